This design comes from an exercise in tuning for small area on the open sky130 flow, not from production work.
RTL that was checked went through simulation tests only; none was proved equivalent to the original.
The runs stand in the order in which they began. Some may have run side by side, so a run need not build on the results above it, and the first need not be the original design.
The series may have gaps, and a smaller design here may also do less where the tests do not look.
Function not checked in runs 6, 15 and 16: the RTL went through the layout flow alone.
Power figures rest on the tool's default switching activity, not on a simulated workload.

## flow/config.mk

```make
export PLATFORM = sky130hd
export DESIGN_NAME = fir_filter
export DESIGN_NICKNAME = fir_filter
export VERILOG_FILES = /design/flow/design.v
export SDC_FILE = /design/flow/constraint.sdc
export NUM_CORES = 4
export LEC_CHECK = 0
export CAP_MARGIN = 20
export CORE_MARGIN = 2
export CORE_UTILIZATION = 40
export SLEW_MARGIN = 20
```

## flow/constraint.sdc

```tcl
create_clock -name core_clock -period 8.0 [get_ports {clk}]
set_input_delay 1.6000 -clock core_clock [delete_from_list [all_inputs] [get_ports {clk}]]
set_output_delay 1.6000 -clock core_clock [all_outputs]
set_load 0.01 [all_outputs]
```

## flow/design.v

```verilog
`timescale 1ns/1ns
module fir_filter (
    input clk,     
    input rst,     
    input signed  [16-1 : 0] input_sig,
    input ready,
    output signed [16-1 : 0] filtred_sig
);
(* ram_style = "block" *) wire signed [16-1 : 0] fir_coefs [0 : 127];
(* ram_style = "block" *) reg signed [16-1: 0] delay [0 : 127];
integer i;
reg  signed [2*16-1: 0] coll_sum;
reg signed [2*16-1 : 0] result;
reg signed [2*16-1 : 0] mult;
reg [6 : 0] r_index;
reg [6 : 0] w_index;
reg [6 : 0] del_index;
reg signed [16-1 : 0] m0;
reg signed [16-1 : 0] m1;
reg signed [16-1 : 0] m0_d;
reg signed [16-1 : 0] m1_d;
always @(posedge clk) begin
    if (rst) begin
        coll_sum <= 0;
        result <= 0;
        mult <= 0;
        r_index <= 8'h7F;
        w_index <= 0;
        del_index <= 0;
    end
    else begin
    if ( r_index == 8'h7F && ready) begin
        result <=  coll_sum  ; 
        w_index <= w_index + 1;
        delay[w_index] <= input_sig;
    end
    if (ready) begin
        r_index <= r_index + 1;
        del_index <= w_index - r_index - 1;
        if (r_index) begin
            m0 <=  fir_coefs[r_index];
            m1 <= delay[del_index];
            m0_d <= m0;
            m1_d <= m1;
            mult <= m0_d * m1_d ;
            coll_sum <= coll_sum + mult;
        end
        else begin
            coll_sum <= 0;
        end
    end
    end
end
assign filtred_sig = result>>> 12;
assign fir_coefs[0] = 16'sd1;
assign fir_coefs[1] = 16'sd1;
assign fir_coefs[2] = 16'sd1;
assign fir_coefs[3] = 16'sd1;
assign fir_coefs[4] = -16'sd1;
assign fir_coefs[5] = -16'sd2;
assign fir_coefs[6] = -16'sd4;
assign fir_coefs[7] = -16'sd4;
assign fir_coefs[8] = -16'sd2;
assign fir_coefs[9] = 16'sd2;
assign fir_coefs[10] = 16'sd6;
assign fir_coefs[11] = 16'sd9;
assign fir_coefs[12] = 16'sd8;
assign fir_coefs[13] = 16'sd4;
assign fir_coefs[14] = -16'sd4;
assign fir_coefs[15] = -16'sd13;
assign fir_coefs[16] = -16'sd18;
assign fir_coefs[17] = -16'sd16;
assign fir_coefs[18] = -16'sd7;
assign fir_coefs[19] = 16'sd8;
assign fir_coefs[20] = 16'sd23;
assign fir_coefs[21] = 16'sd32;
assign fir_coefs[22] = 16'sd29;
assign fir_coefs[23] = 16'sd12;
assign fir_coefs[24] = -16'sd14;
assign fir_coefs[25] = -16'sd39;
assign fir_coefs[26] = -16'sd54;
assign fir_coefs[27] = -16'sd48;
assign fir_coefs[28] = -16'sd20;
assign fir_coefs[29] = 16'sd22;
assign fir_coefs[30] = 16'sd63;
assign fir_coefs[31] = 16'sd85;
assign fir_coefs[32] = 16'sd75;
assign fir_coefs[33] = 16'sd31;
assign fir_coefs[34] = -16'sd34;
assign fir_coefs[35] = -16'sd97;
assign fir_coefs[36] = -16'sd131;
assign fir_coefs[37] = -16'sd115;
assign fir_coefs[38] = -16'sd48;
assign fir_coefs[39] = 16'sd52;
assign fir_coefs[40] = 16'sd147;
assign fir_coefs[41] = 16'sd197;
assign fir_coefs[42] = 16'sd173;
assign fir_coefs[43] = 16'sd72;
assign fir_coefs[44] = -16'sd78;
assign fir_coefs[45] = -16'sd221;
assign fir_coefs[46] = -16'sd298;
assign fir_coefs[47] = -16'sd262;
assign fir_coefs[48] = -16'sd109;
assign fir_coefs[49] = 16'sd120;
assign fir_coefs[50] = 16'sd344;
assign fir_coefs[51] = 16'sd469;
assign fir_coefs[52] = 16'sd421;
assign fir_coefs[53] = 16'sd179;
assign fir_coefs[54] = -16'sd201;
assign fir_coefs[55] = -16'sd596;
assign fir_coefs[56] = -16'sd846;
assign fir_coefs[57] = -16'sd798;
assign fir_coefs[58] = -16'sd364;
assign fir_coefs[59] = 16'sd448;
assign fir_coefs[60] = 16'sd1517;
assign fir_coefs[61] = 16'sd2638;
assign fir_coefs[62] = 16'sd3568;
assign fir_coefs[63] = 16'sd4095;
assign fir_coefs[64] = 16'sd4095;
assign fir_coefs[65] = 16'sd3568;
assign fir_coefs[66] = 16'sd2638;
assign fir_coefs[67] = 16'sd1517;
assign fir_coefs[68] = 16'sd448;
assign fir_coefs[69] = -16'sd364;
assign fir_coefs[70] = -16'sd798;
assign fir_coefs[71] = -16'sd846;
assign fir_coefs[72] = -16'sd596;
assign fir_coefs[73] = -16'sd201;
assign fir_coefs[74] = 16'sd179;
assign fir_coefs[75] = 16'sd421;
assign fir_coefs[76] = 16'sd469;
assign fir_coefs[77] = 16'sd344;
assign fir_coefs[78] = 16'sd120;
assign fir_coefs[79] = -16'sd109;
assign fir_coefs[80] = -16'sd262;
assign fir_coefs[81] = -16'sd298;
assign fir_coefs[82] = -16'sd221;
assign fir_coefs[83] = -16'sd78;
assign fir_coefs[84] = 16'sd72;
assign fir_coefs[85] = 16'sd173;
assign fir_coefs[86] = 16'sd197;
assign fir_coefs[87] = 16'sd147;
assign fir_coefs[88] = 16'sd52;
assign fir_coefs[89] = -16'sd48;
assign fir_coefs[90] = -16'sd115;
assign fir_coefs[91] = -16'sd131;
assign fir_coefs[92] = -16'sd97;
assign fir_coefs[93] = -16'sd34;
assign fir_coefs[94] = 16'sd31;
assign fir_coefs[95] = 16'sd75;
assign fir_coefs[96] = 16'sd85;
assign fir_coefs[97] = 16'sd63;
assign fir_coefs[98] = 16'sd22;
assign fir_coefs[99] = -16'sd20;
assign fir_coefs[100] = -16'sd48;
assign fir_coefs[101] = -16'sd54;
assign fir_coefs[102] = -16'sd39;
assign fir_coefs[103] = -16'sd14;
assign fir_coefs[104] = 16'sd12;
assign fir_coefs[105] = 16'sd29;
assign fir_coefs[106] = 16'sd32;
assign fir_coefs[107] = 16'sd23;
assign fir_coefs[108] = 16'sd8;
assign fir_coefs[109] = -16'sd7;
assign fir_coefs[110] = -16'sd16;
assign fir_coefs[111] = -16'sd18;
assign fir_coefs[112] = -16'sd13;
assign fir_coefs[113] = -16'sd4;
assign fir_coefs[114] = 16'sd4;
assign fir_coefs[115] = 16'sd8;
assign fir_coefs[116] = 16'sd9;
assign fir_coefs[117] = 16'sd6;
assign fir_coefs[118] = 16'sd2;
assign fir_coefs[119] = -16'sd2;
assign fir_coefs[120] = -16'sd4;
assign fir_coefs[121] = -16'sd4;
assign fir_coefs[122] = -16'sd2;
assign fir_coefs[123] = -16'sd1;
assign fir_coefs[124] = 16'sd1;
assign fir_coefs[125] = 16'sd1;
assign fir_coefs[126] = 16'sd1;
assign fir_coefs[127] = 16'sd1;
endmodule
```

## flow/run.sh

```bash
#!/bin/bash
# synth_recipe.tcl (not shown) runs the flow's synth.tcl, then flattens the netlist and writes it again
# the make line also repeats each setting of config.mk as NAME=value (left out here)
make -C /OpenROAD-flow-scripts/flow DESIGN_CONFIG=/design/flow/config.mk WORK_HOME=/design/flow/orfs CLKGATE_MAP_FILE= SYNTH_SCRIPT=/design/flow/synth_recipe.tcl finish
```

==> results of run 1 <==
-- worst register-to-register path: stages (launching register included) --
cell	delay, ns
edfxtp_1	0.76
nand2_1	0.17
fa_1	0.52
fa_1	0.58
fa_1	0.45
fa_1	0.55
inv_1	0.05
fa_1	0.48
inv_1	0.07
fa_1	0.48
inv_1	0.04
ha_1	0.36
and3_1	0.25
and3_1	0.18
a21oi_1	0.31
a21oi_1	0.22
a211oi_1	0.41
nor4b_1	0.14
o31a_1	0.30
o31a_1	0.27
-- cells in the mapped netlist (all sizes together), types with 78 or more instances --
master and instances:
ha 112, nand2 261, a21oi 86, buf 93, mux4 672, dfxtp 93, nor2 211, and2 107
clkbuf 161, edfxtp 2106, o21ai 78, fa 216, inv 278
-- stage by stage --
step	power (mW)	worst slack (ns)
2_1_floorplan	19.7	2.03
3_3_place_gp	22.0	1.47
3_5_place_dp	22.1	1.37
4_1_cts	32.2	1.31
5_1_grt	33.6	0.910
6_report	31.9	1.28
-- power by group --
part	switching [mW]	total, mW	internal (mW)
clock	4.37	10.1	5.70
sequential	0.173	12.9	12.8
combinational	5.09	8.87	3.78
-- sequential cells by signal, indices dropped and copies added (netlist names) --
register / count
m1_d: 16
coll_sum: 28
w_index: 7
m1: 16
m0_d: 13
r_index: 7
mult: 28
m0: 13
delay: 2048
del_index: 7
result: 16
-- final timing paths --
path	slack, ns	endpoint	from	depth (start not counted)
min reg2reg	0.42	m1_d[15]$_DFFE_PP_	m1[15]$_DFFE_PP_	0
max	1.28	mult[27]$_SDFFE_PP0P_	m0_d[9]$_DFFE_PP_	19
min	0.42	m1_d[15]$_DFFE_PP_	m1[15]$_DFFE_PP_	0
max reg2reg	1.28	mult[27]$_SDFFE_PP0P_	m0_d[9]$_DFFE_PP_	19
-- cell families (layout without fill, tap and decap cells) --
group                    after synthesis  after routing  synth area share
multiplexers                         700            700             0.163
AO/OA/AOI/OAI                        332            332            0.0227
XOR/XNOR                              60             60           0.00554
adder cells (fa/ha/maj)              328            328            0.0604
buffers and inverters                532            908            0.0219
flip-flops                          2199           2199             0.686
AND/OR/NAND/NOR                      796            796            0.0403
other                                  0              4                 0
-- per-layer routing --
metal,GRT usage,part of all wire,vias up
li1,-,-,19999
met1,0.281,0.44,25707
met2,0.299,0.47,1618
met3,0.0309,0.065,289
met4,0.0430,0.020,6
met5,0,0.00015,-
-- layout make-up --
class,count,area (um2),area share
diodes,4,10.0,0.0000937
repair buffers,230,1960,0.0184
clock inverters,128,1260,0.0118
flip-flops and latches,2199,65100,0.610
inverters,278,1040,0.00977
clock buffers,272,5770,0.0541
multi-input cells,2216,27700,0.259
well taps,3150,3940,0.0369
==> flow_metrics.py, run 1 <==
metrics = {
    "synthesis": {
        "async_reset_ff_frac": 0,
        "synthesis.area_um2": 94800,
        "synth_top_cell_by_area": "edfxtp_1",
        "yosysUniqueCellTypes": 74,
        "synth_ff_type": "edfxtp_1",
        "synth-edff-count": 2106,
        "avgSynthCellArea_um2": 19.2,
        "synth_top_area_frac": 0.667,
        "synthTopCellsByArea": "edfxtp_1 (67%), mux4_2 (16%), fa_1 (4.6%)",
        "yosysWarningCount": 1,
        "postSynthCellCount": 4947,
        "synth_seq_cells": 2199,
        "yosysSeqAreaShare": 0.686,
    },
    "clock_tree": {
        "htreeDepth": 4,
        "clock-sinks": 2199,
        "clock_latency_ns": 0.88,
        "cts_root_buffer": "clkbuf_16",
        "cts_tree": "yes",
        "path_clk_slew_ns": 0.06,
        "cts_buffers": 220,
        "ctsHoldBuffers": 0,
        "post_cts_buffers": 0,
        "cts.repair.resized": 0,
        "cts_buffer_depth": 3,
    },
    "cells_and_area": {
        "utilization": 0.454,
        "drive_gt1_frac": 0.232,
        "fillers": 19871,
        "layout_common_cells": "edfxtp_1 (2106), mux4_2 (672), inv_1 (274), nand2_1 (261), clkbuf_16 (222)",
        "post-route-cell-area_um2": 107000,
        "fin_nets": 5492,
        "fin_cells": 8477,
        "final_common_cell": "edfxtp_1",
        "syn_to_final_growth_pct": 12.6,
    },
    "timing": {
        "period_minus_slack_ns": 6.72,
        "slew_headroom": 0.229,
        "slew_violations": 0,
        "hold_viol_final": 0,
        "fmax_mhz": 149,
        "setup_tns_ns": 0,
        "post-route-period-util": 0.840,
        "tightest_slew_ns": 1.16,
        "setup_viol": 0,
        "holdWs_ns": 0.415,
        "grt_setup_unrepaired": "false",
        "clock_skew_ns": 0.0515,
    },
    "floorplanning": {
        "chipWidth_um": 491,
        "fp.dieH_um": 491,
        "start_util": 0.403,
        "placementRows": 178,
        "ioPinCount": 35,
        "core_area_um2": 235000,
        "die-area_um2": 241000,
    },
    "power_and_ir_drop": {
        "ir_worst_vdd_mv": 0.801,
        "cellLeakagePower_nw": 34.4,
        "p_per_area_nw_per_um2": 299,
    },
    "routing": {
        "viasPerCell": 5.62,
        "drc": 0,
        "wire_per_inst_um": 27.2,
        "ant_nets": 0,
        "dr.pass1.iters": 6,
        "dr.first_iter.drc_count": 5152,
        "wirelength_um": 231000,
        "vias": 47619,
    },
    "placement": {
        "io_buffers": 34,
        "place_area_um2": 99700,
        "dp_hpwl_um": 140000,
        "place.gp.congestion": 0.866,
        "dp_cells": 8070,
    },
    "grt": {
        "grt_usage": 0.191,
        "grt_pass1_wl_um": 337000,
        "overflow": 0,
        "antenna_found_initial": 7,
        "grt_pass1_vias": 47922,
        "grt_max_degree": 120,
    },
    "critical_path": {
        "start_kind": "flip-flop",
        "critPathKind": "reg -> reg",
        "cp_num_buf_inv": 3,
        "cp_common_cell": "fa_1",
        "path_cells": "nand2_1 > fa_1 > fa_1 > fa_1 > fa_1 > inv_1 > fa_1 > inv_1 > fa_1 > inv_1 > ha_1 > and3_1 > and3_1 > a21oi_1 > a21oi_1 > a211oi_1 > nor4b_1 > o31a_1 > o31a_1",
        "cp.arrival_ns": 7.44,
        "critical-path-top-delay-family": "adder cells",
        "max_stage_delay_ns": 0.76,
        "path_max_fanout": 16,
        "worstPathRequired_ns": 8.73,
        "end_kind": "flip-flop",
        "cp_slowest_cell": "edfxtp_1",
    },
    "worst_hold_path": {
        "hold_class": "reg -> reg",
    },
    "run": {
        "max_cap_viol_count": 0,
    },
    "outcome": {
        "status": "timing/DRC/antenna clean",
    },
}
==> run 2, diff against run 1 <==
==> flow/design.v (replaced) <==
`timescale 1ns/1ns
module fir_filter (
    input clk,     
    input rst,     
    input signed  [16-1 : 0] input_sig,
    input ready,
    output signed [16-1 : 0] filtred_sig
);
reg [128*16-1 : 0] ring;
reg [6:0] cnt;         
reg [6:0] agehead;     
reg [7:0] ph;          
reg pending;
reg signed [16-1 : 0] stage;
reg [27:0] acc;
reg [16-1 : 0] result;
wire accept = !rst && ready && (cnt == 7'd127);
wire use_stage = pending && (agehead == 7'd0);
wire signed [16-1 : 0] head = use_stage ? stage : ring[16-1 : 0];
wire active = (ph != 8'd0) && (ph <= 8'd128);
reg signed [12:0] coef;
always @(*) begin
    case (agehead)
    7'd0: coef = 13'sd1;
    7'd1: coef = 13'sd1;
    7'd2: coef = 13'sd1;
    7'd3: coef = -13'sd1;
    7'd4: coef = -13'sd2;
    7'd5: coef = -13'sd4;
    7'd6: coef = -13'sd4;
    7'd7: coef = -13'sd2;
    7'd8: coef = 13'sd2;
    7'd9: coef = 13'sd6;
    7'd10: coef = 13'sd9;
    7'd11: coef = 13'sd8;
    7'd12: coef = 13'sd4;
    7'd13: coef = -13'sd4;
    7'd14: coef = -13'sd13;
    7'd15: coef = -13'sd18;
    7'd16: coef = -13'sd16;
    7'd17: coef = -13'sd7;
    7'd18: coef = 13'sd8;
    7'd19: coef = 13'sd23;
    7'd20: coef = 13'sd32;
    7'd21: coef = 13'sd29;
    7'd22: coef = 13'sd12;
    7'd23: coef = -13'sd14;
    7'd24: coef = -13'sd39;
    7'd25: coef = -13'sd54;
    7'd26: coef = -13'sd48;
    7'd27: coef = -13'sd20;
    7'd28: coef = 13'sd22;
    7'd29: coef = 13'sd63;
    7'd30: coef = 13'sd85;
    7'd31: coef = 13'sd75;
    7'd32: coef = 13'sd31;
    7'd33: coef = -13'sd34;
    7'd34: coef = -13'sd97;
    7'd35: coef = -13'sd131;
    7'd36: coef = -13'sd115;
    7'd37: coef = -13'sd48;
    7'd38: coef = 13'sd52;
    7'd39: coef = 13'sd147;
    7'd40: coef = 13'sd197;
    7'd41: coef = 13'sd173;
    7'd42: coef = 13'sd72;
    7'd43: coef = -13'sd78;
    7'd44: coef = -13'sd221;
    7'd45: coef = -13'sd298;
    7'd46: coef = -13'sd262;
    7'd47: coef = -13'sd109;
    7'd48: coef = 13'sd120;
    7'd49: coef = 13'sd344;
    7'd50: coef = 13'sd469;
    7'd51: coef = 13'sd421;
    7'd52: coef = 13'sd179;
    7'd53: coef = -13'sd201;
    7'd54: coef = -13'sd596;
    7'd55: coef = -13'sd846;
    7'd56: coef = -13'sd798;
    7'd57: coef = -13'sd364;
    7'd58: coef = 13'sd448;
    7'd59: coef = 13'sd1517;
    7'd60: coef = 13'sd2638;
    7'd61: coef = 13'sd3568;
    7'd62: coef = 13'sd4095;
    7'd63: coef = 13'sd4095;
    7'd64: coef = 13'sd3568;
    7'd65: coef = 13'sd2638;
    7'd66: coef = 13'sd1517;
    7'd67: coef = 13'sd448;
    7'd68: coef = -13'sd364;
    7'd69: coef = -13'sd798;
    7'd70: coef = -13'sd846;
    7'd71: coef = -13'sd596;
    7'd72: coef = -13'sd201;
    7'd73: coef = 13'sd179;
    7'd74: coef = 13'sd421;
    7'd75: coef = 13'sd469;
    7'd76: coef = 13'sd344;
    7'd77: coef = 13'sd120;
    7'd78: coef = -13'sd109;
    7'd79: coef = -13'sd262;
    7'd80: coef = -13'sd298;
    7'd81: coef = -13'sd221;
    7'd82: coef = -13'sd78;
    7'd83: coef = 13'sd72;
    7'd84: coef = 13'sd173;
    7'd85: coef = 13'sd197;
    7'd86: coef = 13'sd147;
    7'd87: coef = 13'sd52;
    7'd88: coef = -13'sd48;
    7'd89: coef = -13'sd115;
    7'd90: coef = -13'sd131;
    7'd91: coef = -13'sd97;
    7'd92: coef = -13'sd34;
    7'd93: coef = 13'sd31;
    7'd94: coef = 13'sd75;
    7'd95: coef = 13'sd85;
    7'd96: coef = 13'sd63;
    7'd97: coef = 13'sd22;
    7'd98: coef = -13'sd20;
    7'd99: coef = -13'sd48;
    7'd100: coef = -13'sd54;
    7'd101: coef = -13'sd39;
    7'd102: coef = -13'sd14;
    7'd103: coef = 13'sd12;
    7'd104: coef = 13'sd29;
    7'd105: coef = 13'sd32;
    7'd106: coef = 13'sd23;
    7'd107: coef = 13'sd8;
    7'd108: coef = -13'sd7;
    7'd109: coef = -13'sd16;
    7'd110: coef = -13'sd18;
    7'd111: coef = -13'sd13;
    7'd112: coef = -13'sd4;
    7'd113: coef = 13'sd4;
    7'd114: coef = 13'sd8;
    7'd115: coef = 13'sd9;
    7'd116: coef = 13'sd6;
    7'd117: coef = 13'sd2;
    7'd118: coef = -13'sd2;
    7'd119: coef = -13'sd4;
    7'd120: coef = -13'sd4;
    7'd121: coef = -13'sd2;
    7'd122: coef = -13'sd1;
    7'd123: coef = 13'sd0;
    7'd124: coef = 13'sd0;
    default: coef = 13'sd1;
    endcase
end
wire signed [27:0] prod = head * coef;
wire [27:0] sum = (ph == 8'd1 ? 28'd0 : acc) + (active ? prod : 28'd0);
always @(posedge clk) begin
    ring <= {head, ring[128*16-1 : 16]};
    acc <= sum;
    if (rst) begin
        cnt <= 7'd127;
        agehead <= 7'd0;
        ph <= 8'd129;
        pending <= 1'b0;
    end
    else begin
        if (ready)
            cnt <= cnt + 7'd1;
        agehead <= agehead + 7'd1 + {6'd0, accept};
        if (accept)
            ph <= 8'd1;
        else if (ph != 8'd129)
            ph <= ph + 8'd1;
        if (accept) begin
            pending <= 1'b1;
            stage <= input_sig;
        end
        else if (use_stage)
            pending <= 1'b0;
    end
    if (accept)
        result <= sum[27:12];
end
assign filtred_sig = result;
endmodule
==> run 2 against run 1 <==
Effect of this change:
- global-route usage fell by 7.4 points
- still clean
- first-iteration DRC count decreased by 74%
- sequential power decreased by 13%
- synthesized cell count down 27%
- core utilization grew 2.3 points
- combinational power is 82% lower
- clock-buffer cell count down 10
- die area is 42% lower
==> flow_metrics.py, run 2 <==
metrics = {
    "timing": {
        "slew_violations": 0,
        "tightest_slew_ns": 0.965,
        "fin_ws_ns": 0.135,
        "setup_viol": 0,
        "setup_tns_ns": 0,
        "hold_viol_final": 0,
        "post-route-period-util": 0.983,
        "grt_setup_unrepaired": "true",
        "fmax_mhz": 127,
        "slew_headroom": 0.354,
        "period_minus_slack_ns": 7.86,
        "holdWs_ns": 0.302,
        "clock_skew_ns": 0.0387,
    },
    "synthesis": {
        "synth_seq_cells": 2144,
        "synthesis.area_um2": 55000,
        "synth-edff-count": 32,
        "postSynthCellCount": 3630,
        "async_reset_ff_frac": 0,
        "ys_top_cells_by_count": "dfxtp_1 (2112), inv_1 (198), fa_1 (192)",
        "synth_top_cell_by_area": "dfxtp_1",
        "synthTopCellsByArea": "dfxtp_1 (77%), fa_1 (7.0%), ha_1 (2.6%)",
        "synth_ff_type": "dfxtp_1",
        "synth_top_area_frac": 0.769,
        "yosysSeqAreaShare": 0.787,
        "synth.most_common_cell": "dfxtp_1",
        "yosysWarningCount": 1,
        "avgSynthCellArea_um2": 15.1,
        "yosysUniqueCellTypes": 81,
    },
    "critical_path": {
        "timing.rr.start": "agehead[4]$_SDFF_PP0_",
        "cp.arrival_ns": 8.39,
        "path_max_fanout": 5,
        "end_kind": "flip-flop",
        "max_stage_delay_ns": 0.55,
        "crit_start": "agehead[4]$_SDFF_PP0_",
        "cp_slowest_cell": "fa_1",
        "cp_common_cell": "fa_1",
        "critPathKind": "reg -> reg",
        "start_kind": "flip-flop",
        "worstPathRequired_ns": 8.52,
    },
    "grt": {
        "overflow": 0,
        "antenna_found_initial": 1,
        "grt_max_degree": 52,
        "grt_pass1_wl_um": 132000,
        "grt_pass1_vias": 25300,
        "grt_usage": 0.117,
    },
    "clock_tree": {
        "cts_root_buffer": "clkbuf_16",
        "path_clk_slew_ns": 0.06,
        "cts_tree": "yes",
        "clock-sinks": 2144,
        "cts_buffers": 187,
        "ctsHoldBuffers": 0,
        "cts_buffer_depth": 3,
        "htreeDepth": 4,
        "clock_latency_ns": 0.79,
    },
    "cells_and_area": {
        "syn_to_final_growth_pct": 18.8,
        "utilization": 0.476,
        "post-route-cell-area_um2": 65300,
        "largest-register": "ring",
        "final_common_cell": "dfxtp_1",
        "fin_nets": 4250,
        "fillers": 11840,
        "fin_cells": 5876,
        "drive_gt1_frac": 0.140,
        "biggestRegsByFlops": "ring x2048, acc x28",
        "layout_common_cells": "dfxtp_1 (2110), inv_1 (193), fa_1 (191), clkbuf_16 (191), nand2_1 (172)",
        "largest_reg_flops": 2048,
        "diodes": 0,
    },
    "routing": {
        "ant_nets": 0,
        "wire_per_inst_um": 13.6,
        "dr.pass1.iters": 5,
        "drc": 0,
        "wirelength_um": 80000,
        "viasPerCell": 4.24,
        "dr.first_iter.drc_count": 1351,
        "vias": 24885,
    },
    "run": {
        "max_cap_viol_count": 0,
    },
    "power_and_ir_drop": {
        "seq_power_share": 0.512,
        "clkPwrFrac": 0.415,
        "power.switching_mw": 4.81,
        "swShare": 0.220,
        "ir_worst_vdd_mv": 0.235,
        "cellLeakagePower_nw": 27.3,
        "power_mw": 21.9,
        "p_int_mw": 17.1,
        "p_per_area_nw_per_um2": 335,
        "power_frac_comb": 0.074,
    },
    "placement": {
        "dp_cells": 5514,
        "place.gp.congestion": 0.812,
        "pre_cts_slack_ns": -0.246,
        "place_area_um2": 58200,
        "io_buffers": 34,
        "dp_hpwl_um": 48800,
    },
    "worst_hold_path": {
        "hold_class": "reg -> reg",
        "hp-start": "ring[1940]$_DFF_P_",
    },
    "floorplanning": {
        "chipWidth_um": 375,
        "die-area_um2": 140000,
        "placementRows": 136,
        "fp.dieH_um": 375,
        "start_util": 0.401,
        "core_area_um2": 137000,
        "ioPinCount": 35,
    },
    "outcome": {
        "status": "timing/DRC/antenna clean",
    },
}
-- run 2: changes by cell type in the layout (fill, tap and decap cells not counted), sizes merged, moves of 13 or more --
| cell | before | now |
|---|---|---|
| buf | 213 | 152 |
| dfxtp | 93 | 2112 |
| o21ai | 78 | 65 |
| clkdlybuf4s50 | 17 | 34 |
| nor2 | 211 | 97 |
| edfxtp | 2106 | 32 |
| nand2 | 261 | 176 |
| nand3b | 17 | 1 |
| clkinv | 100 | 53 |
| mux4 | 672 | 0 |
| inv | 284 | 208 |
| nor3 | 34 | 19 |
| fa | 216 | 192 |
-- run 2: worst paths after layout --
check | cells past startpoint | slack [ns] | to
setup / recovery | 29 | 0.14 | result[14]$_DFFE_PP_
hold / removal | 0 | 0.30 | ring[1924]$_DFF_P_
setup reg to reg | 29 | 0.14 | result[14]$_DFFE_PP_
hold reg to reg | 0 | 0.30 | ring[1924]$_DFF_P_
-- run 2: area by class of cell --
type | count | area [um2] | area share
sequential | 2144 | 43200 | 0.663
multi-input combinational | 1206 | 11000 | 0.169
clock buffer | 262 | 5420 | 0.0830
tap | 1794 | 2240 | 0.0344
timing repair buffer | 186 | 1530 | 0.0234
clock inverter | 85 | 1050 | 0.0161
inverter | 199 | 747 | 0.0114
-- run 2: timing repair --
item,in CTS,in global routing
endpoints found under the setup margin,8,18
gates resized for setup,14,85
gates cloned,1,0
buffers inserted,0,14
pin swaps,8,63
-- run 2: cell families (layout without fill, tap and decap cells) --
| logic type | after synthesis | after routing | share of synthesized area |
|---|---|---|---|
| flip-flops | 2144 | 2144 | 0.787 |
| AND/OR/NAND/NOR | 508 | 509 | 0.0452 |
| adder cells (fa/ha/maj) | 307 | 307 | 0.0961 |
| AO/OA/AOI/OAI | 301 | 301 | 0.0363 |
| buffers and inverters | 281 | 732 | 0.0198 |
| XOR/XNOR | 69 | 69 | 0.0115 |
| multiplexers | 20 | 20 | 0.00408 |
-- run 2: critical path: cells and delay by family, from the launching register on --
| family | cells | cell delay, ns |
|---|---|---|
| mux | 1 | 0.33 |
| compound gates | 6 | 1.23 |
| buf+inv | 5 | 0.59 |
| simple gates | 7 | 1.20 |
| fa+ha+maj | 8 | 3.64 |
| xor+xnor | 2 | 0.28 |
| flops | 1 | 0.34 |
-- run 2: metal layers --
metal,vias up,routed length (um),GRT usage
met1,12032,39500,0.164
met4,0,2450,0.0533
met3,182,3820,0.0259
li1,12162,-,-
met5,-,0,0
met2,509,34200,0.172
-- run 2: power groups by stage --
stage               Sequential [mW]  Combinational [mW]  Clock, mW
floorplan                      11.4               0.991          0
CTS                            11.2                1.54       9.40
finish                         11.2                1.61       9.08
global route                   11.2                1.80       9.82
detailed placement             11.4                1.51          0
global placement               11.4                1.52          0
==> run 3, diff against run 2 <==
==> flow/design.v (replaced) <==
`timescale 1ns/1ns
module fir_filter (
    input clk,     
    input rst,     
    input signed  [16-1 : 0] input_sig,
    input ready,
    output signed [16-1 : 0] filtred_sig
);
reg [128*16-1 : 0] ring;
reg [6:0] cnt;         
reg [6:0] kidx;        
reg [7:0] ph;          
reg pending;
reg signed [16-1 : 0] stage;
reg [27:0] acc;
reg [16-1 : 0] result;
wire accept = !rst && ready && (cnt == 7'd127);
wire use_stage = pending && (kidx == 7'd1);
wire [16-1 : 0] head = use_stage ? stage : ring[16-1 : 0];
wire active = (ph != 8'd0) && (ph <= 8'd128);
wire [27:0] acc_sel = (ph == 8'd1) ? 28'd0 : acc;
wire [5:0] fidx = kidx[6] ? ~kidx[5:0] : kidx[5:0];
reg signed [12:0] fc;
always @(*) begin
    case (fidx)
    6'd0: fc = 13'sd1;
    6'd1: fc = 13'sd1;
    6'd2: fc = 13'sd1;
    6'd3: fc = 13'sd1;
    6'd4: fc = -13'sd1;
    6'd5: fc = -13'sd2;
    6'd6: fc = -13'sd4;
    6'd7: fc = -13'sd4;
    6'd8: fc = -13'sd2;
    6'd9: fc = 13'sd2;
    6'd10: fc = 13'sd6;
    6'd11: fc = 13'sd9;
    6'd12: fc = 13'sd8;
    6'd13: fc = 13'sd4;
    6'd14: fc = -13'sd4;
    6'd15: fc = -13'sd13;
    6'd16: fc = -13'sd18;
    6'd17: fc = -13'sd16;
    6'd18: fc = -13'sd7;
    6'd19: fc = 13'sd8;
    6'd20: fc = 13'sd23;
    6'd21: fc = 13'sd32;
    6'd22: fc = 13'sd29;
    6'd23: fc = 13'sd12;
    6'd24: fc = -13'sd14;
    6'd25: fc = -13'sd39;
    6'd26: fc = -13'sd54;
    6'd27: fc = -13'sd48;
    6'd28: fc = -13'sd20;
    6'd29: fc = 13'sd22;
    6'd30: fc = 13'sd63;
    6'd31: fc = 13'sd85;
    6'd32: fc = 13'sd75;
    6'd33: fc = 13'sd31;
    6'd34: fc = -13'sd34;
    6'd35: fc = -13'sd97;
    6'd36: fc = -13'sd131;
    6'd37: fc = -13'sd115;
    6'd38: fc = -13'sd48;
    6'd39: fc = 13'sd52;
    6'd40: fc = 13'sd147;
    6'd41: fc = 13'sd197;
    6'd42: fc = 13'sd173;
    6'd43: fc = 13'sd72;
    6'd44: fc = -13'sd78;
    6'd45: fc = -13'sd221;
    6'd46: fc = -13'sd298;
    6'd47: fc = -13'sd262;
    6'd48: fc = -13'sd109;
    6'd49: fc = 13'sd120;
    6'd50: fc = 13'sd344;
    6'd51: fc = 13'sd469;
    6'd52: fc = 13'sd421;
    6'd53: fc = 13'sd179;
    6'd54: fc = -13'sd201;
    6'd55: fc = -13'sd596;
    6'd56: fc = -13'sd846;
    6'd57: fc = -13'sd798;
    6'd58: fc = -13'sd364;
    6'd59: fc = 13'sd448;
    6'd60: fc = 13'sd1517;
    6'd61: fc = 13'sd2638;
    6'd62: fc = 13'sd3568;
    6'd63: fc = 13'sd4095;
    default: fc = 13'sd0;
    endcase
end
wire [12:0] coef = (active && kidx != 7'd124 && kidx != 7'd125) ? fc : 13'd0;
wire [14:0] pp0 = head[14:0] & {15{coef[0]}};
wire ppn0 = ~(head[15] & coef[0]);
wire [14:0] pp1 = head[14:0] & {15{coef[1]}};
wire ppn1 = ~(head[15] & coef[1]);
wire [14:0] pp2 = head[14:0] & {15{coef[2]}};
wire ppn2 = ~(head[15] & coef[2]);
wire [14:0] pp3 = head[14:0] & {15{coef[3]}};
wire ppn3 = ~(head[15] & coef[3]);
wire [14:0] pp4 = head[14:0] & {15{coef[4]}};
wire ppn4 = ~(head[15] & coef[4]);
wire [14:0] pp5 = head[14:0] & {15{coef[5]}};
wire ppn5 = ~(head[15] & coef[5]);
wire [14:0] pp6 = head[14:0] & {15{coef[6]}};
wire ppn6 = ~(head[15] & coef[6]);
wire [14:0] pp7 = head[14:0] & {15{coef[7]}};
wire ppn7 = ~(head[15] & coef[7]);
wire [14:0] pp8 = head[14:0] & {15{coef[8]}};
wire ppn8 = ~(head[15] & coef[8]);
wire [14:0] pp9 = head[14:0] & {15{coef[9]}};
wire ppn9 = ~(head[15] & coef[9]);
wire [14:0] pp10 = head[14:0] & {15{coef[10]}};
wire ppn10 = ~(head[15] & coef[10]);
wire [14:0] pp11 = head[14:0] & {15{coef[11]}};
wire ppn11 = ~(head[15] & coef[11]);
wire [14:0] pq = ~(head[14:0] & {15{coef[12]}});
wire pt = head[15] & coef[12];
wire k12 = ~acc_sel[12];
wire k15 = ~acc_sel[15];
wire hs0 = k12 ^ pp0[12];
wire hc0 = k12 & pp0[12];
wire fs0 = acc_sel[12] ^ acc_sel[13] ^ pp0[13];
wire fc0 = (acc_sel[12] & acc_sel[13]) | (pp0[13] & (acc_sel[12] ^ acc_sel[13]));
wire hs1 = pp1[12] ^ pp2[11];
wire hc1 = pp1[12] & pp2[11];
wire fs1 = acc_sel[14] ^ pp0[14] ^ pp1[13];
wire fc1 = (acc_sel[14] & pp0[14]) | (pp1[13] & (acc_sel[14] ^ pp0[14]));
wire hs2 = pp2[12] ^ pp3[11];
wire hc2 = pp2[12] & pp3[11];
wire fs2 = k15 ^ ppn0 ^ pp1[14];
wire fc2 = (k15 & ppn0) | (pp1[14] & (k15 ^ ppn0));
wire hs3 = pp2[13] ^ pp3[12];
wire hc3 = pp2[13] & pp3[12];
wire fs3 = acc_sel[15] ^ acc_sel[16] ^ ppn1;
wire fc3 = (acc_sel[15] & acc_sel[16]) | (ppn1 & (acc_sel[15] ^ acc_sel[16]));
wire hs4 = pp2[14] ^ pp3[13];
wire hc4 = pp2[14] & pp3[13];
wire hs5 = acc_sel[17] ^ ppn2;
wire hc5 = acc_sel[17] & ppn2;
wire hs6 = acc_sel[8] ^ pp0[8];
wire hc6 = acc_sel[8] & pp0[8];
wire fs4 = acc_sel[9] ^ pp0[9] ^ pp1[8];
wire fc4 = (acc_sel[9] & pp0[9]) | (pp1[8] & (acc_sel[9] ^ pp0[9]));
wire hs7 = pp2[7] ^ pp3[6];
wire hc7 = pp2[7] & pp3[6];
wire fs5 = acc_sel[10] ^ pp0[10] ^ pp1[9];
wire fc5 = (acc_sel[10] & pp0[10]) | (pp1[9] & (acc_sel[10] ^ pp0[10]));
wire fs6 = pp2[8] ^ pp3[7] ^ pp4[6];
wire fc6 = (pp2[8] & pp3[7]) | (pp4[6] & (pp2[8] ^ pp3[7]));
wire hs8 = pp5[5] ^ pp6[4];
wire hc8 = pp5[5] & pp6[4];
wire fs7 = acc_sel[11] ^ pp0[11] ^ pp1[10];
wire fc7 = (acc_sel[11] & pp0[11]) | (pp1[10] & (acc_sel[11] ^ pp0[11]));
wire fs8 = pp2[9] ^ pp3[8] ^ pp4[7];
wire fc8 = (pp2[9] & pp3[8]) | (pp4[7] & (pp2[9] ^ pp3[8]));
wire fs9 = pp5[6] ^ pp6[5] ^ pp7[4];
wire fc9 = (pp5[6] & pp6[5]) | (pp7[4] & (pp5[6] ^ pp6[5]));
wire hs9 = pp8[3] ^ pp9[2];
wire hc9 = pp8[3] & pp9[2];
wire fs10 = pp1[11] ^ pp2[10] ^ pp3[9];
wire fc10 = (pp1[11] & pp2[10]) | (pp3[9] & (pp1[11] ^ pp2[10]));
wire fs11 = pp4[8] ^ pp5[7] ^ pp6[6];
wire fc11 = (pp4[8] & pp5[7]) | (pp6[6] & (pp4[8] ^ pp5[7]));
wire fs12 = pp7[5] ^ pp8[4] ^ pp9[3];
wire fc12 = (pp7[5] & pp8[4]) | (pp9[3] & (pp7[5] ^ pp8[4]));
wire fs13 = pp10[2] ^ pp11[1] ^ pq[0];
wire fc13 = (pp10[2] & pp11[1]) | (pq[0] & (pp10[2] ^ pp11[1]));
wire fs14 = pp3[10] ^ pp4[9] ^ pp5[8];
wire fc14 = (pp3[10] & pp4[9]) | (pp5[8] & (pp3[10] ^ pp4[9]));
wire fs15 = pp6[7] ^ pp7[6] ^ pp8[5];
wire fc15 = (pp6[7] & pp7[6]) | (pp8[5] & (pp6[7] ^ pp7[6]));
wire fs16 = pp9[4] ^ pp10[3] ^ pp11[2];
wire fc16 = (pp9[4] & pp10[3]) | (pp11[2] & (pp9[4] ^ pp10[3]));
wire fs17 = pq[1] ^ hc0 ^ fs0;
wire fc17 = (pq[1] & hc0) | (fs0 & (pq[1] ^ hc0));
wire fs18 = pp4[10] ^ pp5[9] ^ pp6[8];
wire fc18 = (pp4[10] & pp5[9]) | (pp6[8] & (pp4[10] ^ pp5[9]));
wire fs19 = pp7[7] ^ pp8[6] ^ pp9[5];
wire fc19 = (pp7[7] & pp8[6]) | (pp9[5] & (pp7[7] ^ pp8[6]));
wire fs20 = pp10[4] ^ pp11[3] ^ pq[2];
wire fc20 = (pp10[4] & pp11[3]) | (pq[2] & (pp10[4] ^ pp11[3]));
wire fs21 = fc0 ^ hc1 ^ fs1;
wire fc21 = (fc0 & hc1) | (fs1 & (fc0 ^ hc1));
wire fs22 = pp4[11] ^ pp5[10] ^ pp6[9];
wire fc22 = (pp4[11] & pp5[10]) | (pp6[9] & (pp4[11] ^ pp5[10]));
wire fs23 = pp7[8] ^ pp8[7] ^ pp9[6];
wire fc23 = (pp7[8] & pp8[7]) | (pp9[6] & (pp7[8] ^ pp8[7]));
wire fs24 = pp10[5] ^ pp11[4] ^ pq[3];
wire fc24 = (pp10[5] & pp11[4]) | (pq[3] & (pp10[5] ^ pp11[4]));
wire fs25 = fc1 ^ hc2 ^ fs2;
wire fc25 = (fc1 & hc2) | (fs2 & (fc1 ^ hc2));
wire fs26 = pp4[12] ^ pp5[11] ^ pp6[10];
wire fc26 = (pp4[12] & pp5[11]) | (pp6[10] & (pp4[12] ^ pp5[11]));
wire fs27 = pp7[9] ^ pp8[8] ^ pp9[7];
wire fc27 = (pp7[9] & pp8[8]) | (pp9[7] & (pp7[9] ^ pp8[8]));
wire fs28 = pp10[6] ^ pp11[5] ^ pq[4];
wire fc28 = (pp10[6] & pp11[5]) | (pq[4] & (pp10[6] ^ pp11[5]));
wire fs29 = fc2 ^ hc3 ^ fs3;
wire fc29 = (fc2 & hc3) | (fs3 & (fc2 ^ hc3));
wire fs30 = pp3[14] ^ pp4[13] ^ pp5[12];
wire fc30 = (pp3[14] & pp4[13]) | (pp5[12] & (pp3[14] ^ pp4[13]));
wire fs31 = pp6[11] ^ pp7[10] ^ pp8[9];
wire fc31 = (pp6[11] & pp7[10]) | (pp8[9] & (pp6[11] ^ pp7[10]));
wire fs32 = pp9[8] ^ pp10[7] ^ pp11[6];
wire fc32 = (pp9[8] & pp10[7]) | (pp11[6] & (pp9[8] ^ pp10[7]));
wire fs33 = pq[5] ^ fc3 ^ hc4;
wire fc33 = (pq[5] & fc3) | (hc4 & (pq[5] ^ fc3));
wire fs34 = acc_sel[18] ^ ppn3 ^ pp4[14];
wire fc34 = (acc_sel[18] & ppn3) | (pp4[14] & (acc_sel[18] ^ ppn3));
wire fs35 = pp5[13] ^ pp6[12] ^ pp7[11];
wire fc35 = (pp5[13] & pp6[12]) | (pp7[11] & (pp5[13] ^ pp6[12]));
wire fs36 = pp8[10] ^ pp9[9] ^ pp10[8];
wire fc36 = (pp8[10] & pp9[9]) | (pp10[8] & (pp8[10] ^ pp9[9]));
wire hs10 = pp11[7] ^ pq[6];
wire hc10 = pp11[7] & pq[6];
wire fs37 = acc_sel[19] ^ ppn4 ^ pp5[14];
wire fc37 = (acc_sel[19] & ppn4) | (pp5[14] & (acc_sel[19] ^ ppn4));
wire fs38 = pp6[13] ^ pp7[12] ^ pp8[11];
wire fc38 = (pp6[13] & pp7[12]) | (pp8[11] & (pp6[13] ^ pp7[12]));
wire hs11 = pp9[10] ^ pp10[9];
wire hc11 = pp9[10] & pp10[9];
wire fs39 = acc_sel[20] ^ ppn5 ^ pp6[14];
wire fc39 = (acc_sel[20] & ppn5) | (pp6[14] & (acc_sel[20] ^ ppn5));
wire hs12 = pp7[13] ^ pp8[12];
wire hc12 = pp7[13] & pp8[12];
wire hs13 = acc_sel[21] ^ ppn6;
wire hc13 = acc_sel[21] & ppn6;
wire hs14 = acc_sel[5] ^ pp0[5];
wire hc14 = acc_sel[5] & pp0[5];
wire fs40 = acc_sel[6] ^ pp0[6] ^ pp1[5];
wire fc40 = (acc_sel[6] & pp0[6]) | (pp1[5] & (acc_sel[6] ^ pp0[6]));
wire hs15 = pp2[4] ^ pp3[3];
wire hc15 = pp2[4] & pp3[3];
wire fs41 = acc_sel[7] ^ pp0[7] ^ pp1[6];
wire fc41 = (acc_sel[7] & pp0[7]) | (pp1[6] & (acc_sel[7] ^ pp0[7]));
wire fs42 = pp2[5] ^ pp3[4] ^ pp4[3];
wire fc42 = (pp2[5] & pp3[4]) | (pp4[3] & (pp2[5] ^ pp3[4]));
wire hs16 = pp5[2] ^ pp6[1];
wire hc16 = pp5[2] & pp6[1];
wire fs43 = pp1[7] ^ pp2[6] ^ pp3[5];
wire fc43 = (pp1[7] & pp2[6]) | (pp3[5] & (pp1[7] ^ pp2[6]));
wire fs44 = pp4[4] ^ pp5[3] ^ pp6[2];
wire fc44 = (pp4[4] & pp5[3]) | (pp6[2] & (pp4[4] ^ pp5[3]));
wire fs45 = pp7[1] ^ pp8[0] ^ hs6;
wire fc45 = (pp7[1] & pp8[0]) | (hs6 & (pp7[1] ^ pp8[0]));
wire fs46 = pp4[5] ^ pp5[4] ^ pp6[3];
wire fc46 = (pp4[5] & pp5[4]) | (pp6[3] & (pp4[5] ^ pp5[4]));
wire fs47 = pp7[2] ^ pp8[1] ^ pp9[0];
wire fc47 = (pp7[2] & pp8[1]) | (pp9[0] & (pp7[2] ^ pp8[1]));
wire fs48 = hc6 ^ fs4 ^ hs7;
wire fc48 = (hc6 & fs4) | (hs7 & (hc6 ^ fs4));
wire fs49 = pp7[3] ^ pp8[2] ^ pp9[1];
wire fc49 = (pp7[3] & pp8[2]) | (pp9[1] & (pp7[3] ^ pp8[2]));
wire fs50 = pp10[0] ^ fc4 ^ hc7;
wire fc50 = (pp10[0] & fc4) | (hc7 & (pp10[0] ^ fc4));
wire fs51 = fs5 ^ fs6 ^ hs8;
wire fc51 = (fs5 & fs6) | (hs8 & (fs5 ^ fs6));
wire fs52 = pp10[1] ^ pp11[0] ^ fc5;
wire fc52 = (pp10[1] & pp11[0]) | (fc5 & (pp10[1] ^ pp11[0]));
wire fs53 = fc6 ^ hc8 ^ fs7;
wire fc53 = (fc6 & hc8) | (fs7 & (fc6 ^ hc8));
wire fs54 = fs8 ^ fs9 ^ hs9;
wire fc54 = (fs8 & fs9) | (hs9 & (fs8 ^ fs9));
wire fs55 = fc7 ^ fc8 ^ fc9;
wire fc55 = (fc7 & fc8) | (fc9 & (fc7 ^ fc8));
wire fs56 = hc9 ^ fs10 ^ fs11;
wire fc56 = (hc9 & fs10) | (fs11 & (hc9 ^ fs10));
wire fs57 = fs12 ^ fs13 ^ hs0;
wire fc57 = (fs12 & fs13) | (hs0 & (fs12 ^ fs13));
wire fs58 = fc10 ^ fc11 ^ fc12;
wire fc58 = (fc10 & fc11) | (fc12 & (fc10 ^ fc11));
wire fs59 = fc13 ^ fs14 ^ fs15;
wire fc59 = (fc13 & fs14) | (fs15 & (fc13 ^ fs14));
wire fs60 = fs16 ^ hs1 ^ fs17;
wire fc60 = (fs16 & hs1) | (fs17 & (fs16 ^ hs1));
wire fs61 = fc14 ^ fc15 ^ fc16;
wire fc61 = (fc14 & fc15) | (fc16 & (fc14 ^ fc15));
wire fs62 = fs18 ^ fs19 ^ fs20;
wire fc62 = (fs18 & fs19) | (fs20 & (fs18 ^ fs19));
wire fs63 = hs2 ^ fc17 ^ fs21;
wire fc63 = (hs2 & fc17) | (fs21 & (hs2 ^ fc17));
wire fs64 = fc18 ^ fc19 ^ fc20;
wire fc64 = (fc18 & fc19) | (fc20 & (fc18 ^ fc19));
wire fs65 = fs22 ^ fs23 ^ fs24;
wire fc65 = (fs22 & fs23) | (fs24 & (fs22 ^ fs23));
wire fs66 = hs3 ^ fc21 ^ fs25;
wire fc66 = (hs3 & fc21) | (fs25 & (hs3 ^ fc21));
wire fs67 = fc22 ^ fc23 ^ fc24;
wire fc67 = (fc22 & fc23) | (fc24 & (fc22 ^ fc23));
wire fs68 = fs26 ^ fs27 ^ fs28;
wire fc68 = (fs26 & fs27) | (fs28 & (fs26 ^ fs27));
wire fs69 = hs4 ^ fc25 ^ fs29;
wire fc69 = (hs4 & fc25) | (fs29 & (hs4 ^ fc25));
wire fs70 = fc26 ^ fc27 ^ fc28;
wire fc70 = (fc26 & fc27) | (fc28 & (fc26 ^ fc27));
wire fs71 = fs30 ^ fs31 ^ fs32;
wire fc71 = (fs30 & fs31) | (fs32 & (fs30 ^ fs31));
wire fs72 = hs5 ^ fc29 ^ fs33;
wire fc72 = (hs5 & fc29) | (fs33 & (hs5 ^ fc29));
wire fs73 = fc30 ^ fc31 ^ fc32;
wire fc73 = (fc30 & fc31) | (fc32 & (fc30 ^ fc31));
wire fs74 = fs34 ^ fs35 ^ fs36;
wire fc74 = (fs34 & fs35) | (fs36 & (fs34 ^ fs35));
wire fs75 = hs10 ^ hc5 ^ fc33;
wire fc75 = (hs10 & hc5) | (fc33 & (hs10 ^ hc5));
wire fs76 = pp11[8] ^ pq[7] ^ fc34;
wire fc76 = (pp11[8] & pq[7]) | (fc34 & (pp11[8] ^ pq[7]));
wire fs77 = fc35 ^ fc36 ^ hc10;
wire fc77 = (fc35 & fc36) | (hc10 & (fc35 ^ fc36));
wire fs78 = fs37 ^ fs38 ^ hs11;
wire fc78 = (fs37 & fs38) | (hs11 & (fs37 ^ fs38));
wire fs79 = pp9[11] ^ pp10[10] ^ pp11[9];
wire fc79 = (pp9[11] & pp10[10]) | (pp11[9] & (pp9[11] ^ pp10[10]));
wire fs80 = pq[8] ^ fc37 ^ fc38;
wire fc80 = (pq[8] & fc37) | (fc38 & (pq[8] ^ fc37));
wire fs81 = hc11 ^ fs39 ^ hs12;
wire fc81 = (hc11 & fs39) | (hs12 & (hc11 ^ fs39));
wire fs82 = pp7[14] ^ pp8[13] ^ pp9[12];
wire fc82 = (pp7[14] & pp8[13]) | (pp9[12] & (pp7[14] ^ pp8[13]));
wire fs83 = pp10[11] ^ pp11[10] ^ pq[9];
wire fc83 = (pp10[11] & pp11[10]) | (pq[9] & (pp10[11] ^ pp11[10]));
wire fs84 = fc39 ^ hc12 ^ hs13;
wire fc84 = (fc39 & hc12) | (hs13 & (fc39 ^ hc12));
wire fs85 = acc_sel[22] ^ ppn7 ^ pp8[14];
wire fc85 = (acc_sel[22] & ppn7) | (pp8[14] & (acc_sel[22] ^ ppn7));
wire fs86 = pp9[13] ^ pp10[12] ^ pp11[11];
wire fc86 = (pp9[13] & pp10[12]) | (pp11[11] & (pp9[13] ^ pp10[12]));
wire hs17 = pq[10] ^ hc13;
wire hc17 = pq[10] & hc13;
wire fs87 = acc_sel[23] ^ ppn8 ^ pp9[14];
wire fc87 = (acc_sel[23] & ppn8) | (pp9[14] & (acc_sel[23] ^ ppn8));
wire hs18 = pp10[13] ^ pp11[12];
wire hc18 = pp10[13] & pp11[12];
wire hs19 = acc_sel[24] ^ ppn9;
wire hc19 = acc_sel[24] & ppn9;
wire hs20 = acc_sel[3] ^ pp0[3];
wire hc20 = acc_sel[3] & pp0[3];
wire fs88 = acc_sel[4] ^ pp0[4] ^ pp1[3];
wire fc88 = (acc_sel[4] & pp0[4]) | (pp1[3] & (acc_sel[4] ^ pp0[4]));
wire hs21 = pp2[2] ^ pp3[1];
wire hc21 = pp2[2] & pp3[1];
wire fs89 = pp1[4] ^ pp2[3] ^ pp3[2];
wire fc89 = (pp1[4] & pp2[3]) | (pp3[2] & (pp1[4] ^ pp2[3]));
wire fs90 = pp4[1] ^ pp5[0] ^ hs14;
wire fc90 = (pp4[1] & pp5[0]) | (hs14 & (pp4[1] ^ pp5[0]));
wire fs91 = pp4[2] ^ pp5[1] ^ pp6[0];
wire fc91 = (pp4[2] & pp5[1]) | (pp6[0] & (pp4[2] ^ pp5[1]));
wire fs92 = hc14 ^ fs40 ^ hs15;
wire fc92 = (hc14 & fs40) | (hs15 & (hc14 ^ fs40));
wire fs93 = pp7[0] ^ fc40 ^ hc15;
wire fc93 = (pp7[0] & fc40) | (hc15 & (pp7[0] ^ fc40));
wire fs94 = fs41 ^ fs42 ^ hs16;
wire fc94 = (fs41 & fs42) | (hs16 & (fs41 ^ fs42));
wire fs95 = fc41 ^ fc42 ^ hc16;
wire fc95 = (fc41 & fc42) | (hc16 & (fc41 ^ fc42));
wire fs96 = fs43 ^ fs44 ^ fs45;
wire fc96 = (fs43 & fs44) | (fs45 & (fs43 ^ fs44));
wire fs97 = fc43 ^ fc44 ^ fs46;
wire fc97 = (fc43 & fc44) | (fs46 & (fc43 ^ fc44));
wire fs98 = fs47 ^ fc45 ^ fs48;
wire fc98 = (fs47 & fc45) | (fs48 & (fs47 ^ fc45));
wire fs99 = fc46 ^ fc47 ^ fs49;
wire fc99 = (fc46 & fc47) | (fs49 & (fc46 ^ fc47));
wire fs100 = fc48 ^ fs50 ^ fs51;
wire fc100 = (fc48 & fs50) | (fs51 & (fc48 ^ fs50));
wire fs101 = fc49 ^ fc50 ^ fc51;
wire fc101 = (fc49 & fc50) | (fc51 & (fc49 ^ fc50));
wire fs102 = fs52 ^ fs53 ^ fs54;
wire fc102 = (fs52 & fs53) | (fs54 & (fs52 ^ fs53));
wire fs103 = fc52 ^ fc53 ^ fc54;
wire fc103 = (fc52 & fc53) | (fc54 & (fc52 ^ fc53));
wire fs104 = fs55 ^ fs56 ^ fs57;
wire fc104 = (fs55 & fs56) | (fs57 & (fs55 ^ fs56));
wire fs105 = fc55 ^ fc56 ^ fc57;
wire fc105 = (fc55 & fc56) | (fc57 & (fc55 ^ fc56));
wire fs106 = fs58 ^ fs59 ^ fs60;
wire fc106 = (fs58 & fs59) | (fs60 & (fs58 ^ fs59));
wire fs107 = fc58 ^ fc59 ^ fs61;
wire fc107 = (fc58 & fc59) | (fs61 & (fc58 ^ fc59));
wire fs108 = fs62 ^ fc60 ^ fs63;
wire fc108 = (fs62 & fc60) | (fs63 & (fs62 ^ fc60));
wire fs109 = fc61 ^ fc62 ^ fs64;
wire fc109 = (fc61 & fc62) | (fs64 & (fc61 ^ fc62));
wire fs110 = fs65 ^ fc63 ^ fs66;
wire fc110 = (fs65 & fc63) | (fs66 & (fs65 ^ fc63));
wire fs111 = fc64 ^ fc65 ^ fs67;
wire fc111 = (fc64 & fc65) | (fs67 & (fc64 ^ fc65));
wire fs112 = fs68 ^ fc66 ^ fs69;
wire fc112 = (fs68 & fc66) | (fs69 & (fs68 ^ fc66));
wire fs113 = fc67 ^ fc68 ^ fs70;
wire fc113 = (fc67 & fc68) | (fs70 & (fc67 ^ fc68));
wire fs114 = fs71 ^ fc69 ^ fs72;
wire fc114 = (fs71 & fc69) | (fs72 & (fs71 ^ fc69));
wire fs115 = fc70 ^ fc71 ^ fs73;
wire fc115 = (fc70 & fc71) | (fs73 & (fc70 ^ fc71));
wire fs116 = fs74 ^ fc72 ^ fs75;
wire fc116 = (fs74 & fc72) | (fs75 & (fs74 ^ fc72));
wire fs117 = fc73 ^ fc74 ^ fs76;
wire fc117 = (fc73 & fc74) | (fs76 & (fc73 ^ fc74));
wire fs118 = fs77 ^ fs78 ^ fc75;
wire fc118 = (fs77 & fs78) | (fc75 & (fs77 ^ fs78));
wire fs119 = fs79 ^ fc76 ^ fc77;
wire fc119 = (fs79 & fc76) | (fc77 & (fs79 ^ fc76));
wire fs120 = fc78 ^ fs80 ^ fs81;
wire fc120 = (fc78 & fs80) | (fs81 & (fc78 ^ fs80));
wire fs121 = fc79 ^ fs82 ^ fs83;
wire fc121 = (fc79 & fs82) | (fs83 & (fc79 ^ fs82));
wire fs122 = fc80 ^ fc81 ^ fs84;
wire fc122 = (fc80 & fc81) | (fs84 & (fc80 ^ fc81));
wire fs123 = fc82 ^ fc83 ^ fs85;
wire fc123 = (fc82 & fc83) | (fs85 & (fc82 ^ fc83));
wire fs124 = fs86 ^ fc84 ^ hs17;
wire fc124 = (fs86 & fc84) | (hs17 & (fs86 ^ fc84));
wire fs125 = pq[11] ^ fc85 ^ fc86;
wire fc125 = (pq[11] & fc85) | (fc86 & (pq[11] ^ fc85));
wire fs126 = fs87 ^ hs18 ^ hc17;
wire fc126 = (fs87 & hs18) | (hc17 & (fs87 ^ hs18));
wire fs127 = pp10[14] ^ pp11[13] ^ pq[12];
wire fc127 = (pp10[14] & pp11[13]) | (pq[12] & (pp10[14] ^ pp11[13]));
wire fs128 = fc87 ^ hc18 ^ hs19;
wire fc128 = (fc87 & hc18) | (hs19 & (fc87 ^ hc18));
wire fs129 = acc_sel[25] ^ ppn10 ^ pp11[14];
wire fc129 = (acc_sel[25] & ppn10) | (pp11[14] & (acc_sel[25] ^ ppn10));
wire hs22 = pq[13] ^ hc19;
wire hc22 = pq[13] & hc19;
wire hs23 = acc_sel[26] ^ ppn11;
wire hc23 = acc_sel[26] & ppn11;
wire hs24 = acc_sel[2] ^ pp0[2];
wire hc24 = acc_sel[2] & pp0[2];
wire fs130 = pp1[2] ^ pp2[1] ^ pp3[0];
wire fc130 = (pp1[2] & pp2[1]) | (pp3[0] & (pp1[2] ^ pp2[1]));
wire fs131 = pp4[0] ^ hc20 ^ fs88;
wire fc131 = (pp4[0] & hc20) | (fs88 & (pp4[0] ^ hc20));
wire fs132 = fc88 ^ hc21 ^ fs89;
wire fc132 = (fc88 & hc21) | (fs89 & (fc88 ^ hc21));
wire fs133 = fc89 ^ fs91 ^ fc90;
wire fc133 = (fc89 & fs91) | (fc90 & (fc89 ^ fs91));
wire fs134 = fc91 ^ fc92 ^ fs93;
wire fc134 = (fc91 & fc92) | (fs93 & (fc91 ^ fc92));
wire fs135 = fc93 ^ fc94 ^ fs95;
wire fc135 = (fc93 & fc94) | (fs95 & (fc93 ^ fc94));
wire fs136 = fc95 ^ fs97 ^ fc96;
wire fc136 = (fc95 & fs97) | (fc96 & (fc95 ^ fs97));
wire fs137 = fc97 ^ fs99 ^ fc98;
wire fc137 = (fc97 & fs99) | (fc98 & (fc97 ^ fs99));
wire fs138 = fc99 ^ fc100 ^ fs101;
wire fc138 = (fc99 & fc100) | (fs101 & (fc99 ^ fc100));
wire fs139 = fc101 ^ fc102 ^ fs103;
wire fc139 = (fc101 & fc102) | (fs103 & (fc101 ^ fc102));
wire fs140 = fc103 ^ fc104 ^ fs105;
wire fc140 = (fc103 & fc104) | (fs105 & (fc103 ^ fc104));
wire fs141 = fc105 ^ fs107 ^ fc106;
wire fc141 = (fc105 & fs107) | (fc106 & (fc105 ^ fs107));
wire fs142 = fc107 ^ fs109 ^ fc108;
wire fc142 = (fc107 & fs109) | (fc108 & (fc107 ^ fs109));
wire fs143 = fc109 ^ fs111 ^ fc110;
wire fc143 = (fc109 & fs111) | (fc110 & (fc109 ^ fs111));
wire fs144 = fc111 ^ fs113 ^ fc112;
wire fc144 = (fc111 & fs113) | (fc112 & (fc111 ^ fs113));
wire fs145 = fc113 ^ fs115 ^ fc114;
wire fc145 = (fc113 & fs115) | (fc114 & (fc113 ^ fs115));
wire fs146 = fc115 ^ fs117 ^ fc116;
wire fc146 = (fc115 & fs117) | (fc116 & (fc115 ^ fs117));
wire fs147 = fc117 ^ fs119 ^ fs120;
wire fc147 = (fc117 & fs119) | (fs120 & (fc117 ^ fs119));
wire fs148 = fs121 ^ fc119 ^ fc120;
wire fc148 = (fs121 & fc119) | (fc120 & (fs121 ^ fc119));
wire fs149 = fc121 ^ fs123 ^ fc122;
wire fc149 = (fc121 & fs123) | (fc122 & (fc121 ^ fs123));
wire fs150 = fc123 ^ fs125 ^ fc124;
wire fc150 = (fc123 & fs125) | (fc124 & (fc123 ^ fs125));
wire fs151 = fs127 ^ fc125 ^ fs128;
wire fc151 = (fs127 & fc125) | (fs128 & (fs127 ^ fc125));
wire fs152 = fc127 ^ fs129 ^ fc128;
wire fc152 = (fc127 & fs129) | (fc128 & (fc127 ^ fs129));
wire fs153 = pq[14] ^ fc129 ^ hs23;
wire fc153 = (pq[14] & fc129) | (hs23 & (pq[14] ^ fc129));
wire hs25 = acc_sel[27] ^ pt;
wire hc25 = acc_sel[27] & pt;
wire hs26 = acc_sel[1] ^ pp0[1];
wire hc26 = acc_sel[1] & pp0[1];
wire fs154 = pp1[1] ^ pp2[0] ^ hs24;
wire fc154 = (pp1[1] & pp2[0]) | (hs24 & (pp1[1] ^ pp2[0]));
wire fs155 = hc24 ^ fs130 ^ hs20;
wire fc155 = (hc24 & fs130) | (hs20 & (hc24 ^ fs130));
wire fs156 = fc130 ^ hs21 ^ fs131;
wire fc156 = (fc130 & hs21) | (fs131 & (fc130 ^ hs21));
wire fs157 = fc131 ^ fs132 ^ fs90;
wire fc157 = (fc131 & fs132) | (fs90 & (fc131 ^ fs132));
wire fs158 = fc132 ^ fs92 ^ fs133;
wire fc158 = (fc132 & fs92) | (fs133 & (fc132 ^ fs92));
wire fs159 = fs94 ^ fc133 ^ fs134;
wire fc159 = (fs94 & fc133) | (fs134 & (fs94 ^ fc133));
wire fs160 = fc134 ^ fs135 ^ fs96;
wire fc160 = (fc134 & fs135) | (fs96 & (fc134 ^ fs135));
wire fs161 = fc135 ^ fs98 ^ fs136;
wire fc161 = (fc135 & fs98) | (fs136 & (fc135 ^ fs98));
wire fs162 = fs100 ^ fc136 ^ fs137;
wire fc162 = (fs100 & fc136) | (fs137 & (fs100 ^ fc136));
wire fs163 = fs102 ^ fc137 ^ fs138;
wire fc163 = (fs102 & fc137) | (fs138 & (fs102 ^ fc137));
wire fs164 = fs104 ^ fc138 ^ fs139;
wire fc164 = (fs104 & fc138) | (fs139 & (fs104 ^ fc138));
wire fs165 = fc139 ^ fs140 ^ fs106;
wire fc165 = (fc139 & fs140) | (fs106 & (fc139 ^ fs140));
wire fs166 = fc140 ^ fs108 ^ fs141;
wire fc166 = (fc140 & fs108) | (fs141 & (fc140 ^ fs108));
wire fs167 = fs110 ^ fc141 ^ fs142;
wire fc167 = (fs110 & fc141) | (fs142 & (fs110 ^ fc141));
wire fs168 = fs112 ^ fc142 ^ fs143;
wire fc168 = (fs112 & fc142) | (fs143 & (fs112 ^ fc142));
wire fs169 = fs114 ^ fc143 ^ fs144;
wire fc169 = (fs114 & fc143) | (fs144 & (fs114 ^ fc143));
wire fs170 = fs116 ^ fc144 ^ fs145;
wire fc170 = (fs116 & fc144) | (fs145 & (fs116 ^ fc144));
wire fs171 = fs118 ^ fc145 ^ fs146;
wire fc171 = (fs118 & fc145) | (fs146 & (fs118 ^ fc145));
wire fs172 = fs147 ^ fc118 ^ fc146;
wire fc172 = (fs147 & fc118) | (fc146 & (fs147 ^ fc118));
wire fs173 = fs122 ^ fc147 ^ fs148;
wire fc173 = (fs122 & fc147) | (fs148 & (fs122 ^ fc147));
wire fs174 = fs124 ^ fc148 ^ fs149;
wire fc174 = (fs124 & fc148) | (fs149 & (fs124 ^ fc148));
wire fs175 = fs126 ^ fc149 ^ fs150;
wire fc175 = (fs126 & fc149) | (fs150 & (fs126 ^ fc149));
wire fs176 = fs151 ^ fc126 ^ fc150;
wire fc176 = (fs151 & fc126) | (fc150 & (fs151 ^ fc126));
wire fs177 = hs22 ^ fc151 ^ fs152;
wire fc177 = (hs22 & fc151) | (fs152 & (hs22 ^ fc151));
wire fs178 = fs153 ^ hc22 ^ fc152;
wire fc178 = (fs153 & hc22) | (fc152 & (fs153 ^ hc22));
wire fs179 = hs25 ^ hc23 ^ fc153;
wire fc179 = (hs25 & hc23) | (fc153 & (hs25 ^ hc23));
wire [27:0] tree_a = {fc178, fc177, fc176, fc175, fc174, fc173, fc172, fc171, fc170, fc169, fc168, fc167, fc166, fc165, fc164, fc163, fc162, fc161, fc160, fc159, fc158, fc157, fc156, fc155, fc154, hc26, hs26, acc_sel[0]};
wire [27:0] tree_b = {fs179, fs178, fs177, fs176, fs175, fs174, fs173, fs172, fs171, fs170, fs169, fs168, fs167, fs166, fs165, fs164, fs163, fs162, fs161, fs160, fs159, fs158, fs157, fs156, fs155, fs154, pp1[0], pp0[0]};
wire [27:0] sum = tree_a + tree_b;
always @(posedge clk) begin
    ring <= {head, ring[128*16-1 : 16]};
    acc <= sum;
    if (rst) begin
        cnt <= 7'd127;
        kidx <= 7'd1;
        ph <= 8'd129;
        pending <= 1'b0;
    end
    else begin
        if (ready)
            cnt <= cnt + 7'd1;
        kidx <= kidx + 7'd1 + {6'd0, accept};
        if (accept)
            ph <= 8'd1;
        else if (ph != 8'd129)
            ph <= ph + 8'd1;
        if (accept) begin
            pending <= 1'b1;
            stage <= input_sig;
        end
        else if (use_stage)
            pending <= 1'b0;
    end
    if (accept)
        result <= sum[27:12];
end
assign filtred_sig = result;
endmodule
--- a/flow/config.mk
+++ b/flow/config.mk
@@ -8,4 +8,6 @@
 export CAP_MARGIN = 20
 export CORE_MARGIN = 2
 export CORE_UTILIZATION = 40
+export CTS_BUF_LIST = sky130_fd_sc_hd__clkbuf_4 sky130_fd_sc_hd__clkbuf_8
+export GPL_TIMING_DRIVEN = 0
 export SLEW_MARGIN = 20
==> run 3 against run 2 <==
Effect of this change:
- global-route usage rose by 0.10 points
- final cell count is 3.1% lower
- setup slack improved by 0.072 ns
- via count fell by 6.7%
- sequential power about the same
- first-iteration DRC count shrank 8.7%
- critical path type unchanged
==> flow_metrics.py, run 3 <==
metrics = {
    "critical_path": {
        "crit_end": "result[15]$_DFFE_PP_",
        "cp_num_buf_inv": 7,
        "critical-path-top-delay-family": "adder cells",
        "end_kind": "flip-flop",
        "critPathKind": "reg -> reg",
        "timing.rr.start": "kidx[6]$_SDFF_PP0_",
        "cp_slowest_cell": "fa_2",
        "rrSetupSlack_ns": 0.21,
        "path_max_fanout": 10,
        "max_stage_delay_ns": 0.62,
        "reg2reg_depth": 25,
        "crit_start": "kidx[6]$_SDFF_PP0_",
        "start_kind": "flip-flop",
        "r2r_end": "result[15]$_DFFE_PP_",
        "cp_common_cell": "fa_1",
        "cp.depth": 25,
        "cp.arrival_ns": 8.42,
        "worstPathRequired_ns": 8.63,
    },
    "timing": {
        "hold_viol_final": 0,
        "period_minus_slack_ns": 7.79,
        "fin_ws_ns": 0.208,
        "setup_viol": 0,
        "slew_headroom": 0.329,
        "post-route-period-util": 0.974,
        "clock_skew_ns": 0.0715,
        "tightest_slew_ns": 0.987,
        "slew_violations": 0,
        "grt_setup_unrepaired": "true",
        "fmax_mhz": 128,
    },
    "synthesis": {
        "synth_seq_cells": 2131,
        "ys_top_cells_by_count": "dfxtp_1 (2099), inv_1 (228), fa_1 (180)",
        "synth.most_common_cell": "dfxtp_1",
        "synthTopCellsByArea": "dfxtp_1 (81%), fa_1 (6.9%), edfxtp_1 (1.8%)",
        "postSynthCellCount": 3317,
        "async_reset_ff_frac": 0,
        "avgSynthCellArea_um2": 15.7,
        "yosysSeqAreaShare": 0.824,
        "synth-edff-count": 32,
        "yosysWarningCount": 1,
        "synth_ff_type": "dfxtp_1",
        "yosysUniqueCellTypes": 65,
        "synth_top_area_frac": 0.805,
        "synthesis.area_um2": 52200,
        "synth_top_cell_by_area": "dfxtp_1",
    },
    "floorplanning": {
        "die-area_um2": 133000,
        "ioPinCount": 35,
        "core_area_um2": 129000,
        "chipWidth_um": 365,
        "start_util": 0.403,
        "fp.dieH_um": 365,
        "placementRows": 132,
    },
    "outcome": {
        "status": "timing/DRC/antenna clean",
    },
    "clock_tree": {
        "clock_latency_ns": 0.92,
        "cts_root_buffer": "clkbuf_8",
        "cts_buffer_depth": 4,
        "cts_tree": "yes",
        "clock-sinks": 2131,
        "path_clk_slew_ns": 0.06,
        "ctsHoldBuffers": 0,
        "cts_buffers": 310,
        "htreeDepth": 5,
    },
    "routing": {
        "vias": 23217,
        "dr.first_iter.drc_count": 1233,
        "ant_nets": 0,
        "dr.pass1.iters": 5,
        "viasPerCell": 4.08,
        "drc": 0,
        "wirelength_um": 76200,
        "wire_per_inst_um": 13.4,
    },
    "grt": {
        "grt_usage": 0.118,
        "grt_max_degree": 17,
        "overflow": 0,
        "antenna_found_initial": 4,
        "grt_pass1_wl_um": 124000,
        "grt_pass1_vias": 23780,
    },
    "cells_and_area": {
        "post-route-cell-area_um2": 62800,
        "fin_nets": 4012,
        "drive_gt1_frac": 0.191,
        "syn_to_final_growth_pct": 20.4,
        "final_common_cell": "dfxtp_1",
        "largest_reg_flops": 2048,
        "largest-register": "ring",
        "biggestRegsByFlops": "ring x2048, acc x28",
        "layout_common_cells": "dfxtp_1 (2097), clkbuf_8 (380), inv_1 (225), fa_1 (175), nand2_1 (144)",
        "fin_cells": 5695,
        "utilization": 0.485,
    },
    "placement": {
        "dp_cells": 5098,
        "dp_hpwl_um": 45500,
        "io_buffers": 34,
        "place_area_um2": 54800,
        "place.gp.congestion": 0.861,
        "pre_cts_slack_ns": -1.53,
    },
    "power_and_ir_drop": {
        "p_int_mw": 18.0,
        "power_mw": 24.2,
        "cellLeakagePower_nw": 25.7,
        "power_frac_comb": 0.176,
        "p_per_area_nw_per_um2": 385,
        "seq_power_share": 0.467,
        "ir_worst_vdd_mv": 0.344,
        "power.switching_mw": 6.22,
        "swShare": 0.257,
        "clkPwrFrac": 0.357,
    },
    "worst_hold_path": {
        "hp-start": "ring[691]$_DFF_P_",
        "hold_class": "reg -> reg",
    },
    "run": {
        "max_cap_viol_count": 0,
    },
}
## run 3: cell types whose count changed after synthesis, moves of 28 or more
| cell | delta |
|---|---|
| clkbuf_1 | -42 |
| ha_1 | -48 |
| inv_1 | +30 |
| nor2_1 | +60 |
| o21ai_0 | -28 |
| a21oi_1 | -42 |
| and2_1 | -77 |
## run 3: worst reg2reg max path, delay by kind of cell, from the launching register on
kind / cells / cell delay, ns
flops: 1 / 0.33
fa+ha+maj: 7 / 3.11
xor+xnor: 1 / 0.53
simple gates: 1 / 0.05
buf+inv: 7 / 1.23
compound gates: 9 / 2.27
## run 3: final cells by class
type,instances,area [um2]
fillers,11094,66700
multi-input cells,907,8860
plain buffers,36,272
well taps,1742,2180
repair buffers,125,1180
flip-flops and latches,2131,43000
diodes,3,7.51
clock buffers,467,5880
inverters,235,916
clock inverters,49,539
## run 3: worst min-delay path by stage
stage,end,cells past startpoint
floorplan,ring[0]$_DFF_P_,0
global placement,ring[797]$_DFF_P_,0
detailed placement,ring[1299]$_DFF_P_,0
CTS,ring[952]$_DFF_P_,0
global route,ring[675]$_DFF_P_,0
finish,ring[675]$_DFF_P_,0
## run 3: power groups by stage
stage          logic, mW  registers [mW]  clock network [mW]
2_1_floorplan       2.67            11.4                   0
4_1_cts             3.99            11.3                8.96
6_report            4.27            11.3                8.63
5_1_grt             4.73            11.3                9.44
3_3_place_gp        3.70            11.5                   0
3_5_place_dp        3.73            11.5                   0
## run 3: repair_timing
| action | 4_1_cts | 5_1_grt |
|---|---|---|
| cloned | 1 | 1 |
| pin swaps | 12 | 33 |
| gates resized for setup | 71 | 119 |
| endpoints found under the setup margin | 30 | 22 |
| setup buffers | 16 | 68 |
## run 3: logic make-up (layout without fill, tap and decap cells)
kind of cell,Yosys count,in the layout,synth area share
other cells,0,3,0
mux,19,19,0.00388
fa+ha+maj,247,247,0.0851
simple gates,416,416,0.0348
xor+xnor,51,51,0.00885
compound gates,174,174,0.0226
buf+inv,279,912,0.0210
flops,2131,2131,0.824
## run 3: routing by layer
metal	track usage	wire (um)
met4	0.0631	2320
met3	0.0310	4000
met1	0.170	39100
met2	0.160	30800
met5	0	0
## run 3: stage by stage
step / hold slack, ns / setup TNS [ns]
floorplan: 0.310 / 0
global placement: 0.310 / -36.66
detailed placement: 0.312 / -27.05
CTS: 0.245 / 0
global route: 0.258 / -0.0719
finish: 0.255 / 0
==> run 4, diff against run 3 <==
==> flow/flow/run.sh (new file) <==
#!/bin/bash
set -e
cd "$(dirname "$0")/.."
cp standard.sh standard_sh_copy.txt
export CTS_ARGS="$(cat flow/cts_args.txt)"
echo "CTS_ARGS=$CTS_ARGS" > flow_settings.log
bash standard.sh > standard.log 2>&1
==> flow/flow/cts_args.txt (new file) <==
-sink_clustering_enable -repair_clock_nets -sink_buffer_max_cap_derate 1.0 -dont_use_dummy_load -buf_list sky130_fd_sc_hd__clkbuf_4 -sink_clustering_size 12 -sink_clustering_max_diameter 40
==> flow/standard.sh (new file) <==
#!/bin/bash
# synth_recipe.tcl (not shown) runs the flow's synth.tcl, then flattens the netlist and writes it again
# the make line also repeats each setting of config.mk as NAME=value (left out here)
make -C /OpenROAD-flow-scripts/flow DESIGN_CONFIG=/design/flow/config.mk WORK_HOME=/design/flow/orfs CLKGATE_MAP_FILE= SYNTH_SCRIPT=/design/flow/synth_recipe.tcl "${@:-finish}"
--- a/flow/config.mk
+++ b/flow/config.mk
@@ -8,6 +8,5 @@
 export CAP_MARGIN = 20
 export CORE_MARGIN = 2
 export CORE_UTILIZATION = 40
-export CTS_BUF_LIST = sky130_fd_sc_hd__clkbuf_4 sky130_fd_sc_hd__clkbuf_8
 export GPL_TIMING_DRIVEN = 0
 export SLEW_MARGIN = 20
removed: flow/run.sh
==> run 4 against run 3 <==
Effect of this change:
- via count decreased by 4.7%
- clock power down 54%
- largest power group unchanged
- area after synthesis did not move
- sequential power hardly changed
- largest cell class unchanged
==> flow_metrics.py, run 4 <==
metrics = {
    "outcome": {
        "status": "timing/DRC/antenna clean",
    },
    "clock_tree": {
        "clock_latency_ns": 1.10,
        "htreeDepth": 4,
        "cts_tree": "yes",
        "cts_buffer_depth": 3,
        "ctsHoldBuffers": 0,
        "clock-sinks": 2131,
        "path_clk_slew_ns": 0.12,
        "cts_root_buffer": "clkbuf_4",
        "cts_buffers": 202,
    },
    "synthesis": {
        "synth_seq_cells": 2131,
        "yosysUniqueCellTypes": 65,
        "synth_top_cell_by_area": "dfxtp_1",
        "yosysWarningCount": 1,
        "avgSynthCellArea_um2": 15.7,
        "synthesis.area_um2": 52200,
        "postSynthCellCount": 3317,
        "yosysSeqAreaShare": 0.824,
        "synth_top_area_frac": 0.805,
        "ys_top_cells_by_count": "dfxtp_1 (2099), inv_1 (228), fa_1 (180)",
        "synth_ff_type": "dfxtp_1",
        "async_reset_ff_frac": 0,
        "synthTopCellsByArea": "dfxtp_1 (81%), fa_1 (6.9%), edfxtp_1 (1.8%)",
        "synth.most_common_cell": "dfxtp_1",
        "synth-edff-count": 32,
    },
    "cells_and_area": {
        "layout_common_cells": "dfxtp_1 (2098), inv_1 (226), clkbuf_4 (203), fa_1 (178), nand2_1 (147)",
        "syn_to_final_growth_pct": 10.0,
        "final_common_cell": "dfxtp_1",
        "post-route-cell-area_um2": 57400,
        "fin_cells": 5347,
        "fin_nets": 3868,
        "largest-register": "ring",
        "drive_gt1_frac": 0.107,
        "largest_reg_flops": 2048,
        "biggestRegsByFlops": "ring x2048, acc x28",
        "fillers": 11632,
    },
    "power_and_ir_drop": {
        "cellLeakagePower_nw": 23.0,
        "seq_power_share": 0.582,
        "power_frac_comb": 0.214,
        "clkPwrFrac": 0.204,
        "power.switching_mw": 5.34,
        "p_per_area_nw_per_um2": 337,
        "swShare": 0.276,
        "ir_worst_vdd_mv": 0.340,
        "p_int_mw": 14.0,
    },
    "critical_path": {
        "timing.rr.start": "kidx[6]$_SDFF_PP0_",
        "rrSetupSlack_ns": 0.18,
        "cp.arrival_ns": 8.60,
        "start_kind": "flip-flop",
        "r2r_end": "result[15]$_DFFE_PP_",
        "worstPathRequired_ns": 8.79,
        "path_max_fanout": 10,
        "end_kind": "flip-flop",
        "critPathKind": "reg -> reg",
        "reg2reg_depth": 24,
    },
    "floorplanning": {
        "fp.dieH_um": 365,
        "placementRows": 132,
        "core_area_um2": 129000,
        "chipWidth_um": 365,
        "ioPinCount": 35,
        "die-area_um2": 133000,
        "start_util": 0.403,
    },
    "routing": {
        "vias": 22132,
        "drc": 0,
        "ant_nets": 0,
        "dr.pass1.iters": 5,
        "dr.first_iter.drc_count": 1174,
        "wirelength_um": 72200,
        "viasPerCell": 4.14,
        "wire_per_inst_um": 13.5,
    },
    "timing": {
        "hold_viol_final": 0,
        "period_minus_slack_ns": 7.82,
        "slew_headroom": 0.317,
        "grt_setup_unrepaired": "true",
        "holdWs_ns": 0.228,
        "clock_skew_ns": 0.137,
        "slew_violations": 0,
        "setup_viol": 0,
        "post-route-period-util": 0.977,
        "tightest_slew_ns": 1.00,
        "fmax_mhz": 128,
        "setup_tns_ns": 0,
    },
    "worst_hold_path": {
        "whs_endpoint": "ring[111]$_DFF_P_",
        "hold_depth": 0,
        "hold_class": "reg -> reg",
        "hp-start": "ring[127]$_DFF_P_",
    },
    "placement": {
        "dp_cells": 5098,
        "place.gp.congestion": 0.861,
        "io_buffers": 34,
        "dp_hpwl_um": 45500,
        "place_area_um2": 54800,
    },
    "grt": {
        "grt_usage": 0.113,
        "grt_pass1_vias": 22293,
        "grt_pass1_wl_um": 118000,
        "grt_max_degree": 17,
        "antenna_found_initial": 7,
        "overflow": 0,
    },
    "run": {
        "max_cap_viol_count": 0,
    },
}
run 4: cell type report:
| cell class | instances | area (um2) | area share |
|---|---|---|---|
| Antenna cell | 5 | 12.5 | 0.000218 |
| Buffer | 36 | 235 | 0.00410 |
| Sequential cell | 2131 | 43000 | 0.749 |
| Multi-Input combinational cell | 907 | 8700 | 0.152 |
| Inverter | 235 | 911 | 0.0159 |
| Timing Repair Buffer | 89 | 867 | 0.0151 |
| Clock buffer | 202 | 1520 | 0.0264 |
| Tap cell | 1742 | 2180 | 0.0380 |
run 4: worst max-delay path, stage by stage (launching register included):
cell,delay (ns)
dfxtp_1,0.32
buf_6,0.16
buf_12,0.15
buf_2,0.25
xor2_2,0.52
clkbuf_1,0.68
a211o_4,0.32
nor2_1,0.07
fa_1,0.44
fa_1,0.52
inv_1,0.06
fa_1,0.47
fa_1,0.38
inv_1,0.07
fa_1,0.42
fa_2,0.58
ha_4,0.22
a21o_1,0.19
a31o_2,0.23
a211o_4,0.36
a221oi_4,0.33
a21oi_2,0.13
o41a_1,0.50
o21ai_2,0.16
a211oi_2,0.05
run 4: how the worst max path moves through the flow:
stage / cells past startpoint / start / endpoint
global placement: 31 / kidx[6]$_SDFF_PP0_ / result[14]$_DFFE_PP_
finish: 24 / kidx[6]$_SDFF_PP0_ / result[15]$_DFFE_PP_
floorplan: 27 / kidx[6]$_SDFF_PP0_ / result[15]$_DFFE_PP_
detailed placement: 28 / kidx[6]$_SDFF_PP0_ / result[15]$_DFFE_PP_
CTS: 29 / kidx[6]$_SDFF_PP0_ / result[15]$_DFFE_PP_
global route: 29 / ph[0]$_SDFFE_PP1P_ / result[15]$_DFFE_PP_
run 4: through the flow:
step	utilization	total power [mW]	worst slack, ns
after floorplan	-	14.1	0.347
after global placement	0.422	15.2	-2.00
after detailed placement	0.423	15.2	-1.53
after CTS	0.439	19.5	0.00210
after global routing	0.443	20.5	-0.0469
final	0.443	19.4	0.184
run 4: kinds of logic after synthesis:
| logic type | count (synthesis) | share of synthesized area |
|---|---|---|
| adder cells (fa/ha/maj) | 247 | 0.0851 |
| XOR/XNOR | 51 | 0.00885 |
| multiplexers | 19 | 0.00388 |
| flip-flops | 2131 | 0.824 |
| buffers and inverters | 279 | 0.0210 |
| AND/OR/NAND/NOR | 416 | 0.0348 |
| AO/OA/AOI/OAI | 174 | 0.0226 |
run 4: metal layers:
metal | wire length [um] | up-vias | track usage
met5 | 0 | - | 0
met4 | 2140 | 0 | 0.0536
met3 | 3590 | 162 | 0.0279
met2 | 28600 | 420 | 0.154
met1 | 37900 | 10713 | 0.166
li1 | - | 10837 | -
run 4: power groups by stage:
| stage | sequential (mW) | combinational [mW] | clock (mW) |
|---|---|---|---|
| final | 11.3 | 4.15 | 3.95 |
| after CTS | 11.3 | 3.98 | 4.23 |
| after global routing | 11.3 | 4.61 | 4.64 |
| after global placement | 11.5 | 3.70 | 0 |
| after detailed placement | 11.5 | 3.73 | 0 |
| after floorplan | 11.4 | 2.67 | 0 |
run 4: timing repair:
action,CTS,global route
gates cloned,1,0
setup buffers,18,31
pin swaps,10,13
hold endpoints to repair,0,0
endpoints found under the setup margin,30,21
resized for setup,65,72
==> run 5, diff against run 4 <==
==> flow/flow/cts_args.txt (replaced) <==
-sink_clustering_enable -repair_clock_nets -sink_buffer_max_cap_derate 1.0 -dont_use_dummy_load -buf_list sky130_fd_sc_hd__clkbuf_8 -sink_clustering_size 20 -sink_clustering_max_diameter 50
==> run 5 against run 4 <==
Effect of this change:
- still clean
- critical path depth is 6 higher
- final cell count is 1.1% lower
- register-to-register slack hardly changed
- critical endpoint unchanged
- largest cell class unchanged
- largest power group unchanged
==> flow_metrics.py, run 5 <==
metrics = {
    "outcome": {
        "status": "timing/DRC/antenna clean",
    },
    "timing": {
        "period_minus_slack_ns": 7.82,
        "fmax_mhz": 128,
        "clock_skew_ns": 0.0659,
        "setup_viol": 0,
        "holdWs_ns": 0.274,
        "slew_violations": 0,
        "hold_viol_final": 0,
        "slew_headroom": 0.309,
        "post-route-period-util": 0.978,
        "tightest_slew_ns": 1.02,
        "grt_setup_unrepaired": "true",
    },
    "floorplanning": {
        "start_util": 0.403,
        "die-area_um2": 133000,
        "placementRows": 132,
        "core_area_um2": 129000,
        "ioPinCount": 35,
        "chipWidth_um": 365,
        "fp.dieH_um": 365,
    },
    "power_and_ir_drop": {
        "p_int_mw": 14.5,
        "power.switching_mw": 5.40,
        "swShare": 0.272,
        "power_frac_comb": 0.217,
        "p_per_area_nw_per_um2": 342,
        "ir_worst_vdd_mv": 0.414,
        "seq_power_share": 0.567,
        "clkPwrFrac": 0.216,
        "cellLeakagePower_nw": 23.1,
    },
    "worst_hold_path": {
        "whs_endpoint": "ring[942]$_DFF_P_",
        "hold_depth": 0,
        "hp-start": "ring[958]$_DFF_P_",
        "hold_class": "reg -> reg",
    },
    "grt": {
        "overflow": 0,
        "grt_pass1_wl_um": 116000,
        "grt_max_degree": 21,
        "grt_pass1_vias": 21582,
        "grt_usage": 0.111,
        "antenna_found_initial": 6,
    },
    "critical_path": {
        "cp.arrival_ns": 8.37,
        "cp_common_cell": "fa_1",
        "critPathKind": "reg -> reg",
        "end_kind": "flip-flop",
        "max_stage_delay_ns": 0.62,
        "path_max_fanout": 10,
        "start_kind": "flip-flop",
        "cp_slowest_cell": "fa_2",
        "worstPathRequired_ns": 8.55,
        "timing.rr.start": "kidx[6]$_SDFF_PP0_",
        "rrSetupSlack_ns": 0.18,
        "r2r_end": "result[15]$_DFFE_PP_",
        "reg2reg_depth": 30,
    },
    "routing": {
        "drc": 0,
        "wirelength_um": 71900,
        "vias": 21828,
        "dr.first_iter.drc_count": 1116,
        "viasPerCell": 4.13,
        "ant_nets": 0,
        "dr.pass1.iters": 6,
        "wire_per_inst_um": 13.6,
    },
    "synthesis": {
        "synthTopCellsByArea": "dfxtp_1 (81%), fa_1 (6.9%), edfxtp_1 (1.8%)",
        "synthesis.area_um2": 52200,
        "synth.most_common_cell": "dfxtp_1",
        "synth_ff_type": "dfxtp_1",
        "async_reset_ff_frac": 0,
        "synth_top_area_frac": 0.805,
        "synth_seq_cells": 2131,
        "yosysWarningCount": 1,
        "synth_top_cell_by_area": "dfxtp_1",
        "synth-edff-count": 32,
        "yosysUniqueCellTypes": 65,
        "yosysSeqAreaShare": 0.824,
        "avgSynthCellArea_um2": 15.7,
        "postSynthCellCount": 3317,
        "ys_top_cells_by_count": "dfxtp_1 (2099), inv_1 (228), fa_1 (180)",
    },
    "placement": {
        "io_buffers": 34,
        "dp_hpwl_um": 45500,
        "place.gp.congestion": 0.861,
        "dp_cells": 5098,
        "place_area_um2": 54800,
    },
    "clock_tree": {
        "cts_root_buffer": "clkbuf_8",
        "cts_tree": "yes",
        "htreeDepth": 4,
        "cts_buffer_depth": 3,
        "clock-sinks": 2131,
        "ctsHoldBuffers": 0,
        "cts_buffers": 133,
        "clock_latency_ns": 0.82,
        "path_clk_slew_ns": 0.11,
    },
    "cells_and_area": {
        "syn_to_final_growth_pct": 11.2,
        "post-route-cell-area_um2": 58000,
        "biggestRegsByFlops": "ring x2048, acc x28",
        "largest_reg_flops": 2048,
        "layout_common_cells": "dfxtp_1 (2097), inv_1 (225), fa_1 (173), nand2_1 (145), nor2_1 (143)",
        "largest-register": "ring",
        "fin_nets": 3813,
        "fin_cells": 5290,
        "final_common_cell": "dfxtp_1",
        "drive_gt1_frac": 0.0984,
    },
    "run": {
        "max_cap_viol_count": 0,
    },
}
## run 5: cell counts after synthesis
No cell type changed its count.
## run 5: cells by family after synthesis
kind of cell,after synthesis,share of synthesized area
AOI/OAI and AO/OA,174,0.0226
xor gates and xnor gates,51,0.00885
adders and majority gates,247,0.0851
buffers and inverters,279,0.0210
DFF,2131,0.824
muxes,19,0.00388
and+or+nand+nor,416,0.0348
## run 5: power by group through the flow
stage          logic (mW)  registers (mW)  clock network [mW]
2_1_floorplan        2.67            11.4                   0
3_3_place_gp         3.70            11.5                   0
3_5_place_dp         3.73            11.5                   0
4_1_cts              3.97            11.3                4.54
5_1_grt              4.76            11.3                4.92
6_report             4.30            11.3                4.29
## run 5: worst max-delay path, delay by kind of cell, from the launching register on
kind | cells | cell delay [ns]
flops | 1 | 0.32
compound gates | 11 | 2.77
mux | 1 | 0.13
xor+xnor | 1 | 0.14
buf+inv | 6 | 0.69
simple gates | 3 | 0.24
fa+ha+maj | 8 | 3.26
## run 5: timing repair
item,CTS,global route
cloned,0,1
resized for setup,63,113
pin swaps,12,29
buffers inserted,18,45
endpoints found under the setup margin,30,23
## run 5: metal layers
metal | track usage | share of wire | vias to the layer above
met5 | 0 | 0 | -
met4 | 0.0475 | 0.030 | 0
met3 | 0.0268 | 0.054 | 152
met2 | 0.152 | 0.39 | 389
met1 | 0.165 | 0.52 | 10628
li1 | - | - | 10659
## run 5: final cells by class
class                   instances  area (um2)
clock buffers                 133        1830
multi-input cells             907        8820
plain buffers                  36         256
repair buffers                103        1000
inverters                     235         911
diodes                          3        7.51
well taps                    1742        2180
fillers                     11538       71500
flip-flops and latches       2131       43000
## run 5: worst max-delay path by stage
stage                             from              endpoint  slack, ns
detailed placement  kidx[6]$_SDFF_PP0_  result[15]$_DFFE_PP_      -1.53
global route        kidx[6]$_SDFF_PP0_  result[15]$_DFFE_PP_      -0.05
global placement    kidx[6]$_SDFF_PP0_  result[14]$_DFFE_PP_      -2.00
finish              kidx[6]$_SDFF_PP0_  result[15]$_DFFE_PP_       0.18
CTS                 kidx[6]$_SDFF_PP0_  result[14]$_DFFE_PP_       0.01
floorplan           kidx[6]$_SDFF_PP0_  result[15]$_DFFE_PP_       0.35
## run 5: through the flow
step | power (mW) | worst slack, ns | util | TNS, ns
floorplan | 14.1 | 0.347 | - | 0
global placement | 15.2 | -2.00 | 0.422 | -36.66
detailed placement | 15.2 | -1.53 | 0.423 | -27.05
CTS | 19.8 | 0.0118 | 0.441 | 0
global route | 21.0 | -0.0533 | 0.448 | -0.0533
finish | 19.8 | 0.180 | 0.448 | 0
==> run 6, diff against run 5 <==
--- a/flow/design.v
+++ b/flow/design.v
@@ -12,17 +12,27 @@
 reg [7:0] ph;          
 reg pending;
 reg signed [16-1 : 0] stage;
+reg [12:0] ncoef;      
 reg [27:0] acc;
-reg [16-1 : 0] result;
+reg c7, c14, c21;
+reg [16-1 : 0] res;
+reg res_l, res_c14, res_c21;
 wire accept = !rst && ready && (cnt == 7'd127);
 wire use_stage = pending && (kidx == 7'd1);
 wire [16-1 : 0] head = use_stage ? stage : ring[16-1 : 0];
-wire active = (ph != 8'd0) && (ph <= 8'd128);
-wire [27:0] acc_sel = (ph == 8'd1) ? 28'd0 : acc;
-wire [5:0] fidx = kidx[6] ? ~kidx[5:0] : kidx[5:0];
+wire clr = (ph == 8'd1);
+wire [27:0] acc_sel = clr ? 28'd0 : acc;
+wire csel7 = !clr && c7;
+wire csel14 = !clr && c14;
+wire csel21 = !clr && c21;
+wire [6:0] kidx_n = rst ? 7'd1 : kidx + 7'd1 + {6'd0, accept};
+wire [7:0] ph_n = rst ? 8'd129 : accept ? 8'd1 : (ph == 8'd129) ? ph : ph + 8'd1;
+wire active_n = (ph_n != 8'd0) && (ph_n <= 8'd128);
+wire [12:0] coef = ~ncoef;
+wire [5:0] fidx_n = kidx_n[6] ? ~kidx_n[5:0] : kidx_n[5:0];
 reg signed [12:0] fc;
 always @(*) begin
-    case (fidx)
+    case (fidx_n)
     6'd0: fc = 13'sd1;
     6'd1: fc = 13'sd1;
     6'd2: fc = 13'sd1;
@@ -90,7 +100,6 @@
     default: fc = 13'sd0;
     endcase
 end
-wire [12:0] coef = (active && kidx != 7'd124 && kidx != 7'd125) ? fc : 13'd0;
 wire [14:0] pp0 = head[14:0] & {15{coef[0]}};
 wire ppn0 = ~(head[15] & coef[0]);
 wire [14:0] pp1 = head[14:0] & {15{coef[1]}};
@@ -533,26 +542,82 @@
 wire fc178 = (fs153 & hc22) | (fc152 & (fs153 ^ hc22));
 wire fs179 = hs25 ^ hc23 ^ fc153;
 wire fc179 = (hs25 & hc23) | (fc153 & (hs25 ^ hc23));
-wire [27:0] tree_a = {fc178, fc177, fc176, fc175, fc174, fc173, fc172, fc171, fc170, fc169, fc168, fc167, fc166, fc165, fc164, fc163, fc162, fc161, fc160, fc159, fc158, fc157, fc156, fc155, fc154, hc26, hs26, acc_sel[0]};
-wire [27:0] tree_b = {fs179, fs178, fs177, fs176, fs175, fs174, fs173, fs172, fs171, fs170, fs169, fs168, fs167, fs166, fs165, fs164, fs163, fs162, fs161, fs160, fs159, fs158, fs157, fs156, fs155, fs154, pp1[0], pp0[0]};
-wire [27:0] sum = tree_a + tree_b;
+wire hs27 = acc_sel[0] ^ pp0[0];
+wire hc27 = acc_sel[0] & pp0[0];
+wire fs180 = hs26 ^ pp1[0] ^ hc27;
+wire fc180 = (hs26 & pp1[0]) | (hc27 & (hs26 ^ pp1[0]));
+wire fs181 = hc26 ^ fs154 ^ fc180;
+wire fc181 = (hc26 & fs154) | (fc180 & (hc26 ^ fs154));
+wire fs182 = fc154 ^ fs155 ^ fc181;
+wire fc182 = (fc154 & fs155) | (fc181 & (fc154 ^ fs155));
+wire fs183 = fc155 ^ fs156 ^ fc182;
+wire fc183 = (fc155 & fs156) | (fc182 & (fc155 ^ fs156));
+wire fs184 = fc156 ^ fs157 ^ fc183;
+wire fc184 = (fc156 & fs157) | (fc183 & (fc156 ^ fs157));
+wire fs185 = fc157 ^ fs158 ^ fc184;
+wire fc185 = (fc157 & fs158) | (fc184 & (fc157 ^ fs158));
+wire cout7 = fc185;
+wire fs186 = fc158 ^ fs159 ^ csel7;
+wire fc186 = (fc158 & fs159) | (csel7 & (fc158 ^ fs159));
+wire fs187 = fc159 ^ fs160 ^ fc186;
+wire fc187 = (fc159 & fs160) | (fc186 & (fc159 ^ fs160));
+wire fs188 = fc160 ^ fs161 ^ fc187;
+wire fc188 = (fc160 & fs161) | (fc187 & (fc160 ^ fs161));
+wire fs189 = fc161 ^ fs162 ^ fc188;
+wire fc189 = (fc161 & fs162) | (fc188 & (fc161 ^ fs162));
+wire fs190 = fc162 ^ fs163 ^ fc189;
+wire fc190 = (fc162 & fs163) | (fc189 & (fc162 ^ fs163));
+wire fs191 = fc163 ^ fs164 ^ fc190;
+wire fc191 = (fc163 & fs164) | (fc190 & (fc163 ^ fs164));
+wire fs192 = fc164 ^ fs165 ^ fc191;
+wire fc192 = (fc164 & fs165) | (fc191 & (fc164 ^ fs165));
+wire cout14 = fc192;
+wire fs193 = fc165 ^ fs166 ^ csel14;
+wire fc193 = (fc165 & fs166) | (csel14 & (fc165 ^ fs166));
+wire fs194 = fc166 ^ fs167 ^ fc193;
+wire fc194 = (fc166 & fs167) | (fc193 & (fc166 ^ fs167));
+wire fs195 = fc167 ^ fs168 ^ fc194;
+wire fc195 = (fc167 & fs168) | (fc194 & (fc167 ^ fs168));
+wire fs196 = fc168 ^ fs169 ^ fc195;
+wire fc196 = (fc168 & fs169) | (fc195 & (fc168 ^ fs169));
+wire fs197 = fc169 ^ fs170 ^ fc196;
+wire fc197 = (fc169 & fs170) | (fc196 & (fc169 ^ fs170));
+wire fs198 = fc170 ^ fs171 ^ fc197;
+wire fc198 = (fc170 & fs171) | (fc197 & (fc170 ^ fs171));
+wire fs199 = fc171 ^ fs172 ^ fc198;
+wire fc199 = (fc171 & fs172) | (fc198 & (fc171 ^ fs172));
+wire cout21 = fc199;
+wire fs200 = fc172 ^ fs173 ^ csel21;
+wire fc200 = (fc172 & fs173) | (csel21 & (fc172 ^ fs173));
+wire fs201 = fc173 ^ fs174 ^ fc200;
+wire fc201 = (fc173 & fs174) | (fc200 & (fc173 ^ fs174));
+wire fs202 = fc174 ^ fs175 ^ fc201;
+wire fc202 = (fc174 & fs175) | (fc201 & (fc174 ^ fs175));
+wire fs203 = fc175 ^ fs176 ^ fc202;
+wire fc203 = (fc175 & fs176) | (fc202 & (fc175 ^ fs176));
+wire fs204 = fc176 ^ fs177 ^ fc203;
+wire fc204 = (fc176 & fs177) | (fc203 & (fc176 ^ fs177));
+wire fs205 = fc177 ^ fs178 ^ fc204;
+wire fc205 = (fc177 & fs178) | (fc204 & (fc177 ^ fs178));
+wire fs206 = fc178 ^ fs179 ^ fc205;
+wire fc206 = (fc178 & fs179) | (fc205 & (fc178 ^ fs179));
+wire [27:0] sum = {fs206, fs205, fs204, fs203, fs202, fs201, fs200, fs199, fs198, fs197, fs196, fs195, fs194, fs193, fs192, fs191, fs190, fs189, fs188, fs187, fs186, fs185, fs184, fs183, fs182, fs181, fs180, hs27};
 always @(posedge clk) begin
     ring <= {head, ring[128*16-1 : 16]};
     acc <= sum;
+    c7 <= cout7;
+    c14 <= cout14;
+    c21 <= cout21;
+    ncoef <= (active_n && kidx_n != 7'd124 && kidx_n != 7'd125) ? ~fc : 13'h1fff;
+    kidx <= kidx_n;
+    ph <= ph_n;
     if (rst) begin
         cnt <= 7'd127;
-        kidx <= 7'd1;
-        ph <= 8'd129;
         pending <= 1'b0;
     end
     else begin
         if (ready)
             cnt <= cnt + 7'd1;
-        kidx <= kidx + 7'd1 + {6'd0, accept};
-        if (accept)
-            ph <= 8'd1;
-        else if (ph != 8'd129)
-            ph <= ph + 8'd1;
         if (accept) begin
             pending <= 1'b1;
             stage <= input_sig;
@@ -560,8 +625,44 @@
         else if (use_stage)
             pending <= 1'b0;
     end
-    if (accept)
-        result <= sum[27:12];
+    if (accept) begin
+        res <= sum[27:12];
+        res_c14 <= cout14;
+        res_c21 <= cout21;
+        res_l <= cout7 && (sum[11:7] == 5'h1f);
+    end
 end
-assign filtred_sig = result;
+wire os0 = res[0] ^ res_l;
+wire oc0 = res[0] & res_l;
+wire os1 = res[1] ^ oc0;
+wire oc1 = res[1] & oc0;
+wire os2 = res[2] ^ res_c14 ^ oc1;
+wire oc2 = (res[2] & res_c14) | (oc1 & (res[2] ^ res_c14));
+wire os3 = res[3] ^ oc2;
+wire oc3 = res[3] & oc2;
+wire os4 = res[4] ^ oc3;
+wire oc4 = res[4] & oc3;
+wire os5 = res[5] ^ oc4;
+wire oc5 = res[5] & oc4;
+wire os6 = res[6] ^ oc5;
+wire oc6 = res[6] & oc5;
+wire os7 = res[7] ^ oc6;
+wire oc7 = res[7] & oc6;
+wire os8 = res[8] ^ oc7;
+wire oc8 = res[8] & oc7;
+wire os9 = res[9] ^ res_c21 ^ oc8;
+wire oc9 = (res[9] & res_c21) | (oc8 & (res[9] ^ res_c21));
+wire os10 = res[10] ^ oc9;
+wire oc10 = res[10] & oc9;
+wire os11 = res[11] ^ oc10;
+wire oc11 = res[11] & oc10;
+wire os12 = res[12] ^ oc11;
+wire oc12 = res[12] & oc11;
+wire os13 = res[13] ^ oc12;
+wire oc13 = res[13] & oc12;
+wire os14 = res[14] ^ oc13;
+wire oc14 = res[14] & oc13;
+wire os15 = res[15] ^ oc14;
+wire oc15 = res[15] & oc14;
+assign filtred_sig = {os15, os14, os13, os12, os11, os10, os9, os8, os7, os6, os5, os4, os3, os2, os1, os0};
 endmodule
==> flow/flow/cts_args.txt (replaced) <==
-sink_clustering_enable -repair_clock_nets -sink_buffer_max_cap_derate 1.0 -dont_use_dummy_load -buf_list sky130_fd_sc_hd__clkbuf_4 -sink_clustering_size 12 -sink_clustering_max_diameter 40
--- a/flow/config.mk
+++ b/flow/config.mk
@@ -5,6 +5,7 @@
 export SDC_FILE = /design/flow/constraint.sdc
 export NUM_CORES = 4
 export LEC_CHECK = 0
+export ABC_AREA = 1
 export CAP_MARGIN = 20
 export CORE_MARGIN = 2
 export CORE_UTILIZATION = 40
==> run 6 against run 5 <==
Effect of this change:
- still clean
- routed wire length shrank 4.9%
- combinational power shrank 37%
- total power shrank 8.7%
- via count shrank 2.0%
- first-iteration DRC count grew 1.4%
- critical path depth shrank 6
- clock skew grew 0.015 ns
- final cell count grew 1.8%
- fmax grew 2.1%
- clock-buffer cell count grew 72
- largest cell class unchanged
==> flow_metrics.py, run 6 <==
metrics = {
    "outcome": {
        "status": "timing/DRC/antenna clean",
    },
    "cells_and_area": {
        "final_common_cell": "dfxtp_1",
        "fin_nets": 3907,
        "largest_reg_flops": 2048,
        "biggestRegsByFlops": "ring x2048, acc x28",
        "drive_gt1_frac": 0.0932,
        "fillers": 11867,
        "syn_to_final_growth_pct": 8.10,
        "largest-register": "ring",
        "fin_cells": 5386,
        "layout_common_cells": "dfxtp_1 (2115), inv_1 (294), nand2_1 (279), fa_1 (207), clkbuf_4 (206)",
    },
    "placement": {
        "dp_hpwl_um": 42800,
        "dp_cells": 5166,
        "io_buffers": 33,
        "place.gp.congestion": 0.893,
    },
    "critical_path": {
        "path_cells": "inv_1 > nor4_4 > nand2_2 > buf_4 > o21ai_2 > clkinv_1 > nand2_1 > fa_1 > fa_1 > inv_1 > fa_1 > fa_1 > fa_1 > inv_1 > fa_1 > fa_1 > fa_1 > inv_1 > fa_1 > inv_1 > fa_1 > inv_1 > fa_1 > fa_1",
        "cp_slowest_cell": "clkinv_1",
        "start_kind": "flip-flop",
        "rrSetupSlack_ns": 0.34,
        "cp_common_cell": "fa_1",
        "worstPathRequired_ns": 8.79,
        "r2r_end": "res[8]$_DFFE_PP_",
        "path_max_fanout": 10,
        "timing.rr.start": "pending$_SDFFE_PP0P_",
        "max_stage_delay_ns": 0.61,
        "cp.arrival_ns": 8.45,
        "end_kind": "flip-flop",
        "reg2reg_depth": 24,
        "critPathKind": "reg -> reg",
    },
    "grt": {
        "overflow": 0,
        "grt_usage": 0.107,
        "grt_pass1_wl_um": 115000,
        "grt_pass1_vias": 22208,
        "grt_max_degree": 20,
        "antenna_found_initial": 4,
    },
    "power_and_ir_drop": {
        "power_frac_comb": 0.149,
        "power_mw": 18.1,
        "swShare": 0.248,
        "p_per_area_nw_per_um2": 319,
        "clkPwrFrac": 0.221,
        "seq_power_share": 0.630,
        "power.switching_mw": 4.48,
        "cellLeakagePower_nw": 23.1,
        "p_int_mw": 13.6,
        "ir_worst_vdd_mv": 0.232,
    },
    "synthesis": {
        "postSynthCellCount": 3378,
        "avgSynthCellArea_um2": 15.6,
        "synth_xor_area_frac": 0.00181,
        "synth_top_family_by_area": "adder cells",
        "yosysUniqueCellTypes": 44,
        "synthTopCellsByArea": "dfxtp_1 (81%), fa_1 (7.9%), inv_1 (2.1%)",
        "synth_top_cell_by_area": "dfxtp_1",
        "synth_compound_area_frac": 0.00614,
        "synth_ff_type": "dfxtp_1",
        "synthAdderAreaFrac": 0.0912,
        "synth-simple-area-share": 0.0464,
        "synth_seq_cells": 2150,
        "yosysSeqAreaShare": 0.825,
        "ys_top_cells_by_count": "dfxtp_1 (2115), inv_1 (295), nand2_1 (278)",
        "synth_top_area_frac": 0.805,
        "yosysWarningCount": 1,
        "synth-edff-count": 35,
        "synthesis.area_um2": 52600,
        "synth.most_common_cell": "dfxtp_1",
        "synthMuxAreaShare": 0,
        "async_reset_ff_frac": 0,
    },
    "clock_tree": {
        "path_clk_slew_ns": 0.11,
        "clock-sinks": 2150,
        "ctsHoldBuffers": 0,
        "htreeDepth": 4,
        "cts_buffer_depth": 3,
        "cts_root_buffer": "clkbuf_4",
        "cts_buffers": 205,
        "clock_latency_ns": 1.07,
        "cts_tree": "yes",
    },
    "timing": {
        "hold_viol_final": 0,
        "setup_tns_ns": 0,
        "post-route-period-util": 0.958,
        "slew_violations": 0,
        "fmax_mhz": 130,
        "setup_viol": 0,
        "tightest_slew_ns": 0.910,
        "slew_headroom": 0.393,
        "period_minus_slack_ns": 7.66,
        "clock_skew_ns": 0.0813,
    },
    "floorplanning": {
        "placementRows": 133,
        "core_area_um2": 131000,
        "fp.dieH_um": 367,
        "die-area_um2": 134000,
        "chipWidth_um": 367,
        "start_util": 0.401,
        "ioPinCount": 35,
    },
    "run": {
        "max_cap_viol_count": 0,
    },
    "routing": {
        "viasPerCell": 3.97,
        "dr.first_iter.drc_count": 1132,
        "vias": 21396,
        "wirelength_um": 68400,
        "wire_per_inst_um": 12.7,
        "drc": 0,
        "dr.pass1.iters": 5,
        "ant_nets": 0,
    },
    "worst_hold_path": {
        "hold_depth": 0,
        "whs_endpoint": "ring[13]$_DFF_P_",
        "hold_class": "reg -> reg",
        "hp-start": "ring[29]$_DFF_P_",
    },
}
==> run 6: cell types whose count changed after synthesis, moves of 27 or more <==
cell,before,now
nand2_1,148,278
nand3_1,18,73
fa_1,180,207
a21oi_1,42,7
inv_1,228,295
xnor2_1,30,3
==> run 6: cell families (layout without fill, tap and decap cells) <==
family                     after synthesis  count (layout)
AOI/OAI and AO/OA                       40              40
adders and majority gates              259             259
DFF                                   2150            2150
and+or+nand+nor                        555             556
xor gates and xnor gates                10              10
other                                    0               4
buffers and inverters                  364             612
==> run 6: worst max-delay path by stage <==
stage                          from                end  slack, ns  depth (start not counted)
3_3_place_gp          ph[0]$_DFF_P_  res[15]$_DFFE_PP_      -0.31                         26
2_1_floorplan       kidx[6]$_DFF_P_   res[8]$_DFFE_PP_       0.70                         26
3_5_place_dp          ph[0]$_DFF_P_  res[15]$_DFFE_PP_      -0.32                         26
5_1_grt        pending$_SDFFE_PP0P_   res[8]$_DFFE_PP_     -0.006                         27
4_1_cts             kidx[4]$_DFF_P_  res[15]$_DFFE_PP_       0.03                         25
6_report       pending$_SDFFE_PP0P_   res[8]$_DFFE_PP_       0.34                         24
==> run 6: metal layers <==
layer,up-vias,routed length (um),GRT usage
li1,10636,-,-
met1,10243,34500,0.151
met2,374,28300,0.153
met3,141,4010,0.0309
met4,2,1650,0.0447
met5,-,13,0
==> run 6: area by class of cell <==
type                       count  area (um2)  area share
multi-input combinational    865        7720       0.136
inverter                     319        1210      0.0213
sequential                  2150       43400       0.764
clock buffer                 205        1540      0.0271
antenna                        4        10.0    0.000176
timing repair buffer          44         438     0.00771
tap                         1755        2200      0.0386
buffer                        44         325     0.00572
==> run 6: power by group through the flow <==
stage	logic, mW	clock network (mW)	registers [mW]
2_1_floorplan	1.99	0	11.6
3_3_place_gp	2.79	0	11.7
3_5_place_dp	2.80	0	11.7
4_1_cts	2.81	4.28	11.4
5_1_grt	3.26	4.70	11.5
6_report	2.71	4.00	11.4
==> run 6: stage by stage <==
step	utilization	hold WS, ns	setup WS (ns)	cell area, um2
2_1_floorplan	-	0.310	0.703	52600
3_3_place_gp	0.421	0.310	-0.306	55100
3_5_place_dp	0.421	0.312	-0.316	55100
4_1_cts	0.433	0.251	0.0336	56700
5_1_grt	0.434	0.226	-0.00554	56800
6_report	0.434	0.250	0.337	56800
==> run 6: worst max-delay path: cells and delay by family (launching register included) <==
kind | cells | cell delay [ns]
adders and majority gates | 12 | 4.73
buffers and inverters | 8 | 1.18
and+or+nand+nor | 3 | 0.74
AOI/OAI and AO/OA | 1 | 0.46
DFF | 1 | 0.31
==> run 6: what timing repair did <==
| action | 4_1_cts | 5_1_grt |
|---|---|---|
| gates cloned | 0 | 1 |
| endpoints found under the setup margin | 4 | 5 |
| pin swaps | 1 | 4 |
| resized for setup | 3 | 16 |
| setup buffers | 2 | 9 |
==> run 7, diff against run 6 <==
==> flow/design.v (replaced) <==
`timescale 1ns/1ns
module fir_filter (
    input clk,     
    input rst,     
    input signed  [16-1 : 0] input_sig,
    input ready,
    output signed [16-1 : 0] filtred_sig
);
reg [128*16-1 : 0] ring;
reg [6:0] cnt;         
reg [6:0] kidx;        
reg [7:0] ph;          
reg pending;
reg signed [16-1 : 0] stage;
reg [12:0] ncoef;      
reg [27:0] acc;
reg c7, c14, c21;
reg [16-1 : 0] res;
reg res_l, res_c14, res_c21;
wire accept = !rst && ready && (cnt == 7'd127);
wire use_stage = pending && (kidx == 7'd1);
wire [16-1 : 0] head = use_stage ? stage : ring[16-1 : 0];
wire clr = (ph == 8'd1);
wire [27:0] acc_sel = clr ? 28'd0 : acc;
wire csel7 = !clr && c7;
wire csel14 = !clr && c14;
wire csel21 = !clr && c21;
wire [6:0] kidx_n = rst ? 7'd1 : kidx + 7'd1 + {6'd0, accept};
wire [7:0] ph_n = rst ? 8'd129 : accept ? 8'd1 : (ph == 8'd129) ? ph : ph + 8'd1;
wire active_n = (ph_n != 8'd0) && (ph_n <= 8'd128);
wire [12:0] coef = ~ncoef;
wire [5:0] fidx_n = kidx_n[6] ? ~kidx_n[5:0] : kidx_n[5:0];
reg signed [12:0] fc;
always @(*) begin
    case (fidx_n)
    6'd0: fc = 13'sd1;
    6'd1: fc = 13'sd1;
    6'd2: fc = 13'sd1;
    6'd3: fc = 13'sd1;
    6'd4: fc = -13'sd1;
    6'd5: fc = -13'sd2;
    6'd6: fc = -13'sd4;
    6'd7: fc = -13'sd4;
    6'd8: fc = -13'sd2;
    6'd9: fc = 13'sd2;
    6'd10: fc = 13'sd6;
    6'd11: fc = 13'sd9;
    6'd12: fc = 13'sd8;
    6'd13: fc = 13'sd4;
    6'd14: fc = -13'sd4;
    6'd15: fc = -13'sd13;
    6'd16: fc = -13'sd18;
    6'd17: fc = -13'sd16;
    6'd18: fc = -13'sd7;
    6'd19: fc = 13'sd8;
    6'd20: fc = 13'sd23;
    6'd21: fc = 13'sd32;
    6'd22: fc = 13'sd29;
    6'd23: fc = 13'sd12;
    6'd24: fc = -13'sd14;
    6'd25: fc = -13'sd39;
    6'd26: fc = -13'sd54;
    6'd27: fc = -13'sd48;
    6'd28: fc = -13'sd20;
    6'd29: fc = 13'sd22;
    6'd30: fc = 13'sd63;
    6'd31: fc = 13'sd85;
    6'd32: fc = 13'sd75;
    6'd33: fc = 13'sd31;
    6'd34: fc = -13'sd34;
    6'd35: fc = -13'sd97;
    6'd36: fc = -13'sd131;
    6'd37: fc = -13'sd115;
    6'd38: fc = -13'sd48;
    6'd39: fc = 13'sd52;
    6'd40: fc = 13'sd147;
    6'd41: fc = 13'sd197;
    6'd42: fc = 13'sd173;
    6'd43: fc = 13'sd72;
    6'd44: fc = -13'sd78;
    6'd45: fc = -13'sd221;
    6'd46: fc = -13'sd298;
    6'd47: fc = -13'sd262;
    6'd48: fc = -13'sd109;
    6'd49: fc = 13'sd120;
    6'd50: fc = 13'sd344;
    6'd51: fc = 13'sd469;
    6'd52: fc = 13'sd421;
    6'd53: fc = 13'sd179;
    6'd54: fc = -13'sd201;
    6'd55: fc = -13'sd596;
    6'd56: fc = -13'sd846;
    6'd57: fc = -13'sd798;
    6'd58: fc = -13'sd364;
    6'd59: fc = 13'sd448;
    6'd60: fc = 13'sd1517;
    6'd61: fc = 13'sd2638;
    6'd62: fc = 13'sd3568;
    6'd63: fc = 13'sd4095;
    default: fc = 13'sd0;
    endcase
end
wire [14:0] pp0 = head[14:0] & {15{coef[0]}};
wire ppn0 = ~(head[15] & coef[0]);
wire [14:0] pp1 = head[14:0] & {15{coef[1]}};
wire ppn1 = ~(head[15] & coef[1]);
wire [14:0] pp2 = head[14:0] & {15{coef[2]}};
wire ppn2 = ~(head[15] & coef[2]);
wire [14:0] pp3 = head[14:0] & {15{coef[3]}};
wire ppn3 = ~(head[15] & coef[3]);
wire [14:0] pp4 = head[14:0] & {15{coef[4]}};
wire ppn4 = ~(head[15] & coef[4]);
wire [14:0] pp5 = head[14:0] & {15{coef[5]}};
wire ppn5 = ~(head[15] & coef[5]);
wire [14:0] pp6 = head[14:0] & {15{coef[6]}};
wire ppn6 = ~(head[15] & coef[6]);
wire [14:0] pp7 = head[14:0] & {15{coef[7]}};
wire ppn7 = ~(head[15] & coef[7]);
wire [14:0] pp8 = head[14:0] & {15{coef[8]}};
wire ppn8 = ~(head[15] & coef[8]);
wire [14:0] pp9 = head[14:0] & {15{coef[9]}};
wire ppn9 = ~(head[15] & coef[9]);
wire [14:0] pp10 = head[14:0] & {15{coef[10]}};
wire ppn10 = ~(head[15] & coef[10]);
wire [14:0] pp11 = head[14:0] & {15{coef[11]}};
wire ppn11 = ~(head[15] & coef[11]);
wire [14:0] pq = ~(head[14:0] & {15{coef[12]}});
wire pt = head[15] & coef[12];
wire k12 = ~acc_sel[12];
wire k15 = ~acc_sel[15];
wire hs0, hc0;
fir_ha u_hs0 (.a(k12), .b(pp0[12]), .s(hs0), .co(hc0));
wire fs0, fc0;
fir_fa u_fs0 (.a(acc_sel[12]), .b(acc_sel[13]), .c(pp0[13]), .s(fs0), .co(fc0));
wire hs1, hc1;
fir_ha u_hs1 (.a(pp1[12]), .b(pp2[11]), .s(hs1), .co(hc1));
wire fs1, fc1;
fir_fa u_fs1 (.a(acc_sel[14]), .b(pp0[14]), .c(pp1[13]), .s(fs1), .co(fc1));
wire hs2, hc2;
fir_ha u_hs2 (.a(pp2[12]), .b(pp3[11]), .s(hs2), .co(hc2));
wire fs2, fc2;
fir_fa u_fs2 (.a(k15), .b(ppn0), .c(pp1[14]), .s(fs2), .co(fc2));
wire hs3, hc3;
fir_ha u_hs3 (.a(pp2[13]), .b(pp3[12]), .s(hs3), .co(hc3));
wire fs3, fc3;
fir_fa u_fs3 (.a(acc_sel[15]), .b(acc_sel[16]), .c(ppn1), .s(fs3), .co(fc3));
wire hs4, hc4;
fir_ha u_hs4 (.a(pp2[14]), .b(pp3[13]), .s(hs4), .co(hc4));
wire hs5, hc5;
fir_ha u_hs5 (.a(acc_sel[17]), .b(ppn2), .s(hs5), .co(hc5));
wire hs6, hc6;
fir_ha u_hs6 (.a(acc_sel[8]), .b(pp0[8]), .s(hs6), .co(hc6));
wire fs4, fc4;
fir_fa u_fs4 (.a(acc_sel[9]), .b(pp0[9]), .c(pp1[8]), .s(fs4), .co(fc4));
wire hs7, hc7;
fir_ha u_hs7 (.a(pp2[7]), .b(pp3[6]), .s(hs7), .co(hc7));
wire fs5, fc5;
fir_fa u_fs5 (.a(acc_sel[10]), .b(pp0[10]), .c(pp1[9]), .s(fs5), .co(fc5));
wire fs6, fc6;
fir_fa u_fs6 (.a(pp2[8]), .b(pp3[7]), .c(pp4[6]), .s(fs6), .co(fc6));
wire hs8, hc8;
fir_ha u_hs8 (.a(pp5[5]), .b(pp6[4]), .s(hs8), .co(hc8));
wire fs7, fc7;
fir_fa u_fs7 (.a(acc_sel[11]), .b(pp0[11]), .c(pp1[10]), .s(fs7), .co(fc7));
wire fs8, fc8;
fir_fa u_fs8 (.a(pp2[9]), .b(pp3[8]), .c(pp4[7]), .s(fs8), .co(fc8));
wire fs9, fc9;
fir_fa u_fs9 (.a(pp5[6]), .b(pp6[5]), .c(pp7[4]), .s(fs9), .co(fc9));
wire hs9, hc9;
fir_ha u_hs9 (.a(pp8[3]), .b(pp9[2]), .s(hs9), .co(hc9));
wire fs10, fc10;
fir_fa u_fs10 (.a(pp1[11]), .b(pp2[10]), .c(pp3[9]), .s(fs10), .co(fc10));
wire fs11, fc11;
fir_fa u_fs11 (.a(pp4[8]), .b(pp5[7]), .c(pp6[6]), .s(fs11), .co(fc11));
wire fs12, fc12;
fir_fa u_fs12 (.a(pp7[5]), .b(pp8[4]), .c(pp9[3]), .s(fs12), .co(fc12));
wire fs13, fc13;
fir_fa u_fs13 (.a(pp10[2]), .b(pp11[1]), .c(pq[0]), .s(fs13), .co(fc13));
wire fs14, fc14;
fir_fa u_fs14 (.a(pp3[10]), .b(pp4[9]), .c(pp5[8]), .s(fs14), .co(fc14));
wire fs15, fc15;
fir_fa u_fs15 (.a(pp6[7]), .b(pp7[6]), .c(pp8[5]), .s(fs15), .co(fc15));
wire fs16, fc16;
fir_fa u_fs16 (.a(pp9[4]), .b(pp10[3]), .c(pp11[2]), .s(fs16), .co(fc16));
wire fs17, fc17;
fir_fa u_fs17 (.a(pq[1]), .b(hc0), .c(fs0), .s(fs17), .co(fc17));
wire fs18, fc18;
fir_fa u_fs18 (.a(pp4[10]), .b(pp5[9]), .c(pp6[8]), .s(fs18), .co(fc18));
wire fs19, fc19;
fir_fa u_fs19 (.a(pp7[7]), .b(pp8[6]), .c(pp9[5]), .s(fs19), .co(fc19));
wire fs20, fc20;
fir_fa u_fs20 (.a(pp10[4]), .b(pp11[3]), .c(pq[2]), .s(fs20), .co(fc20));
wire fs21, fc21;
fir_fa u_fs21 (.a(fc0), .b(hc1), .c(fs1), .s(fs21), .co(fc21));
wire fs22, fc22;
fir_fa u_fs22 (.a(pp4[11]), .b(pp5[10]), .c(pp6[9]), .s(fs22), .co(fc22));
wire fs23, fc23;
fir_fa u_fs23 (.a(pp7[8]), .b(pp8[7]), .c(pp9[6]), .s(fs23), .co(fc23));
wire fs24, fc24;
fir_fa u_fs24 (.a(pp10[5]), .b(pp11[4]), .c(pq[3]), .s(fs24), .co(fc24));
wire fs25, fc25;
fir_fa u_fs25 (.a(fc1), .b(hc2), .c(fs2), .s(fs25), .co(fc25));
wire fs26, fc26;
fir_fa u_fs26 (.a(pp4[12]), .b(pp5[11]), .c(pp6[10]), .s(fs26), .co(fc26));
wire fs27, fc27;
fir_fa u_fs27 (.a(pp7[9]), .b(pp8[8]), .c(pp9[7]), .s(fs27), .co(fc27));
wire fs28, fc28;
fir_fa u_fs28 (.a(pp10[6]), .b(pp11[5]), .c(pq[4]), .s(fs28), .co(fc28));
wire fs29, fc29;
fir_fa u_fs29 (.a(fc2), .b(hc3), .c(fs3), .s(fs29), .co(fc29));
wire fs30, fc30;
fir_fa u_fs30 (.a(pp3[14]), .b(pp4[13]), .c(pp5[12]), .s(fs30), .co(fc30));
wire fs31, fc31;
fir_fa u_fs31 (.a(pp6[11]), .b(pp7[10]), .c(pp8[9]), .s(fs31), .co(fc31));
wire fs32, fc32;
fir_fa u_fs32 (.a(pp9[8]), .b(pp10[7]), .c(pp11[6]), .s(fs32), .co(fc32));
wire fs33, fc33;
fir_fa u_fs33 (.a(pq[5]), .b(fc3), .c(hc4), .s(fs33), .co(fc33));
wire fs34, fc34;
fir_fa u_fs34 (.a(acc_sel[18]), .b(ppn3), .c(pp4[14]), .s(fs34), .co(fc34));
wire fs35, fc35;
fir_fa u_fs35 (.a(pp5[13]), .b(pp6[12]), .c(pp7[11]), .s(fs35), .co(fc35));
wire fs36, fc36;
fir_fa u_fs36 (.a(pp8[10]), .b(pp9[9]), .c(pp10[8]), .s(fs36), .co(fc36));
wire hs10, hc10;
fir_ha u_hs10 (.a(pp11[7]), .b(pq[6]), .s(hs10), .co(hc10));
wire fs37, fc37;
fir_fa u_fs37 (.a(acc_sel[19]), .b(ppn4), .c(pp5[14]), .s(fs37), .co(fc37));
wire fs38, fc38;
fir_fa u_fs38 (.a(pp6[13]), .b(pp7[12]), .c(pp8[11]), .s(fs38), .co(fc38));
wire hs11, hc11;
fir_ha u_hs11 (.a(pp9[10]), .b(pp10[9]), .s(hs11), .co(hc11));
wire fs39, fc39;
fir_fa u_fs39 (.a(acc_sel[20]), .b(ppn5), .c(pp6[14]), .s(fs39), .co(fc39));
wire hs12, hc12;
fir_ha u_hs12 (.a(pp7[13]), .b(pp8[12]), .s(hs12), .co(hc12));
wire hs13, hc13;
fir_ha u_hs13 (.a(acc_sel[21]), .b(ppn6), .s(hs13), .co(hc13));
wire hs14, hc14;
fir_ha u_hs14 (.a(acc_sel[5]), .b(pp0[5]), .s(hs14), .co(hc14));
wire fs40, fc40;
fir_fa u_fs40 (.a(acc_sel[6]), .b(pp0[6]), .c(pp1[5]), .s(fs40), .co(fc40));
wire hs15, hc15;
fir_ha u_hs15 (.a(pp2[4]), .b(pp3[3]), .s(hs15), .co(hc15));
wire fs41, fc41;
fir_fa u_fs41 (.a(acc_sel[7]), .b(pp0[7]), .c(pp1[6]), .s(fs41), .co(fc41));
wire fs42, fc42;
fir_fa u_fs42 (.a(pp2[5]), .b(pp3[4]), .c(pp4[3]), .s(fs42), .co(fc42));
wire hs16, hc16;
fir_ha u_hs16 (.a(pp5[2]), .b(pp6[1]), .s(hs16), .co(hc16));
wire fs43, fc43;
fir_fa u_fs43 (.a(pp1[7]), .b(pp2[6]), .c(pp3[5]), .s(fs43), .co(fc43));
wire fs44, fc44;
fir_fa u_fs44 (.a(pp4[4]), .b(pp5[3]), .c(pp6[2]), .s(fs44), .co(fc44));
wire fs45, fc45;
fir_fa u_fs45 (.a(pp7[1]), .b(pp8[0]), .c(hs6), .s(fs45), .co(fc45));
wire fs46, fc46;
fir_fa u_fs46 (.a(pp4[5]), .b(pp5[4]), .c(pp6[3]), .s(fs46), .co(fc46));
wire fs47, fc47;
fir_fa u_fs47 (.a(pp7[2]), .b(pp8[1]), .c(pp9[0]), .s(fs47), .co(fc47));
wire fs48, fc48;
fir_fa u_fs48 (.a(hc6), .b(fs4), .c(hs7), .s(fs48), .co(fc48));
wire fs49, fc49;
fir_fa u_fs49 (.a(pp7[3]), .b(pp8[2]), .c(pp9[1]), .s(fs49), .co(fc49));
wire fs50, fc50;
fir_fa u_fs50 (.a(pp10[0]), .b(fc4), .c(hc7), .s(fs50), .co(fc50));
wire fs51, fc51;
fir_fa u_fs51 (.a(fs5), .b(fs6), .c(hs8), .s(fs51), .co(fc51));
wire fs52, fc52;
fir_fa u_fs52 (.a(pp10[1]), .b(pp11[0]), .c(fc5), .s(fs52), .co(fc52));
wire fs53, fc53;
fir_fa u_fs53 (.a(fc6), .b(hc8), .c(fs7), .s(fs53), .co(fc53));
wire fs54, fc54;
fir_fa u_fs54 (.a(fs8), .b(fs9), .c(hs9), .s(fs54), .co(fc54));
wire fs55, fc55;
fir_fa u_fs55 (.a(fc7), .b(fc8), .c(fc9), .s(fs55), .co(fc55));
wire fs56, fc56;
fir_fa u_fs56 (.a(hc9), .b(fs10), .c(fs11), .s(fs56), .co(fc56));
wire fs57, fc57;
fir_fa u_fs57 (.a(fs12), .b(fs13), .c(hs0), .s(fs57), .co(fc57));
wire fs58, fc58;
fir_fa u_fs58 (.a(fc10), .b(fc11), .c(fc12), .s(fs58), .co(fc58));
wire fs59, fc59;
fir_fa u_fs59 (.a(fc13), .b(fs14), .c(fs15), .s(fs59), .co(fc59));
wire fs60, fc60;
fir_fa u_fs60 (.a(fs16), .b(hs1), .c(fs17), .s(fs60), .co(fc60));
wire fs61, fc61;
fir_fa u_fs61 (.a(fc14), .b(fc15), .c(fc16), .s(fs61), .co(fc61));
wire fs62, fc62;
fir_fa u_fs62 (.a(fs18), .b(fs19), .c(fs20), .s(fs62), .co(fc62));
wire fs63, fc63;
fir_fa u_fs63 (.a(hs2), .b(fc17), .c(fs21), .s(fs63), .co(fc63));
wire fs64, fc64;
fir_fa u_fs64 (.a(fc18), .b(fc19), .c(fc20), .s(fs64), .co(fc64));
wire fs65, fc65;
fir_fa u_fs65 (.a(fs22), .b(fs23), .c(fs24), .s(fs65), .co(fc65));
wire fs66, fc66;
fir_fa u_fs66 (.a(hs3), .b(fc21), .c(fs25), .s(fs66), .co(fc66));
wire fs67, fc67;
fir_fa u_fs67 (.a(fc22), .b(fc23), .c(fc24), .s(fs67), .co(fc67));
wire fs68, fc68;
fir_fa u_fs68 (.a(fs26), .b(fs27), .c(fs28), .s(fs68), .co(fc68));
wire fs69, fc69;
fir_fa u_fs69 (.a(hs4), .b(fc25), .c(fs29), .s(fs69), .co(fc69));
wire fs70, fc70;
fir_fa u_fs70 (.a(fc26), .b(fc27), .c(fc28), .s(fs70), .co(fc70));
wire fs71, fc71;
fir_fa u_fs71 (.a(fs30), .b(fs31), .c(fs32), .s(fs71), .co(fc71));
wire fs72, fc72;
fir_fa u_fs72 (.a(hs5), .b(fc29), .c(fs33), .s(fs72), .co(fc72));
wire fs73, fc73;
fir_fa u_fs73 (.a(fc30), .b(fc31), .c(fc32), .s(fs73), .co(fc73));
wire fs74, fc74;
fir_fa u_fs74 (.a(fs34), .b(fs35), .c(fs36), .s(fs74), .co(fc74));
wire fs75, fc75;
fir_fa u_fs75 (.a(hs10), .b(hc5), .c(fc33), .s(fs75), .co(fc75));
wire fs76, fc76;
fir_fa u_fs76 (.a(pp11[8]), .b(pq[7]), .c(fc34), .s(fs76), .co(fc76));
wire fs77, fc77;
fir_fa u_fs77 (.a(fc35), .b(fc36), .c(hc10), .s(fs77), .co(fc77));
wire fs78, fc78;
fir_fa u_fs78 (.a(fs37), .b(fs38), .c(hs11), .s(fs78), .co(fc78));
wire fs79, fc79;
fir_fa u_fs79 (.a(pp9[11]), .b(pp10[10]), .c(pp11[9]), .s(fs79), .co(fc79));
wire fs80, fc80;
fir_fa u_fs80 (.a(pq[8]), .b(fc37), .c(fc38), .s(fs80), .co(fc80));
wire fs81, fc81;
fir_fa u_fs81 (.a(hc11), .b(fs39), .c(hs12), .s(fs81), .co(fc81));
wire fs82, fc82;
fir_fa u_fs82 (.a(pp7[14]), .b(pp8[13]), .c(pp9[12]), .s(fs82), .co(fc82));
wire fs83, fc83;
fir_fa u_fs83 (.a(pp10[11]), .b(pp11[10]), .c(pq[9]), .s(fs83), .co(fc83));
wire fs84, fc84;
fir_fa u_fs84 (.a(fc39), .b(hc12), .c(hs13), .s(fs84), .co(fc84));
wire fs85, fc85;
fir_fa u_fs85 (.a(acc_sel[22]), .b(ppn7), .c(pp8[14]), .s(fs85), .co(fc85));
wire fs86, fc86;
fir_fa u_fs86 (.a(pp9[13]), .b(pp10[12]), .c(pp11[11]), .s(fs86), .co(fc86));
wire hs17, hc17;
fir_ha u_hs17 (.a(pq[10]), .b(hc13), .s(hs17), .co(hc17));
wire fs87, fc87;
fir_fa u_fs87 (.a(acc_sel[23]), .b(ppn8), .c(pp9[14]), .s(fs87), .co(fc87));
wire hs18, hc18;
fir_ha u_hs18 (.a(pp10[13]), .b(pp11[12]), .s(hs18), .co(hc18));
wire hs19, hc19;
fir_ha u_hs19 (.a(acc_sel[24]), .b(ppn9), .s(hs19), .co(hc19));
wire hs20, hc20;
fir_ha u_hs20 (.a(acc_sel[3]), .b(pp0[3]), .s(hs20), .co(hc20));
wire fs88, fc88;
fir_fa u_fs88 (.a(acc_sel[4]), .b(pp0[4]), .c(pp1[3]), .s(fs88), .co(fc88));
wire hs21, hc21;
fir_ha u_hs21 (.a(pp2[2]), .b(pp3[1]), .s(hs21), .co(hc21));
wire fs89, fc89;
fir_fa u_fs89 (.a(pp1[4]), .b(pp2[3]), .c(pp3[2]), .s(fs89), .co(fc89));
wire fs90, fc90;
fir_fa u_fs90 (.a(pp4[1]), .b(pp5[0]), .c(hs14), .s(fs90), .co(fc90));
wire fs91, fc91;
fir_fa u_fs91 (.a(pp4[2]), .b(pp5[1]), .c(pp6[0]), .s(fs91), .co(fc91));
wire fs92, fc92;
fir_fa u_fs92 (.a(hc14), .b(fs40), .c(hs15), .s(fs92), .co(fc92));
wire fs93, fc93;
fir_fa u_fs93 (.a(pp7[0]), .b(fc40), .c(hc15), .s(fs93), .co(fc93));
wire fs94, fc94;
fir_fa u_fs94 (.a(fs41), .b(fs42), .c(hs16), .s(fs94), .co(fc94));
wire fs95, fc95;
fir_fa u_fs95 (.a(fc41), .b(fc42), .c(hc16), .s(fs95), .co(fc95));
wire fs96, fc96;
fir_fa u_fs96 (.a(fs43), .b(fs44), .c(fs45), .s(fs96), .co(fc96));
wire fs97, fc97;
fir_fa u_fs97 (.a(fc43), .b(fc44), .c(fs46), .s(fs97), .co(fc97));
wire fs98, fc98;
fir_fa u_fs98 (.a(fs47), .b(fc45), .c(fs48), .s(fs98), .co(fc98));
wire fs99, fc99;
fir_fa u_fs99 (.a(fc46), .b(fc47), .c(fs49), .s(fs99), .co(fc99));
wire fs100, fc100;
fir_fa u_fs100 (.a(fc48), .b(fs50), .c(fs51), .s(fs100), .co(fc100));
wire fs101, fc101;
fir_fa u_fs101 (.a(fc49), .b(fc50), .c(fc51), .s(fs101), .co(fc101));
wire fs102, fc102;
fir_fa u_fs102 (.a(fs52), .b(fs53), .c(fs54), .s(fs102), .co(fc102));
wire fs103, fc103;
fir_fa u_fs103 (.a(fc52), .b(fc53), .c(fc54), .s(fs103), .co(fc103));
wire fs104, fc104;
fir_fa u_fs104 (.a(fs55), .b(fs56), .c(fs57), .s(fs104), .co(fc104));
wire fs105, fc105;
fir_fa u_fs105 (.a(fc55), .b(fc56), .c(fc57), .s(fs105), .co(fc105));
wire fs106, fc106;
fir_fa u_fs106 (.a(fs58), .b(fs59), .c(fs60), .s(fs106), .co(fc106));
wire fs107, fc107;
fir_fa u_fs107 (.a(fc58), .b(fc59), .c(fs61), .s(fs107), .co(fc107));
wire fs108, fc108;
fir_fa u_fs108 (.a(fs62), .b(fc60), .c(fs63), .s(fs108), .co(fc108));
wire fs109, fc109;
fir_fa u_fs109 (.a(fc61), .b(fc62), .c(fs64), .s(fs109), .co(fc109));
wire fs110, fc110;
fir_fa u_fs110 (.a(fs65), .b(fc63), .c(fs66), .s(fs110), .co(fc110));
wire fs111, fc111;
fir_fa u_fs111 (.a(fc64), .b(fc65), .c(fs67), .s(fs111), .co(fc111));
wire fs112, fc112;
fir_fa u_fs112 (.a(fs68), .b(fc66), .c(fs69), .s(fs112), .co(fc112));
wire fs113, fc113;
fir_fa u_fs113 (.a(fc67), .b(fc68), .c(fs70), .s(fs113), .co(fc113));
wire fs114, fc114;
fir_fa u_fs114 (.a(fs71), .b(fc69), .c(fs72), .s(fs114), .co(fc114));
wire fs115, fc115;
fir_fa u_fs115 (.a(fc70), .b(fc71), .c(fs73), .s(fs115), .co(fc115));
wire fs116, fc116;
fir_fa u_fs116 (.a(fs74), .b(fc72), .c(fs75), .s(fs116), .co(fc116));
wire fs117, fc117;
fir_fa u_fs117 (.a(fc73), .b(fc74), .c(fs76), .s(fs117), .co(fc117));
wire fs118, fc118;
fir_fa u_fs118 (.a(fs77), .b(fs78), .c(fc75), .s(fs118), .co(fc118));
wire fs119, fc119;
fir_fa u_fs119 (.a(fs79), .b(fc76), .c(fc77), .s(fs119), .co(fc119));
wire fs120, fc120;
fir_fa u_fs120 (.a(fc78), .b(fs80), .c(fs81), .s(fs120), .co(fc120));
wire fs121, fc121;
fir_fa u_fs121 (.a(fc79), .b(fs82), .c(fs83), .s(fs121), .co(fc121));
wire fs122, fc122;
fir_fa u_fs122 (.a(fc80), .b(fc81), .c(fs84), .s(fs122), .co(fc122));
wire fs123, fc123;
fir_fa u_fs123 (.a(fc82), .b(fc83), .c(fs85), .s(fs123), .co(fc123));
wire fs124, fc124;
fir_fa u_fs124 (.a(fs86), .b(fc84), .c(hs17), .s(fs124), .co(fc124));
wire fs125, fc125;
fir_fa u_fs125 (.a(pq[11]), .b(fc85), .c(fc86), .s(fs125), .co(fc125));
wire fs126, fc126;
fir_fa u_fs126 (.a(fs87), .b(hs18), .c(hc17), .s(fs126), .co(fc126));
wire fs127, fc127;
fir_fa u_fs127 (.a(pp10[14]), .b(pp11[13]), .c(pq[12]), .s(fs127), .co(fc127));
wire fs128, fc128;
fir_fa u_fs128 (.a(fc87), .b(hc18), .c(hs19), .s(fs128), .co(fc128));
wire fs129, fc129;
fir_fa u_fs129 (.a(acc_sel[25]), .b(ppn10), .c(pp11[14]), .s(fs129), .co(fc129));
wire hs22, hc22;
fir_ha u_hs22 (.a(pq[13]), .b(hc19), .s(hs22), .co(hc22));
wire hs23, hc23;
fir_ha u_hs23 (.a(acc_sel[26]), .b(ppn11), .s(hs23), .co(hc23));
wire hs24, hc24;
fir_ha u_hs24 (.a(acc_sel[2]), .b(pp0[2]), .s(hs24), .co(hc24));
wire fs130, fc130;
fir_fa u_fs130 (.a(pp1[2]), .b(pp2[1]), .c(pp3[0]), .s(fs130), .co(fc130));
wire fs131, fc131;
fir_fa u_fs131 (.a(pp4[0]), .b(hc20), .c(fs88), .s(fs131), .co(fc131));
wire fs132, fc132;
fir_fa u_fs132 (.a(fc88), .b(hc21), .c(fs89), .s(fs132), .co(fc132));
wire fs133, fc133;
fir_fa u_fs133 (.a(fc89), .b(fs91), .c(fc90), .s(fs133), .co(fc133));
wire fs134, fc134;
fir_fa u_fs134 (.a(fc91), .b(fc92), .c(fs93), .s(fs134), .co(fc134));
wire fs135, fc135;
fir_fa u_fs135 (.a(fc93), .b(fc94), .c(fs95), .s(fs135), .co(fc135));
wire fs136, fc136;
fir_fa u_fs136 (.a(fc95), .b(fs97), .c(fc96), .s(fs136), .co(fc136));
wire fs137, fc137;
fir_fa u_fs137 (.a(fc97), .b(fs99), .c(fc98), .s(fs137), .co(fc137));
wire fs138, fc138;
fir_fa u_fs138 (.a(fc99), .b(fc100), .c(fs101), .s(fs138), .co(fc138));
wire fs139, fc139;
fir_fa u_fs139 (.a(fc101), .b(fc102), .c(fs103), .s(fs139), .co(fc139));
wire fs140, fc140;
fir_fa u_fs140 (.a(fc103), .b(fc104), .c(fs105), .s(fs140), .co(fc140));
wire fs141, fc141;
fir_fa u_fs141 (.a(fc105), .b(fs107), .c(fc106), .s(fs141), .co(fc141));
wire fs142, fc142;
fir_fa u_fs142 (.a(fc107), .b(fs109), .c(fc108), .s(fs142), .co(fc142));
wire fs143, fc143;
fir_fa u_fs143 (.a(fc109), .b(fs111), .c(fc110), .s(fs143), .co(fc143));
wire fs144, fc144;
fir_fa u_fs144 (.a(fc111), .b(fs113), .c(fc112), .s(fs144), .co(fc144));
wire fs145, fc145;
fir_fa u_fs145 (.a(fc113), .b(fs115), .c(fc114), .s(fs145), .co(fc145));
wire fs146, fc146;
fir_fa u_fs146 (.a(fc115), .b(fs117), .c(fc116), .s(fs146), .co(fc146));
wire fs147, fc147;
fir_fa u_fs147 (.a(fc117), .b(fs119), .c(fs120), .s(fs147), .co(fc147));
wire fs148, fc148;
fir_fa u_fs148 (.a(fs121), .b(fc119), .c(fc120), .s(fs148), .co(fc148));
wire fs149, fc149;
fir_fa u_fs149 (.a(fc121), .b(fs123), .c(fc122), .s(fs149), .co(fc149));
wire fs150, fc150;
fir_fa u_fs150 (.a(fc123), .b(fs125), .c(fc124), .s(fs150), .co(fc150));
wire fs151, fc151;
fir_fa u_fs151 (.a(fs127), .b(fc125), .c(fs128), .s(fs151), .co(fc151));
wire fs152, fc152;
fir_fa u_fs152 (.a(fc127), .b(fs129), .c(fc128), .s(fs152), .co(fc152));
wire fs153, fc153;
fir_fa u_fs153 (.a(pq[14]), .b(fc129), .c(hs23), .s(fs153), .co(fc153));
wire hs25, hc25;
fir_ha u_hs25 (.a(acc_sel[27]), .b(pt), .s(hs25), .co(hc25));
wire hs26, hc26;
fir_ha u_hs26 (.a(acc_sel[1]), .b(pp0[1]), .s(hs26), .co(hc26));
wire fs154, fc154;
fir_fa u_fs154 (.a(pp1[1]), .b(pp2[0]), .c(hs24), .s(fs154), .co(fc154));
wire fs155, fc155;
fir_fa u_fs155 (.a(hc24), .b(fs130), .c(hs20), .s(fs155), .co(fc155));
wire fs156, fc156;
fir_fa u_fs156 (.a(fc130), .b(hs21), .c(fs131), .s(fs156), .co(fc156));
wire fs157, fc157;
fir_fa u_fs157 (.a(fc131), .b(fs132), .c(fs90), .s(fs157), .co(fc157));
wire fs158, fc158;
fir_fa u_fs158 (.a(fc132), .b(fs92), .c(fs133), .s(fs158), .co(fc158));
wire fs159, fc159;
fir_fa u_fs159 (.a(fs94), .b(fc133), .c(fs134), .s(fs159), .co(fc159));
wire fs160, fc160;
fir_fa u_fs160 (.a(fc134), .b(fs135), .c(fs96), .s(fs160), .co(fc160));
wire fs161, fc161;
fir_fa u_fs161 (.a(fc135), .b(fs98), .c(fs136), .s(fs161), .co(fc161));
wire fs162, fc162;
fir_fa u_fs162 (.a(fs100), .b(fc136), .c(fs137), .s(fs162), .co(fc162));
wire fs163, fc163;
fir_fa u_fs163 (.a(fs102), .b(fc137), .c(fs138), .s(fs163), .co(fc163));
wire fs164, fc164;
fir_fa u_fs164 (.a(fs104), .b(fc138), .c(fs139), .s(fs164), .co(fc164));
wire fs165, fc165;
fir_fa u_fs165 (.a(fc139), .b(fs140), .c(fs106), .s(fs165), .co(fc165));
wire fs166, fc166;
fir_fa u_fs166 (.a(fc140), .b(fs108), .c(fs141), .s(fs166), .co(fc166));
wire fs167, fc167;
fir_fa u_fs167 (.a(fs110), .b(fc141), .c(fs142), .s(fs167), .co(fc167));
wire fs168, fc168;
fir_fa u_fs168 (.a(fs112), .b(fc142), .c(fs143), .s(fs168), .co(fc168));
wire fs169, fc169;
fir_fa u_fs169 (.a(fs114), .b(fc143), .c(fs144), .s(fs169), .co(fc169));
wire fs170, fc170;
fir_fa u_fs170 (.a(fs116), .b(fc144), .c(fs145), .s(fs170), .co(fc170));
wire fs171, fc171;
fir_fa u_fs171 (.a(fs118), .b(fc145), .c(fs146), .s(fs171), .co(fc171));
wire fs172, fc172;
fir_fa u_fs172 (.a(fs147), .b(fc118), .c(fc146), .s(fs172), .co(fc172));
wire fs173, fc173;
fir_fa u_fs173 (.a(fs122), .b(fc147), .c(fs148), .s(fs173), .co(fc173));
wire fs174, fc174;
fir_fa u_fs174 (.a(fs124), .b(fc148), .c(fs149), .s(fs174), .co(fc174));
wire fs175, fc175;
fir_fa u_fs175 (.a(fs126), .b(fc149), .c(fs150), .s(fs175), .co(fc175));
wire fs176, fc176;
fir_fa u_fs176 (.a(fs151), .b(fc126), .c(fc150), .s(fs176), .co(fc176));
wire fs177, fc177;
fir_fa u_fs177 (.a(hs22), .b(fc151), .c(fs152), .s(fs177), .co(fc177));
wire fs178, fc178;
fir_fa u_fs178 (.a(fs153), .b(hc22), .c(fc152), .s(fs178), .co(fc178));
wire fs179, fc179;
fir_fa u_fs179 (.a(hs25), .b(hc23), .c(fc153), .s(fs179), .co(fc179));
wire hs27, hc27;
fir_ha u_hs27 (.a(acc_sel[0]), .b(pp0[0]), .s(hs27), .co(hc27));
wire fs180, fc180;
fir_fa u_fs180 (.a(hs26), .b(pp1[0]), .c(hc27), .s(fs180), .co(fc180));
wire fs181, fc181;
fir_fa u_fs181 (.a(hc26), .b(fs154), .c(fc180), .s(fs181), .co(fc181));
wire fs182, fc182;
fir_fa u_fs182 (.a(fc154), .b(fs155), .c(fc181), .s(fs182), .co(fc182));
wire fs183, fc183;
fir_fa u_fs183 (.a(fc155), .b(fs156), .c(fc182), .s(fs183), .co(fc183));
wire fs184, fc184;
fir_fa u_fs184 (.a(fc156), .b(fs157), .c(fc183), .s(fs184), .co(fc184));
wire fs185, fc185;
fir_fa u_fs185 (.a(fc157), .b(fs158), .c(fc184), .s(fs185), .co(fc185));
wire cout7 = fc185;
wire fs186, fc186;
fir_fa u_fs186 (.a(fc158), .b(fs159), .c(csel7), .s(fs186), .co(fc186));
wire fs187, fc187;
fir_fa u_fs187 (.a(fc159), .b(fs160), .c(fc186), .s(fs187), .co(fc187));
wire fs188, fc188;
fir_fa u_fs188 (.a(fc160), .b(fs161), .c(fc187), .s(fs188), .co(fc188));
wire fs189, fc189;
fir_fa u_fs189 (.a(fc161), .b(fs162), .c(fc188), .s(fs189), .co(fc189));
wire fs190, fc190;
fir_fa u_fs190 (.a(fc162), .b(fs163), .c(fc189), .s(fs190), .co(fc190));
wire fs191, fc191;
fir_fa u_fs191 (.a(fc163), .b(fs164), .c(fc190), .s(fs191), .co(fc191));
wire fs192, fc192;
fir_fa u_fs192 (.a(fc164), .b(fs165), .c(fc191), .s(fs192), .co(fc192));
wire cout14 = fc192;
wire fs193, fc193;
fir_fa u_fs193 (.a(fc165), .b(fs166), .c(csel14), .s(fs193), .co(fc193));
wire fs194, fc194;
fir_fa u_fs194 (.a(fc166), .b(fs167), .c(fc193), .s(fs194), .co(fc194));
wire fs195, fc195;
fir_fa u_fs195 (.a(fc167), .b(fs168), .c(fc194), .s(fs195), .co(fc195));
wire fs196, fc196;
fir_fa u_fs196 (.a(fc168), .b(fs169), .c(fc195), .s(fs196), .co(fc196));
wire fs197, fc197;
fir_fa u_fs197 (.a(fc169), .b(fs170), .c(fc196), .s(fs197), .co(fc197));
wire fs198, fc198;
fir_fa u_fs198 (.a(fc170), .b(fs171), .c(fc197), .s(fs198), .co(fc198));
wire fs199, fc199;
fir_fa u_fs199 (.a(fc171), .b(fs172), .c(fc198), .s(fs199), .co(fc199));
wire cout21 = fc199;
wire fs200, fc200;
fir_fa u_fs200 (.a(fc172), .b(fs173), .c(csel21), .s(fs200), .co(fc200));
wire fs201, fc201;
fir_fa u_fs201 (.a(fc173), .b(fs174), .c(fc200), .s(fs201), .co(fc201));
wire fs202, fc202;
fir_fa u_fs202 (.a(fc174), .b(fs175), .c(fc201), .s(fs202), .co(fc202));
wire fs203, fc203;
fir_fa u_fs203 (.a(fc175), .b(fs176), .c(fc202), .s(fs203), .co(fc203));
wire fs204, fc204;
fir_fa u_fs204 (.a(fc176), .b(fs177), .c(fc203), .s(fs204), .co(fc204));
wire fs205, fc205;
fir_fa u_fs205 (.a(fc177), .b(fs178), .c(fc204), .s(fs205), .co(fc205));
wire fs206, fc206;
fir_fa u_fs206 (.a(fc178), .b(fs179), .c(fc205), .s(fs206), .co(fc206));
wire [27:0] sum = {fs206, fs205, fs204, fs203, fs202, fs201, fs200, fs199, fs198, fs197, fs196, fs195, fs194, fs193, fs192, fs191, fs190, fs189, fs188, fs187, fs186, fs185, fs184, fs183, fs182, fs181, fs180, hs27};
always @(posedge clk) begin
    ring <= {head, ring[128*16-1 : 16]};
    acc <= sum;
    c7 <= cout7;
    c14 <= cout14;
    c21 <= cout21;
    ncoef <= (active_n && kidx_n != 7'd124 && kidx_n != 7'd125) ? ~fc : 13'h1fff;
    kidx <= kidx_n;
    ph <= ph_n;
    if (rst) begin
        cnt <= 7'd127;
        pending <= 1'b0;
    end
    else begin
        if (ready)
            cnt <= cnt + 7'd1;
        if (accept) begin
            pending <= 1'b1;
            stage <= input_sig;
        end
        else if (use_stage)
            pending <= 1'b0;
    end
    if (accept) begin
        res <= sum[27:12];
        res_c14 <= cout14;
        res_c21 <= cout21;
        res_l <= cout7 && (sum[11:7] == 5'h1f);
    end
end
wire os0 = res[0] ^ res_l;
wire oc0 = res[0] & res_l;
wire os1 = res[1] ^ oc0;
wire oc1 = res[1] & oc0;
wire os2 = res[2] ^ res_c14 ^ oc1;
wire oc2 = (res[2] & res_c14) | (oc1 & (res[2] ^ res_c14));
wire os3 = res[3] ^ oc2;
wire oc3 = res[3] & oc2;
wire os4 = res[4] ^ oc3;
wire oc4 = res[4] & oc3;
wire os5 = res[5] ^ oc4;
wire oc5 = res[5] & oc4;
wire os6 = res[6] ^ oc5;
wire oc6 = res[6] & oc5;
wire os7 = res[7] ^ oc6;
wire oc7 = res[7] & oc6;
wire os8 = res[8] ^ oc7;
wire oc8 = res[8] & oc7;
wire os9 = res[9] ^ res_c21 ^ oc8;
wire oc9 = (res[9] & res_c21) | (oc8 & (res[9] ^ res_c21));
wire os10 = res[10] ^ oc9;
wire oc10 = res[10] & oc9;
wire os11 = res[11] ^ oc10;
wire oc11 = res[11] & oc10;
wire os12 = res[12] ^ oc11;
wire oc12 = res[12] & oc11;
wire os13 = res[13] ^ oc12;
wire oc13 = res[13] & oc12;
wire os14 = res[14] ^ oc13;
wire oc14 = res[14] & oc13;
wire os15 = res[15] ^ oc14;
wire oc15 = res[15] & oc14;
assign filtred_sig = {os15, os14, os13, os12, os11, os10, os9, os8, os7, os6, os5, os4, os3, os2, os1, os0};
endmodule
module fir_fa (input a, input b, input c, output s, output co);
assign s = a ^ b ^ c;
assign co = (a & b) | (c & (a ^ b));
endmodule
module fir_ha (input a, input b, output s, output co);
assign s = a ^ b;
assign co = a & b;
endmodule
--- a/flow/config.mk
+++ b/flow/config.mk
@@ -11,3 +11,5 @@
 export CORE_UTILIZATION = 40
 export GPL_TIMING_DRIVEN = 0
 export SLEW_MARGIN = 20
+export SYNTH_HIERARCHICAL = 1
+export SYNTH_MINIMUM_KEEP_SIZE = 0
==> run 7 against run 6 <==
Effect of this change:
- sequential power is essentially flat
- clock skew grew 0.042 ns
- still clean on timing, DRC and antenna
- first-iteration DRC count shrank 21%
- fmax shrank 0.93%
- routed wire length shrank 2.4%
- critical endpoint unchanged
- combinational power is essentially flat
- critical path type unchanged
- final cell count shrank 5.5%
- worst hold slack lost 0.0062 ns
- core utilization grew 0.32 points
- area after synthesis shrank 1.7%
- global-route usage is essentially flat
==> flow_metrics.py, run 7 <==
metrics = {
    "routing": {
        "dr.first_iter.drc_count": 892,
        "dr.pass1.iters": 4,
        "ant_nets": 0,
        "m1WireLength_um": 33700,
        "wire_per_inst_um": 13.1,
        "met3_length_um": 4000,
        "drc": 0,
        "highest_layer": "met5",
        "wirelength_um": 66700,
        "viasPerCell": 4.07,
        "wl_met2_um": 27000,
        "vias": 20716,
    },
    "floorplanning": {
        "ioPinCount": 35,
        "core_area_um2": 128000,
        "start_util": 0.404,
        "chipWidth_um": 363,
        "placementRows": 131,
        "fp.dieH_um": 363,
        "die-area_um2": 132000,
    },
    "cells_and_area": {
        "seq_area_um2": 43400,
        "fin_nets": 3702,
        "post-route-cell-area_um2": 55900,
        "final_common_cell": "dfxtp_1",
        "layout_common_cells": "dfxtp_1 (2115), nor2_1 (244), clkbuf_4 (211), fa_1 (209), nand2_1 (164)",
        "largest-register": "ring",
        "fillers": 11481,
        "multi_input_area_um2": 7670,
        "syn_to_final_growth_pct": 8.17,
        "largest_reg_flops": 2048,
        "drive_gt1_frac": 0.0974,
        "biggestRegsByFlops": "ring x2048, acc x28",
    },
    "timing": {
        "clock_skew_ns": 0.123,
        "slew_headroom": 0.424,
        "setup_tns_ns": 0,
        "hold_viol_final": 0,
        "post-route-period-util": 0.967,
        "setup_viol": 0,
        "fmax_mhz": 129,
        "tightest_slew_ns": 0.864,
        "holdWs_ns": 0.244,
        "period_minus_slack_ns": 7.73,
        "slew_violations": 0,
    },
    "power_and_ir_drop": {
        "p_per_area_nw_per_um2": 327,
        "cellLeakagePower_nw": 22.9,
        "ir_worst_vdd_mv": 0.194,
        "power_mw": 18.3,
    },
    "critical_path": {
        "critical-path-top-delay-family": "adder cells",
        "max_stage_delay_ns": 0.57,
        "worstPathRequired_ns": 8.84,
        "cp.arrival_ns": 8.58,
        "cp_slowest_cell": "o21ai_2",
        "cp_common_cell": "fa_1",
        "cp_num_buf_inv": 2,
        "critPathKind": "reg -> reg",
        "path_max_fanout": 10,
        "end_kind": "flip-flop",
        "path_cells": "nor4_1 > nand2_2 > buf_4 > o21ai_2 > clkbuf_1 > nor2_1 > fa_1 > fa_1 > fa_1 > fa_1 > fa_1 > fa_1 > fa_1 > fa_1 > fa_1 > fa_1 > fa_1 > fa_1",
        "start_kind": "flip-flop",
    },
    "clock_tree": {
        "cts_tree": "yes",
        "cts_buffers": 208,
        "cts_buffer_depth": 3,
        "cts_root_buffer": "clkbuf_4",
        "htreeDepth": 4,
        "clock-sinks": 2150,
        "path_clk_slew_ns": 0.11,
        "clock_latency_ns": 1.15,
        "ctsHoldBuffers": 0,
    },
    "run": {
        "max_cap_viol_count": 0,
    },
    "synthesis": {
        "postSynthCellCount": 3170,
        "synthTopCellsByArea": "dfxtp_1 (82%), fa_1 (8.1%), edfxtp_1 (2.0%)",
        "yosysSeqAreaShare": 0.840,
        "yosysUniqueCellTypes": 35,
        "synth_top_area_frac": 0.819,
        "synth_seq_cells": 2150,
        "synthesis.area_um2": 51700,
        "async_reset_ff_frac": 0,
        "synth_ff_type": "dfxtp_1",
        "avgSynthCellArea_um2": 16.3,
        "synth_top_cell_by_area": "dfxtp_1",
        "synth.most_common_cell": "dfxtp_1",
        "yosysWarningCount": 7,
        "synth-edff-count": 35,
        "ys_top_cells_by_count": "dfxtp_1 (2115), nor2_1 (244), fa_1 (209)",
    },
    "placement": {
        "place_area_um2": 54200,
        "io_buffers": 33,
        "dp_hpwl_um": 42700,
        "place.gp.congestion": 0.830,
    },
    "grt": {
        "grt_pass1_wl_um": 111000,
        "overflow": 0,
        "grt_usage": 0.107,
        "grt_max_degree": 17,
        "antenna_found_initial": 8,
        "grt_pass1_vias": 21294,
    },
    "worst_hold_path": {
        "hold_class": "reg -> reg",
    },
    "outcome": {
        "status": "timing/DRC/antenna clean",
    },
}
[run 7: metrics by stage]
| step | cells | setup WS (ns) | util |
|---|---|---|---|
| floorplan | 3170 | 0.880 | - |
| global placement | 4865 | -1.56 | 0.423 |
| detailed placement | 4872 | -0.673 | 0.424 |
| CTS | 5079 | 0.000757 | 0.437 |
| global route | 5090 | -0.00299 | 0.437 |
| finish | 5092 | 0.265 | 0.437 |
[run 7: power by group]
| group | internal (mW) | switching [mW] |
|---|---|---|
| registers | 11.4 | 0.146 |
| clock network | 1.19 | 2.83 |
| logic | 1.20 | 1.48 |
| total | 13.8 | 4.46 |
[run 7: final cells by class]
type / instances / share of cell area
buffer: 59 / 0.00634
clock buffer: 208 / 0.0279
sequential: 2150 / 0.776
tap: 1662 / 0.0372
timing repair buffer: 45 / 0.00822
antenna: 11 / 0.000493
multi-input combinational: 866 / 0.137
inverter: 91 / 0.00611
[run 7: Yosys stat by module (local to each module, per instance)]
| module | times used | flip-flops and latches | cell area [um2] |
|---|---|---|---|
| fir_fa | 207 | 0 | 20.0 |
| fir_ha | 28 | 0 | 12.5 |
| fir_filter | 1 | 2150 | 47200 |
[run 7: path summary, 6_finish.rpt]
check | from | to | slack (ns) | depth (start not counted)
worst max-delay path | kidx[3]$_DFF_P_ | res[8]$_DFFE_PP_ | 0.27 | 18
worst min-delay path | ring[1150]$_DFF_P_ | ring[1134]$_DFF_P_ | 0.24 | 0
worst max register to register | kidx[3]$_DFF_P_ | res[8]$_DFFE_PP_ | 0.27 | 18
worst min register to register | ring[1150]$_DFF_P_ | ring[1134]$_DFF_P_ | 0.24 | 0
[run 7: what timing repair did]
item / CTS / global route
endpoints found under the setup margin: 10 / 5
setup buffers: 1 / 4
resized for setup: 19 / 6
hold endpoints to repair: 0 / 0
pin swaps: 2 / 2
[run 7: routing by layer]
metal  GRT usage  up-vias
met5           0        -
met4      0.0499        4
met3      0.0345      150
met2       0.149      344
met1       0.150     9987
li1            -    10231
[run 7: logic make-up (layout without fill, tap and decap cells)]
family          count (synthesis)  after routing  synth area share
flops                        2150           2150             0.840
simple gates                  556            556            0.0468
buf+inv                       154            403            0.0135
xor+xnor                        9              9           0.00189
fa+ha+maj                     262            262            0.0938
other cells                     0             11                 0
compound gates                 39             39           0.00426
==> run 8, diff against run 7 <==
--- a/flow/design.v
+++ b/flow/design.v
@@ -18,7 +18,7 @@
 reg [16-1 : 0] res;
 reg res_l, res_c14, res_c21;
 wire accept = !rst && ready && (cnt == 7'd127);
-wire use_stage = pending && (kidx == 7'd1);
+reg use_stage;         
 wire [16-1 : 0] head = use_stage ? stage : ring[16-1 : 0];
 wire clr = (ph == 8'd1);
 wire [27:0] acc_sel = clr ? 28'd0 : acc;
@@ -26,6 +26,7 @@
 wire csel14 = !clr && c14;
 wire csel21 = !clr && c21;
 wire [6:0] kidx_n = rst ? 7'd1 : kidx + 7'd1 + {6'd0, accept};
+wire pending_n = rst ? 1'b0 : accept ? 1'b1 : use_stage ? 1'b0 : pending;
 wire [7:0] ph_n = rst ? 8'd129 : accept ? 8'd1 : (ph == 8'd129) ? ph : ph + 8'd1;
 wire active_n = (ph_n != 8'd0) && (ph_n <= 8'd128);
 wire [12:0] coef = ~ncoef;
@@ -611,20 +612,14 @@
     ncoef <= (active_n && kidx_n != 7'd124 && kidx_n != 7'd125) ? ~fc : 13'h1fff;
     kidx <= kidx_n;
     ph <= ph_n;
-    if (rst) begin
+    pending <= pending_n;
+    use_stage <= pending_n && (kidx_n == 7'd1);
+    if (rst)
         cnt <= 7'd127;
-        pending <= 1'b0;
-    end
-    else begin
-        if (ready)
-            cnt <= cnt + 7'd1;
-        if (accept) begin
-            pending <= 1'b1;
-            stage <= input_sig;
-        end
-        else if (use_stage)
-            pending <= 1'b0;
-    end
+    else if (ready)
+        cnt <= cnt + 7'd1;
+    if (accept)
+        stage <= input_sig;
     if (accept) begin
         res <= sum[27:12];
         res_c14 <= cout14;
==> flow/flow/run.sh (replaced) <==
#!/bin/bash
set -e
cd "$(dirname "$0")/.."
cp standard.sh standard_sh_copy.txt
export CTS_ARGS="$(cat flow/cts_args.txt)"
export BUFFER_PORTS_ARGS="$(cat flow/buffer_ports_args.txt)"
{ echo "CTS_ARGS=$CTS_ARGS"; echo "BUFFER_PORTS_ARGS=$BUFFER_PORTS_ARGS"; } > flow_settings.log
bash standard.sh > standard.log 2>&1
==> flow/flow/buffer_ports_args.txt (new file) <==
-buffer_cell sky130_fd_sc_hd__buf_1
==> run 8 against run 7 <==
Effect of this change:
- still clean on timing, DRC and antenna
- design area shrank 0.61%
- critical path depth is the same
- register-to-register slack gained 0.02 ns
- global-route usage grew 0.17 points
- sequential share of layout area grew 0.51 points
- critical path type unchanged
- critical endpoint is now res[15]$_DFFE_PP_
==> flow_metrics.py, run 8 <==
metrics = {
    "routing": {
        "ant_nets": 0,
        "wire_per_inst_um": 13.2,
        "drc": 0,
        "dr.pass1.iters": 5,
        "vias": 20829,
        "viasPerCell": 4.09,
        "dr.first_iter.drc_count": 1042,
        "wirelength_um": 67500,
    },
    "placement": {
        "pre_cts_slack_ns": -0.315,
        "io_buffers": 33,
        "place.gp.congestion": 0.806,
        "dp_hpwl_um": 42300,
    },
    "clock_tree": {
        "htreeDepth": 4,
        "clock-sinks": 2151,
        "cts_root_buffer": "clkbuf_4",
        "cts_tree": "yes",
        "cts_buffer_depth": 3,
        "cts_buffers": 212,
        "clock_latency_ns": 1.17,
        "path_clk_slew_ns": 0.12,
        "ctsHoldBuffers": 0,
    },
    "critical_path": {
        "start_kind": "flip-flop",
        "r2r_end": "res[15]$_DFFE_PP_",
        "rrSetupSlack_ns": 0.29,
        "path_max_fanout": 10,
        "critPathKind": "reg -> reg",
        "timing.rr.start": "use_stage$_DFF_P_",
        "end_kind": "flip-flop",
        "cp.arrival_ns": 8.60,
        "reg2reg_depth": 18,
        "worstPathRequired_ns": 8.89,
    },
    "cells_and_area": {
        "drive_gt1_frac": 0.0952,
        "largest-register": "ring",
        "largest_reg_flops": 2048,
        "layout_common_cells": "dfxtp_1 (2116), nor2_1 (238), clkbuf_4 (212), fa_1 (209), nand2_1 (172)",
        "final_common_cell": "dfxtp_1",
        "fin_nets": 3707,
        "syn_to_final_growth_pct": 7.51,
        "fillers": 11489,
        "biggestRegsByFlops": "ring x2048, acc x28",
        "utilization": 0.434,
    },
    "timing": {
        "clock_skew_ns": 0.109,
        "fmax_mhz": 130,
        "setup_viol": 0,
        "post-route-period-util": 0.964,
        "grt_setup_unrepaired": "false",
        "slew_violations": 0,
        "period_minus_slack_ns": 7.71,
        "slew_headroom": 0.378,
        "hold_viol_final": 0,
        "tightest_slew_ns": 0.923,
        "fin_ws_ns": 0.285,
    },
    "power_and_ir_drop": {
        "swShare": 0.245,
        "power_mw": 18.2,
        "clkPwrFrac": 0.224,
        "cellLeakagePower_nw": 22.8,
        "p_int_mw": 13.8,
        "p_per_area_nw_per_um2": 329,
        "seq_power_share": 0.635,
        "power.switching_mw": 4.47,
        "ir_worst_vdd_mv": 0.204,
        "power_frac_comb": 0.140,
    },
    "synthesis": {
        "yosysSeqAreaShare": 0.840,
        "synthTopCellsByArea": "dfxtp_1 (82%), fa_1 (8.1%), edfxtp_1 (2.0%)",
        "synth_top_area_frac": 0.820,
        "synth_seq_cells": 2151,
        "ys_top_cells_by_count": "dfxtp_1 (2116), nor2_1 (238), fa_1 (209)",
        "synth.most_common_cell": "dfxtp_1",
        "yosysWarningCount": 7,
        "synth_top_cell_by_area": "dfxtp_1",
        "avgSynthCellArea_um2": 16.3,
        "synth_ff_type": "dfxtp_1",
        "yosysUniqueCellTypes": 36,
        "synth-edff-count": 35,
        "postSynthCellCount": 3178,
        "async_reset_ff_frac": 0,
        "synthesis.area_um2": 51700,
    },
    "grt": {
        "grt_pass1_wl_um": 112000,
        "grt_max_degree": 31,
        "overflow": 0,
        "grt_usage": 0.108,
        "grt_pass1_vias": 21322,
        "antenna_found_initial": 6,
    },
    "worst_hold_path": {
        "hp-start": "ring[124]$_DFF_P_",
        "whs_endpoint": "ring[108]$_DFF_P_",
        "hold_depth": 0,
        "hold_class": "reg -> reg",
    },
    "floorplanning": {
        "fp.dieH_um": 363,
        "start_util": 0.404,
        "core_area_um2": 128000,
        "placementRows": 131,
        "chipWidth_um": 363,
        "die-area_um2": 132000,
        "ioPinCount": 35,
    },
    "outcome": {
        "status": "timing/DRC/antenna clean",
    },
    "run": {
        "max_cap_viol_count": 0,
    },
}
## run 8: worst max-delay path, stage by stage (launching register included)
cell and delay, ns:
dfxtp_1 0.47, inv_1 0.15, clkbuf_1 0.23, or2_2 0.32
o21ai_1 0.41, buf_2 0.44, nor2_1 0.10, fa_1 0.44
fa_1 0.43, fa_1 0.47, fa_1 0.52, fa_1 0.46
fa_1 0.46, fa_1 0.43, fa_1 0.41, fa_1 0.39
fa_1 0.41, fa_1 0.41, fa_1 0.49
## run 8: logic make-up (layout without fill, tap and decap cells)
group,after synthesis,count (layout),share of synthesized area
flip-flops,2151,2151,0.840
AND/OR/NAND/NOR,557,557,0.0466
adder cells (fa/ha/maj),262,262,0.0938
buffers and inverters,164,410,0.0140
AO/OA/AOI/OAI,38,38,0.00419
XOR/XNOR,6,6,0.00116
other,0,9,0
## run 8: how the worst max path moves through the flow
stage	end	slack [ns]	cells after the start	from
2_1_floorplan	res[8]$_DFFE_PP_	0.89	21	ph[0]$_DFF_P_
3_3_place_gp	res[8]$_DFFE_PP_	-0.28	21	ph[0]$_DFF_P_
3_5_place_dp	res[8]$_DFFE_PP_	-0.31	21	ph[0]$_DFF_P_
4_1_cts	res[15]$_DFFE_PP_	0.02	18	use_stage$_DFF_P_
5_1_grt	res[8]$_DFFE_PP_	0.01	18	use_stage$_DFF_P_
6_report	res[15]$_DFFE_PP_	0.29	18	use_stage$_DFF_P_
## run 8: power by group through the flow
| stage | Clock (mW) | Sequential (mW) | Combinational [mW] |
|---|---|---|---|
| CTS | 4.39 | 11.6 | 2.67 |
| floorplan | 0 | 11.8 | 1.85 |
| detailed placement | 0 | 11.8 | 2.61 |
| global route | 4.82 | 11.6 | 3.02 |
| finish | 4.10 | 11.6 | 2.56 |
| global placement | 0 | 11.8 | 2.64 |
## run 8: area by class of cell
class / count / area, um2 / share of cell area
flip-flops and latches: 2151 / 43400 / 0.782
multi-input cells: 863 / 7560 / 0.136
well taps: 1662 / 2080 / 0.0374
clock buffers: 212 / 1590 / 0.0287
inverters: 100 / 378 / 0.00680
plain buffers: 64 / 363 / 0.00653
repair buffers: 34 / 144 / 0.00259
diodes: 9 / 22.5 / 0.000405
## run 8: metrics by stage
stage | std cells | hold WS, ns | area (um2) | setup TNS [ns]
detailed placement | 4874 | 0.312 | 53900 | -1.19
finish | 5095 | 0.255 | 55500 | 0
floorplan | 3178 | 0.310 | 51700 | 0
global placement | 4873 | 0.310 | 53900 | -0.970
CTS | 5086 | 0.235 | 55500 | 0
global route | 5095 | 0.232 | 55500 | 0
## run 8: per-module statistics from Yosys (local to each module, per instance)
module | cell area [um2] | cells | flops+latches | times used
fir_filter | 47200 | 2943 | 2151 | 1
fir_ha | 12.5 | 1 | 0 | 28
fir_fa | 20.0 | 1 | 0 | 207
## run 8: per-layer routing
metal / routed length [um] / GRT usage / up-vias
li1: - / - / 10239
met1: 34300 / 0.154 / 10068
met2: 27500 / 0.150 / 372
met3: 3900 / 0.0355 / 146
met4: 1820 / 0.0485 / 4
met5: 23 / 0 / -
## run 8: what timing repair did
action | in CTS | in global routing
endpoints found under the setup margin | 6 | 6
buffers inserted | 0 | 0
cloned | 0 | 0
gates resized for setup | 2 | 34
==> run 9, diff against run 8 <==
--- a/flow/flow/run.sh
+++ b/flow/flow/run.sh
@@ -5,4 +5,6 @@
 export CTS_ARGS="$(cat flow/cts_args.txt)"
 export BUFFER_PORTS_ARGS="$(cat flow/buffer_ports_args.txt)"
 { echo "CTS_ARGS=$CTS_ARGS"; echo "BUFFER_PORTS_ARGS=$BUFFER_PORTS_ARGS"; } > flow_settings.log
+export REMOVE_ABC_BUFFERS=1
+echo "REMOVE_ABC_BUFFERS=1" >> flow_settings.log
 bash standard.sh > standard.log 2>&1
==> run 9 against run 8 <==
Effect of this change:
- routed wire length shrank 6.8%
- combinational power grew 4%
- critical path depth grew 3
- synthesized cell count is the same
- core utilization shrank 0.060 points
- fmax grew 2.5%
==> flow_metrics.py, run 9 <==
metrics = {
    "power_and_ir_drop": {
        "seq_power_share": 0.635,
        "power.switching_mw": 4.54,
        "power_frac_comb": 0.145,
        "cellLeakagePower_nw": 22.7,
        "swShare": 0.248,
        "p_per_area_nw_per_um2": 330,
        "p_int_mw": 13.7,
        "clkPwrFrac": 0.220,
        "ir_worst_vdd_mv": 0.315,
    },
    "placement": {
        "pre_cts_slack_ns": -0.642,
        "place.gp.congestion": 0.824,
        "dp_hpwl_um": 37300,
        "io_buffers": 34,
        "place_area_um2": 53900,
        "dp_cells": 4825,
    },
    "synthesis": {
        "yosysUniqueCellTypes": 36,
        "synth.most_common_cell": "dfxtp_1",
        "synth_ff_type": "dfxtp_1",
        "synthesis.area_um2": 51700,
        "yosysSeqAreaShare": 0.840,
        "synth-edff-count": 35,
        "async_reset_ff_frac": 0,
        "synth_seq_cells": 2151,
        "synth_top_cell_by_area": "dfxtp_1",
        "synth_top_area_frac": 0.820,
        "yosysWarningCount": 7,
        "ys_top_cells_by_count": "dfxtp_1 (2116), nor2_1 (238), fa_1 (209)",
        "avgSynthCellArea_um2": 16.3,
        "synthTopCellsByArea": "dfxtp_1 (82%), fa_1 (8.1%), edfxtp_1 (2.0%)",
        "postSynthCellCount": 3178,
    },
    "floorplanning": {
        "fp.dieH_um": 363,
        "die-area_um2": 132000,
        "start_util": 0.404,
        "ioPinCount": 35,
        "placementRows": 131,
        "chipWidth_um": 363,
        "core_area_um2": 128000,
    },
    "cells_and_area": {
        "fillers": 11351,
        "biggestRegsByFlops": "ring x2048, acc x28",
        "layout_common_cells": "dfxtp_1 (2115), nor2_1 (238), fa_1 (209), clkbuf_4 (205), nand2_1 (171)",
        "largest-register": "ring",
        "fin_cells": 5039,
        "largest_reg_flops": 2048,
        "drive_gt1_frac": 0.0913,
        "fin_nets": 3657,
        "post-route-cell-area_um2": 55500,
        "final_common_cell": "dfxtp_1",
        "syn_to_final_growth_pct": 7.37,
        "utilization": 0.434,
    },
    "critical_path": {
        "worstPathRequired_ns": 8.80,
        "start_kind": "flip-flop",
        "path_max_fanout": 30,
        "timing.rr.start": "ph[0]$_DFF_P_",
        "end_kind": "flip-flop",
        "reg2reg_depth": 21,
        "critPathKind": "reg -> reg",
        "crit_end": "res[8]$_DFFE_PP_",
        "cp.arrival_ns": 8.33,
        "rrSetupSlack_ns": 0.47,
        "r2r_end": "res[8]$_DFFE_PP_",
        "crit_start": "ph[0]$_DFF_P_",
    },
    "timing": {
        "grt_setup_unrepaired": "false",
        "tightest_slew_ns": 0.981,
        "fin_ws_ns": 0.471,
        "slew_headroom": 0.345,
        "post-route-period-util": 0.941,
        "period_minus_slack_ns": 7.53,
        "slew_violations": 0,
        "holdWs_ns": 0.237,
        "hold_viol_final": 0,
        "fmax_mhz": 133,
        "setup_viol": 0,
        "clock_skew_ns": 0.134,
    },
    "clock_tree": {
        "path_clk_slew_ns": 0.12,
        "clock-sinks": 2151,
        "cts_buffer_depth": 3,
        "cts_buffers": 205,
        "htreeDepth": 4,
        "cts_tree": "yes",
        "ctsHoldBuffers": 0,
        "cts_root_buffer": "clkbuf_4",
        "clock_latency_ns": 1.11,
    },
    "grt": {
        "gr-usage-met1": 0.147,
        "grt_max_degree": 31,
        "grt_usage": 0.101,
        "grt_pass1_wl_um": 106000,
        "antenna_found_initial": 2,
        "met3_usage": 0.0303,
        "grt_busiest_layer": "met1",
        "use_met2": 0.132,
        "grt_pass1_vias": 20939,
        "overflow": 0,
    },
    "worst_hold_path": {
        "hold_class": "reg -> reg",
    },
    "outcome": {
        "status": "timing/DRC/antenna clean",
    },
    "routing": {
        "drc": 0,
        "wire_per_inst_um": 12.5,
        "ant_nets": 0,
        "viasPerCell": 4.06,
        "wirelength_um": 62900,
        "vias": 20463,
        "dr.pass1.iters": 5,
        "dr.first_iter.drc_count": 1156,
    },
    "run": {
        "max_cap_viol_count": 0,
    },
}
-- run 9: cell counts after synthesis --
Identical to the previous run, type by type.
-- run 9: repair_timing --
item                                    4_1_cts  5_1_grt
endpoints found under the setup margin        8        2
buffers inserted                              4        2
gates resized for setup                       3        1
-- run 9: through the flow --
step | setup TNS (ns) | power [mW]
finish | 0 | 18.3
global route | 0 | 19.4
CTS | 0 | 18.6
detailed placement | -2.50 | 14.5
global placement | -15.19 | 14.5
floorplan | 0 | 13.5
-- run 9: Yosys stat by module, one instance, submodules excluded --
module / flops+latches / times used
fir_fa: 0 / 207
fir_ha: 0 / 28
fir_filter: 2151 / 1
-- run 9: kinds of logic after synthesis --
logic type | synth area share
AO/OA/AOI/OAI | 0.00419
XOR/XNOR | 0.00116
flip-flops | 0.840
AND/OR/NAND/NOR | 0.0466
buffers and inverters | 0.0140
adder cells (fa/ha/maj) | 0.0938
-- run 9: power groups by stage --
stage	combinational (mW)	sequential, mW	clock [mW]
after CTS	2.71	11.6	4.30
after global placement	2.61	11.9	0
after global routing	3.05	11.7	4.71
after floorplan	1.76	11.8	0
after detailed placement	2.61	11.9	0
final	2.65	11.6	4.02
-- run 9: critical path: stages (launching register included) --
cell and delay (ns):
dfxtp_1 0.42, ha_1 0.17, nand2_1 0.05, nor2_1 0.15, and3_2 0.23, buf_12 0.20, inv_1 0.09, nand2_1 0.09
inv_1 0.07, fa_1 0.57, fa_1 0.44, fa_1 0.47, fa_1 0.39, fa_1 0.51, fa_1 0.46, fa_1 0.43
fa_1 0.40, fa_1 0.39, fa_1 0.40, fa_1 0.39, fa_1 0.40, fa_1 0.53
-- run 9: metal layers --
layer / wire [um] / up-vias
met5: 0 / -
li1: - / 10116
met4: 1990 / 0
met2: 24200 / 423
met3: 4080 / 166
met1: 32600 / 9758
-- run 9: layout make-up --
class / count / area, um2 / area share
antenna: 3 / 7.51 / 0.000135
clock buffer: 205 / 1540 / 0.0277
multi-input combinational: 863 / 7620 / 0.137
inverter: 100 / 382 / 0.00688
timing repair buffer: 55 / 430 / 0.00776
tap: 1662 / 2080 / 0.0375
sequential: 2151 / 43400 / 0.783
-- run 9: worst min-delay path by stage --
stage	from	to	slack, ns	depth (start not counted)
finish	ring[1437]$_DFF_P_	ring[1421]$_DFF_P_	0.24	0
global route	ring[1384]$_DFF_P_	ring[1368]$_DFF_P_	0.25	0
CTS	ring[1800]$_DFF_P_	ring[1784]$_DFF_P_	0.25	0
detailed placement	ring[1187]$_DFF_P_	ring[1171]$_DFF_P_	0.31	0
global placement	ring[1823]$_DFF_P_	ring[1807]$_DFF_P_	0.31	0
floorplan	ring[16]$_DFF_P_	ring[0]$_DFF_P_	0.31	0
==> run 10, diff against run 9 <==
--- a/flow/config.mk
+++ b/flow/config.mk
@@ -8,7 +8,7 @@
 export ABC_AREA = 1
 export CAP_MARGIN = 20
 export CORE_MARGIN = 2
-export CORE_UTILIZATION = 40
+export CORE_UTILIZATION = 55
 export GPL_TIMING_DRIVEN = 0
 export SLEW_MARGIN = 20
 export SYNTH_HIERARCHICAL = 1
==> run 10 against run 9 <==
Effect of this change:
- critical path depth is 3 lower
- setup slack worse by 0.092 ns
- still clean
- highest routed layer unchanged
- critical path type unchanged
- sequential share of layout area is 0.73 points higher
==> flow_metrics.py, run 10 <==
metrics = {
    "synthesis": {
        "synth.most_common_cell": "dfxtp_1",
        "async_reset_ff_frac": 0,
        "avgSynthCellArea_um2": 16.3,
        "postSynthCellCount": 3178,
        "synthesis.area_um2": 51700,
        "yosysUniqueCellTypes": 36,
        "synth_top_cell_by_area": "dfxtp_1",
        "synth-edff-count": 35,
        "synth_ff_type": "dfxtp_1",
        "ys_top_cells_by_count": "dfxtp_1 (2116), nor2_1 (238), fa_1 (209)",
        "synth_seq_cells": 2151,
        "synthTopCellsByArea": "dfxtp_1 (82%), fa_1 (8.1%), edfxtp_1 (2.0%)",
        "synth_top_area_frac": 0.820,
        "yosysWarningCount": 7,
        "yosysSeqAreaShare": 0.840,
    },
    "critical_path": {
        "critPathKind": "reg -> reg",
        "cp_num_buf_inv": 2,
        "max_stage_delay_ns": 0.59,
        "path_cells": "inv_1 > or2_2 > o21ai_4 > buf_12 > nor2_1 > fa_1 > fa_1 > fa_1 > fa_1 > fa_1 > fa_1 > fa_1 > fa_1 > fa_1 > fa_1 > fa_1 > fa_1 > fa_1",
        "end_kind": "flip-flop",
        "cp.arrival_ns": 8.45,
        "path_max_fanout": 17,
        "cp_slowest_cell": "dfxtp_4",
        "start_kind": "flip-flop",
        "critical-path-top-delay-family": "adder cells",
        "worstPathRequired_ns": 8.83,
        "cp_common_cell": "fa_1",
    },
    "floorplanning": {
        "ioPinCount": 35,
        "placementRows": 112,
        "start_util": 0.554,
        "chipWidth_um": 310,
        "die-area_um2": 96400,
        "core_area_um2": 93200,
        "fp.dieH_um": 310,
    },
    "cells_and_area": {
        "drive_gt1_frac": 0.0913,
        "fin_nets": 3657,
        "largest_reg_flops": 2048,
        "final_common_cell": "dfxtp_1",
        "biggestRegsByFlops": "ring x2048, acc x28",
        "post-route-cell-area_um2": 55000,
        "largest-register": "ring",
        "syn_to_final_growth_pct": 6.37,
        "layout_common_cells": "dfxtp_1 (2115), nor2_1 (237), clkbuf_4 (210), fa_1 (209), nand2_1 (171)",
        "fillers": 7176,
        "seq_area_um2": 43400,
        "multi_input_area_um2": 7620,
    },
    "clock_tree": {
        "clock-sinks": 2151,
        "cts.repair.resized": 2,
        "cts_root_buffer": "clkbuf_4",
        "cts_buffers": 210,
        "post_cts_buffers": 0,
        "htreeDepth": 4,
        "ctsHoldBuffers": 0,
        "clock_latency_ns": 1.10,
        "path_clk_slew_ns": 0.10,
        "cts_buffer_depth": 3,
        "cts_tree": "yes",
    },
    "timing": {
        "post-route-period-util": 0.953,
        "hold_viol_final": 0,
        "grt_setup_unrepaired": "false",
        "slew_violations": 0,
        "holdWs_ns": 0.225,
        "fmax_mhz": 131,
        "setup_viol": 0,
        "slew_headroom": 0.354,
        "tightest_slew_ns": 0.968,
        "period_minus_slack_ns": 7.62,
        "clock_skew_ns": 0.157,
    },
    "routing": {
        "vias": 20653,
        "highest_layer": "met4",
        "wirelength_um": 68800,
        "ant_nets": 0,
        "viasPerCell": 4.45,
        "m1WireLength_um": 33000,
        "dr.first_iter.drc_count": 754,
        "drc": 0,
        "met3_length_um": 3170,
        "wire_per_inst_um": 14.8,
        "dr.pass1.iters": 8,
        "wl_met2_um": 30600,
    },
    "placement": {
        "place.gp.congestion": 0.749,
        "dp_hpwl_um": 41800,
        "place_area_um2": 53400,
        "io_buffers": 34,
    },
    "grt": {
        "grt_pass1_wl_um": 113000,
        "grt_pass1_vias": 22147,
        "grt_usage": 0.151,
        "overflow": 0,
        "antenna_found_initial": 3,
        "grt_max_degree": 31,
    },
    "power_and_ir_drop": {
        "ir_worst_vdd_mv": 0.249,
        "p_per_area_nw_per_um2": 333,
        "cellLeakagePower_nw": 22.7,
    },
    "worst_hold_path": {
        "hold_class": "reg -> reg",
    },
    "run": {
        "max_cap_viol_count": 0,
    },
    "outcome": {
        "status": "timing/DRC/antenna clean",
    },
}
==> run 10: worst paths after layout <==
kind / startpoint / end / slack [ns] / cells after the start
hold reg to reg: ring[2020]$_DFF_P_ / ring[2004]$_DFF_P_ / 0.23 / 0
setup reg to reg: use_stage$_DFF_P_ / res[8]$_DFFE_PP_ / 0.38 / 18
hold / removal: ring[2020]$_DFF_P_ / ring[2004]$_DFF_P_ / 0.23 / 0
setup / recovery: use_stage$_DFF_P_ / res[8]$_DFFE_PP_ / 0.38 / 18
==> run 10: metrics by stage <==
step           cells   util  TNS (ns)  power, mW  worst slack (ns)
5_1_grt         4632  0.590         0       19.4             0.161
4_1_cts         4628  0.589         0       18.6             0.333
3_3_place_gp    4402  0.569    -16.82       14.5             -1.56
2_1_floorplan   3114      -         0       13.5             0.654
6_report        4636  0.590         0       18.3             0.380
3_5_place_dp    4418  0.573    -0.825       14.6            -0.327
==> run 10: metal layers <==
metal | GRT usage | up-vias
li1 | - | 10106
met1 | 0.202 | 10023
met2 | 0.229 | 357
met3 | 0.0420 | 167
met4 | 0.0676 | 0
met5 | 0 | -
==> run 10: power breakdown <==
group | switching, mW | internal [mW]
combinational | 1.49 | 1.14
sequential | 0.200 | 11.4
clock | 2.82 | 1.21
total | 4.51 | 13.8
==> run 10: area by class of cell <==
cell class                 instances  area share
antenna                            8    0.000364
tap                             1254      0.0285
timing repair buffer              50     0.00683
clock buffer                     210      0.0287
inverter                         100     0.00688
multi-input combinational        863       0.139
sequential                      2151       0.790
==> run 10: Yosys stat by module, one instance, submodules excluded <==
module,cells,flip-flops and latches,times used
fir_fa,1,0,207
fir_filter,2943,2151,1
fir_ha,1,0,28
==> run 10: cell families after synthesis <==
kind of cell             after synthesis  share of synthesized area
AO/OA/AOI/OAI                         38                    0.00419
XOR/XNOR                               6                    0.00116
adder cells (fa/ha/maj)              262                     0.0938
buffers and inverters                164                     0.0140
flip-flops                          2151                      0.840
AND/OR/NAND/NOR                      557                     0.0466
==> run 11, diff against run 10 <==
==> flow/flow/cts_args.txt (replaced) <==
-sink_clustering_enable -repair_clock_nets -sink_buffer_max_cap_derate 1.0 -dont_use_dummy_load -buf_list sky130_fd_sc_hd__clkbuf_4 -sink_clustering_size 11 -sink_clustering_max_diameter 40
==> run 11 against run 10 <==
Effect of this change:
- fmax decreased by 0.70%
- non-clock buffer count unchanged
- critical endpoint unchanged
- still clean on timing, DRC and antenna
- flip-flop and latch count did not move
- critical path type unchanged
- largest power group unchanged
- total power increased by 0.52%
==> flow_metrics.py, run 11 <==
metrics = {
    "timing": {
        "post-route-period-util": 0.959,
        "clock_skew_ns": 0.113,
        "holdWs_ns": 0.249,
        "slew_headroom": 0.337,
        "hold_viol_final": 0,
        "period_minus_slack_ns": 7.67,
        "grt_setup_unrepaired": "false",
        "setup_viol": 0,
        "fin_ws_ns": 0.326,
        "slew_violations": 0,
        "fmax_mhz": 130,
        "tightest_slew_ns": 0.993,
    },
    "clock_tree": {
        "cts_buffer_depth": 3,
        "ctsHoldBuffers": 0,
        "clock_latency_ns": 1.08,
        "path_clk_slew_ns": 0.11,
        "htreeDepth": 4,
        "post_cts_buffers": 0,
        "cts_buffers": 226,
        "cts.repair.resized": 2,
        "cts_tree": "yes",
        "cts_root_buffer": "clkbuf_4",
        "clock-sinks": 2151,
    },
    "synthesis": {
        "synthesis.area_um2": 51700,
        "synth_top_cell_by_area": "dfxtp_1",
        "postSynthCellCount": 3178,
        "avgSynthCellArea_um2": 16.3,
        "synth-edff-count": 35,
        "synth_top_area_frac": 0.820,
        "ys_top_cells_by_count": "dfxtp_1 (2116), nor2_1 (238), fa_1 (209)",
        "yosysWarningCount": 7,
        "synth_seq_cells": 2151,
        "synth_ff_type": "dfxtp_1",
        "yosysSeqAreaShare": 0.840,
        "synth.most_common_cell": "dfxtp_1",
        "synthTopCellsByArea": "dfxtp_1 (82%), fa_1 (8.1%), edfxtp_1 (2.0%)",
        "yosysUniqueCellTypes": 36,
        "async_reset_ff_frac": 0,
    },
    "floorplanning": {
        "start_util": 0.554,
        "placementRows": 112,
        "die-area_um2": 96400,
        "chipWidth_um": 310,
        "ioPinCount": 35,
        "fp.dieH_um": 310,
        "core_area_um2": 93200,
    },
    "worst_hold_path": {
        "hold_depth": 0,
        "whs_endpoint": "ring[1108]$_DFF_P_",
        "hp-start": "ring[1124]$_DFF_P_",
        "hold_class": "reg -> reg",
    },
    "critical_path": {
        "cp_num_buf_inv": 2,
        "reg2reg_depth": 18,
        "cp_slowest_cell": "dfxtp_4",
        "critical-path-top-delay-family": "adder cells",
        "rrSetupSlack_ns": 0.33,
        "critPathKind": "reg -> reg",
        "start_kind": "flip-flop",
        "crit_start": "use_stage$_DFF_P_",
        "timing.rr.start": "use_stage$_DFF_P_",
        "end_kind": "flip-flop",
        "max_stage_delay_ns": 0.59,
        "worstPathRequired_ns": 8.80,
        "path_cells": "inv_1 > or2_2 > o21ai_4 > buf_12 > nor2_1 > fa_1 > fa_1 > fa_1 > fa_1 > fa_1 > fa_1 > fa_1 > fa_1 > fa_1 > fa_1 > fa_1 > fa_1 > fa_1",
        "cp_common_cell": "fa_1",
        "cp.arrival_ns": 8.47,
        "r2r_end": "res[8]$_DFFE_PP_",
        "path_max_fanout": 17,
    },
    "cells_and_area": {
        "syn_to_final_growth_pct": 6.60,
        "biggestRegsByFlops": "ring x2048, acc x28",
        "drive_gt1_frac": 0.0956,
        "largest_reg_flops": 2048,
        "final_common_cell": "dfxtp_1",
        "layout_common_cells": "dfxtp_1 (2115), nor2_1 (237), clkbuf_4 (226), fa_1 (209), nand2_1 (171)",
        "utilization": 0.591,
        "fin_nets": 3673,
        "largest-register": "ring",
    },
    "grt": {
        "grt_usage": 0.151,
        "grt_max_degree": 31,
        "grt_pass1_vias": 22317,
        "antenna_found_initial": 3,
        "grt_pass1_wl_um": 114000,
        "overflow": 0,
    },
    "placement": {
        "io_buffers": 34,
        "dp_hpwl_um": 41800,
        "pre_cts_slack_ns": -0.327,
        "place.gp.congestion": 0.749,
    },
    "routing": {
        "ant_nets": 0,
        "vias": 20781,
        "dr.pass1.iters": 5,
        "wirelength_um": 69100,
        "wire_per_inst_um": 14.9,
        "dr.first_iter.drc_count": 706,
        "drc": 0,
        "viasPerCell": 4.47,
    },
    "outcome": {
        "status": "timing/DRC/antenna clean",
    },
    "power_and_ir_drop": {
        "p_per_area_nw_per_um2": 334,
        "ir_worst_vdd_mv": 0.239,
        "power_mw": 18.4,
        "cellLeakagePower_nw": 22.7,
    },
    "run": {
        "max_cap_viol_count": 0,
    },
}
## run 11: kinds of logic (layout without fill, tap and decap cells)
kind of cell / count (synthesis) / in the layout / synth area share
other: 0 / 7 / 0
AOI/OAI and AO/OA: 38 / 38 / 0.00419
DFF: 2151 / 2151 / 0.840
adders and majority gates: 262 / 262 / 0.0938
buffers and inverters: 164 / 376 / 0.0140
xor gates and xnor gates: 6 / 6 / 0.00116
and+or+nand+nor: 557 / 557 / 0.0466
## run 11: Yosys stat by module, one instance, submodules excluded
module | times used | flip-flops and latches | cells inside | area, um2
fir_ha | 28 | 0 | 1 | 12.5
fir_fa | 207 | 0 | 1 | 20.0
fir_filter | 1 | 2151 | 2943 | 47200
## run 11: final cells by class
cell class,count,area (um2)
Timing Repair Buffer,50,375
Clock buffer,226,1700
Multi-Input combinational cell,863,7620
Sequential cell,2151,43400
Antenna cell,7,17.5
Fill cell,7137,38100
Tap cell,1254,1570
Inverter,100,378
## run 11: metrics by stage
step                      area [um2]  std cells  TNS [ns]
after floorplan                51300       3114         0
after global placement         53000       4402    -16.82
after detailed placement       53400       4418    -0.825
after CTS                      55100       4644         0
after global routing           55100       4651         0
final                          55100       4651         0
## run 11: worst max-delay path by stage
stage,cells past startpoint,to
2_1_floorplan,20,res[8]$_DFFE_PP_
3_3_place_gp,15,res[8]$_DFFE_PP_
3_5_place_dp,17,res[15]$_DFFE_PP_
4_1_cts,18,res[8]$_DFFE_PP_
5_1_grt,18,res[8]$_DFFE_PP_
6_report,18,res[8]$_DFFE_PP_
## run 11: power by group
part,switching (mW),internal [mW],leakage (nW)
Clock,2.85,1.29,1.04
Combinational,1.47,1.14,4.29
Sequential,0.199,11.4,17.4
## run 11: worst register-to-register path, cell delays in order, from the launching register on
cell and delay, ns:
dfxtp_4 0.59, inv_1 0.38, or2_2 0.42, o21ai_4 0.08, buf_12 0.18, nor2_1 0.12, fa_1 0.54, fa_1 0.43
fa_1 0.46, fa_1 0.39, fa_1 0.52, fa_1 0.45, fa_1 0.44, fa_1 0.41, fa_1 0.41, fa_1 0.40
fa_1 0.39, fa_1 0.39, fa_1 0.49
## run 11: metal layers
layer,share of wire,up-vias,global-route usage
li1,-,10157,-
met1,0.47,10029,0.201
met2,0.45,423,0.230
met3,0.055,172,0.0446
met4,0.029,0,0.0686
met5,0,-,0
==> run 12, diff against run 11 <==
--- a/flow/flow/run.sh
+++ b/flow/flow/run.sh
@@ -7,4 +7,6 @@
 { echo "CTS_ARGS=$CTS_ARGS"; echo "BUFFER_PORTS_ARGS=$BUFFER_PORTS_ARGS"; } > flow_settings.log
 export REMOVE_ABC_BUFFERS=1
 echo "REMOVE_ABC_BUFFERS=1" >> flow_settings.log
+export RECOVER_POWER=100
+echo "RECOVER_POWER=100" >> flow_settings.log
 bash standard.sh > standard.log 2>&1
==> run 12 against run 11 <==
Effect of this change:
- now fails the layout checks on capacitance limit, slew limit
- flip-flop and latch count did not move
- global-route usage unchanged
- sequential share of layout area rose by 0.11 points
- critical path depth unchanged
- area after synthesis unchanged
- clock-buffer cell count unchanged
- combinational power is essentially flat
- die area stayed put
- clock skew barely moved
- fmax increased by 0.27%
- final cell count unchanged
==> flow_metrics.py, run 12 <==
metrics = {
    "outcome": {
        "violations": "capacitance limit, slew limit",
        "status": "failed layout checks",
    },
    "synthesis": {
        "synth-edff-count": 35,
        "synth_top_family_by_area": "adder cells",
        "yosysSeqAreaShare": 0.840,
        "ys_top_cells_by_count": "dfxtp_1 (2116), nor2_1 (238), fa_1 (209)",
        "synth_ff_type": "dfxtp_1",
        "synth_compound_area_frac": 0.00419,
        "synth-simple-area-share": 0.0466,
        "synth_seq_cells": 2151,
        "synth_top_cell_by_area": "dfxtp_1",
        "synthMuxAreaShare": 0,
        "synth.most_common_cell": "dfxtp_1",
        "synthesis.area_um2": 51700,
        "postSynthCellCount": 3178,
        "synth_top_area_frac": 0.820,
        "synth_xor_area_frac": 0.00116,
        "avgSynthCellArea_um2": 16.3,
        "async_reset_ff_frac": 0,
        "synthTopCellsByArea": "dfxtp_1 (82%), fa_1 (8.1%), edfxtp_1 (2.0%)",
        "synthAdderAreaFrac": 0.0938,
        "yosysWarningCount": 7,
        "yosysUniqueCellTypes": 36,
    },
    "timing": {
        "fmax_mhz": 131,
        "slew_headroom": -0.251,
        "period_minus_slack_ns": 7.65,
        "fin_ws_ns": 0.347,
        "post-route-period-util": 0.957,
        "slew_violations": 26,
        "setup_viol": 0,
        "setup_tns_ns": 0,
        "grt_setup_unrepaired": "false",
        "clock_skew_ns": 0.114,
        "tightest_slew_ns": 1.88,
        "hold_viol_final": 0,
    },
    "power_and_ir_drop": {
        "swShare": 0.246,
        "p_int_mw": 13.9,
        "ir_worst_vdd_mv": 0.245,
        "seq_power_share": 0.633,
        "cellLeakagePower_nw": 22.7,
        "power.switching_mw": 4.52,
        "power_frac_comb": 0.142,
        "power_mw": 18.4,
        "p_per_area_nw_per_um2": 334,
        "clkPwrFrac": 0.226,
    },
    "cells_and_area": {
        "post-route-cell-area_um2": 55000,
        "fin_nets": 3673,
        "largest-register": "ring",
        "biggestRegsByFlops": "ring x2048, acc x28",
        "largest_reg_flops": 2048,
        "layout_common_cells": "dfxtp_1 (2115), nor2_1 (238), clkbuf_4 (226), fa_1 (209), nand2_1 (175)",
        "final_common_cell": "dfxtp_1",
        "fillers": 7148,
        "syn_to_final_growth_pct": 6.45,
        "drive_gt1_frac": 0.0909,
        "utilization": 0.590,
    },
    "routing": {
        "wire_per_inst_um": 14.9,
        "dr.first_iter.drc_count": 730,
        "wirelength_um": 69100,
        "vias": 20773,
        "ant_nets": 0,
        "drc": 0,
        "dr.pass1.iters": 5,
        "viasPerCell": 4.47,
    },
    "critical_path": {
        "crit_start": "use_stage$_DFF_P_",
        "worstPathRequired_ns": 8.80,
        "timing.rr.start": "use_stage$_DFF_P_",
        "cp.arrival_ns": 8.45,
        "path_max_fanout": 17,
        "end_kind": "flip-flop",
        "critPathKind": "reg -> reg",
        "start_kind": "flip-flop",
    },
    "floorplanning": {
        "fp.dieH_um": 310,
        "die-area_um2": 96400,
        "ioPinCount": 35,
        "chipWidth_um": 310,
        "placementRows": 112,
        "start_util": 0.554,
        "core_area_um2": 93200,
    },
    "grt": {
        "grt_max_degree": 31,
        "overflow": 0,
        "grt_pass1_vias": 22317,
        "grt_usage": 0.151,
        "antenna_found_initial": 3,
        "grt_pass1_wl_um": 114000,
    },
    "clock_tree": {
        "cts_root_buffer": "clkbuf_4",
        "htreeDepth": 4,
        "cts_tree": "yes",
        "cts_buffers": 226,
        "ctsHoldBuffers": 0,
        "clock_latency_ns": 1.08,
        "cts_buffer_depth": 3,
        "clock-sinks": 2151,
        "path_clk_slew_ns": 0.11,
    },
    "placement": {
        "dp_hpwl_um": 41800,
        "place_area_um2": 53400,
        "pre_cts_slack_ns": -0.327,
        "io_buffers": 34,
        "place.gp.congestion": 0.749,
    },
    "run": {
        "max_cap_viol_count": 1,
    },
    "worst_hold_path": {
        "hold_class": "reg -> reg",
        "hp-start": "ring[1124]$_DFF_P_",
    },
}
==> run 12: kinds of logic (layout without fill, tap and decap cells) <==
logic type               after synthesis  after routing
other                                  0              7
XOR/XNOR                               6              6
flip-flops                          2151           2151
buffers and inverters                164            376
AO/OA/AOI/OAI                         38             38
adder cells (fa/ha/maj)              262            262
AND/OR/NAND/NOR                      557            557
==> run 12: path summary, 6_finish.rpt <==
check,end,slack (ns),depth (start not counted)
worst max-delay path,res[8]$_DFFE_PP_,0.35,18
worst max register to register,res[8]$_DFFE_PP_,0.35,18
worst min register to register,ring[1108]$_DFF_P_,0.25,0
worst min-delay path,ring[1108]$_DFF_P_,0.25,0
==> run 12: per-module statistics from Yosys (local to each module, per instance) <==
module / times used / cells / flops+latches / area, um2
fir_filter: 1 / 2943 / 2151 / 47200
fir_fa: 207 / 1 / 0 / 20.0
fir_ha: 28 / 1 / 0 / 12.5
==> run 12: power groups by stage <==
| stage | registers, mW | clock network, mW | logic [mW] |
|---|---|---|---|
| floorplan | 11.8 | 0 | 1.76 |
| global placement | 11.9 | 0 | 2.60 |
| detailed placement | 11.9 | 0 | 2.69 |
| CTS | 11.6 | 4.41 | 2.71 |
| global route | 11.7 | 4.84 | 2.99 |
| finish | 11.6 | 4.15 | 2.60 |
==> run 12: cell type report <==
class	count	area, um2	share of cell area
Sequential cell	2151	43400	0.789
Multi-Input combinational cell	863	7560	0.137
Clock buffer	226	1700	0.0308
Tap cell	1254	1570	0.0285
Inverter	100	378	0.00687
Timing Repair Buffer	50	359	0.00653
Antenna cell	7	17.5	0.000319
==> run 12: per-stage QoR <==
step	hold WS, ns	instances
after global routing	0.249	4651
after global placement	0.310	4402
final	0.249	4651
after floorplan	0.310	3114
after detailed placement	0.312	4418
after CTS	0.244	4644
==> run 12: timing repair <==
action                                  CTS  global route
buffers inserted                          0             0
hold endpoints to repair                  0             0
endpoints found under the setup margin    4             0
gates resized for setup                   2             0
==> run 12: metal layers <==
| layer | global-route usage | wire length, um |
|---|---|---|
| met1 | 0.201 | 32800 |
| met2 | 0.230 | 30700 |
| met3 | 0.0446 | 3560 |
| met4 | 0.0686 | 1960 |
| met5 | 0 | 0 |
==> run 12: critical path, cell delays in order (launching register included) <==
cell and delay, ns:
dfxtp_4 0.58, inv_1 0.37, or2_2 0.41, o21ai_4 0.07
buf_12 0.18, nor2_1 0.08, fa_1 0.54, fa_1 0.43
fa_1 0.46, fa_1 0.39, fa_1 0.52, fa_1 0.45
fa_1 0.44, fa_1 0.41, fa_1 0.41, fa_1 0.40
fa_1 0.39, fa_1 0.39, fa_1 0.49
==> run 13, diff against run 12 <==
--- a/flow/flow/run.sh
+++ b/flow/flow/run.sh
@@ -7,6 +7,4 @@
 { echo "CTS_ARGS=$CTS_ARGS"; echo "BUFFER_PORTS_ARGS=$BUFFER_PORTS_ARGS"; } > flow_settings.log
 export REMOVE_ABC_BUFFERS=1
 echo "REMOVE_ABC_BUFFERS=1" >> flow_settings.log
-export RECOVER_POWER=100
-echo "RECOVER_POWER=100" >> flow_settings.log
 bash standard.sh > standard.log 2>&1
--- a/flow/config.mk
+++ b/flow/config.mk
@@ -6,10 +6,10 @@
 export NUM_CORES = 4
 export LEC_CHECK = 0
 export ABC_AREA = 1
-export CAP_MARGIN = 20
+export CAP_MARGIN = 5
 export CORE_MARGIN = 2
 export CORE_UTILIZATION = 55
 export GPL_TIMING_DRIVEN = 0
-export SLEW_MARGIN = 20
+export SLEW_MARGIN = 5
 export SYNTH_HIERARCHICAL = 1
 export SYNTH_MINIMUM_KEEP_SIZE = 0
==> run 13 against run 12 <==
Effect of this change:
- now clean on timing, DRC and antenna
- flip-flop and latch count did not move
- routed wire length shrank 0.24%
- sequential share of layout area shrank 0.19 points
- register-to-register slack better by 0.08 ns
- non-clock buffer count grew 3
- fmax is 1.0% higher
- global-route usage about the same
- area after synthesis did not move
- final cell count grew 0.15%
- combinational power about the same
- first-iteration DRC count grew 35%
- critical path type unchanged
- largest power group unchanged
==> flow_metrics.py, run 13 <==
metrics = {
    "critical_path": {
        "critical-path-top-delay-family": "adder cells",
        "cp.arrival_ns": 8.41,
        "cp_slowest_cell": "fa_1",
        "start_kind": "flip-flop",
        "end_kind": "flip-flop",
        "critPathKind": "reg -> reg",
        "worstPathRequired_ns": 8.83,
        "cp_common_cell": "fa_1",
        "max_stage_delay_ns": 0.56,
        "path_cells": "ha_1 > nand2_1 > nor2_1 > and3_4 > inv_1 > nand2_1 > inv_1 > fa_1 > fa_1 > fa_1 > fa_1 > fa_1 > fa_1 > fa_1 > fa_1 > fa_1 > fa_1 > fa_1 > fa_1 > fa_1",
        "path_max_fanout": 30,
        "cp_num_buf_inv": 2,
    },
    "grt": {
        "grt_pass1_wl_um": 114000,
        "antenna_found_initial": 3,
        "overflow": 0,
        "grt_pass1_vias": 22472,
        "grt_max_degree": 31,
        "grt_usage": 0.151,
    },
    "routing": {
        "wl_met2_um": 30500,
        "drc": 0,
        "dr.pass1.iters": 7,
        "ant_nets": 0,
        "viasPerCell": 4.47,
        "wirelength_um": 68900,
        "vias": 20805,
        "highest_layer": "met5",
        "met3_length_um": 3200,
        "wire_per_inst_um": 14.8,
        "dr.first_iter.drc_count": 982,
        "m1WireLength_um": 33000,
    },
    "clock_tree": {
        "htreeDepth": 4,
        "ctsHoldBuffers": 0,
        "clock-sinks": 2151,
        "path_clk_slew_ns": 0.10,
        "cts_tree": "yes",
        "cts_root_buffer": "clkbuf_4",
        "clock_latency_ns": 1.10,
        "cts_buffer_depth": 3,
        "cts_buffers": 227,
    },
    "cells_and_area": {
        "fin_nets": 3677,
        "post-route-cell-area_um2": 55100,
        "largest-register": "ring",
        "syn_to_final_growth_pct": 6.71,
        "final_common_cell": "dfxtp_1",
        "biggestRegsByFlops": "ring x2048, acc x28",
        "layout_common_cells": "dfxtp_1 (2115), nor2_1 (238), clkbuf_4 (227), fa_1 (209), nand2_1 (171)",
        "fin_cells": 4658,
        "drive_gt1_frac": 0.0961,
        "largest_reg_flops": 2048,
        "utilization": 0.592,
    },
    "synthesis": {
        "ys_top_cells_by_count": "dfxtp_1 (2116), nor2_1 (238), fa_1 (209)",
        "async_reset_ff_frac": 0,
        "postSynthCellCount": 3178,
        "yosysSeqAreaShare": 0.840,
        "yosysWarningCount": 7,
        "synth_top_area_frac": 0.820,
        "synth_top_cell_by_area": "dfxtp_1",
        "synth-edff-count": 35,
        "synth_ff_type": "dfxtp_1",
        "synthTopCellsByArea": "dfxtp_1 (82%), fa_1 (8.1%), edfxtp_1 (2.0%)",
        "synthesis.area_um2": 51700,
        "yosysUniqueCellTypes": 36,
        "avgSynthCellArea_um2": 16.3,
        "synth_seq_cells": 2151,
        "synth.most_common_cell": "dfxtp_1",
    },
    "timing": {
        "holdWs_ns": 0.235,
        "setup_tns_ns": 0,
        "grt_setup_unrepaired": "false",
        "clock_skew_ns": 0.134,
        "slew_headroom": 0.223,
        "period_minus_slack_ns": 7.58,
        "post-route-period-util": 0.947,
        "setup_viol": 0,
        "fmax_mhz": 132,
        "slew_violations": 0,
        "hold_viol_final": 0,
        "fin_ws_ns": 0.423,
        "tightest_slew_ns": 1.16,
    },
    "placement": {
        "dp_hpwl_um": 41700,
        "pre_cts_slack_ns": -0.814,
        "place_area_um2": 53400,
        "dp_cells": 4418,
        "place.gp.congestion": 0.749,
        "io_buffers": 34,
    },
    "floorplanning": {
        "ioPinCount": 35,
        "chipWidth_um": 310,
        "start_util": 0.554,
        "die-area_um2": 96400,
        "core_area_um2": 93200,
        "placementRows": 112,
        "fp.dieH_um": 310,
    },
    "power_and_ir_drop": {
        "power_mw": 18.4,
        "ir_worst_vdd_mv": 0.245,
        "p_per_area_nw_per_um2": 334,
        "cellLeakagePower_nw": 22.8,
    },
    "outcome": {
        "status": "timing/DRC/antenna clean",
    },
    "worst_hold_path": {
        "hold_class": "reg -> reg",
    },
    "run": {
        "max_cap_viol_count": 0,
    },
}
run 13: path summary, 6_finish.rpt:
kind | startpoint | end | slack [ns] | depth (start not counted)
setup / recovery | ph[0]$_DFF_P_ | res[8]$_DFFE_PP_ | 0.42 | 20
hold / removal | ring[2020]$_DFF_P_ | ring[2004]$_DFF_P_ | 0.23 | 0
setup reg to reg | ph[0]$_DFF_P_ | res[8]$_DFFE_PP_ | 0.42 | 20
hold reg to reg | ring[2020]$_DFF_P_ | ring[2004]$_DFF_P_ | 0.23 | 0
run 13: power by group:
| group | leakage (nW) | internal (mW) | switching (mW) | total (mW) |
|---|---|---|---|---|
| clock network | 1.04 | 1.30 | 2.84 | 4.14 |
| registers | 17.4 | 11.4 | 0.199 | 11.6 |
| logic | 4.31 | 1.14 | 1.48 | 2.62 |
run 13: area by class of cell:
cell class | count | area [um2]
Antenna cell | 10 | 25.0
Clock buffer | 227 | 1700
Fill cell | 7144 | 38100
Inverter | 100 | 382
Multi-Input combinational cell | 863 | 7590
Sequential cell | 2151 | 43400
Tap cell | 1254 | 1570
Timing Repair Buffer | 53 | 449
run 13: logic make-up (layout without fill, tap and decap cells):
group                    after synthesis  in the layout  share of synthesized area
other                                  0             10                          0
AO/OA/AOI/OAI                         38             38                    0.00419
XOR/XNOR                               6              6                    0.00116
adder cells (fa/ha/maj)              262            262                     0.0938
AND/OR/NAND/NOR                      557            557                     0.0466
buffers and inverters                164            380                     0.0140
flip-flops                          2151           2151                      0.840
run 13: layer usage:
metal / up-vias / global-route usage
met5: - / 0
met4: 2 / 0.0746
met3: 142 / 0.0413
met2: 389 / 0.227
met1: 10106 / 0.204
li1: 10166 / -
run 13: per-module statistics from Yosys (local to each module, per instance):
module / flip-flops and latches / cells / times used / area (um2)
fir_filter: 2151 / 2943 / 1 / 47200
fir_fa: 0 / 1 / 207 / 20.0
fir_ha: 0 / 1 / 28 / 12.5
run 13: worst reg2reg max path, cell delays in order, from the launching register on:
cell and delay, ns:
dfxtp_1 0.41, ha_1 0.19, nand2_1 0.06, nor2_1 0.18
and3_4 0.50, inv_1 0.15, nand2_1 0.11, inv_1 0.07
fa_1 0.56, fa_1 0.43, fa_1 0.46, fa_1 0.39
fa_1 0.52, fa_1 0.45, fa_1 0.44, fa_1 0.41
fa_1 0.41, fa_1 0.40, fa_1 0.39, fa_1 0.40
fa_1 0.49
run 13: what timing repair did:
action	CTS	global route
resized for setup	3	2
buffers inserted	3	0
setup endpoints to repair	10	2
==> run 14, diff against run 13 <==
--- a/flow/design.v
+++ b/flow/design.v
@@ -18,15 +18,17 @@
 reg [16-1 : 0] res;
 reg res_l, res_c14, res_c21;
 wire accept = !rst && ready && (cnt == 7'd127);
-reg use_stage;         
-wire [16-1 : 0] head = use_stage ? stage : ring[16-1 : 0];
+wire [16-1 : 0] head = ring[16-1 : 0];
 wire clr = (ph == 8'd1);
 wire [27:0] acc_sel = clr ? 28'd0 : acc;
 wire csel7 = !clr && c7;
 wire csel14 = !clr && c14;
 wire csel21 = !clr && c21;
 wire [6:0] kidx_n = rst ? 7'd1 : kidx + 7'd1 + {6'd0, accept};
-wire pending_n = rst ? 1'b0 : accept ? 1'b1 : use_stage ? 1'b0 : pending;
+wire pend = accept || pending;
+wire ins_n = !rst && pend && (kidx_n == 7'd1);
+wire pending_n = !rst && pend && !ins_n;
+wire [16-1 : 0] stage_n = accept ? input_sig : stage;
 wire [7:0] ph_n = rst ? 8'd129 : accept ? 8'd1 : (ph == 8'd129) ? ph : ph + 8'd1;
 wire active_n = (ph_n != 8'd0) && (ph_n <= 8'd128);
 wire [12:0] coef = ~ncoef;
@@ -604,7 +606,7 @@
 fir_fa u_fs206 (.a(fc178), .b(fs179), .c(fc205), .s(fs206), .co(fc206));
 wire [27:0] sum = {fs206, fs205, fs204, fs203, fs202, fs201, fs200, fs199, fs198, fs197, fs196, fs195, fs194, fs193, fs192, fs191, fs190, fs189, fs188, fs187, fs186, fs185, fs184, fs183, fs182, fs181, fs180, hs27};
 always @(posedge clk) begin
-    ring <= {head, ring[128*16-1 : 16]};
+    ring <= {head, ring[128*16-1 : 2*16], ins_n ? stage_n : ring[2*16-1 : 16]};
     acc <= sum;
     c7 <= cout7;
     c14 <= cout14;
@@ -613,13 +615,11 @@
     kidx <= kidx_n;
     ph <= ph_n;
     pending <= pending_n;
-    use_stage <= pending_n && (kidx_n == 7'd1);
+    stage <= stage_n;
     if (rst)
         cnt <= 7'd127;
     else if (ready)
         cnt <= cnt + 7'd1;
-    if (accept)
-        stage <= input_sig;
     if (accept) begin
         res <= sum[27:12];
         res_c14 <= cout14;
--- a/flow/config.mk
+++ b/flow/config.mk
@@ -6,10 +6,10 @@
 export NUM_CORES = 4
 export LEC_CHECK = 0
 export ABC_AREA = 1
-export CAP_MARGIN = 5
+export CAP_MARGIN = 20
 export CORE_MARGIN = 2
 export CORE_UTILIZATION = 55
 export GPL_TIMING_DRIVEN = 0
-export SLEW_MARGIN = 5
+export SLEW_MARGIN = 20
 export SYNTH_HIERARCHICAL = 1
 export SYNTH_MINIMUM_KEEP_SIZE = 0
==> run 14 against run 13 <==
Effect of this change:
- still clean on timing, DRC and antenna
- synthesized cell count rose by 2.0%
- register-to-register slack got worse by 0.08 ns
- core utilization fell by 0.37 points
- design area fell by 0.62%
- die area barely moved
- area after synthesis barely moved
- final cell count rose by 0.75%
- clock-buffer cell count fell by 3
- setup slack got worse by 0.078 ns
- largest cell class unchanged
==> flow_metrics.py, run 14 <==
metrics = {
    "outcome": {
        "status": "timing/DRC/antenna clean",
    },
    "synthesis": {
        "synth_top_cell_by_area": "dfxtp_1",
        "synth_seq_cells": 2150,
        "synthTopCellsByArea": "dfxtp_1 (83%), fa_1 (8.1%), nor2_1 (1.8%)",
        "ys_top_cells_by_count": "dfxtp_1 (2131), nor2_1 (245), nand2_1 (231)",
        "avgSynthCellArea_um2": 16.0,
        "synth_ff_type": "dfxtp_1",
        "async_reset_ff_frac": 0,
        "synth-edff-count": 19,
        "synth_top_area_frac": 0.825,
        "yosysWarningCount": 7,
        "yosysSeqAreaShare": 0.836,
        "yosysUniqueCellTypes": 37,
        "synthesis.area_um2": 51700,
        "postSynthCellCount": 3241,
        "synth.most_common_cell": "dfxtp_1",
    },
    "routing": {
        "wire_per_inst_um": 15.2,
        "dr.pass1.iters": 6,
        "wirelength_um": 71200,
        "drc": 0,
        "viasPerCell": 4.43,
        "ant_nets": 0,
        "vias": 20771,
        "dr.first_iter.drc_count": 967,
    },
    "timing": {
        "slew_headroom": 0.290,
        "setup_viol": 0,
        "fin_ws_ns": 0.345,
        "hold_viol_final": 0,
        "clock_skew_ns": 0.126,
        "fmax_mhz": 131,
        "period_minus_slack_ns": 7.66,
        "tightest_slew_ns": 1.06,
        "slew_violations": 0,
        "post-route-period-util": 0.957,
        "grt_setup_unrepaired": "false",
    },
    "grt": {
        "overflow": 0,
        "grt_max_degree": 27,
        "grt_usage": 0.155,
        "grt_pass1_vias": 22438,
        "grt_pass1_wl_um": 118000,
        "antenna_found_initial": 2,
    },
    "worst_hold_path": {
        "hold_class": "reg -> reg",
    },
    "clock_tree": {
        "ctsHoldBuffers": 0,
        "clock-sinks": 2150,
        "cts_buffers": 224,
        "cts_root_buffer": "clkbuf_4",
        "cts_buffer_depth": 3,
        "path_clk_slew_ns": 0.10,
        "clock_latency_ns": 1.06,
        "cts_tree": "yes",
        "htreeDepth": 4,
    },
    "floorplanning": {
        "ioPinCount": 35,
        "placementRows": 112,
        "fp.dieH_um": 311,
        "die-area_um2": 96500,
        "start_util": 0.555,
        "core_area_um2": 93200,
        "chipWidth_um": 311,
    },
    "cells_and_area": {
        "utilization": 0.588,
        "largest_reg_flops": 2048,
        "syn_to_final_growth_pct": 5.96,
        "layout_common_cells": "dfxtp_1 (2131), nor2_1 (245), nand2_1 (231), clkbuf_4 (224), fa_1 (209)",
        "fin_nets": 3719,
        "drive_gt1_frac": 0.0792,
        "fillers": 7141,
        "largest-register": "ring",
        "biggestRegsByFlops": "ring x2048, acc x28",
        "final_common_cell": "dfxtp_1",
    },
    "critical_path": {
        "path_max_fanout": 18,
        "worstPathRequired_ns": 8.70,
        "path_cells": "ha_1 > nand2_1 > nor2_1 > and3_4 > buf_16 > inv_1 > nand2_1 > inv_1 > fa_1 > fa_1 > fa_1 > fa_1 > fa_1 > fa_1 > fa_1 > fa_1 > fa_1 > fa_1 > fa_1 > fa_1 > fa_1",
        "end_kind": "flip-flop",
        "max_stage_delay_ns": 0.56,
        "critPathKind": "reg -> reg",
        "cp_common_cell": "fa_1",
        "cp.arrival_ns": 8.36,
        "critical-path-top-delay-family": "adder cells",
        "cp_num_buf_inv": 3,
        "start_kind": "flip-flop",
        "cp_slowest_cell": "fa_1",
    },
    "power_and_ir_drop": {
        "ir_worst_vdd_mv": 0.953,
        "power_mw": 23.0,
        "p_per_area_nw_per_um2": 420,
        "cellLeakagePower_nw": 23.0,
    },
    "placement": {
        "dp_hpwl_um": 43200,
        "io_buffers": 34,
        "pre_cts_slack_ns": -0.0508,
        "place.gp.congestion": 0.756,
    },
    "run": {
        "max_cap_viol_count": 0,
    },
}
[run 14: what timing repair did]
item,in CTS,in global routing
buffers inserted,0,1
pin swaps,0,1
gates resized for setup,1,0
setup endpoints to repair,1,2
gates cloned,0,0
[run 14: cell type report]
| cell class | instances | area, um2 | share of cell area |
|---|---|---|---|
| flip-flops and latches | 2150 | 43200 | 0.789 |
| multi-input cells | 912 | 7690 | 0.140 |
| diodes | 3 | 7.51 | 0.000137 |
| well taps | 1254 | 1570 | 0.0286 |
| clock buffers | 224 | 1680 | 0.0307 |
| repair buffers | 39 | 189 | 0.00345 |
| inverters | 111 | 419 | 0.00765 |
[run 14: logic make-up after synthesis]
kind of cell / count (synthesis) / share of synthesized area
AOI/OAI and AO/OA: 44 / 0.00482
xor gates and xnor gates: 8 / 0.00150
adders and majority gates: 262 / 0.0937
buffers and inverters: 179 / 0.0152
DFF: 2150 / 0.836
and+or+nand+nor: 598 / 0.0486
[run 14: metrics by stage]
stage               area [um2]  cells  hold WS [ns]  setup TNS [ns]
detailed placement       53100   4465         0.312         -0.0508
global route             54800   4692         0.228               0
floorplan                51300   3173         0.310               0
CTS                      54800   4689         0.235               0
global placement         53000   4461         0.310           -3.67
finish                   54800   4693         0.252               0
[run 14: power breakdown]
group	switching (mW)	internal (mW)	leakage [nW]
sequential	0.221	11.8	17.4
clock	2.85	1.28	1.03
combinational	3.88	3.01	4.53
[run 14: worst register-to-register path: cells and delay by family (launching register included)]
kind	cells	cell delay [ns]
buffers and inverters	3	0.30
and+or+nand+nor	4	0.66
DFF	1	0.42
adders and majority gates	14	5.97
[run 14: worst paths after layout]
path	from	to	slack (ns)	cells past startpoint
setup / recovery	ph[0]$_DFF_P_	res[8]$_DFFE_PP_	0.34	21
hold / removal	ring[1906]$_DFF_P_	ring[1890]$_DFF_P_	0.25	0
setup reg to reg	ph[0]$_DFF_P_	res[8]$_DFFE_PP_	0.34	21
hold reg to reg	ring[1906]$_DFF_P_	ring[1890]$_DFF_P_	0.25	0
[run 14: Yosys stat by module, one instance, submodules excluded]
module | flip-flops and latches | cells inside
fir_filter | 2150 | 3006
fir_fa | 0 | 1
fir_ha | 0 | 1
[run 14: metal layers]
layer  up-vias  track usage  routed length [um]
met5         -            0                   0
met3       155       0.0395                3400
met1      9938        0.220               35200
met2       406        0.228               30700
met4         0       0.0621                1930
li1      10272            -                   -
==> run 15, diff against run 14 <==
--- a/flow/design.v
+++ b/flow/design.v
@@ -19,7 +19,7 @@
 reg res_l, res_c14, res_c21;
 wire accept = !rst && ready && (cnt == 7'd127);
 wire [16-1 : 0] head = ring[16-1 : 0];
-wire clr = (ph == 8'd1);
+reg clr;               
 wire [27:0] acc_sel = clr ? 28'd0 : acc;
 wire csel7 = !clr && c7;
 wire csel14 = !clr && c14;
@@ -614,6 +614,7 @@
     ncoef <= (active_n && kidx_n != 7'd124 && kidx_n != 7'd125) ? ~fc : 13'h1fff;
     kidx <= kidx_n;
     ph <= ph_n;
+    clr <= accept;
     pending <= pending_n;
     stage <= stage_n;
     if (rst)
==> run 15 against run 14 <==
Effect of this change:
- design area about the same
- setup slack improved by 0.50 ns
- largest power group unchanged
- critical path depth decreased by 5
- largest cell class unchanged
- clock-buffer cell count is 4 lower
- via count is 0.17% lower
- final cell count fell by 0.21%
- sequential share of layout area barely moved
==> flow_metrics.py, run 15 <==
metrics = {
    "synthesis": {
        "synth_top_cell_by_area": "dfxtp_1",
        "yosysWarningCount": 7,
        "synth-edff-count": 19,
        "ys_top_cells_by_count": "dfxtp_1 (2132), nor2_1 (236), nand2_1 (230)",
        "yosysUniqueCellTypes": 37,
        "synthAdderAreaFrac": 0.0936,
        "synthesis.area_um2": 51800,
        "synthMuxAreaShare": 0,
        "synth_ff_type": "dfxtp_1",
        "postSynthCellCount": 3238,
        "avgSynthCellArea_um2": 16.0,
        "synth-simple-area-share": 0.0499,
        "synth_seq_cells": 2151,
        "yosysSeqAreaShare": 0.835,
        "synthTopCellsByArea": "dfxtp_1 (82%), fa_1 (8.1%), nor2_1 (1.7%)",
        "synth_compound_area_frac": 0.00490,
        "synth.most_common_cell": "dfxtp_1",
        "synth_xor_area_frac": 0.00138,
        "synth_top_area_frac": 0.824,
        "synth_top_family_by_area": "adder cells",
        "async_reset_ff_frac": 0,
    },
    "timing": {
        "slew_violations": 0,
        "period_minus_slack_ns": 7.16,
        "tightest_slew_ns": 0.994,
        "setup_viol": 0,
        "fmax_mhz": 140,
        "grt_setup_unrepaired": "false",
        "hold_viol_final": 0,
        "slew_headroom": 0.333,
        "clock_skew_ns": 0.112,
        "setup_tns_ns": 0,
        "holdWs_ns": 0.256,
        "post-route-period-util": 0.895,
    },
    "cells_and_area": {
        "final_common_cell": "dfxtp_1",
        "largest_reg_flops": 2048,
        "largest-register": "ring",
        "layout_common_cells": "dfxtp_1 (2131), nor2_1 (236), nand2_1 (230), clkbuf_4 (220), fa_1 (209)",
        "biggestRegsByFlops": "ring x2048, acc x28",
        "fin_nets": 3708,
        "drive_gt1_frac": 0.0820,
        "syn_to_final_growth_pct": 5.79,
    },
    "critical_path": {
        "path_max_fanout": 30,
        "max_stage_delay_ns": 0.79,
        "end_kind": "flip-flop",
        "worstPathRequired_ns": 8.68,
        "path_cells": "inv_1 > nand2_1 > inv_1 > fa_1 > fa_1 > fa_1 > fa_1 > fa_1 > fa_1 > fa_1 > fa_1 > fa_1 > fa_1 > fa_1 > fa_1 > fa_1",
        "crit_start": "clr$_DFF_P_",
        "start_kind": "flip-flop",
        "cp_common_cell": "fa_1",
        "crit_end": "res[8]$_DFFE_PP_",
        "reg2reg_depth": 16,
        "rrSetupSlack_ns": 0.84,
        "timing.rr.start": "clr$_DFF_P_",
        "cp_slowest_cell": "dfxtp_2",
        "r2r_end": "res[8]$_DFFE_PP_",
        "cp.arrival_ns": 7.84,
        "critPathKind": "reg -> reg",
    },
    "clock_tree": {
        "cts_tree": "yes",
        "cts_root_buffer": "clkbuf_4",
        "cts_buffers": 220,
        "post_cts_buffers": 0,
        "clock-sinks": 2151,
        "htreeDepth": 4,
        "clock_latency_ns": 1.05,
        "path_clk_slew_ns": 0.11,
        "cts_buffer_depth": 3,
        "ctsHoldBuffers": 0,
        "cts.repair.resized": 0,
    },
    "power_and_ir_drop": {
        "seq_power_share": 0.548,
        "power_frac_comb": 0.264,
        "p_int_mw": 15.6,
        "p_per_area_nw_per_um2": 398,
        "power.switching_mw": 6.25,
        "cellLeakagePower_nw": 23.0,
        "clkPwrFrac": 0.188,
        "ir_worst_vdd_mv": 0.706,
        "swShare": 0.287,
    },
    "floorplanning": {
        "core_area_um2": 93300,
        "placementRows": 112,
        "ioPinCount": 35,
        "start_util": 0.555,
        "die-area_um2": 96700,
        "fp.dieH_um": 311,
        "chipWidth_um": 311,
    },
    "placement": {
        "io_buffers": 34,
        "dp_hpwl_um": 40900,
        "place.gp.congestion": 0.781,
    },
    "grt": {
        "grt_pass1_wl_um": 114000,
        "overflow": 0,
        "grt_pass1_vias": 22233,
        "antenna_found_initial": 2,
        "grt_max_degree": 38,
        "grt_usage": 0.149,
    },
    "worst_hold_path": {
        "hold_class": "reg -> reg",
        "hold_depth": 0,
    },
    "routing": {
        "wirelength_um": 68200,
        "dr.pass1.iters": 5,
        "dr.first_iter.drc_count": 985,
        "ant_nets": 0,
        "vias": 20736,
        "drc": 0,
        "viasPerCell": 4.43,
        "wire_per_inst_um": 14.6,
    },
    "run": {
        "max_cap_viol_count": 0,
    },
    "outcome": {
        "status": "timing/DRC/antenna clean",
    },
}
[run 15: cell types whose count changed in the layout (fill, tap and decap cells not counted), moves of 5 or more]
| cell | before | now |
|---|---|---|
| inv_2 | 2 | 7 |
| nand2_4 | 2 | 7 |
| nand3_1 | 73 | 68 |
| nor2_1 | 245 | 236 |
| o21ai_0 | 21 | 9 |
| o21ai_1 | 6 | 18 |
[run 15: power by group through the flow]
stage | combinational [mW] | sequential [mW] | clock, mW
floorplan | 3.93 | 12.1 | 0
global placement | 5.97 | 12.2 | 0
detailed placement | 5.84 | 12.2 | 0
CTS | 6.01 | 12.0 | 4.36
global route | 6.71 | 12.0 | 4.78
finish | 5.76 | 11.9 | 4.11
[run 15: kinds of logic (layout without fill, tap and decap cells)]
family / count (synthesis) / after routing
simple gates: 594 / 594
buf+inv: 180 / 367
xor+xnor: 6 / 6
compound gates: 45 / 45
other cells: 0 / 4
fa+ha+maj: 262 / 262
flops: 2151 / 2151
[run 15: worst max-delay path, delay by kind of cell, from the launching register on]
kind | cells | cell delay, ns
fa+ha+maj | 13 | 5.74
flops | 1 | 0.79
buf+inv | 2 | 0.18
simple gates | 1 | 0.12
[run 15: final cells by class]
class                      instances  area (um2)
sequential                      2151       43300
clock buffer                     220        1650
inverter                         111         417
fill                            7284       38500
multi-input combinational        907        7760
tap                             1254        1570
antenna                            4        10.0
timing repair buffer              36         146
[run 15: how the worst min path moves through the flow]
stage                       start            endpoint  slack [ns]
2_1_floorplan  ring[1016]$_DFF_P_  ring[1000]$_DFF_P_        0.31
6_report       ring[2033]$_DFF_P_  ring[2017]$_DFF_P_        0.26
4_1_cts        ring[1093]$_DFF_P_  ring[1077]$_DFF_P_        0.24
3_3_place_gp   ring[1524]$_DFF_P_  ring[1508]$_DFF_P_        0.31
3_5_place_dp    ring[118]$_DFF_P_   ring[102]$_DFF_P_        0.31
5_1_grt        ring[1093]$_DFF_P_  ring[1077]$_DFF_P_        0.26
[run 15: modules after synthesis, one instance, submodules excluded]
| module | cell area, um2 | cells inside |
|---|---|---|
| fir_fa | 20.0 | 1 |
| fir_filter | 47300 | 3003 |
| fir_ha | 12.5 | 1 |
[run 15: metrics by stage]
stage | utilization | power (mW) | cells | worst slack, ns | cell area [um2]
floorplan | - | 16.0 | 3169 | 1.24 | 51400
global placement | 0.569 | 18.2 | 4457 | 0.247 | 53100
detailed placement | 0.569 | 18.0 | 4459 | 0.768 | 53100
CTS | 0.587 | 22.3 | 4679 | 0.726 | 54800
global route | 0.587 | 23.5 | 4682 | 0.551 | 54800
finish | 0.587 | 21.8 | 4683 | 0.842 | 54800
[run 15: layer usage]
metal  part of all wire  global-route usage  vias up
met2               0.43               0.219      398
li1                   -                   -    10246
met1               0.49               0.209     9940
met3              0.052              0.0408      152
met5                  0                   0        -
met4              0.026              0.0626        0
==> run 16, diff against run 15 <==
==> flow/flow/cts_args.txt (replaced) <==
-sink_clustering_enable -repair_clock_nets -sink_buffer_max_cap_derate 1.0 -dont_use_dummy_load -buf_list sky130_fd_sc_hd__clkbuf_4 -sink_clustering_size 12 -sink_clustering_max_diameter 40
--- a/flow/config.mk
+++ b/flow/config.mk
@@ -10,6 +10,7 @@
 export CORE_MARGIN = 2
 export CORE_UTILIZATION = 55
 export GPL_TIMING_DRIVEN = 0
+export PLACE_DENSITY = 0.75
 export SLEW_MARGIN = 20
 export SYNTH_HIERARCHICAL = 1
 export SYNTH_MINIMUM_KEEP_SIZE = 0
==> run 16 against run 15 <==
Effect of this change:
- still clean on timing, DRC and antenna
- register-to-register slack improved by 0.08 ns
- non-clock buffer count did not move
- sequential power barely moved
- die area did not move
- clock skew fell by 0.0041 ns
- critical path depth did not move
- core utilization fell by 0.14 points
- synthesized cell count did not move
- worst hold slack got worse by 0.010 ns
- design area fell by 0.24%
- fmax rose by 1.2%
- clock-buffer cell count fell by 17
- critical endpoint unchanged
==> flow_metrics.py, run 16 <==
metrics = {
    "clock_tree": {
        "clock-sinks": 2151,
        "htreeDepth": 4,
        "post_cts_buffers": 0,
        "cts_tree": "yes",
        "cts_buffer_depth": 3,
        "path_clk_slew_ns": 0.12,
        "cts.repair.resized": 0,
        "cts_buffers": 203,
        "clock_latency_ns": 1.05,
        "cts_root_buffer": "clkbuf_4",
        "ctsHoldBuffers": 0,
    },
    "cells_and_area": {
        "final_common_cell": "dfxtp_1",
        "seq_area_um2": 43300,
        "fin_cells": 4666,
        "multi_input_area_um2": 7760,
        "fillers": 7004,
        "layout_common_cells": "dfxtp_1 (2131), nor2_1 (236), nand2_1 (230), fa_1 (209), clkbuf_4 (203)",
        "drive_gt1_frac": 0.0775,
        "largest_reg_flops": 2048,
        "utilization": 0.586,
        "fin_nets": 3691,
        "syn_to_final_growth_pct": 5.53,
        "biggestRegsByFlops": "ring x2048, acc x28",
        "largest-register": "ring",
    },
    "synthesis": {
        "synth-simple-area-share": 0.0499,
        "yosysWarningCount": 7,
        "yosysSeqAreaShare": 0.835,
        "synthTopCellsByArea": "dfxtp_1 (82%), fa_1 (8.1%), nor2_1 (1.7%)",
        "synth.most_common_cell": "dfxtp_1",
        "async_reset_ff_frac": 0,
        "avgSynthCellArea_um2": 16.0,
        "synth_top_cell_by_area": "dfxtp_1",
        "synth_seq_cells": 2151,
        "ys_top_cells_by_count": "dfxtp_1 (2132), nor2_1 (236), nand2_1 (230)",
        "yosysUniqueCellTypes": 37,
        "synth_compound_area_frac": 0.00490,
        "synthesis.area_um2": 51800,
        "synth-edff-count": 19,
        "synthMuxAreaShare": 0,
        "postSynthCellCount": 3238,
        "synthAdderAreaFrac": 0.0936,
        "synth_xor_area_frac": 0.00138,
        "synth_ff_type": "dfxtp_1",
        "synth_top_family_by_area": "adder cells",
        "synth_top_area_frac": 0.824,
    },
    "timing": {
        "fmax_mhz": 141,
        "setup_tns_ns": 0,
        "setup_viol": 0,
        "tightest_slew_ns": 0.856,
        "fin_ws_ns": 0.927,
        "slew_headroom": 0.429,
        "holdWs_ns": 0.246,
        "clock_skew_ns": 0.108,
        "slew_violations": 0,
        "hold_viol_final": 0,
        "post-route-period-util": 0.884,
        "period_minus_slack_ns": 7.07,
        "grt_setup_unrepaired": "false",
    },
    "floorplanning": {
        "start_util": 0.555,
        "fp.dieH_um": 311,
        "chipWidth_um": 311,
        "die-area_um2": 96700,
        "placementRows": 112,
        "core_area_um2": 93300,
        "ioPinCount": 35,
    },
    "critical_path": {
        "max_stage_delay_ns": 0.78,
        "start_kind": "flip-flop",
        "path_max_fanout": 30,
        "end_kind": "flip-flop",
        "critPathKind": "reg -> reg",
        "cp.arrival_ns": 7.84,
        "cp_common_cell": "fa_1",
        "cp_slowest_cell": "dfxtp_2",
        "path_cells": "inv_1 > nand2_1 > inv_1 > fa_1 > fa_1 > fa_1 > fa_1 > fa_1 > fa_1 > fa_1 > fa_1 > fa_1 > fa_1 > fa_1 > fa_1 > fa_1",
        "worstPathRequired_ns": 8.77,
    },
    "grt": {
        "grt_pass1_vias": 21194,
        "antenna_found_initial": 4,
        "overflow": 0,
        "grt_max_degree": 38,
        "grt_pass1_wl_um": 108000,
        "grt_usage": 0.140,
    },
    "routing": {
        "wire_per_inst_um": 13.8,
        "vias": 20511,
        "drc": 0,
        "dr.first_iter.drc_count": 1102,
        "ant_nets": 0,
        "wirelength_um": 64600,
        "viasPerCell": 4.40,
        "dr.pass1.iters": 5,
    },
    "outcome": {
        "status": "timing/DRC/antenna clean",
    },
    "run": {
        "max_cap_viol_count": 0,
    },
    "power_and_ir_drop": {
        "seq_power_share": 0.554,
        "ir_worst_vdd_mv": 0.591,
        "cellLeakagePower_nw": 22.9,
        "power.switching_mw": 6.10,
        "power_frac_comb": 0.260,
        "p_per_area_nw_per_um2": 394,
        "swShare": 0.283,
        "p_int_mw": 15.4,
        "clkPwrFrac": 0.186,
    },
    "placement": {
        "dp_cells": 4459,
        "place.gp.congestion": 0.845,
        "pre_cts_slack_ns": 0.875,
        "io_buffers": 34,
        "dp_hpwl_um": 39000,
    },
    "worst_hold_path": {
        "hold_class": "reg -> reg",
    },
}
==> run 16: cell families after synthesis <==
logic type               Yosys count
AND/OR/NAND/NOR                  594
flip-flops                      2151
XOR/XNOR                           6
buffers and inverters            180
AO/OA/AOI/OAI                     45
adder cells (fa/ha/maj)          262
==> run 16: layout make-up <==
class	count	area share
multi-input combinational	907	0.142
tap	1254	0.0287
clock buffer	203	0.0279
inverter	111	0.00762
timing repair buffer	36	0.00261
sequential	2151	0.791
antenna	4	0.000183
==> run 16: power groups by stage <==
stage	clock network [mW]	logic, mW	registers, mW
after detailed placement	0	5.62	12.2
after global routing	4.60	6.55	12.0
after floorplan	0	3.93	12.1
final	3.99	5.60	11.9
after CTS	4.19	5.77	11.9
after global placement	0	5.58	12.2
==> run 16: worst max-delay path, delay by kind of cell, from the launching register on <==
family,cells,cell delay (ns)
buffers and inverters,2,0.18
flip-flops,1,0.78
adder cells (fa/ha/maj),13,5.73
AND/OR/NAND/NOR,1,0.12
==> run 16: routing by layer <==
layer	track usage	up-vias	share of wire	wire length, um
met5	0	-	0.00045	29
met1	0.207	9761	0.51	33200
met2	0.194	419	0.41	26300
met4	0.0585	4	0.025	1590
li1	-	10196	-	-
met3	0.0381	131	0.054	3490
==> run 16: final timing paths <==
check                                       start               end  slack [ns]  cells after the start
worst max-delay path                  clr$_DFF_P_  res[8]$_DFFE_PP_        0.93                     16
worst min-delay path            ring[111]$_DFF_P_  ring[95]$_DFF_P_        0.25                      0
worst max register to register        clr$_DFF_P_  res[8]$_DFFE_PP_        0.93                     16
worst min register to register  ring[111]$_DFF_P_  ring[95]$_DFF_P_        0.25                      0
==> run 16: per-stage QoR <==
stage	power (mW)	cell area, um2
floorplan	16.0	51400
global placement	17.7	53100
detailed placement	17.8	53100
CTS	21.9	54700
global route	23.1	54700
finish	21.5	54700
==> run 16: modules after synthesis, one instance, submodules excluded <==
module | cells | flip-flops and latches | times used
fir_fa | 1 | 0 | 207
fir_filter | 3003 | 2151 | 1
fir_ha | 1 | 0 | 28

## afterwards: timing with drivers on the ports
In the flow no input, the clock included, has a driving cell. The finished layouts below were timed again as built, in two steps.
Step 1: set_driving_cell puts a clkbuf_16 on clk and a buf_2 on each other input, an assumption about the parent block.
Step 2 times the ports against the registers' clock, not the clock port: input delays grow and output delays shrink by t, the midpoint of the rising clock arrivals with the driver on.
a / b / c = ideal / step 1 / step 2; a / b = the first two.
| run | t (ns) | slack for setup (ns) | worst setup path after step 2 | clock arrival spread, ns | worst slew at a driven data input, ns |
|---|---|---|---|---|---|
| run 1 | 0.948 | 1.284 / 1.284 / 1.284 | register to register | 0.051 / 0.052 | 0.08 |
| run 2 | 0.834 | 0.135 / 0.135 / 0.135 | register to register | 0.043 / 0.043 | 0.07 |
| run 3 | 0.946 | 0.208 / 0.208 / 0.208 | register to register | 0.114 / 0.114 | 0.05 |
| run 4 | 1.097 | 0.184 / 0.184 / 0.184 | register to register | 0.173 / 0.173 | 0.05 |
| run 5 | 0.863 | 0.180 / 0.180 / 0.180 | register to register | 0.091 / 0.091 | 0.05 |
| run 6 | 1.060 | 0.337 / 0.337 / 0.337 | register to register | 0.134 / 0.134 | 0.14 |
| run 7 | 1.122 | 0.265 / 0.265 / 0.265 | register to register | 0.186 / 0.186 | 0.15 |
| run 8 | 1.175 | 0.285 / 0.285 / 0.285 | register to register | 0.131 / 0.131 | 0.09 |
| run 9 | 1.118 | 0.471 / 0.471 / 0.471 | register to register | 0.148 / 0.148 | 0.06 |
| run 10 | 1.073 | 0.380 / 0.380 / 0.380 | register to register | 0.169 / 0.169 | 0.08 |
| run 11 | 1.083 | 0.326 / 0.326 / 0.326 | register to register | 0.144 / 0.143 | 0.08 |
| run 12 | 1.082 | 0.347 / 0.347 / 0.347 | register to register | 0.144 / 0.144 | 0.08 |
| run 13 | 1.092 | 0.423 / 0.423 / 0.423 | register to register | 0.141 / 0.140 | 0.08 |
| run 14 | 1.059 | 0.345 / 0.345 / 0.345 | register to register | 0.132 / 0.131 | 0.09 |
| run 15 | 1.058 | 0.842 / 0.842 / 0.842 | register to register | 0.115 / 0.115 | 0.03 |
| run 16 | 1.052 | 0.927 / 0.927 / 0.927 | register to register | 0.116 / 0.117 | 0.12 |
